What follows belongs to an exercise in optimizing a design on an open flow for small area; a production flow would make more cautious choices.
The RTL was checked by simulation tests, not by an equivalence proof against the original design.
Runs are listed by start time; runs that overlapped did not see each other's results, and the first one shown may already differ from the original design.
The series may have gaps, and a smaller design here may also do less where the tests do not look.
The clock cells of runs 7 to 13 come from the design's own scripts or RTL, not from TritonCTS.
The clock port is modelled as an ideal driver, which makes a skipped or thinned clock tree look cheaper than it is; a real chip needs a root buffer or a tree.
Power figures rest on the tool's default switching activity, not on a simulated workload.

==> design.v <==
module i2c_slave
    #(
        parameter ADDR_BYTES = 1,
        parameter DATA_BYTES = 2,
        parameter REG_ADDR_WIDTH = 8 * ADDR_BYTES,
        parameter REG_DATA_WIDTH = 8 * DATA_BYTES
    )(
        input  clk,         
        input  reset,       
	    input  enable,
        input  open_drain,  
        input  data_size,
        input  sda_in,     
        output sda_out,    
        output sda_oen,    
        input  scl_in,     
        output scl_out,    
        output scl_oen,    
        input [6:0] chip_addr,   
        input [8 * DATA_BYTES - 1:0] data_in,     
        output reg write_en,     
        output reg [REG_ADDR_WIDTH - 1:0] reg_addr,   
        output reg [8 * DATA_BYTES - 1:0] data_out,   
        output reg done,
        output reg busy
    );
    localparam s_idle   = 0,
              s_shift   = 1,
              s_write   = 2,
              s_send    = 3,
              s_ack     = 4,
              s_ack2    = 5,
              s_chk_ack = 6;
    reg [7:0] sr;    
    reg [REG_DATA_WIDTH - 1:0] sr_send;
    reg [1:0] reg_bytes;
    reg [1:0] addr_bytes;
    reg [1:0] scl_count;
    reg [11:0] clk_count;
    reg sda_reg, oen_reg;
    reg writing, reading, continuing;
    reg rw_bit;
    reg nack;
    reg [6:0] chip_addr_reg;
    wire [7:0] word;
    wire [REG_DATA_WIDTH - 1:0] word_exp;
    wire [REG_ADDR_WIDTH + 8 - 1:0] reg_addr_sh;
    reg  sda_s, scl_s, sda_ss, scl_ss;
    wire scl_rising, scl_falling, sda_rising, sda_falling;
    (* syn_encoding = "safe" *)
    reg [2:0] state;
    assign scl_oen = 1'b1;
    assign scl_out = 1'b0;
    assign sda_oen = oen_reg;
    assign sda_out = sda_reg;
    assign word = {sr[6:0], sda_s};
    assign word_exp = word;
    assign reg_addr_sh = {reg_addr, word};
    assign scl_rising  =  scl_s && ~scl_ss;
    assign scl_falling = ~scl_s &&  scl_ss;
    assign sda_rising  =  sda_s && ~sda_ss;
    assign sda_falling = ~sda_s &&  sda_ss;
    always @(posedge clk) begin
        if (~reset | ~enable) begin
            state       <= s_idle;
            scl_s       <= 1'b1;
            scl_ss      <= 1'b1;
            sda_s       <= 1'b1;
            sda_ss      <= 1'b1;
            sda_reg     <= 1'b1;
            oen_reg     <= 1'b1;
            reg_bytes   <= 1'b0;
            addr_bytes  <= 1'b0;
            sr          <= 8'h01;
            data_out    <= 1'b0;
            reg_addr    <= 1'b0;
            write_en    <= 1'b0;
            rw_bit      <= 1'b0;
            sr_send     <= 1'b0;
            nack        <= 1'b0;
            done        <= 1'b0;
            busy        <= 1'b0;
            chip_addr_reg <= 7'h00;
        end
        else begin
            scl_s         <= scl_in;
            scl_ss        <= scl_s;
            sda_s         <= sda_in;
            sda_ss        <= sda_s;
            chip_addr_reg <= chip_addr;
            if (scl_ss && sda_falling) begin
                state       <= s_shift;
                sda_reg     <= open_drain ? 1'b0 : 1'b1;
                oen_reg     <= 1'b1;
                reg_bytes   <= 1'b0;
                addr_bytes  <= 1'b0;
                sr          <= 8'h01;
                write_en    <= 1'b0;
                busy        <= 1'b1;
                done        <= 1'b0;
            end
            else if (scl_ss && sda_rising) begin
                state    <= s_idle;
                sda_reg  <= open_drain ? 1'b0 : 1'b1;
                oen_reg  <= 1'b1;
                write_en <= 1'b0;
                done     <= busy ? 1'b1 : 1'b0;
            end
            else begin
                case (state)
                    s_idle: begin
                        sda_reg     <= open_drain ? 1'b0 : 1'b1;
                        oen_reg     <= 1'b1;
                        reg_bytes   <= 1'b0;
                        addr_bytes  <= 1'b0;
                        sr          <= 8'h01;
                        write_en    <= 1'b0;
                        busy        <= 1'b0;
                        done        <= 1'b0;
                    end
                    s_shift: begin
                        sda_reg <= open_drain ? 1'b0 : 1'b1;
                        oen_reg <= 1'b1;
                        if (scl_rising) begin
                            sr <= word;
                            if (sr[7]) begin
                                if (addr_bytes <= ADDR_BYTES) begin
                                    addr_bytes <= addr_bytes + 1'b1;
                                    if (addr_bytes == 2'b00) begin
                                        if (word[7:1] != chip_addr_reg) begin
                                            state <= s_idle;
                                            done  <= 1'b1;
                                        end
                                        else begin
                                            state   <= s_ack;
                                            rw_bit  <= word[0];
                                            if (data_size) begin
                                                sr_send <= data_in;
                                            end else begin
                                                sr_send <= {data_in[7:0], 8'b0};
                                            end
                                        end
                                    end
                                    else begin
                                        state    <= s_ack;
                                        reg_addr <= reg_addr_sh[REG_ADDR_WIDTH - 1:0];
                                    end
                                end
                                else begin
                                    data_out <= (data_out << 8) | word_exp;
                                    if (reg_bytes == data_size) begin
                                        state      <= s_write;
                                        write_en   <= 1'b1;
                                        reg_bytes  <= reg_bytes - data_size;
                                    end
                                    else begin
                                        state      <= s_ack;
                                        reg_bytes  <= reg_bytes + 1'b1;
                                    end
                                end
                            end
                        end
                    end
                    s_write: begin
                        state    <= s_ack;
                        sda_reg  <= open_drain ? 1'b0 : 1'b1;
                        oen_reg  <= 1'b1;
                        reg_addr <= reg_addr + 1'b1;
                        write_en <= 1'b0;
                    end
                    s_send: begin
                        if (scl_falling) begin
                            sr <= word;
                            if (sr[7]) begin
                                state     <= s_chk_ack;
                                sda_reg   <= open_drain ? 1'b0 : 1'b1;
                                oen_reg   <= 1'b1;
                                reg_bytes <= reg_bytes + 1'b1;
                                if (reg_bytes == data_size) begin
                                    reg_addr  <= reg_addr + 1'b1;
                                    reg_bytes <= 1'b0;
                                end
                            end
                            else begin
                                sda_reg <= open_drain ? 1'b0 : sr_send[REG_DATA_WIDTH - 1];
                                oen_reg <= open_drain ? sr_send[REG_DATA_WIDTH - 1] : 1'b0;
                                sr_send <= sr_send << 1;
                            end
                        end
                    end
                    s_ack: begin
                        write_en <= 0;
                        if (~scl_ss) begin
                            state   <= s_ack2;
                            sda_reg <= 1'b0;
                            oen_reg <= 1'b0;
                            if (rw_bit && (reg_bytes == 0)) begin
                                if (data_size) begin
                                    sr_send <= data_in;
                                end else begin
                                    sr_send <= {data_in[7:0], 8'b0};
                                end
                            end
                        end
                    end
                    s_ack2: begin
                        sr <= 8'h01;
                        write_en <= 0;
                        if (scl_falling) begin
                            if (rw_bit) begin
                                state   <= s_send;
                                sda_reg <= open_drain ? 1'b0 : sr_send[REG_DATA_WIDTH - 1];
                                oen_reg <= open_drain ? sr_send[REG_DATA_WIDTH - 1] : 1'b0;
                                sr_send <= sr_send << 1;
                            end
                            else begin
                                state   <= s_shift;
                                sda_reg <= open_drain ? 1'b0 : 1'b1;
                                oen_reg <= 1'b1;
                            end
                        end
                    end
                    s_chk_ack: begin
                        sr <= 8'h01;
                        if (scl_rising) begin
                            nack <= sda_s;
                        end
                        if (scl_falling) begin
                            if (nack) begin
                                state   <= s_idle;
                                sda_reg <= open_drain ? 1'b0 : 1'b1;
                                oen_reg <= 1'b1;
                                done    <= 1'b1;
                            end
                            else begin
                                state   <= s_send;
                                sda_reg <= open_drain ? 1'b0 : sr_send[REG_DATA_WIDTH - 1];
                                oen_reg <= open_drain ? sr_send[REG_DATA_WIDTH - 1] : 1'b0;
                                sr_send <= sr_send << 1;
                            end
                        end
                    end
                endcase
            end
        end
    end
endmodule
module i2c_master
    #(
        parameter ADDR_BYTES = 1,
        parameter DATA_BYTES = 2,
        parameter ST_WIDTH = 1 + ADDR_BYTES + DATA_BYTES,
        parameter REG_ADDR_WIDTH = 8 * ADDR_BYTES
    )(
        input  clk,             
        input  reset,           
        input  [11:0] clk_div,  
	    input  enable,
        input open_drain,  
        input  data_size,
        input  sda_in,     
        output sda_out,    
        output sda_oen,    
        input  scl_in,     
        output scl_out,    
        output scl_oen,    
        input [6:0] chip_addr,  
        input [REG_ADDR_WIDTH - 1:0] reg_addr,  
        input write_en,     
        input write_mode,   
        input read_en,      
        output reg [8 * DATA_BYTES - 1:0] data_out,    
        input [8 * DATA_BYTES - 1:0] data_in,          
        output reg [ST_WIDTH - 1:0] status,
        output reg done,
        output reg busy
    );
    localparam SR_WIDTH = 8 * ST_WIDTH;
    localparam s_idle         = 0,
               s_start_write  = 1,
               s_start_read   = 2,
               s_stop         = 3,
               s_shift_out    = 4,
               s_shift_in     = 5,
               s_send_ack     = 6,
               s_send_nack    = 7,
               s_rcv_ack      = 8;
    reg [SR_WIDTH-1:0] sr;    
    reg [5:0] sr_count;       
    wire [2:0] byte_count;
    reg [1:0] scl_count;
    reg [11:0] clk_count;
    reg sda_reg, oen_reg, sda_s, scl_s;
    reg writing, reading, in_prog;
    (* syn_encoding = "safe" *)
    reg [3:0] state;
    assign sda_out = sda_reg;
    assign sda_oen = oen_reg;
    assign scl_out = open_drain ? 1'b0 : scl_count[1];
    assign scl_oen = open_drain ? scl_count[1] : 1'b0;
    assign byte_count = sr_count[5:3];
    always @ (posedge clk) begin
        if (~reset | ~enable) begin
            state     <= s_idle;
            sda_s     <= 1'b1;
            scl_s     <= 1'b1;
            sda_reg   <= 1'b1;
            oen_reg   <= 1'b1;
            sr_count  <= 6'b00_0000;
            sr        <= 24'hFFF;
            writing   <= 1'b1;
            reading   <= 1'b0;
            in_prog   <= 1'b0;
            status    <= 1'b0;
            done      <= 1'b0;
            busy      <= 1'b0;
            data_out  <= 1'b0;
            scl_count <= 2'b10;
            clk_count <= 12'b0000_0000_0000;
        end
        else begin
            sda_s <= sda_in;
            scl_s <= scl_in;
            if (state == s_idle) begin
                done <= 1'b0;
                sr_count <= 6'b00_0000;
                if (~write_mode) begin
                    in_prog <= 1'b0;
                    if (in_prog) begin
                        state <= s_stop;
                        sda_reg <= 1'b0;
                        oen_reg <= 1'b0;
                    end
                    else begin
                        sda_reg <= open_drain ? 1'b0 : 1'b1;
                        oen_reg <= 1'b1;
                        clk_count <= 0;
                    end
                end
                if (in_prog) begin
                    scl_count <= 2'b00;
                    if (data_size) begin
                        sr <= {data_in, {SR_WIDTH - 8 * DATA_BYTES{1'b0}}};
                    end else begin
                        sr <= {data_in[7:0], {SR_WIDTH - 8 {1'b0}}};
                    end
                end
                else begin
                    scl_count <= 2'b10;
                    if (ADDR_BYTES == 0) begin
                        sr <= {chip_addr, 1'b0, data_in};
                    end
                    else begin
                        if (data_size) begin
                            sr <= {chip_addr, 1'b0, reg_addr, data_in};
                        end else begin
                            sr <= {chip_addr, 1'b0, reg_addr, data_in[7:0], {8'b0}};
                        end
                    end
                end
                if (write_en) begin
                    state   <= in_prog ? s_shift_out : s_start_write;
                    writing <= 1'b1;
                    status  <= 1'b0;
                    busy    <= 1'b1;
                end
                else if (read_en) begin
                    state    <= ADDR_BYTES == 0 ? s_start_read : s_start_write;
                    writing  <= 1'b0;
                    reading  <= 1'b0;
                    status   <= 1'b0;
                    busy     <= 1'b1;
                end
                else begin
                    busy     <= 1'b0;
                end
            end
            else begin
                if (clk_count == clk_div) begin
                    clk_count <= 2'b00;
                    scl_count <= scl_count + 1'b1;
                    case (state)
                        s_start_write: begin
                            state   <= s_shift_out;
                            sda_reg <= 1'b0;
                            oen_reg <= 1'b0;
                        end
                        s_start_read: begin
                            if (scl_count == 2'b10) begin
                                state    <= s_shift_out;
                                sda_reg  <= 1'b0;
                                oen_reg  <= 1'b0;
                                sr       <= {chip_addr, 1'b1, reg_addr, {8 * DATA_BYTES{1'b0}}};
                                sr_count <= 6'b00_0000;
                                reading  <= 1'b1;
                            end
                        end
                        s_stop: begin
                            if (scl_count == 2'b10) begin
                                state   <= s_idle;
                                sda_reg <= open_drain ? 1'b0 : 1'b1;
                                oen_reg <= 1'b1;
                                done    <= 1'b1;
                            end
                        end
                        s_shift_out: begin
                            if (scl_count == 2'b00) begin
                                if ((sr_count[2:0]) == 3'b000 && (|sr_count)) begin
                                    state   <= s_rcv_ack;
                                    sda_reg <= open_drain ? 1'b0 : 1'b1;
                                    oen_reg <= 1'b1;
                                end
                                else begin
                                    sda_reg  <= open_drain ? 1'b0 : sr[SR_WIDTH - 1];
                                    oen_reg  <= open_drain ? sr[SR_WIDTH - 1] : 1'b0;
                                    sr       <= {sr[SR_WIDTH - 2:0], 1'b1};
                                    sr_count <= sr_count + 1'b1;
                                end
                            end
                        end
                        s_shift_in: begin
                            if (scl_count == 2'b00) begin
                                if (sr_count == 8 * (data_size + 2)) begin
                                    state   <= s_send_nack;
                                    sda_reg <= open_drain ? 1'b0 : 1'b1;
                                    oen_reg <= 1'b1;
                                end
                                else if (sr_count[2:0] == 3'b000) begin
                                    state   <= s_send_ack;
                                    sda_reg <= 1'b0;
                                    oen_reg <= 1'b0;
                                end
                            end
                            else if (scl_count == 2'b01) begin
                                data_out <= {data_out[8 * DATA_BYTES - 2:0], sda_s};
                                sda_reg  <= open_drain ? 1'b0 : 1'b1;
                                oen_reg  <= 1'b1;
                                sr_count <= sr_count + 1'b1;
                            end
                        end
                        s_send_ack: begin
                            if (scl_count == 2'b00) begin
                                state   <= s_shift_in;
                                sda_reg <= open_drain ? 1'b0 : 1'b1;
                                oen_reg <= 1'b1;
                            end
                            else if (scl_count == 2'b01) begin
                                status <= {status[ST_WIDTH - 2:0], sda_s};
                            end
                        end
                        s_send_nack: begin
                            if (scl_count == 2'b00) begin
                                state   <= s_stop;
                                sda_reg <= 1'b0;
                                oen_reg <= 1'b0;
                            end
                            else begin
                                sda_reg <= open_drain ? 1'b0 : 1'b1;
                                oen_reg <= 1'b1;
                            end
                        end
                        s_rcv_ack: begin
                            if (scl_count == 2'b00) begin
                                if (writing && ((byte_count == data_size + ADDR_BYTES + 2 && ~in_prog) || (byte_count == data_size + 1 && in_prog))) begin
                                    if (write_mode) begin
                                        state   <= s_idle;
                                        in_prog <= 1'b1;
                                        done    <= 1'b1;
                                    end else begin
                                        state   <= s_stop;
                                        sda_reg <= 1'b0;
                                        oen_reg <= 1'b0;
                                    end
                                end
                                else if (~writing && ~reading && (byte_count == ADDR_BYTES + 1)) begin
                                    state <= s_start_read;
                                end
                                else if (~writing && reading) begin
                                    state <= s_shift_in;
                                end
                                else begin
                                    state    <= s_shift_out;
                                    sda_reg  <= open_drain ? 1'b0 : sr[SR_WIDTH - 1];
                                    oen_reg  <= open_drain ? sr[SR_WIDTH - 1] : 1'b0;
                                    sr       <= {sr[SR_WIDTH - 2:0], 1'b1};
                                    sr_count <= sr_count + 1'b1;
                                end
                            end
                            else if (scl_count == 2'b01) begin
                                status <= {status[ST_WIDTH - 2:0], sda_s};
                            end
                        end
                    endcase
                end
                else begin
                    if (scl_count[1] == 1'b0 || scl_s == 1'b1) begin
                        clk_count <= clk_count + 1'b1;
                    end
                end
            end
        end
    end
endmodule
module i2c
    #(
        parameter ADDR_BYTES = 1,
        parameter DATA_BYTES = 2,
        parameter ST_WIDTH = 1 + ADDR_BYTES + DATA_BYTES,
        parameter REG_ADDR_WIDTH = 8 * ADDR_BYTES,
        parameter REG_DATA_WIDTH = 8 * DATA_BYTES
    )(
        input enable,           
        input  clk,             
        input  reset,           
        input  [11:0] clk_div,  
        input  open_drain,      
        input  data_size,       
        input [6:0] chip_addr,                         
        input [REG_ADDR_WIDTH - 1:0] reg_addr,         
        input write_en,                                
        input write_mode,                              
        input read_en,                                 
        output [ST_WIDTH - 1:0] status,
        input [6:0]  chip_id,                           
        output [REG_ADDR_WIDTH - 1:0] slave_reg_addr,   
        output slave_write_en,                          
        input [8 * DATA_BYTES - 1:0] data_in1,          
        input [8 * DATA_BYTES - 1:0] data_in0,          
        output reg [8 * DATA_BYTES - 1:0] data_out1,        
        output reg [8 * DATA_BYTES - 1:0] data_out0,        
        output done,
        output busy,
        input  sda_in,     
        output sda_out,    
        output sda_oen,    
        input  scl_in,     
        output scl_out,    
        output scl_oen     
        );
	    reg i2c_count_write;
	    reg i2c_count_read;
	    reg write_en_pulse;
	    reg read_en_pulse;
        wire master_sda_out;
        wire slave_sda_out;
        wire master_sda_oen;
        wire slave_sda_oen;
        wire master_scl_out;
        wire slave_scl_out;
        wire master_scl_oen;
        wire slave_scl_oen;
        wire [8 * DATA_BYTES - 1:0] master_data_out;
        wire [8 * DATA_BYTES - 1:0] slave_data_out;
        wire master_done;
        wire slave_done;
        wire master_busy;
        wire slave_busy;
        wire [8 * DATA_BYTES - 1:0] data_in;
        wire [8 * DATA_BYTES - 1:0] data_out;
        i2c_master #(
        .ADDR_BYTES     (ADDR_BYTES),
        .DATA_BYTES     (DATA_BYTES),
        .ST_WIDTH       (ST_WIDTH),
        .REG_ADDR_WIDTH (REG_ADDR_WIDTH)
        ) i2c_master (
            .clk        (clk),
            .reset      (reset),
            .clk_div    (clk_div),
            .open_drain (open_drain),
            .data_size  (data_size),
	        .enable	    (enable),
            .chip_addr  (chip_addr),
            .reg_addr   (reg_addr),
            .data_in    (data_in),
            .write_en   (write_en_pulse),
            .write_mode (write_mode),
            .read_en    (read_en_pulse),
            .status     (status),
            .done       (master_done),
            .busy       (master_busy),
            .data_out   (master_data_out),
            .sda_in     (sda_in),
            .scl_in     (scl_in),
            .sda_out    (master_sda_out),
            .sda_oen    (master_sda_oen),
            .scl_out    (master_scl_out),
            .scl_oen    (master_scl_oen)
        );
        i2c_slave #(
        .ADDR_BYTES     (ADDR_BYTES),
        .DATA_BYTES     (DATA_BYTES),
        .REG_ADDR_WIDTH (REG_ADDR_WIDTH),
        .REG_DATA_WIDTH (REG_DATA_WIDTH)
        ) i2c_slave (
            .clk        (clk),
            .reset      (reset),
	        .enable 	(~enable),
            .open_drain (open_drain),
            .data_size  (data_size),
            .chip_addr  (chip_id),
            .reg_addr   (slave_reg_addr),
            .data_in    (data_in),
            .write_en   (slave_write_en),
            .data_out   (slave_data_out),
            .done       (slave_done),
            .busy       (slave_busy),
            .sda_in     (sda_in),
            .scl_in     (scl_in),
            .sda_out    (slave_sda_out),
            .sda_oen    (slave_sda_oen),
            .scl_out    (slave_scl_out),
            .scl_oen    (slave_scl_oen)
        );
        assign sda_out = enable ? master_sda_out : slave_sda_out;
        assign sda_oen = enable ? master_sda_oen : slave_sda_oen;
        assign scl_out = enable ? master_scl_out : slave_scl_out;
        assign scl_oen = enable ? master_scl_oen : slave_scl_oen;
        assign data_out = enable ? master_data_out : slave_data_out;
        assign done = enable ? master_done : slave_done;
        assign busy = enable ? master_busy : slave_busy;
        assign data_in = (enable || (slave_reg_addr == 8'h00)) ? data_in0 : data_in1;
        reg  capture_q;
        wire capture = slave_write_en || master_done;
        always @ (posedge clk) begin
            if (~reset) begin
                capture_q <= 1'b0;
                data_out0 <= 0;
                data_out1 <= 0;
            end else begin
                capture_q <= capture;
                if (capture && ~capture_q) begin
                    if ((slave_reg_addr == 8'h00) || enable) begin
                        data_out0 <= data_out;
                    end else if (slave_reg_addr == 8'h01) begin
                        data_out1 <= data_out;
                    end
                end
            end
        end
        always @ (posedge clk) begin
		    if (~reset) begin
			    i2c_count_write <= 0;
			    write_en_pulse <= 0;
		    end
		    else if (write_en == 1) begin
			    if (i2c_count_write == 0) begin
				    write_en_pulse <= 1; 
				    i2c_count_write <= 1;
			        end
			    else begin
				    write_en_pulse <= 0; 
			    end 
		    end	
		    else begin
			    i2c_count_write <= 0;
			    write_en_pulse <= 0; 
		    end
    	end
	    always @ (posedge clk) begin
		    if (~reset) begin
			    i2c_count_read <= 0;
			    read_en_pulse <= 0;
		    end
		    else if (read_en == 1) begin
			    if (i2c_count_read == 0) begin
				    read_en_pulse <= 1; 
				    i2c_count_read <= 1;
			    end
			else begin
				    read_en_pulse <= 0; 
			    end 
		    end	
		    else begin
			    i2c_count_read <= 0;
			    read_en_pulse <= 0; 
		    end
    	end
endmodule
==> run.sh <==
#!/bin/bash
# synth_recipe.tcl (not shown) runs the flow's synth.tcl, then flattens the netlist and writes it again
# the make line also repeats each setting of config.mk as NAME=value (left out here)
make -C /OpenROAD-flow-scripts/flow DESIGN_CONFIG=/design/flow/config.mk WORK_HOME=/design/flow/orfs CLKGATE_MAP_FILE= SYNTH_SCRIPT=/design/flow/synth_recipe.tcl finish
==> config.mk <==
export PLATFORM = sky130hd
export DESIGN_NAME = i2c
export DESIGN_NICKNAME = i2c
export VERILOG_FILES = /design/flow/design.v
export SDC_FILE = /design/flow/constraint.sdc
export NUM_CORES = 4
export LEC_CHECK = 0
export CAP_MARGIN = 20
export CORE_MARGIN = 2
export CORE_UTILIZATION = 40
export PLACE_DENSITY = 0.6
export SLEW_MARGIN = 20
==> constraint.sdc <==
create_clock -name core_clock -period 10.0 [get_ports {clk}]
set_input_delay 2.0000 -clock core_clock [delete_from_list [all_inputs] [get_ports {clk}]]
set_output_delay 2.0000 -clock core_clock [all_outputs]
set_load 0.01 [all_outputs]
==> metrics.csv, run 1 <==
stage,metric,value,unit
status,status,no timing/DRC/antenna violations,
power_and_ir_drop,power,2.434,mW
cells_and_area,diodes,0,
worst_setup_path,reg2reg_to,i2c_master.sr[28],
clock_network,root_buffer,clkbuf_16,
power_and_ir_drop,irDropWorstVdd,216.8,uV
die,die-area,26980,um^2
place,hpwl,19.49,mm
yosys,ys.flop_type,dfxtp_1,
die,coreArea,25180,um^2
die,die_h,164.3,um
global_route,grt_pass1_vias,8513,
detailed_routing,viasPerCell,5.598,
cells_and_area,fin_cells,1661,
die,die_w,164.3,um
worst_setup_path,crit_type,in2out,
timing,setup_tns,0,ns
global_route,grt_pass1_wl,45.75,mm
yosys,synth_area,10270,um^2
clock_network,cts_made_buffers,17,
hold_path,min_from,i2c_count_write,
detailed_routing,drt-pass1-iter-count,5,
timing,worst_slew_pin_slew,1.112,ns
worst_setup_path,worstSetupEndpointType,output port,
worst_setup_path,path_buf_inv,3,
cells_and_area,final_core_util,48.90,%
timing,finalCritPeriodShare,57.48,%
place,gp_congestion,0.8858,
yosys,yosysWarnings,3,
power_and_ir_drop,seq_power_share,37.4,%
timing,whs,0.3887,ns
yosys,seq_area_frac_synth,37.99,%
clock_network,ctsHoldBuffers,0,
detailed_routing,initialDrtViolationCount,958,
power_and_ir_drop,switchingPower,0.9320,mW
run,cap_violations,0,
cells_and_area,final_common_cell,dfxtp_1,
timing,setup_viol,0,
detailed_routing,drc,0,
die,initial_core_util,40.80,%
die,rows,58,
detailed_routing,avgRoutedWirePerCell,16.99,um
detailed_routing,drtAntennaViolNets,0,
cells_and_area,final_cell_mix,"dfxtp_1 (195), nand2_1 (176), clkdlybuf4s50_1 (125), nor2_1 (100), a21oi_1 (81)",
timing,period_minus_slack,5.748,ns
yosys,syn_avg_cell_area,8.142,um^2
clock_network,clockBufferDepth,2,
yosys,synthesis.nets,1351,
worst_setup_path,path_max_fanout,27,
timing,slew-limit-headroom,25.84,%
detailed_routing,vias,9298,
worst_setup_path,cp_cell_sequence,"clkdlybuf4s50_1, buf_4, mux2_2, clkdlybuf4s50_1",
worst_setup_path,critPathTopFamily,buffers and inverters,
cells_and_area,top_register,i2c_master.sr,
detailed_routing,wl,28.23,mm
cells_and_area,nets,1407,
timing,rsz0062_at_grt,false,
clock_network,h-tree-depth,4,
worst_setup_path,cpMaxStageDelayCell,clkdlybuf4s50_1,
worst_setup_path,r2r_slack,6.74,ns
power_and_ir_drop,leakagePower,4.900,nW
timing,hold_viol,0,
clock_network,ctsResizeCount,0,
power_and_ir_drop,p_comb_share,32.5,%
clock_network,cts_tree,done,
worst_setup_path,regToRegStartpoint,i2c_master.state[0],
clock_network,clkTransAtPathRegs,0.08,ns
power_and_ir_drop,powerDensity,197.6,nW/um^2
timing,slew_violations,0,
place,dpl_cell_area,11630,um^2
global_route,grt_overflow,0,
cells_and_area,design_area,12310,um^2
hold_path,holdPathStages,1,
cells_and_area,largest_reg_flops,32,
global_route,grt_max_degree,43,
clock_network,insertion_delay,0.44,ns
timing,fin_skew,0.01196,ns
die,pin_count,127,
worst_setup_path,crit_arrival,3.75,ns
power_and_ir_drop,p_int,1.502,mW
place,port_buffers,126,
worst_setup_path,crit_path_start_kind,primary input,
yosys,synthCells,1262,
global_route,track_usage,21.15,%
worst_setup_path,critPathMostFrequentCell,clkdlybuf4s50_1,
yosys,ys_types,79,
clock_network,cts_setup_buffers,0,
yosys,synth_edf_count,0,
hold_path,hold_class,reg2reg,
hold_path,whs_endpoint,write_en_pulse,
timing,max_freq,174.0,MHz
worst_setup_path,cp_data_required_time,8.00,ns
place,dp_slack,4.252,ns
timing,fin_ws,4.252,ns
power_and_ir_drop,p_sw_share,38.30,%
power_and_ir_drop,pwr-share-clk,30.1,%
cells_and_area,drive_above_1_share,7.288,%
worst_setup_path,reg2reg_depth,6,
worst_setup_path,max_stage_delay,0.48,ns
global_route,antenna_found_initial,0,
cells_and_area,area_growth,19.85,%
yosys,async_flop_share,0,%
place,placed_cells_incl_taps,1627,
clock_network,cts.sinks,195,
yosys,synth-seq-cells,195,
[cell families after synthesis]
group,count (synthesis),share of synthesized area [%]
AOI/OAI and AO/OA,332,21.79
buffers and inverters,131,5.443
adders and majority gates,13,1.583
muxes,78,7.769
xor gates and xnor gates,26,2.216
and+or+nand+nor,487,23.21
DFF,195,37.99
[power groups by stage]
| stage | Sequential [mW] | Combinational (mW) | Clock (mW) |
|---|---|---|---|
| after floorplan | 0.880 | 0.598 | 0 |
| final | 0.909 | 0.790 | 0.734 |
| after detailed placement | 0.925 | 0.770 | 0 |
| after CTS | 0.907 | 0.777 | 0.749 |
| after global routing | 0.919 | 0.880 | 0.779 |
| after global placement | 0.926 | 0.765 | 0 |
[routing by layer]
metal / up-vias / GRT usage [%] / wire length (um)
met5: - / 0 / 0
met4: 0 / 4.904 / 343
met3: 21 / 2.955 / 1184
met2: 225 / 32.92 / 12730
met1: 4417 / 30.86 / 13960
li1: 4635 / - / -
[worst max-delay path by stage]
stage,start,end,slack (ns),cells past startpoint
2_1_floorplan,enable,busy,4.96,3
3_5_place_dp,enable,sda_oen,4.25,4
6_report,enable,sda_oen,4.25,4
3_3_place_gp,enable,busy,4.26,4
5_1_grt,enable,sda_oen,4.20,4
4_1_cts,enable,sda_oen,4.25,4
[cell usage after synthesis, types with 16 or more instances]
library cell  number  area, um^2
dfxtp_1          195        3904
nand2_1          176       660.6
nor2_1           100       375.4
a21oi_1           82       410.4
clkbuf_1          70       262.8
mux2i_1           64       640.6
o21ai_0           58       290.3
nand3_1           53       265.3
o211a_1           33       330.3
nand2b_1          28       175.2
o21ai_1           28       140.1
inv_1             24       90.09
xor2_1            23       201.4
a31oi_1           20       125.1
nor2b_1           18       112.6
a221oi_1          16       140.1
[final cells by class]
cell class / count / area, um^2
Tap cell: 330 / 412.9
Clock buffer: 17 / 425.4
Fill cell: 2475 / 12870
Clock inverter: 15 / 225.2
Timing Repair Buffer: 143 / 1391
Sequential cell: 195 / 3904
Multi-Input combinational cell: 936 / 5862
Inverter: 25 / 93.84
==> inputs of run 2 (changes only) <==
==> design.v (replaced) <==
module i2c
    #(
        parameter ADDR_BYTES = 1,
        parameter DATA_BYTES = 2,
        parameter ST_WIDTH = 1 + ADDR_BYTES + DATA_BYTES,
        parameter REG_ADDR_WIDTH = 8 * ADDR_BYTES,
        parameter REG_DATA_WIDTH = 8 * DATA_BYTES
    )(
        input enable,
        input  clk,
        input  reset,
        input  [11:0] clk_div,
        input  open_drain,
        input  data_size,
        input [6:0] chip_addr,
        input [REG_ADDR_WIDTH - 1:0] reg_addr,
        input write_en,
        input write_mode,
        input read_en,
        output [ST_WIDTH - 1:0] status,
        input [6:0]  chip_id,
        output [REG_ADDR_WIDTH - 1:0] slave_reg_addr,
        output slave_write_en,
        input [8 * DATA_BYTES - 1:0] data_in1,
        input [8 * DATA_BYTES - 1:0] data_in0,
        output reg [8 * DATA_BYTES - 1:0] data_out1,
        output reg [8 * DATA_BYTES - 1:0] data_out0,
        output done,
        output busy,
        input  sda_in,
        output sda_out,
        output sda_oen,
        input  scl_in,
        output scl_out,
        output scl_oen
        );
    wire en = enable;
    wire od = open_drain;
    wire ds = data_size;
    localparam m_idle         = 4'd0,
               m_start_write  = 4'd1,
               m_start_read   = 4'd2,
               m_stop         = 4'd3,
               m_shift_out    = 4'd4,
               m_shift_in     = 4'd5,
               m_send_ack     = 4'd6,
               m_send_nack    = 4'd7,
               m_rcv_ack      = 4'd8;
    localparam s_idle    = 4'd0,
               s_shift   = 4'd1,
               s_write   = 4'd2,
               s_send    = 4'd3,
               s_ack     = 4'd4,
               s_ack2    = 4'd5,
               s_chk_ack = 4'd6;
    reg [3:0]  state;
    reg [31:0] sr;
    reg sda_s, scl_s, sda_ss, scl_ss;
    reg sda_reg, oen_reg;
    reg done_r, busy_r;
    reg [5:0]  sr_count;
    reg [1:0]  scl_count;
    reg [11:0] clk_count;
    reg writing, reading, in_prog;
    reg [3:0]  status_r;
    reg wc, wp, rc, rp;
    reg a1, a2;         
    reg rb;             
    reg rw_bit, nack;
    reg [7:0] reg_addr_r;
    reg swe;
    assign status = status_r;
    assign slave_reg_addr = reg_addr_r;
    assign slave_write_en = swe;
    assign done = done_r;
    assign busy = busy_r;
    assign sda_out = sda_reg;
    assign sda_oen = oen_reg;
    assign scl_out = en & ~od & scl_count[1];
    assign scl_oen = ~en | (od & scl_count[1]);
    wire [15:0] data_in = (en || (reg_addr_r == 8'h00)) ? data_in0 : data_in1;
    wire [7:0]  dhi = ds ? data_in[15:8] : data_in[7:0];
    wire [15:0] dload = {dhi, ds ? data_in[7:0] : 8'h00};
    wire rel_sda = ~od;           
    wire bit_sda = od ? 1'b0 : sr[31];
    wire bit_oen = od ? sr[31] : 1'b0;
    wire tick = (clk_count == clk_div);
    wire [2:0] byte_count = sr_count[5:3];
    wire scl_rising  =  scl_s && ~scl_ss;
    wire scl_falling = ~scl_s &&  scl_ss;
    wire sda_rising  =  sda_s && ~sda_ss;
    wire sda_falling = ~sda_s &&  sda_ss;
    wire s_start = scl_ss && sda_falling;
    wire s_stop  = scl_ss && sda_rising;
    wire [7:0] word = {sr[6:0], sda_s};
    always @(posedge clk) begin
        if (~reset) begin
            sda_s <= 1'b1; scl_s <= 1'b1; sda_ss <= 1'b1; scl_ss <= 1'b1;
        end else begin
            sda_s <= sda_in; scl_s <= scl_in; sda_ss <= sda_s; scl_ss <= scl_s;
        end
    end
    always @(posedge clk) begin
        if (~reset) begin
            wc <= 1'b0; wp <= 1'b0; rc <= 1'b0; rp <= 1'b0;
        end else begin
            wc <= write_en; wp <= write_en & ~wc;
            rc <= read_en;  rp <= read_en & ~rc;
        end
    end
    always @(posedge clk) begin
        if (~reset) begin
            state    <= 4'd0;
            sda_reg  <= 1'b1;
            oen_reg  <= 1'b1;
            done_r   <= 1'b0;
            busy_r   <= 1'b0;
            sr[15:8] <= 8'h00;
        end else if (en) begin
            if (state == m_idle) begin
                done_r <= 1'b0;
                if (~write_mode) begin
                    if (in_prog) begin
                        state   <= m_stop;
                        sda_reg <= 1'b0;
                        oen_reg <= 1'b0;
                    end else begin
                        sda_reg <= rel_sda;
                        oen_reg <= 1'b1;
                    end
                end
                if (wp | rp) begin
                    sr[31:16] <= in_prog ? dload : {chip_addr, 1'b0, reg_addr};
                    sr[15:0]  <= in_prog ? 16'h0000 : dload;
                end
                if (wp) begin
                    state  <= in_prog ? m_shift_out : m_start_write;
                    busy_r <= 1'b1;
                end else if (rp) begin
                    state  <= m_start_write;
                    busy_r <= 1'b1;
                end else begin
                    busy_r <= 1'b0;
                end
            end else if (tick) begin
                case (state)
                    m_start_write: begin
                        state   <= m_shift_out;
                        sda_reg <= 1'b0;
                        oen_reg <= 1'b0;
                    end
                    m_start_read: begin
                        if (scl_count == 2'b10) begin
                            state     <= m_shift_out;
                            sda_reg   <= 1'b0;
                            oen_reg   <= 1'b0;
                            sr[31:16] <= {chip_addr, 1'b1, reg_addr};
                        end
                    end
                    m_stop: begin
                        if (scl_count == 2'b10) begin
                            state   <= m_idle;
                            sda_reg <= rel_sda;
                            oen_reg <= 1'b1;
                            done_r  <= 1'b1;
                        end
                    end
                    m_shift_out: begin
                        if (scl_count == 2'b00) begin
                            if (sr_count[2:0] == 3'b000 && (|sr_count)) begin
                                state   <= m_rcv_ack;
                                sda_reg <= rel_sda;
                                oen_reg <= 1'b1;
                            end else begin
                                sda_reg <= bit_sda;
                                oen_reg <= bit_oen;
                                sr      <= {sr[30:0], sda_s};
                            end
                        end
                    end
                    m_shift_in: begin
                        if (scl_count == 2'b00) begin
                            if (sr_count == (ds ? 6'd24 : 6'd16)) begin
                                state   <= m_send_nack;
                                sda_reg <= rel_sda;
                                oen_reg <= 1'b1;
                            end else if (sr_count[2:0] == 3'b000) begin
                                state   <= m_send_ack;
                                sda_reg <= 1'b0;
                                oen_reg <= 1'b0;
                            end
                        end else if (scl_count == 2'b01) begin
                            sr      <= {sr[30:0], sda_s};
                            sda_reg <= rel_sda;
                            oen_reg <= 1'b1;
                        end
                    end
                    m_send_ack: begin
                        if (scl_count == 2'b00) begin
                            state   <= m_shift_in;
                            sda_reg <= rel_sda;
                            oen_reg <= 1'b1;
                        end
                    end
                    m_send_nack: begin
                        if (scl_count == 2'b00) begin
                            state   <= m_stop;
                            sda_reg <= 1'b0;
                            oen_reg <= 1'b0;
                        end else begin
                            sda_reg <= rel_sda;
                            oen_reg <= 1'b1;
                        end
                    end
                    m_rcv_ack: begin
                        if (scl_count == 2'b00) begin
                            if (writing && ((byte_count == (ds ? 3'd2 : 3'd1) && in_prog) ||
                                            (byte_count == (ds ? 3'd4 : 3'd3) && ~in_prog))) begin
                                if (write_mode) begin
                                    state  <= m_idle;
                                    done_r <= 1'b1;
                                end else begin
                                    state   <= m_stop;
                                    sda_reg <= 1'b0;
                                    oen_reg <= 1'b0;
                                end
                            end else if (~writing && ~reading && (byte_count == 3'd2)) begin
                                state <= m_start_read;
                            end else if (~writing && reading) begin
                                state <= m_shift_in;
                            end else begin
                                state   <= m_shift_out;
                                sda_reg <= bit_sda;
                                oen_reg <= bit_oen;
                                sr      <= {sr[30:0], sda_s};
                            end
                        end
                    end
                    default: ;
                endcase
            end
        end else begin
            if (s_start) begin
                state   <= s_shift;
                sda_reg <= rel_sda;
                oen_reg <= 1'b1;
                sr[7:0] <= 8'h01;
                busy_r  <= 1'b1;
                done_r  <= 1'b0;
            end else if (s_stop) begin
                state   <= s_idle;
                sda_reg <= rel_sda;
                oen_reg <= 1'b1;
                done_r  <= busy_r;
            end else begin
                case (state)
                    s_idle: begin
                        sda_reg <= rel_sda;
                        oen_reg <= 1'b1;
                        busy_r  <= 1'b0;
                        done_r  <= 1'b0;
                    end
                    s_shift: begin
                        sda_reg <= rel_sda;
                        oen_reg <= 1'b1;
                        if (scl_rising) begin
                            sr[7:0] <= word;
                            if (sr[7]) begin
                                if (~a1) begin
                                    if (word[7:1] != chip_id) begin
                                        state  <= s_idle;
                                        done_r <= 1'b1;
                                    end else begin
                                        state  <= s_ack;
                                    end
                                end else if (~a2) begin
                                    state <= s_ack;
                                end else begin
                                    state <= (~ds | rb) ? s_write : s_ack;
                                end
                            end
                        end
                    end
                    s_write: begin
                        state   <= s_ack;
                        sda_reg <= rel_sda;
                        oen_reg <= 1'b1;
                    end
                    s_send: begin
                        if (scl_falling) begin
                            sr[7:0] <= word;
                            if (sr[7]) begin
                                state   <= s_chk_ack;
                                sda_reg <= rel_sda;
                                oen_reg <= 1'b1;
                            end else begin
                                sda_reg   <= bit_sda;
                                oen_reg   <= bit_oen;
                                sr[31:16] <= {sr[30:16], 1'b0};
                            end
                        end
                    end
                    s_ack: begin
                        if (~scl_ss) begin
                            state   <= s_ack2;
                            sda_reg <= 1'b0;
                            oen_reg <= 1'b0;
                            if (rw_bit) sr[31:16] <= dload;
                        end
                    end
                    s_ack2: begin
                        sr[7:0] <= 8'h01;
                        if (scl_falling) begin
                            if (rw_bit) begin
                                state     <= s_send;
                                sda_reg   <= bit_sda;
                                oen_reg   <= bit_oen;
                                sr[31:16] <= {sr[30:16], 1'b0};
                            end else begin
                                state   <= s_shift;
                                sda_reg <= rel_sda;
                                oen_reg <= 1'b1;
                            end
                        end
                    end
                    s_chk_ack: begin
                        sr[7:0] <= 8'h01;
                        if (scl_falling) begin
                            if (nack) begin
                                state   <= s_idle;
                                sda_reg <= rel_sda;
                                oen_reg <= 1'b1;
                                done_r  <= 1'b1;
                            end else begin
                                state     <= s_send;
                                sda_reg   <= bit_sda;
                                oen_reg   <= bit_oen;
                                sr[31:16] <= {sr[30:16], 1'b0};
                            end
                        end
                    end
                    default: ;
                endcase
            end
            if ((state == s_write) || (state == s_ack && a2 && rb))
                sr[15:8] <= sr[7:0];
        end
    end
    always @(posedge clk) begin
        if (~reset | ~en) begin
            sr_count  <= 6'd0;
            scl_count <= 2'b10;
            clk_count <= 12'd0;
            writing   <= 1'b1;
            reading   <= 1'b0;
            in_prog   <= 1'b0;
            status_r  <= 4'd0;
        end else begin
            if (state == m_idle) begin
                sr_count <= 6'd0;
                if (~write_mode) begin
                    in_prog <= 1'b0;
                    if (~in_prog) clk_count <= 12'd0;
                end
                scl_count <= in_prog ? 2'b00 : 2'b10;
                if (done_r) reading <= 1'b0;
                if (wp) begin
                    writing  <= 1'b1;
                    status_r <= 4'd0;
                end else if (rp) begin
                    writing  <= 1'b0;
                    reading  <= 1'b0;
                    status_r <= 4'd0;
                end
            end else if (tick) begin
                clk_count <= 12'd0;
                scl_count <= scl_count + 1'b1;
                case (state)
                    m_start_read:
                        if (scl_count == 2'b10) begin
                            sr_count <= 6'd0;
                            reading  <= 1'b1;
                        end
                    m_shift_out:
                        if (scl_count == 2'b00 && !(sr_count[2:0] == 3'b000 && (|sr_count)))
                            sr_count <= sr_count + 1'b1;
                    m_shift_in:
                        if (scl_count == 2'b01)
                            sr_count <= sr_count + 1'b1;
                    m_send_ack:
                        if (scl_count == 2'b01)
                            status_r <= {status_r[2:0], sda_s};
                    m_rcv_ack:
                        if (scl_count == 2'b00) begin
                            if (writing && ((byte_count == (ds ? 3'd2 : 3'd1) && in_prog) ||
                                            (byte_count == (ds ? 3'd4 : 3'd3) && ~in_prog))) begin
                                if (write_mode) in_prog <= 1'b1;
                            end else if (~writing && ~reading && (byte_count == 3'd2)) begin
                            end else if (~writing && reading) begin
                            end else begin
                                sr_count <= sr_count + 1'b1;
                            end
                        end else if (scl_count == 2'b01) begin
                            status_r <= {status_r[2:0], sda_s};
                        end
                    default: ;
                endcase
            end else begin
                if (scl_count[1] == 1'b0 || scl_s == 1'b1)
                    clk_count <= clk_count + 1'b1;
            end
        end
    end
    always @(posedge clk) begin
        if (~reset | en) begin
            reg_addr_r <= 8'h00;
            swe        <= 1'b0;
        end else begin
            swe <= 1'b0;
            if (s_start) begin
                a1 <= 1'b0;
                a2 <= 1'b0;
                rb <= 1'b0;
            end else if (!s_stop) begin
                case (state)
                    s_shift:
                        if (scl_rising && sr[7]) begin
                            if (~a1) begin
                                a1 <= 1'b1;
                                rw_bit <= sda_s;
                            end else if (~a2) begin
                                a2 <= 1'b1;
                                reg_addr_r <= word;
                            end else begin
                                if (~ds | rb) swe <= 1'b1;
                                rb <= ds & ~rb;
                            end
                        end
                    s_write:
                        reg_addr_r <= reg_addr_r + 1'b1;
                    s_send:
                        if (scl_falling && sr[7]) begin
                            if (~ds | rb) reg_addr_r <= reg_addr_r + 1'b1;
                            rb <= ds & ~rb;
                        end
                    s_chk_ack:
                        if (scl_rising) nack <= sda_s;
                    default: ;
                endcase
            end
        end
    end
    always @(posedge clk) begin
        if (~reset) begin
            data_out0 <= 16'h0000;
            data_out1 <= 16'h0000;
        end else if (en) begin
            if (done_r && reading)
                data_out0 <= {ds ? sr[15:8] : data_out0[7:0], sr[7:0]};
        end else if (swe) begin
            if (reg_addr_r == 8'h00)
                data_out0 <= sr[15:0];
            else if (reg_addr_r == 8'h01)
                data_out1 <= sr[15:0];
        end
    end
endmodule
==> run 2 against run 1 <==
Net effect: still clean on timing, DRC and antenna; sequential cell count decreased by 74; sequential power down 26%; global-route usage up 4.2 points; clock power shrank 19%; synthesized cell count is 27% lower; register-to-register slack got worse by 0.17 ns; critical path depth stayed put; critical path type unchanged.
==> metrics.csv, run 2 <==
stage,metric,value,unit,change
worst_setup_path,crit_arrival,3.50,ns,-0.25 ns
detailed_routing,avgRoutedWirePerCell,20.41,um,+20%
yosys,synth_top_family_by_area,simple AND/OR/NAND/NOR gates,,
clock_network,insertion_delay,0.43,ns,about the same
clock_network,h-tree-depth,4,,unchanged
power_and_ir_drop,power,2.172,mW,-11%
cells_and_area,drive_above_1_share,7.353,%,+0.065 points
yosys,ys.flop_type,dfxtp_1,,
power_and_ir_drop,p_sw_share,41.36,%,+3.1 points
clock_network,clockBufferDepth,2,,unchanged
yosys,yosysTopAreaCellShare,24.01,%,-14 points
global_route,track_usage,25.32,%,+4.2 points
yosys,yosys.area_share.simple,22.92,%,-0.29 points
worst_setup_path,max_stage_delay,0.58,ns,+0.10 ns
timing,finalCritPeriodShare,54.99,%,-2.5 points
yosys,synth_compound_area_share,22.82,%,+1.0 points
timing,hold_viol,0,,unchanged
yosys,synthesis.nets,1001,,-26%
die,initial_core_util,40.87,%,+0.064 points
cells_and_area,area_growth,25.71,%,
clock_network,ctsHoldBuffers,0,,unchanged
global_route,grt_pass1_wl,40.08,mm,-12%
power_and_ir_drop,p_comb_share,41.7,%,+9.2 points
yosys,yosys-top-cells-count,"nor2_1 (108), dfxtp_1 (92), nand2_1 (76)",,
timing,fin_skew,0.02116,ns,+0.009195 ns
yosys,yosysWarnings,1,,-2
place,dp_slack,4.495,ns,+0.2429 ns
yosys,synthCells,916,,-27%
yosys,synth_edf_count,29,,+29
die,die_w,142.5,um,-13%
timing,fin_ws,4.501,ns,+0.2483 ns
yosys,synth.most_common_cell,nor2_1,,
die,die-area,20300,um^2,-25%
clock_network,cts.sinks,121,,-38%
yosys,synth_xor_xnor_area_share,3.768,%,+1.6 points
power_and_ir_drop,irDropWorstVdd,199.8,uV,-7.8%
worst_setup_path,r2r_slack,6.57,ns,-0.17 ns
detailed_routing,wl,25.61,mm,-9.3%
place,hpwl,17.87,mm,-8.3%
clock_network,ctsResizeCount,0,,unchanged
place,gp_congestion,0.9804,,+11%
detailed_routing,vias,7553,,-19%
yosys,ys_types,81,,+2.5%
clock_network,cts_made_buffers,17,,unchanged
die,coreArea,18770,um^2,-25%
yosys,yosys-top-cells-area,"dfxtp_1 (24%), edfxtp_1 (11%), mux2i_1 (8.6%), nor2_1 (5.3%), a21oi_1 (3.9%)",,
cells_and_area,final_common_cell,clkdlybuf4s50_1,,
die,die_h,142.5,um,-13%
hold_path,min_from,wc,,
cells_and_area,fin_cells,1255,,-24%
cells_and_area,final_core_util,51.37,%,+2.5 points
cells_and_area,nFillCells,1836,,-26%
clock_network,cts_tree,done,,
yosys,seq_area_frac_synth,35.37,%,-2.6 points
detailed_routing,drc,0,,unchanged
global_route,grt_pass1_vias,6995,,-18%
cells_and_area,register_area,2713,um^2,-31%
timing,max_freq,181.8,MHz,+4.5%
global_route,grt_overflow,0,,unchanged
timing,rsz0062_at_grt,false,,
cells_and_area,nets,1092,,-22%
cells_and_area,final_cell_mix,"clkdlybuf4s50_1 (125), nor2_1 (108), dfxtp_1 (92), nand2_1 (76), mux2i_1 (66)",,
timing,slew_violations,0,,unchanged
timing,period_minus_slack,5.499,ns,-0.2483 ns
worst_setup_path,cpMaxStageDelayCell,clkdlybuf4s50_1,,
timing,setup_tns,0,ns,unchanged
power_and_ir_drop,seq_power_share,31.0,%,-6.4 points
worst_setup_path,path_max_fanout,20,,-26%
clock_network,clkTransAtPathRegs,0.06,ns,-0.02 ns
cells_and_area,top_register,sr,,
worst_setup_path,crit_path_start_kind,primary input,,
place,port_buffers,126,,unchanged
power_and_ir_drop,leakagePower,3.419,nW,-30%
status,status,no timing/DRC/antenna violations,,
die,rows,50,,-14%
timing,setup_viol,0,,unchanged
detailed_routing,initialDrtViolationCount,682,,-29%
yosys,synth.area.mux_share,8.907,%,+1.1 points
worst_setup_path,critPathTopFamily,buffers and inverters,,
power_and_ir_drop,switchingPower,0.8982,mW,-3.6%
detailed_routing,viasPerCell,6.018,,+7.5%
worst_setup_path,cp_data_required_time,8.00,ns,about the same
yosys,syn_avg_cell_area,8.373,um^2,+2.8%
detailed_routing,drt-pass1-iter-count,6,,+1
global_route,grt_max_degree,70,,+63%
run,cap_violations,0,,unchanged
clock_network,cts_setup_buffers,0,,unchanged
power_and_ir_drop,p_int,1.273,mW,-15%
yosys,synth_top_area_cell,dfxtp_1,,
worst_setup_path,regToRegStartpoint,state[2],,
clock_network,root_buffer,clkbuf_16,,
place,placed_cells_incl_taps,1222,,-25%
timing,slew-limit-headroom,32.95,%,+7.1 points
power_and_ir_drop,powerDensity,225.2,nW/um^2,+14%
worst_setup_path,startpoint,enable,,
worst_setup_path,crit_type,in2out,,
worst_setup_path,cp_cell_sequence,"buf_2, inv_1, nor3_1, clkdlybuf4s50_1",,
hold_path,hold_class,reg2reg,,
detailed_routing,drtAntennaViolNets,0,,unchanged
timing,worst_slew_pin_slew,0.9927,ns,-0.1196 ns
cells_and_area,largest_reg_flops,32,,unchanged
cells_and_area,largest_registers,"sr: 32 flops, data_out0: 16 flops, data_out1: 16 flops",,
worst_setup_path,path_buf_inv,3,,unchanged
power_and_ir_drop,pwr-share-clk,27.3,%,-2.8 points
cells_and_area,multi_input_area,4629,um^2,-21%
worst_setup_path,worstSetupEndpointType,output port,,
global_route,antenna_found_initial,1,,+1
yosys,synth_adder_area_share,1.468,%,-0.11 points
yosys,synth-seq-cells,121,,-38%
yosys,async_flop_share,0,%,unchanged
yosys,synth_area,7670,um^2,-25%
die,pin_count,127,,unchanged
[run 2: cell count changes after synthesis, sizes merged, moves of 13 or more]
cell	previous run	this run
edfxtp	0	29
nand2	176	76
nand3	53	29
buf	35	15
dfxtp	195	92
o211a	33	2
clkbuf	71	55
a211oi	6	19
o21ai	86	37
a21oi	82	60
[run 2: cells by family after synthesis]
group / after synthesis
AOI/OAI and AO/OA: 247
and+or+nand+nor: 349
DFF: 121
adders and majority gates: 9
buffers and inverters: 89
muxes: 68
xor gates and xnor gates: 33
[run 2: metal layers]
layer	wire, um	track usage (%)
met5	0	0
met2	11560	38.23
met1	11640	36.13
met3	1771	4.509
met4	636	9.171
[run 2: worst paths after layout]
kind / endpoint / cells past startpoint
max: scl_out / 4
min: wp / 1
max reg2reg: sr[13] / 8
min reg2reg: wp / 1
[run 2: cell type report]
| cell class | count | area share, % |
|---|---|---|
| Clock inverter | 10 | 0.6229 |
| Tap cell | 234 | 3.037 |
| Sequential cell | 121 | 28.13 |
| Timing Repair Buffer | 142 | 14.27 |
| Antenna cell | 1 | 0.02595 |
| Clock buffer | 22 | 5.152 |
| Multi-Input combinational cell | 706 | 48.01 |
| Inverter | 19 | 0.7397 |
[run 2: per-stage QoR]
stage               hold slack, ns  cell area [um^2]
CTS                         0.3792              9632
detailed placement          0.3711              9075
floorplan                   0.3674              7670
finish                      0.3801              9642
global route                0.3966              9642
global placement            0.3711              9075
[run 2: power groups by stage]
stage	Sequential, mW	Combinational [mW]	Clock, mW
after floorplan	0.632	0.632	0
after global placement	0.680	0.883	0
after detailed placement	0.679	0.885	0
after CTS	0.669	0.889	0.599
after global routing	0.678	0.979	0.621
final	0.673	0.905	0.594
==> inputs of run 3 (changes only) <==
==> flow/run.sh (new file) <==
#!/bin/bash
# Standard synthesis, then an area re-mapping of the combinational logic
# (flip-flops untouched), then the standard layout steps.
set -euo pipefail
R=orfs/results/sky130hd/i2c/base
LIB=$FLOW_HOME/platforms/sky130hd/lib/sky130_fd_sc_hd__tt_025C_1v80.lib
export BUFFER_PORTS_ARGS="-buffer_cell sky130_fd_sc_hd__buf_1"
bash standard.sh synth > flow_synth.log 2>&1
cp $R/1_2_yosys.v $R/1_2_yosys_std.v
FLOPS=$(grep -o "sky130_fd_sc_hd__[a-z0-9]*df[a-z0-9_]*" $R/1_2_yosys_std.v | sort -u | tr '\n' ' ')
sed -e "s#LIBFILE#$LIB#g" -e "s#IN_NETLIST#$R/1_2_yosys_std.v#" -e "s#OUT_NETLIST#$R/1_2_yosys.v#" -e "s#FLOPCELLS#$FLOPS#g" flow/reopt.ys > reopt_run.ys
yosys -s reopt_run.ys > flow_reopt.log 2>&1
rm -f $R/1_synth.odb $R/1_synth.sdc
bash standard.sh finish > flow_finish.log 2>&1
==> flow/reopt.ys (new file) <==
# Re-map the combinational logic of the standard synthesis for area.
# Every flip-flop instance is kept as it is (same name, same cell type).
read_liberty -ignore_miss_func LIBFILE
read_verilog -defer IN_NETLIST
hierarchy -top i2c
select -none
setattr -mod -set keep_hierarchy 1 FLOPCELLS
flatten
opt_clean
abc -liberty LIBFILE -dont_use sky130_fd_sc_hd__lpflow_bleeder_1 -dont_use sky130_fd_sc_hd__lpflow_clkbufkapwr_1 -dont_use sky130_fd_sc_hd__lpflow_clkbufkapwr_16 -dont_use sky130_fd_sc_hd__lpflow_clkbufkapwr_2 -dont_use sky130_fd_sc_hd__lpflow_clkbufkapwr_4 -dont_use sky130_fd_sc_hd__lpflow_clkbufkapwr_8 -dont_use sky130_fd_sc_hd__lpflow_clkinvkapwr_1 -dont_use sky130_fd_sc_hd__lpflow_clkinvkapwr_16 -dont_use sky130_fd_sc_hd__lpflow_clkinvkapwr_2 -dont_use sky130_fd_sc_hd__lpflow_clkinvkapwr_4 -dont_use sky130_fd_sc_hd__lpflow_clkinvkapwr_8 -dont_use sky130_fd_sc_hd__lpflow_decapkapwr_12 -dont_use sky130_fd_sc_hd__lpflow_decapkapwr_3 -dont_use sky130_fd_sc_hd__lpflow_decapkapwr_4 -dont_use sky130_fd_sc_hd__lpflow_decapkapwr_6 -dont_use sky130_fd_sc_hd__lpflow_decapkapwr_8 -dont_use sky130_fd_sc_hd__lpflow_inputiso0n_1 -dont_use sky130_fd_sc_hd__lpflow_inputiso0p_1 -dont_use sky130_fd_sc_hd__lpflow_inputiso1n_1 -dont_use sky130_fd_sc_hd__lpflow_inputiso1p_1 -dont_use sky130_fd_sc_hd__lpflow_inputisolatch_1 -dont_use sky130_fd_sc_hd__lpflow_isobufsrc_1 -dont_use sky130_fd_sc_hd__lpflow_isobufsrc_16 -dont_use sky130_fd_sc_hd__lpflow_isobufsrc_2 -dont_use sky130_fd_sc_hd__lpflow_isobufsrc_4 -dont_use sky130_fd_sc_hd__lpflow_isobufsrc_8 -dont_use sky130_fd_sc_hd__lpflow_isobufsrckapwr_16 -dont_use sky130_fd_sc_hd__lpflow_lsbuf_lh_hl_isowell_tap_1 -dont_use sky130_fd_sc_hd__lpflow_lsbuf_lh_hl_isowell_tap_2 -dont_use sky130_fd_sc_hd__lpflow_lsbuf_lh_hl_isowell_tap_4 -dont_use sky130_fd_sc_hd__lpflow_lsbuf_lh_isowell_4 -dont_use sky130_fd_sc_hd__lpflow_lsbuf_lh_isowell_tap_1 -dont_use sky130_fd_sc_hd__lpflow_lsbuf_lh_isowell_tap_2 -dont_use sky130_fd_sc_hd__lpflow_lsbuf_lh_isowell_tap_4 -dont_use sky130_fd_sc_hd__probe_p_8 -dont_use sky130_fd_sc_hd__probec_p_8  -D 10000
opt_clean -purge
blackbox FLOPCELLS
hierarchy -top i2c
splitnets
opt_clean -purge
hilomap -singleton -hicell sky130_fd_sc_hd__conb_1 HI -locell sky130_fd_sc_hd__conb_1 LO
insbuf -buf sky130_fd_sc_hd__buf_4 A X
check -assert -mapped
tee -o reopt_stat.txt stat -liberty LIBFILE
write_verilog -noattr -nohex -nodec OUT_NETLIST
==> standard.sh (new file) <==
#!/bin/bash
# synth_recipe.tcl (not shown) runs the flow's synth.tcl, then flattens the netlist and writes it again
# the make line also repeats each setting of config.mk as NAME=value (left out here)
make -C /OpenROAD-flow-scripts/flow DESIGN_CONFIG=/design/flow/config.mk WORK_HOME=/design/flow/orfs CLKGATE_MAP_FILE= SYNTH_SCRIPT=/design/flow/synth_recipe.tcl "${@:-finish}"
removed: run.sh
==> run 3 against run 2 <==
Net effect: the flow now stops in netlist read-in after synthesis.
==> metrics.csv, run 3 <==
stage,metric,value,unit,change
status,firstError,"[ERROR STA-0171] /design/flow/orfs/results/sky130hd/i2c/base/1_2_yosys.v line 6164, syntax error",,
status,haltStage,netlist read-in after synthesis,,
status,status,did not finish,,
yosys,yosysWarnings,1,,unchanged
==> inputs of run 4 (changes only) <==
==> flow/reopt.ys (replaced) <==
# Re-map the combinational logic of the standard synthesis for area.
# Every flip-flop instance is kept as it is (same name, same cell type);
# the flip-flop cells are black boxes here, so only the logic between them
# is re-mapped.
read_liberty -ignore_miss_func LIBFILE
read_verilog IN_NETLIST
hierarchy -top i2c
blackbox FLOPCELLS
flatten
rename -hide w:*
opt_clean -purge
opt -fast
abc -liberty LIBFILE -dont_use sky130_fd_sc_hd__lpflow_bleeder_1 -dont_use sky130_fd_sc_hd__lpflow_clkbufkapwr_1 -dont_use sky130_fd_sc_hd__lpflow_clkbufkapwr_16 -dont_use sky130_fd_sc_hd__lpflow_clkbufkapwr_2 -dont_use sky130_fd_sc_hd__lpflow_clkbufkapwr_4 -dont_use sky130_fd_sc_hd__lpflow_clkbufkapwr_8 -dont_use sky130_fd_sc_hd__lpflow_clkinvkapwr_1 -dont_use sky130_fd_sc_hd__lpflow_clkinvkapwr_16 -dont_use sky130_fd_sc_hd__lpflow_clkinvkapwr_2 -dont_use sky130_fd_sc_hd__lpflow_clkinvkapwr_4 -dont_use sky130_fd_sc_hd__lpflow_clkinvkapwr_8 -dont_use sky130_fd_sc_hd__lpflow_decapkapwr_12 -dont_use sky130_fd_sc_hd__lpflow_decapkapwr_3 -dont_use sky130_fd_sc_hd__lpflow_decapkapwr_4 -dont_use sky130_fd_sc_hd__lpflow_decapkapwr_6 -dont_use sky130_fd_sc_hd__lpflow_decapkapwr_8 -dont_use sky130_fd_sc_hd__lpflow_inputiso0n_1 -dont_use sky130_fd_sc_hd__lpflow_inputiso0p_1 -dont_use sky130_fd_sc_hd__lpflow_inputiso1n_1 -dont_use sky130_fd_sc_hd__lpflow_inputiso1p_1 -dont_use sky130_fd_sc_hd__lpflow_inputisolatch_1 -dont_use sky130_fd_sc_hd__lpflow_isobufsrc_1 -dont_use sky130_fd_sc_hd__lpflow_isobufsrc_16 -dont_use sky130_fd_sc_hd__lpflow_isobufsrc_2 -dont_use sky130_fd_sc_hd__lpflow_isobufsrc_4 -dont_use sky130_fd_sc_hd__lpflow_isobufsrc_8 -dont_use sky130_fd_sc_hd__lpflow_isobufsrckapwr_16 -dont_use sky130_fd_sc_hd__lpflow_lsbuf_lh_hl_isowell_tap_1 -dont_use sky130_fd_sc_hd__lpflow_lsbuf_lh_hl_isowell_tap_2 -dont_use sky130_fd_sc_hd__lpflow_lsbuf_lh_hl_isowell_tap_4 -dont_use sky130_fd_sc_hd__lpflow_lsbuf_lh_isowell_4 -dont_use sky130_fd_sc_hd__lpflow_lsbuf_lh_isowell_tap_1 -dont_use sky130_fd_sc_hd__lpflow_lsbuf_lh_isowell_tap_2 -dont_use sky130_fd_sc_hd__lpflow_lsbuf_lh_isowell_tap_4 -dont_use sky130_fd_sc_hd__probe_p_8 -dont_use sky130_fd_sc_hd__probec_p_8  -D 10000
opt_clean -purge
read_liberty -lib -ignore_redef LIBFILE
hilomap -singleton -hicell sky130_fd_sc_hd__conb_1 HI -locell sky130_fd_sc_hd__conb_1 LO
opt_clean -purge
check -assert -mapped
tee -o reopt_stat.txt stat -liberty LIBFILE
write_verilog -noattr -nohex -nodec OUT_NETLIST
==> run 4 against run 3 <==
Net effect: now clean on timing, DRC and antenna.
==> metrics.csv, run 4 <==
stage,metric,value,unit,change
die,initial_core_util,41.08,%,
clock_network,insertion_delay,0.43,ns,
place,hpwl,15.64,mm,
timing,finalCritPeriodShare,47.85,%,
clock_network,clkTransAtPathRegs,0.06,ns,
cells_and_area,top_register,sr,,
power_and_ir_drop,powerDensity,233.0,nW/um^2,
cells_and_area,final_common_cell,buf_1,,
hold_path,hold_class,reg2reg,,
timing,setup_tns,0,ns,
worst_setup_path,cpMaxStageDelayCell,a21oi_1,,
yosys,synthCells,813,,
worst_setup_path,worstSetupEndpointType,flop,,
timing,rsz0062_at_grt,false,,
hold_path,whs_endpoint,rp,,
timing,fin_ws,5.215,ns,
place,dp_slack,4.902,ns,
detailed_routing,vias,7066,,
cells_and_area,fin_cells,1200,,
worst_setup_path,r2r_slack,6.59,ns,
clock_network,ctsResizeCount,0,,
global_route,track_usage,24.99,%,
hold_path,min_from,rc,,
place,port_buffers,126,,
timing,whs,0.3795,ns,
clock_network,h-tree-depth,4,,
power_and_ir_drop,leakagePower,2.692,nW,
worst_setup_path,max_stage_delay,0.66,ns,
place,gp_congestion,0.9409,,
worst_setup_path,reg2reg_to,sr[14],,
global_route,grt_pass1_wl,34.59,mm,
place,placed_cells_incl_taps,1168,,
clock_network,cts_setup_buffers,0,,
cells_and_area,largest_registers,"sr: 32 flops, data_out0: 16 flops, data_out1: 16 flops",,
status,status,no timing/DRC/antenna violations,,
worst_setup_path,path_max_fanout,17,,
die,pin_count,127,,
yosys,synth_area,6549,um^2,
timing,slew_violations,0,,
worst_setup_path,reg2reg_depth,9,,
die,rows,46,,
hold_path,holdPathStages,1,,
worst_setup_path,path_buf_inv,1,,
worst_setup_path,critPathMostFrequentCell,a21oi_1,,
clock_network,clockBufferDepth,2,,
global_route,grt_max_degree,60,,
global_route,antenna_found_initial,0,,
detailed_routing,wl,21.89,mm,
detailed_routing,avgRoutedWirePerCell,18.24,um,
timing,max_freq,209.0,MHz,
timing,slew-limit-headroom,31.17,%,
detailed_routing,drtAntennaViolNets,0,,
detailed_routing,drc,0,,
die,coreArea,15940,um^2,
yosys,yosysWarnings,1,,unchanged
die,die_h,132.0,um,
power_and_ir_drop,irDropWorstVdd,138.1,uV,
worst_setup_path,cp_data_required_time,10.05,ns,
timing,setup_viol,0,,
cells_and_area,diodes,0,,
clock_network,ctsHoldBuffers,0,,
yosys,synthesis.nets,889,,
power_and_ir_drop,power,1.864,mW,
cells_and_area,nFillCells,1660,,
worst_setup_path,crit_arrival,4.84,ns,
cells_and_area,nets,1047,,
yosys,syn_avg_cell_area,8.055,um^2,
run,cap_violations,0,,
worst_setup_path,cp_cell_sequence,"buf_1, nor4bb_1, a211oi_1, nand4b_1, nand3_1, a2111oi_0, a21oi_1, a21oi_1",,
detailed_routing,drt-pass1-iter-count,8,,
die,die-area,17410,um^2,
timing,worst_slew_pin_slew,1.032,ns,
timing,fin_skew,0.008576,ns,
global_route,grt_overflow,0,,
die,die_w,132.0,um,
detailed_routing,viasPerCell,5.888,,
timing,period_minus_slack,4.785,ns,
worst_setup_path,crit_path_start_kind,primary input,,
clock_network,cts_tree,done,,
clock_network,cts.sinks,121,,
clock_network,cts_made_buffers,17,,
detailed_routing,initialDrtViolationCount,844,,
timing,hold_viol,0,,
clock_network,root_buffer,clkbuf_16,,
worst_setup_path,crit_type,in2reg,,
worst_setup_path,regToRegStartpoint,state[2],,
cells_and_area,final_cell_mix,"buf_1 (124), nor2_1 (104), o21ai_0 (103), nand2_1 (94), dfxtp_1 (92)",,
cells_and_area,drive_above_1_share,5.081,%,
cells_and_area,largest_reg_flops,32,,
cells_and_area,area_growth,22.12,%,
worst_setup_path,critPathTopFamily,compound AO/OA/AOI/OAI gates,,
global_route,grt_pass1_vias,6380,,
run 4: worst max-delay path by stage:
stage | from | to | slack, ns | cells past startpoint
2_1_floorplan | clk_div[6] | sr[16] | 4.62 | 6
3_3_place_gp | data_size | sr[3] | 5.00 | 8
3_5_place_dp | data_size | sr[3] | 4.90 | 8
4_1_cts | data_size | sr[0] | 5.33 | 8
5_1_grt | data_size | sr[0] | 4.98 | 8
6_report | data_size | sr[0] | 5.21 | 8
run 4: stage by stage:
step           util (%)  instance area, um^2
2_1_floorplan         -                 6549
3_3_place_gp      46.48                 7410
3_5_place_dp      46.48                 7410
4_1_cts           50.16                 7998
5_1_grt           50.16                 7998
6_report          50.16                 7998
run 4: routing by layer:
metal  part of all wire [%]  up-vias  wire (um)  global-route usage (%)
li1                       -     3394          -                       -
met2                     44      322       9648                   37.09
met3                    7.5       63       1643                   5.229
met1                     45     3287       9895                   35.08
met4                    3.2        0        705                   10.81
met5                      0        -          0                       0
run 4: cell type report:
cell class | count | area, um^2 | area share, %
multi-input combinational | 666 | 3756 | 46.96
sequential | 121 | 2713 | 33.92
timing repair buffer | 139 | 573.1 | 7.165
clock buffer | 18 | 450.4 | 5.632
tap | 216 | 270.3 | 3.379
clock inverter | 14 | 137.6 | 1.721
inverter | 26 | 97.59 | 1.220
run 4: worst register-to-register path: stages, from the launching register on:
cell and delay, ns:
dfxtp_1 0.31, buf_4 0.29, or3b_1 0.46, nor2_1 0.61, nand2_1 0.13, nand3_1 0.17, a2111oi_0 0.11, a21oi_1 0.86
o21ai_0 0.23, a21oi_1 0.15
run 4: where the power goes:
| group | internal, mW | total (mW) | leakage, nW | switching [mW] |
|---|---|---|---|---|
| sequential | 0.575 | 0.640 | 1.01 | 0.0646 |
| clock | 0.347 | 0.614 | 0.287 | 0.267 |
| combinational | 0.206 | 0.610 | 1.39 | 0.405 |
| total | 1.13 | 1.86 | 2.69 | 0.736 |
==> inputs of run 5 (changes only) <==
--- a/flow/run.sh
+++ b/flow/run.sh
@@ -6,4 +6,5 @@
 LIB=$FLOW_HOME/platforms/sky130hd/lib/sky130_fd_sc_hd__tt_025C_1v80.lib
 export BUFFER_PORTS_ARGS="-buffer_cell sky130_fd_sc_hd__buf_1"
+export CTS_ARGS="-sink_clustering_enable -repair_clock_nets -dont_use_dummy_load -buf_list sky130_fd_sc_hd__clkbuf_8 -sink_clustering_size 30"
 bash standard.sh synth > flow_synth.log 2>&1
 cp $R/1_2_yosys.v $R/1_2_yosys_std.v
--- a/config.mk
+++ b/config.mk
@@ -6,7 +6,8 @@
 export NUM_CORES = 4
 export LEC_CHECK = 0
-export CAP_MARGIN = 20
+export CAP_MARGIN = 5
 export CORE_MARGIN = 2
 export CORE_UTILIZATION = 40
+export GPL_TIMING_DRIVEN = 0
 export PLACE_DENSITY = 0.6
-export SLEW_MARGIN = 20
+export SLEW_MARGIN = 5
==> run 5 against run 4 <==
Net effect: non-clock buffer count is 9 lower; synthesized cell count stayed put; design area is 4.8% lower; sequential cell count stayed put; clock power down 49%; fmax is 13% lower; die area did not move; sequential power is 5.8% higher; cell count shrank 2.0%.
==> metrics.csv, run 5 <==
stage,metric,value,unit,change
global_route,grt_overflow,0,,unchanged
yosys,synthesis.nets,889,,unchanged
worst_setup_path,startpoint,clk_div[6],,
worst_setup_path,crit_path_start_kind,primary input,,
place,dp_slack,4.216,ns,-0.6863 ns
worst_setup_path,path_buf_inv,1,,unchanged
clock_network,root_buffer,clkbuf_8,,
yosys,yosysWarnings,1,,unchanged
timing,setup_tns,0,ns,unchanged
detailed_routing,wl,21.53,mm,-1.7%
hold_path,min_from,rc,,
die,die-area,17410,um^2,unchanged
cells_and_area,area_growth,16.32,%,
power_and_ir_drop,leakagePower,2.492,nW,-7.4%
global_route,grt_max_degree,55,,-8.3%
timing,setup_viol,0,,unchanged
place,gp_congestion,0.9210,,-2.1%
worst_setup_path,max_stage_delay,1.00,ns,+0.34 ns
cells_and_area,multi_input_area,3765,um^2,+0.23%
timing,finalCritPeriodShare,55.10,%,+7.2 points
power_and_ir_drop,powerDensity,204.0,nW/um^2,-12%
global_route,antenna_found_initial,0,,unchanged
cells_and_area,nets,1038,,-0.86%
place,placed_cells_incl_taps,1159,,-0.77%
global_route,grt_pass1_wl,34.56,mm,about the same
clock_network,h-tree-depth,4,,unchanged
die,initial_core_util,41.08,%,unchanged
timing,rsz0062_at_grt,false,,
timing,worst_slew_pin_slew,1.315,ns,+0.2831 ns
cells_and_area,largest_registers,"sr: 32 flops, data_out0: 16 flops, data_out1: 16 flops",,
detailed_routing,drt-pass1-iter-count,4,,-4
global_route,grt_pass1_vias,6274,,-1.7%
place,port_buffers,126,,unchanged
cells_and_area,nFillCells,1680,,+1.2%
clock_network,insertion_delay,0.45,ns,+0.02 ns
yosys,synth_area,6549,um^2,unchanged
cells_and_area,register_area,2713,um^2,unchanged
timing,fin_skew,0.03327,ns,+0.02469 ns
detailed_routing,initialDrtViolationCount,718,,-15%
timing,max_freq,181.5,MHz,-13%
hold_path,hold_class,reg2reg,,
cells_and_area,diodes,0,,unchanged
timing,fin_ws,4.490,ns,-0.7247 ns
clock_network,cts_tree,done,,
global_route,track_usage,24.83,%,-0.16 points
detailed_routing,vias,6895,,-2.4%
die,coreArea,15940,um^2,unchanged
worst_setup_path,path_max_fanout,16,,-1
worst_setup_path,regToRegStartpoint,state[0],,
cells_and_area,largest_reg_flops,32,,unchanged
clock_network,cts.sinks,121,,unchanged
die,rows,46,,unchanged
timing,slew_violations,0,,unchanged
timing,period_minus_slack,5.510,ns,+0.7247 ns
run,cap_violations,0,,unchanged
yosys,syn_avg_cell_area,8.055,um^2,unchanged
detailed_routing,drc,0,,unchanged
clock_network,clockBufferDepth,2,,unchanged
cells_and_area,top_register,sr,,
cells_and_area,drive_above_1_share,2.708,%,-2.4 points
status,status,no timing/DRC/antenna violations,,
clock_network,clkTransAtPathRegs,0.06,ns,about the same
worst_setup_path,critPathMostFrequentCell,a21oi_1,,
worst_setup_path,crit_type,in2reg,,
clock_network,cts_made_buffers,17,,unchanged
clock_network,ctsResizeCount,0,,unchanged
worst_setup_path,cp_cell_sequence,"buf_1, xor2_1, nor4_1, a21oi_1, a2111oi_0, a21oi_1, o31ai_4",,
cells_and_area,final_cell_mix,"buf_1 (124), nor2_1 (104), o21ai_0 (102), nand2_1 (94), dfxtp_1 (92)",,
worst_setup_path,critPathTopFamily,compound AO/OA/AOI/OAI gates,,
worst_setup_path,cpMaxStageDelayCell,nor4_1,,
detailed_routing,drtAntennaViolNets,0,,unchanged
cells_and_area,final_common_cell,buf_1,,
die,die_h,132.0,um,unchanged
worst_setup_path,worstSetupEndpointType,flop,,
die,pin_count,127,,unchanged
cells_and_area,fin_cells,1176,,-2.0%
worst_setup_path,cp_data_required_time,10.04,ns,about the same
timing,hold_viol,0,,unchanged
yosys,synthCells,813,,unchanged
die,die_w,132.0,um,unchanged
timing,slew-limit-headroom,12.18,%,-19 points
detailed_routing,viasPerCell,5.863,,-0.43%
clock_network,cts_setup_buffers,0,,unchanged
place,hpwl,15.65,mm,about the same
worst_setup_path,crit_arrival,5.55,ns,+0.71 ns
detailed_routing,avgRoutedWirePerCell,18.31,um,+0.34%
power_and_ir_drop,irDropWorstVdd,92.64,uV,-33%
clock_network,ctsHoldBuffers,0,,unchanged
-- run 5: layout make-up --
type	count	area share, %
Clock buffer	17	3.072
Inverter	26	1.281
Multi-Input combinational cell	666	49.43
Sequential cell	121	35.61
Tap cell	216	3.548
Timing Repair Buffer	130	7.063
-- run 5: routing by layer --
| metal | up-vias | GRT usage [%] | part of all wire [%] |
|---|---|---|---|
| li1 | 3356 | - | - |
| met2 | 289 | 36.14 | 44 |
| met5 | - | 0 | 0 |
| met3 | 46 | 5.498 | 6.6 |
| met4 | 0 | 11.05 | 3.0 |
| met1 | 3204 | 35.11 | 46 |
-- run 5: final timing paths --
path | to | slack [ns] | cells past startpoint
max reg2reg | sr[30] | 5.68 | 6
min reg2reg | rp | 0.38 | 1
max | sr[30] | 4.49 | 7
min | rp | 0.38 | 1
-- run 5: power by group --
part           leakage [nW]  internal, mW  switching (mW)
logic                  1.36         0.198           0.362
registers              1.01         0.576           0.102
clock network         0.122         0.149           0.167
total                  2.49         0.923           0.631
-- run 5: per-stage QoR --
step	util [%]	hold slack, ns	power [mW]	cell area, um^2
6_report	47.78	0.3809	1.554	7617
5_1_grt	47.78	0.3988	1.655	7617
4_1_cts	47.78	0.3828	1.553	7617
3_5_place_dp	46.31	0.3742	1.235	7383
3_3_place_gp	45.74	0.3705	1.224	7292
2_1_floorplan	-	0.3674	1.021	6549
==> inputs of run 6 (changes only) <==
--- a/design.v
+++ b/design.v
@@ -85,5 +85,5 @@
     wire bit_sda = od ? 1'b0 : sr[31];
     wire bit_oen = od ? sr[31] : 1'b0;
-    wire tick = (clk_count == clk_div);
+    wire tick = (clk_count == 12'd0);    
     wire [2:0] byte_count = sr_count[5:3];
     wire scl_rising  =  scl_s && ~scl_ss;
@@ -155,5 +155,5 @@
                             sda_reg   <= 1'b0;
                             oen_reg   <= 1'b0;
-                            sr[31:16] <= {chip_addr, 1'b1, reg_addr};
+                            sr[31:24] <= {chip_addr, 1'b1};
                         end
                     end
@@ -351,5 +351,5 @@
             sr_count  <= 6'd0;
             scl_count <= 2'b10;
-            clk_count <= 12'd0;
+            clk_count <= clk_div;
             writing   <= 1'b1;
             reading   <= 1'b0;
@@ -361,5 +361,5 @@
                 if (~write_mode) begin
                     in_prog <= 1'b0;
-                    if (~in_prog) clk_count <= 12'd0;
+                    if (~in_prog) clk_count <= clk_div;
                 end
                 scl_count <= in_prog ? 2'b00 : 2'b10;
@@ -374,5 +374,5 @@
                 end
             end else if (tick) begin
-                clk_count <= 12'd0;
+                clk_count <= clk_div;
                 scl_count <= scl_count + 1'b1;
                 case (state)
@@ -408,5 +408,5 @@
             end else begin
                 if (scl_count[1] == 1'b0 || scl_s == 1'b1)
-                    clk_count <= clk_count + 1'b1;
+                    clk_count <= clk_count - 1'b1;
             end
         end
==> flow/run.sh (replaced) <==
#!/bin/bash
# Standard synthesis; then the combinational logic between the flip-flops is
# re-mapped for area with a few ABC scripts, each result proven equal to the
# standard netlist, and the smallest is kept; then the standard layout steps
# with small port buffers and a clock tree of clkbuf_8 without dummy loads.
set -euo pipefail
R=orfs/results/sky130hd/i2c/base
LIB=$FLOW_HOME/platforms/sky130hd/lib/sky130_fd_sc_hd__tt_025C_1v80.lib
export BUFFER_PORTS_ARGS="-buffer_cell sky130_fd_sc_hd__buf_1"
export CTS_ARGS="-sink_clustering_enable -repair_clock_nets -dont_use_dummy_load -buf_list sky130_fd_sc_hd__clkbuf_8 -sink_clustering_size 30"

bash standard.sh synth > flow_synth.log 2>&1
cp $R/1_2_yosys.v $R/1_2_yosys_std.v
FLOPS=$(grep -o "sky130_fd_sc_hd__[a-z0-9]*df[a-z0-9_]*" $R/1_2_yosys_std.v | sort -u | tr '\n' ' ')

best=""
bestarea=""
# a small beam search: each pass re-maps the three smallest netlists so far
echo "std $R/1_2_yosys_std.v" > beam_0.txt
for pass in 1 2 3; do
  : > cand_$pass.txt
  i=0
  while read -r src file; do
    i=$((i+1))
    for s in default flow/abc_*.script; do
      n=p${pass}b${i}_$(basename $s .script)
      if [ $s = default ]; then cmd="abc"; else cmd="abc -script $PWD/$s"; fi
      sed -e "s#LIBFILE#$LIB#g" -e "s#IN_NETLIST#$file#" \
          -e "s#OUT_NETLIST#reopt_$n.v#" -e "s#STATFILE#reopt_stat_$n.txt#" \
          -e "s#FLOPCELLS#$FLOPS#g" -e "s#ABCCMD#$cmd#" flow/reopt.ys > reopt_$n.ys
      yosys -s reopt_$n.ys > flow_reopt_$n.log 2>&1 || continue
      a=$(grep 'Chip area' reopt_stat_$n.txt | awk '{print $NF}')
      sed -e "s#LIBFILE#$LIB#g" -e "s#GOLD_NETLIST#$R/1_2_yosys_std.v#" \
          -e "s#GATE_NETLIST#reopt_$n.v#" flow/equiv.ys > equiv_$n.ys
      yosys -s equiv_$n.ys > flow_equiv_$n.log 2>&1 || { echo "$n $a not proven" >> reopt_summary.txt; continue; }
      echo "$n $a proven (from $src)" >> reopt_summary.txt
      echo "$a $n" >> cand_$pass.txt
      if [ -z "$bestarea" ] || awk "BEGIN{exit !($a < $bestarea - 0.001)}"; then best=$n; bestarea=$a; fi
    done
  done < beam_$((pass-1)).txt
  sort -n -k1,1 -u cand_$pass.txt | head -3 | awk '{print $2, "reopt_"$2".v"}' > beam_$pass.txt
done
echo "chosen: ${best:-standard} $bestarea" >> reopt_summary.txt
if [ -n "$best" ]; then
  cp reopt_$best.v $R/1_2_yosys.v
  rm -f $R/1_synth.odb $R/1_synth.sdc
fi
bash standard.sh finish > flow_finish.log 2>&1
==> flow/abc_a1.script (new file) <==
strash
ifraig
scorr
dc2
strash
&get -n
&dch -f
&nf -R 1000 -a
&put
==> flow/abc_a2.script (new file) <==
strash
ifraig
scorr
dc2
dc2
strash
&get -n
&dch -f
&nf -R 1000 -a
&put
==> flow/abc_a3.script (new file) <==
strash
ifraig
scorr
dc2
dc2
dc2
strash
&get -n
&dch -f
&nf -R 1000 -a
&put
==> flow/abc_a4.script (new file) <==
strash
ifraig
scorr
balance
rewrite
refactor
balance
rewrite
rewrite -z
balance
refactor -z
rewrite -z
balance
dc2
dc2
strash
&get -n
&dch -f
&nf -R 1000 -a
&put
==> flow/abc_a5.script (new file) <==
strash
ifraig
scorr
dc2
dc2
strash
dch -f
map -a
==> flow/abc_a6.script (new file) <==
strash
dc2
dc2
dch -f
map -a
topo
==> flow/equiv.ys (new file) <==
# Prove the re-mapped netlist equal to the standard synthesis: the
# flip-flops are the same instances, so they are matched by name.
read_liberty -ignore_miss_func LIBFILE
read_verilog GOLD_NETLIST
rename i2c gold
read_verilog GATE_NETLIST
rename i2c gate
flatten gold gate
rename -hide gold/w:_* gate/w:_*
rename -hide gold/w:*net* gate/w:*net*
opt_clean
equiv_make gold gate eq
hierarchy -top eq
equiv_simple
equiv_induct
equiv_status -assert
==> flow/reopt.ys (replaced) <==
# Re-map the combinational logic of the standard synthesis for area.
# Every flip-flop instance is kept as it is (same name, same cell type);
# the flip-flop cells are black boxes here, so only the logic between them
# is re-mapped.
read_liberty -ignore_miss_func LIBFILE
read_verilog IN_NETLIST
hierarchy -top i2c
blackbox FLOPCELLS
flatten
rename -hide w:*
opt_clean -purge
opt -fast
ABCCMD -liberty LIBFILE -dont_use sky130_fd_sc_hd__lpflow_bleeder_1 -dont_use sky130_fd_sc_hd__lpflow_clkbufkapwr_1 -dont_use sky130_fd_sc_hd__lpflow_clkbufkapwr_16 -dont_use sky130_fd_sc_hd__lpflow_clkbufkapwr_2 -dont_use sky130_fd_sc_hd__lpflow_clkbufkapwr_4 -dont_use sky130_fd_sc_hd__lpflow_clkbufkapwr_8 -dont_use sky130_fd_sc_hd__lpflow_clkinvkapwr_1 -dont_use sky130_fd_sc_hd__lpflow_clkinvkapwr_16 -dont_use sky130_fd_sc_hd__lpflow_clkinvkapwr_2 -dont_use sky130_fd_sc_hd__lpflow_clkinvkapwr_4 -dont_use sky130_fd_sc_hd__lpflow_clkinvkapwr_8 -dont_use sky130_fd_sc_hd__lpflow_decapkapwr_12 -dont_use sky130_fd_sc_hd__lpflow_decapkapwr_3 -dont_use sky130_fd_sc_hd__lpflow_decapkapwr_4 -dont_use sky130_fd_sc_hd__lpflow_decapkapwr_6 -dont_use sky130_fd_sc_hd__lpflow_decapkapwr_8 -dont_use sky130_fd_sc_hd__lpflow_inputiso0n_1 -dont_use sky130_fd_sc_hd__lpflow_inputiso0p_1 -dont_use sky130_fd_sc_hd__lpflow_inputiso1n_1 -dont_use sky130_fd_sc_hd__lpflow_inputiso1p_1 -dont_use sky130_fd_sc_hd__lpflow_inputisolatch_1 -dont_use sky130_fd_sc_hd__lpflow_isobufsrc_1 -dont_use sky130_fd_sc_hd__lpflow_isobufsrc_16 -dont_use sky130_fd_sc_hd__lpflow_isobufsrc_2 -dont_use sky130_fd_sc_hd__lpflow_isobufsrc_4 -dont_use sky130_fd_sc_hd__lpflow_isobufsrc_8 -dont_use sky130_fd_sc_hd__lpflow_isobufsrckapwr_16 -dont_use sky130_fd_sc_hd__lpflow_lsbuf_lh_hl_isowell_tap_1 -dont_use sky130_fd_sc_hd__lpflow_lsbuf_lh_hl_isowell_tap_2 -dont_use sky130_fd_sc_hd__lpflow_lsbuf_lh_hl_isowell_tap_4 -dont_use sky130_fd_sc_hd__lpflow_lsbuf_lh_isowell_4 -dont_use sky130_fd_sc_hd__lpflow_lsbuf_lh_isowell_tap_1 -dont_use sky130_fd_sc_hd__lpflow_lsbuf_lh_isowell_tap_2 -dont_use sky130_fd_sc_hd__lpflow_lsbuf_lh_isowell_tap_4 -dont_use sky130_fd_sc_hd__probe_p_8 -dont_use sky130_fd_sc_hd__probec_p_8  -D 10000
opt_clean -purge
read_liberty -lib -ignore_redef LIBFILE
hilomap -singleton -hicell sky130_fd_sc_hd__conb_1 HI -locell sky130_fd_sc_hd__conb_1 LO
opt_clean -purge
check -assert -mapped
tee -o STATFILE stat -liberty LIBFILE
write_verilog -noattr -nohex -nodec OUT_NETLIST
--- a/config.mk
+++ b/config.mk
@@ -8,6 +8,6 @@
 export CAP_MARGIN = 5
 export CORE_MARGIN = 2
-export CORE_UTILIZATION = 40
+export CORE_UTILIZATION = 45
 export GPL_TIMING_DRIVEN = 0
-export PLACE_DENSITY = 0.6
+export PLACE_DENSITY = 0.65
 export SLEW_MARGIN = 5
==> run 6 against run 5 <==
Net effect: register-to-register slack worse by 0.85 ns; area after synthesis is 6.2% lower; count of clock-buffer cells in the layout unchanged; worst setup slack worse by 0.12 ns; still clean on timing, DRC and antenna; die area fell by 16%; combinational power is 36% lower; highest routed layer unchanged; largest cell class unchanged.
==> metrics.csv, run 6 <==
stage,metric,value,unit,change
status,status,no timing/DRC/antenna violations,,
cells_and_area,diodes,0,,unchanged
power_and_ir_drop,leakagePower,2.496,nW,+0.17%
clock_network,h-tree-depth,4,,unchanged
timing,period_minus_slack,5.627,ns,+0.1169 ns
clock_network,cts_tree,done,,
cells_and_area,final_cell_mix,"nor2_1 (134), buf_1 (125), o21ai_0 (112), nand2_1 (94), dfxtp_1 (80)",,
timing,finalCritPeriodShare,56.27,%,+1.2 points
cells_and_area,multi_input_area,3259,um^2,-13%
worst_setup_path,cp_cell_sequence,"buf_1, clkinv_1, o2111a_1, o21ai_0, nor2_1, nor4_1, nand2_1, o21ai_0, o211ai_1, o21ai_0, a31o_1",,
detailed_routing,avgRoutedWirePerCell,19.14,um,+4.6%
place,hpwl,14.76,mm,-5.6%
die,die-area,14600,um^2,-16%
cells_and_area,top_register,sr,,
die,pin_count,127,,unchanged
clock_network,cts.sinks,121,,unchanged
worst_setup_path,cpMaxStageDelayCell,buf_1,,
worst_setup_path,critPathMostFrequentCell,o21ai_0,,
clock_network,clockBufferDepth,2,,unchanged
detailed_routing,vias,6533,,-5.3%
cells_and_area,fin_cells,1072,,-8.8%
power_and_ir_drop,powerDensity,185.1,nW/um^2,-9.3%
timing,fin_ws,4.373,ns,-0.1169 ns
die,initial_core_util,46.21,%,+5.1 points
timing,slew-limit-headroom,10.87,%,-1.3 points
place,port_buffers,126,,unchanged
yosys,yosysWarnings,1,,unchanged
cells_and_area,final_common_cell,nor2_1,,
worst_setup_path,path_max_fanout,22,,+6
clock_network,insertion_delay,0.45,ns,about the same
detailed_routing,viasPerCell,6.094,,+3.9%
timing,max_freq,177.7,MHz,-2.1%
cells_and_area,largest_registers,"sr: 32 flops, data_out0: 16 flops, data_out1: 16 flops",,
yosys,synthesis.nets,828,,-6.9%
hold_path,hold_class,reg2reg,,
global_route,grt_pass1_wl,32.51,mm,-5.9%
detailed_routing,wl_met2,9.213,mm,-2.9%
clock_network,clkTransAtPathRegs,0.06,ns,about the same
worst_setup_path,cp_data_required_time,10.08,ns,+0.04 ns
worst_setup_path,crit_path_start_kind,primary input,,
worst_setup_path,r2r_slack,4.83,ns,-0.85 ns
cells_and_area,final_core_util,53.27,%,+5.5 points
global_route,grt_max_degree,57,,+3.6%
cells_and_area,design_area,7082,um^2,-7.0%
global_route,grt_overflow,0,,unchanged
detailed_routing,wl,20.52,mm,-4.7%
power_and_ir_drop,power,1.311,mW,-16%
clock_network,cts_made_buffers,17,,unchanged
die,die_w,120.8,um,-8.4%
place,gp_congestion,0.9441,,+2.5%
yosys,synthCells,752,,-7.5%
cells_and_area,register_area,2833,um^2,+4.4%
detailed_routing,drtAntennaViolNets,0,,unchanged
timing,rsz0062_at_grt,false,,
yosys,syn_avg_cell_area,8.169,um^2,+1.4%
die,coreArea,13300,um^2,-17%
clock_network,root_buffer,clkbuf_8,,
place,dpl_cell_area,6843,um^2,-7.3%
timing,setup_tns,0,ns,unchanged
worst_setup_path,worstSetupEndpoint,sr[31],,
cells_and_area,drive_above_1_share,2.232,%,-0.48 points
die,die_h,120.8,um,-8.4%
cells_and_area,largest_reg_flops,32,,unchanged
cells_and_area,nFillCells,1335,,-21%
detailed_routing,wl_met1,8.948,mm,-10%
detailed_routing,drc,0,,unchanged
detailed_routing,drt-pass1-iter-count,5,,+1
clock_network,ctsResizeCount,0,,unchanged
global_route,grt_pass1_vias,6186,,-1.4%
timing,slew_violations,0,,unchanged
place,dp_slack,4.081,ns,-0.1347 ns
detailed_routing,highest_layer,met4,,
worst_setup_path,crit_type,in2reg,,
clock_network,ctsHoldBuffers,0,,unchanged
timing,worst_slew_pin_slew,1.323,ns,+0.007459 ns
detailed_routing,met3WireLength,1.929,mm,+36%
worst_setup_path,crit_arrival,5.71,ns,+0.16 ns
worst_setup_path,regToRegStartpoint,clk_count[1],,
global_route,track_usage,28.63,%,+3.8 points
timing,whs,0.3843,ns,+0.003398 ns
global_route,antenna_found_initial,0,,unchanged
cells_and_area,nets,974,,-6.2%
yosys,synth_area,6143,um^2,-6.2%
detailed_routing,initialDrtViolationCount,614,,-14%
clock_network,cts_setup_buffers,0,,unchanged
worst_setup_path,max_stage_delay,0.77,ns,-0.23 ns
worst_setup_path,startpoint,data_size,,
run,cap_violations,0,,unchanged
place,placed_cells_incl_taps,1055,,-9.0%
timing,setup_viol,0,,unchanged
cells_and_area,area_growth,15.27,%,
worst_setup_path,reg2reg_depth,14,,+8
timing,hold_viol,0,,unchanged
worst_setup_path,worstSetupEndpointType,flop,,
timing,fin_skew,0.02355,ns,-0.009722 ns
power_and_ir_drop,irDropWorstVdd,90.41,uV,-2.4%
worst_setup_path,reg2reg_to,sr[31],,
die,rows,42,,-8.7%
run 6: where the power goes:
group | switching (mW) | total (mW) | internal, mW | leakage (nW)
clock network | 0.166 | 0.315 | 0.149 | 0.122
logic | 0.243 | 0.360 | 0.117 | 1.34
registers | 0.0662 | 0.636 | 0.570 | 1.04
run 6: routing by layer:
layer	track usage, %	vias up
met4	9.520	0
met3	7.358	37
li1	-	3072
met5	0	-
met1	39.53	3043
met2	43.64	381
run 6: worst min-delay path by stage:
stage                     cells after the start  start  slack (ns)  endpoint
final                                         1     wc        0.38        wp
after global routing                          1     rc        0.40        rp
after CTS                                     1     wc        0.39        wp
after detailed placement                      1     wc        0.38        wp
after global placement                        1     rc        0.37        rp
after floorplan                               1     rc        0.37        rp
run 6: area by class of cell:
type / instances / share of cell area, %
clock buffers: 17 / 3.304
inverters: 15 / 0.7951
multi-input cells: 616 / 46.02
flip-flops and latches: 121 / 40.00
well taps: 176 / 3.110
repair buffers: 127 / 6.767
run 6: worst max-delay path: cells and delay by family:
kind	cells	cell delay, ns
simple gates	3	0.68
buf+inv	2	1.30
compound gates	6	1.75
==> inputs of run 7 (changes only) <==
--- a/flow/run.sh
+++ b/flow/run.sh
@@ -3,10 +3,11 @@
 # re-mapped for area with a few ABC scripts, each result proven equal to the
 # standard netlist, and the smallest is kept; then the standard layout steps
-# with small port buffers and a clock tree of clkbuf_8 without dummy loads.
+# with small port buffers and a small two-level clock tree (cts_hook.tcl).
 set -euo pipefail
 R=orfs/results/sky130hd/i2c/base
 LIB=$FLOW_HOME/platforms/sky130hd/lib/sky130_fd_sc_hd__tt_025C_1v80.lib
 export BUFFER_PORTS_ARGS="-buffer_cell sky130_fd_sc_hd__buf_1"
-export CTS_ARGS="-sink_clustering_enable -repair_clock_nets -dont_use_dummy_load -buf_list sky130_fd_sc_hd__clkbuf_8 -sink_clustering_size 30"
+export MANUAL_TREE_TCL=$PWD/flow/manual_tree.tcl
+export PRE_CTS_TCL=$PWD/flow/cts_hook.tcl
 
 bash standard.sh synth > flow_synth.log 2>&1
==> flow/cts_hook.tcl (new file) <==
# PRE_CTS hook: replace TritonCTS by a small balanced two-level tree
# (see manual_tree.tcl); the rest of the standard CTS step (placement
# legalisation, timing repair) runs as usual.
source $::env(MANUAL_TREE_TCL)
rename clock_tree_synthesis tritoncts_clock_tree_synthesis
proc clock_tree_synthesis { args } {
  manual_clock_tree sky130_fd_sc_hd__clkbuf_8 sky130_fd_sc_hd__clkbuf_16 30
  set_propagated_clock [all_clocks]
}
==> flow/manual_tree.tcl (new file) <==
# A two-level clock tree: one root buffer at the centre of the registers,
# driving one leaf buffer per group of nearby registers (k-means on their
# placed locations). Every register sees the same two buffers on its clock
# path, so the tree stays balanced.
proc manual_clock_tree { root_cell leaf_cell max_fanout } {
  set block [ord::get_db_block]
  set db [ord::get_db]
  set clk_net [$block findNet clk]
  set sinks {}
  foreach it [$clk_net getITerms] {
    if { [$it isInputSignal] } { lappend sinks $it }
  }
  set n [llength $sinks]
  set k [expr { int(ceil(double($n) / $max_fanout)) }]
  if { $k < 1 } { set k 1 }
  # sink locations
  set xs {}; set ys {}
  foreach it $sinks {
    set inst [$it getInst]
    set bb [$inst getBBox]
    lappend xs [expr { ([$bb xMin] + [$bb xMax]) / 2.0 }]
    lappend ys [expr { ([$bb yMin] + [$bb yMax]) / 2.0 }]
  }
  # k-means, seeded by sorting on the angle around the centroid
  set cx 0.0; set cy 0.0
  foreach x $xs y $ys { set cx [expr {$cx + $x}]; set cy [expr {$cy + $y}] }
  set cx [expr {$cx / $n}]; set cy [expr {$cy / $n}]
  set order {}
  for {set i 0} {$i < $n} {incr i} {
    lappend order [list $i [expr { atan2([lindex $ys $i] - $cy, [lindex $xs $i] - $cx) }]]
  }
  set order [lsort -real -index 1 $order]
  set assign [lrepeat $n 0]
  for {set j 0} {$j < $n} {incr j} {
    lset assign [lindex $order $j 0] [expr { $j * $k / $n }]
  }
  for {set iter 0} {$iter < 30} {incr iter} {
    set sx [lrepeat $k 0.0]; set sy [lrepeat $k 0.0]; set sc [lrepeat $k 0]
    for {set i 0} {$i < $n} {incr i} {
      set c [lindex $assign $i]
      lset sx $c [expr {[lindex $sx $c] + [lindex $xs $i]}]
      lset sy $c [expr {[lindex $sy $c] + [lindex $ys $i]}]
      lset sc $c [expr {[lindex $sc $c] + 1}]
    }
    set mx {}; set my {}
    for {set c 0} {$c < $k} {incr c} {
      set m [lindex $sc $c]
      if { $m == 0 } { set m 1 }
      lappend mx [expr {[lindex $sx $c] / $m}]
      lappend my [expr {[lindex $sy $c] / $m}]
    }
    # capacitated reassignment: nearest centre with room left
    set cnt [lrepeat $k 0]
    set pairs {}
    for {set i 0} {$i < $n} {incr i} {
      for {set c 0} {$c < $k} {incr c} {
        set d [expr { abs([lindex $xs $i] - [lindex $mx $c]) + abs([lindex $ys $i] - [lindex $my $c]) }]
        lappend pairs [list $d $i $c]
      }
    }
    set pairs [lsort -real -index 0 $pairs]
    set done [lrepeat $n 0]
    set cap [expr { int(ceil(double($n) / $k)) }]
    foreach p $pairs {
      lassign $p d i c
      if { [lindex $done $i] } continue
      if { [lindex $cnt $c] >= $cap } continue
      lset assign $i $c
      lset done $i 1
      lset cnt $c [expr {[lindex $cnt $c] + 1}]
    }
  }
  # build the tree
  set root_master [$db findMaster $root_cell]
  set leaf_master [$db findMaster $leaf_cell]
  set root [odb::dbInst_create $block $root_master clkroot]
  set root_net [odb::dbNet_create $block clknet_root]
  $root_net setSigType CLOCK
  [$root findITerm A] connect $clk_net
  [$root findITerm X] connect $root_net
  set rx 0.0; set ry 0.0
  for {set c 0} {$c < $k} {incr c} {
    set leaf [odb::dbInst_create $block $leaf_master clkleaf_$c]
    set net [odb::dbNet_create $block clknet_leaf_$c]
    $net setSigType CLOCK
    [$leaf findITerm A] connect $root_net
    [$leaf findITerm X] connect $net
    set bx [expr { int([lindex $mx $c]) }]
    set by [expr { int([lindex $my $c]) }]
    $leaf setLocation $bx $by
    $leaf setPlacementStatus PLACED
    set rx [expr {$rx + $bx}]; set ry [expr {$ry + $by}]
    puts "clock leaf $c: [lindex $cnt $c] registers at ($bx, $by)"
  }
  for {set i 0} {$i < $n} {incr i} {
    set it [lindex $sinks $i]
    $it disconnect
    $it connect [$block findNet clknet_leaf_[lindex $assign $i]]
  }
  $root setLocation [expr { int($rx / $k) }] [expr { int($ry / $k) }]
  $root setPlacementStatus PLACED
  puts "manual clock tree: $n registers, $k leaf buffers"
}
==> run 7 against run 6 <==
Net effect: die area did not move; cell count is 1.0% lower; clock skew shrank 0.014 ns; total power decreased by 4.7%; routed wire length decreased by 0.47%; clock power fell by 19%; fmax decreased by 0.34%; global-route usage down 1.4 points; first-iteration DRC count up 8.1%; sequential cell count stayed put; worst hold slack better by 0.0048 ns; worst setup slack got worse by 0.019 ns; critical path type unchanged.
==> metrics.csv, run 7 <==
stage,metric,value,unit,change
timing,max_freq,177.1,MHz,-0.34%
detailed_routing,avgRoutedWirePerCell,19.25,um,+0.56%
global_route,grt_max_degree,57,,unchanged
cells_and_area,top_register,sr,,
timing,worst_slew_pin_slew,1.338,ns,+0.01488 ns
global_route,grt_overflow,0,,unchanged
timing,hold_viol,0,,unchanged
power_and_ir_drop,p_int,0.7854,mW,-6.0%
worst_setup_path,worstSetupEndpointType,flop,,
detailed_routing,vias,6495,,-0.58%
power_and_ir_drop,p_sw_share,37.16,%,+0.90 points
run,cap_violations,0,,unchanged
die,die-area,14600,um^2,unchanged
die,coreArea,13300,um^2,unchanged
timing,finalCritPeriodShare,56.46,%,+0.19 points
power_and_ir_drop,irDropWorstVdd,92.34,uV,+2.1%
die,die_w,120.8,um,unchanged
place,hpwl,14.76,mm,unchanged
power_and_ir_drop,powerDensity,178.9,nW/um^2,-3.4%
timing,setup_tns,0,ns,unchanged
cells_and_area,largest_reg_flops,32,,unchanged
detailed_routing,drt-pass1-iter-count,6,,+1
power_and_ir_drop,seq_power_share,50.8,%,+2.3 points
yosys,synthesis.nets,828,,unchanged
power_and_ir_drop,power,1.250,mW,-4.7%
place,gp_congestion,0.9441,,unchanged
timing,rsz0062_at_grt,false,,
yosys,syn_avg_cell_area,8.169,um^2,unchanged
timing,fin_ws,4.354,ns,-0.01899 ns
hold_path,hold_class,reg2reg,,
yosys,synth_area,6143,um^2,unchanged
global_route,grt_pass1_vias,6089,,-1.6%
worst_setup_path,path_max_fanout,22,,unchanged
yosys,yosysWarnings,1,,unchanged
power_and_ir_drop,p_comb_share,28.8,%,+1.3 points
power_and_ir_drop,pwr-share-clk,20.4,%,-3.6 points
worst_setup_path,crit_type,in2reg,,
place,dp_slack,4.081,ns,unchanged
die,initial_core_util,46.21,%,unchanged
detailed_routing,drtAntennaViolNets,0,,unchanged
worst_setup_path,crit_arrival,5.70,ns,about the same
clock_network,ctsResizeCount,0,,unchanged
global_route,grt_pass1_wl,32.17,mm,-1.1%
timing,fin_skew,0.009674,ns,-0.01387 ns
timing,slew-limit-headroom,10.81,%,-0.060 points
cells_and_area,drive_above_1_share,1.017,%,-1.2 points
die,die_h,120.8,um,unchanged
clock_network,ctsHoldBuffers,0,,unchanged
cells_and_area,register_area,2833,um^2,unchanged
cells_and_area,final_cell_mix,"nor2_1 (134), buf_1 (125), o21ai_0 (112), nand2_1 (94), dfxtp_1 (80)",,
worst_setup_path,crit_path_start_kind,primary input,,
detailed_routing,initialDrtViolationCount,664,,+8.1%
detailed_routing,viasPerCell,6.122,,+0.45%
die,rows,42,,unchanged
cells_and_area,largest_registers,"sr: 32 flops, data_out0: 16 flops, data_out1: 16 flops",,
timing,period_minus_slack,5.646,ns,+0.01899 ns
global_route,antenna_found_initial,0,,unchanged
place,port_buffers,126,,unchanged
worst_setup_path,r2r_slack,4.82,ns,about the same
clock_network,insertion_delay,0.40,ns,-0.05 ns
cells_and_area,diodes,0,,unchanged
detailed_routing,wl,20.42,mm,-0.47%
status,status,no timing/DRC/antenna violations,,
power_and_ir_drop,leakagePower,2.442,nW,-2.1%
cells_and_area,nets,963,,-1.1%
power_and_ir_drop,switchingPower,0.4645,mW,-2.3%
timing,slew_violations,0,,unchanged
timing,setup_viol,0,,unchanged
global_route,track_usage,27.19,%,-1.4 points
cells_and_area,area_growth,13.73,%,
cells_and_area,nFillCells,1332,,-0.22%
yosys,synthCells,752,,unchanged
clock_network,cts_setup_buffers,0,,unchanged
cells_and_area,final_common_cell,nor2_1,,
die,pin_count,127,,unchanged
cells_and_area,multi_input_area,3259,um^2,unchanged
clock_network,clkTransAtPathRegs,0.09,ns,+0.03 ns
worst_setup_path,cp_data_required_time,10.06,ns,-0.02 ns
detailed_routing,drc,0,,unchanged
run 7: critical path: stages:
cell	delay, ns
buf_1	0.74
clkinv_1	0.50
o2111a_1	0.24
o21ai_0	0.40
nor2_1	0.20
nor4_1	0.37
nand2_1	0.10
o21ai_0	0.19
o211ai_1	0.21
o21ai_0	0.30
a31o_1	0.44
run 7: area by class of cell:
class                   count  share of cell area (%)
multi-input cells         616                   46.65
flip-flops and latches    121                   40.54
repair buffers            127                   6.859
well taps                 176                   3.152
plain buffers               6                   1.988
inverters                  15                  0.8059
run 7: metal layers:
layer / GRT usage, % / vias up / routed length (um)
met5: 0 / - / 0
met4: 6.977 / 0 / 539
met3: 2.877 / 42 / 1934
met2: 43.15 / 367 / 9051
met1: 39.56 / 3026 / 8895
li1: - / 3060 / -
run 7: final timing paths:
kind	depth (start not counted)	start	end
max	11	data_size	sr[31]
min	1	wc	wp
max reg2reg	14	clk_count[1]	sr[31]
min reg2reg	1	wc	wp
run 7: through the flow:
stage / hold slack (ns) / cells / util, % / instance area [um^2]
after floorplan: 0.3674 / 752 / - / 6143
after global placement: 0.3716 / 1054 / 51.42 / 6837
after detailed placement: 0.3785 / 1055 / 51.47 / 6843
after CTS: 0.3929 / 1061 / 52.51 / 6982
after global routing: 0.4077 / 1061 / 52.55 / 6987
final: 0.3891 / 1061 / 52.55 / 6987
run 7: power groups by stage:
stage | Combinational (mW) | Sequential (mW) | Clock (mW)
floorplan | 0.239 | 0.621 | 0
global placement | 0.344 | 0.641 | 0
detailed placement | 0.351 | 0.643 | 0
CTS | 0.353 | 0.632 | 0.260
global route | 0.401 | 0.642 | 0.275
finish | 0.360 | 0.635 | 0.255
==> inputs of run 8 (changes only) <==
==> flow/run.sh (replaced) <==
#!/bin/bash
# Standard synthesis; then the combinational logic between the flip-flops is
# re-mapped for area with a few ABC scripts, each result proven equal to the
# standard netlist, and the smallest is kept; then the standard layout steps
# with small port buffers and a small two-level clock tree (cts_hook.tcl).
set -euo pipefail
R=orfs/results/sky130hd/i2c/base
LIB=$FLOW_HOME/platforms/sky130hd/lib/sky130_fd_sc_hd__tt_025C_1v80.lib
export BUFFER_PORTS_ARGS="-buffer_cell sky130_fd_sc_hd__buf_1"
export MANUAL_TREE_TCL=$PWD/flow/manual_tree.tcl
export PRE_CTS_TCL=$PWD/flow/cts_hook.tcl

bash standard.sh synth > flow_synth.log 2>&1
cp $R/1_2_yosys.v $R/1_2_yosys_std.v
FLOPS=$(grep -o "sky130_fd_sc_hd__[a-z0-9]*df[a-z0-9_]*" $R/1_2_yosys_std.v | sort -u | tr '\n' ' ')

# one candidate: re-map $2 with script $3 into reopt_$1.v and prove it equal
# to the standard netlist; its area goes to cand_$1.txt only if proven
try_script() {
  local n=$1 file=$2 s=$3 cmd
  if [ $s = default ]; then cmd="abc"; else cmd="abc -script $PWD/$s"; fi
  sed -e "s#LIBFILE#$LIB#g" -e "s#IN_NETLIST#$file#" \
      -e "s#OUT_NETLIST#reopt_$n.v#" -e "s#STATFILE#reopt_stat_$n.txt#" \
      -e "s#FLOPCELLS#$FLOPS#g" -e "s#ABCCMD#$cmd#" flow/reopt.ys > reopt_$n.ys
  yosys -s reopt_$n.ys > flow_reopt_$n.log 2>&1 || return 0
  local a=$(grep 'Chip area' reopt_stat_$n.txt | awk '{print $NF}')
  sed -e "s#LIBFILE#$LIB#g" -e "s#GOLD_NETLIST#$R/1_2_yosys_std.v#" \
      -e "s#GATE_NETLIST#reopt_$n.v#" flow/equiv.ys > equiv_$n.ys
  if yosys -s equiv_$n.ys > flow_equiv_$n.log 2>&1; then
    echo "$a $n" > cand_$n.txt
  else
    echo "$n $a not proven" > cand_$n.failed
  fi
}

# a small beam search: each pass re-maps the three smallest netlists so far
echo "std $R/1_2_yosys_std.v" > beam_0.txt
for pass in 1 2 3; do
  i=0
  while read -r src file; do
    i=$((i+1))
    for s in default flow/abc_*.script; do
      n=p${pass}b${i}_$(basename $s .script)
      try_script $n $file $s &
      while [ $(jobs -rp | wc -l) -ge ${NUM_CORES:-4} ]; do sleep 0.2; done
    done
  done < beam_$((pass-1)).txt
  wait
  cat cand_p${pass}b*.txt 2>/dev/null | sort -n -k1,1 > pass_$pass.txt || true
  cat cand_p${pass}b*.failed 2>/dev/null >> reopt_summary.txt || true
  cat pass_$pass.txt >> reopt_summary.txt
  sort -n -k1,1 -u pass_$pass.txt | head -3 | awk '{print $2, "reopt_"$2".v"}' > beam_$pass.txt
done
cat pass_*.txt | sort -n -k1,1 | head -1 > best.txt
best=$(awk '{print $2}' best.txt)
bestarea=$(awk '{print $1}' best.txt)
echo "chosen: ${best:-standard} $bestarea" >> reopt_summary.txt
if [ -n "$best" ]; then
  cp reopt_$best.v $R/1_2_yosys.v
  rm -f $R/1_synth.odb $R/1_synth.sdc
fi
bash standard.sh finish > flow_finish.log 2>&1
==> run 8 against run 7 <==
Net effect: still clean; sequential cell count stayed put; synthesized cell count stayed put; combinational power hardly changed; design area stayed put; clock skew stayed put; cell count stayed put; area after synthesis stayed put; worst hold slack stayed put; fmax stayed put; worst setup slack stayed put; via count stayed put; global-route usage stayed put; critical path type unchanged; critical endpoint unchanged; largest power group unchanged.
==> metrics.csv, run 8 <==
stage,metric,value,unit,change
status,status,no timing/DRC/antenna violations,,
place,port_buffers,126,,unchanged
worst_setup_path,crit_arrival,5.70,ns,about the same
die,die_w,120.8,um,unchanged
detailed_routing,drt-pass1-iter-count,6,,unchanged
clock_network,cts_setup_buffers,0,,unchanged
place,hpwl,14.76,mm,unchanged
worst_setup_path,crit_path_start_kind,primary input,,
timing,setup_viol,0,,unchanged
place,gp_congestion,0.9441,,unchanged
power_and_ir_drop,seq_power_share,50.8,%,about the same
die,initial_core_util,46.21,%,unchanged
global_route,grt_overflow,0,,unchanged
timing,hold_viol,0,,unchanged
cells_and_area,multi_input_area,3259,um^2,unchanged
clock_network,insertion_delay,0.40,ns,about the same
detailed_routing,initialDrtViolationCount,664,,unchanged
worst_setup_path,crit_type,in2reg,,
timing,worst_slew_pin_slew,1.338,ns,unchanged
power_and_ir_drop,pwr-share-clk,20.4,%,about the same
cells_and_area,final_common_cell,nor2_1,,
worst_setup_path,path_max_fanout,22,,unchanged
cells_and_area,final_core_util,52.55,%,unchanged
timing,finalCritPeriodShare,56.46,%,unchanged
power_and_ir_drop,switchingPower,0.4645,mW,unchanged
worst_setup_path,worstSetupEndpointType,flop,,
timing,slew_violations,0,,unchanged
clock_network,ctsHoldBuffers,0,,unchanged
timing,rsz0062_at_grt,false,,
clock_network,clkTransAtPathRegs,0.09,ns,about the same
die,pin_count,127,,unchanged
global_route,antenna_found_initial,0,,unchanged
cells_and_area,largest_reg_flops,32,,unchanged
timing,max_freq,177.1,MHz,unchanged
power_and_ir_drop,leakagePower,2.442,nW,unchanged
cells_and_area,register_area,2833,um^2,unchanged
yosys,syn_avg_cell_area,8.169,um^2,unchanged
global_route,grt_pass1_vias,6089,,unchanged
detailed_routing,avgRoutedWirePerCell,19.25,um,unchanged
power_and_ir_drop,p_comb_share,28.8,%,about the same
worst_setup_path,cpMaxStageDelayCell,buf_1,,
clock_network,ctsResizeCount,0,,unchanged
detailed_routing,viasPerCell,6.122,,unchanged
cells_and_area,area_growth,13.73,%,unchanged
cells_and_area,diodes,0,,unchanged
timing,fin_skew,0.009674,ns,unchanged
cells_and_area,final_cell_mix,"nor2_1 (134), buf_1 (125), o21ai_0 (112), nand2_1 (94), dfxtp_1 (80)",,
worst_setup_path,cp_data_required_time,10.06,ns,about the same
detailed_routing,drc,0,,unchanged
worst_setup_path,critPathMostFrequentCell,o21ai_0,,
cells_and_area,top_register,sr,,
yosys,synthCells,752,,unchanged
timing,period_minus_slack,5.646,ns,unchanged
global_route,track_usage,27.19,%,unchanged
die,coreArea,13300,um^2,unchanged
power_and_ir_drop,irDropWorstVdd,92.34,uV,unchanged
cells_and_area,nets,963,,unchanged
detailed_routing,vias,6495,,unchanged
die,rows,42,,unchanged
yosys,yosysWarnings,1,,unchanged
timing,slew-limit-headroom,10.81,%,unchanged
worst_setup_path,cp_cell_sequence,"buf_1, clkinv_1, o2111a_1, o21ai_0, nor2_1, nor4_1, nand2_1, o21ai_0, o211ai_1, o21ai_0, a31o_1",,
cells_and_area,nFillCells,1332,,unchanged
hold_path,hold_class,reg2reg,,
power_and_ir_drop,p_sw_share,37.16,%,unchanged
timing,setup_tns,0,ns,unchanged
worst_setup_path,max_stage_delay,0.74,ns,about the same
global_route,grt_max_degree,57,,unchanged
power_and_ir_drop,p_int,0.7854,mW,unchanged
yosys,synth_area,6143,um^2,unchanged
yosys,synthesis.nets,828,,unchanged
run,cap_violations,0,,unchanged
global_route,grt_pass1_wl,32.17,mm,unchanged
cells_and_area,largest_registers,"sr: 32 flops, data_out0: 16 flops, data_out1: 16 flops",,
cells_and_area,drive_above_1_share,1.017,%,unchanged
die,die-area,14600,um^2,unchanged
power_and_ir_drop,powerDensity,178.9,nW/um^2,unchanged
detailed_routing,drtAntennaViolNets,0,,unchanged
detailed_routing,wl,20.42,mm,unchanged
die,die_h,120.8,um,unchanged
[run 8: through the flow]
| step | instances | cell area [um^2] | power, mW | hold slack, ns | setup WS [ns] |
|---|---|---|---|---|---|
| finish | 1061 | 6987 | 1.250 | 0.3891 | 4.354 |
| global route | 1061 | 6987 | 1.317 | 0.4077 | 4.064 |
| CTS | 1061 | 6982 | 1.245 | 0.3929 | 4.523 |
| detailed placement | 1055 | 6843 | 0.9947 | 0.3785 | 4.081 |
| global placement | 1054 | 6837 | 0.9854 | 0.3716 | 3.711 |
| floorplan | 752 | 6143 | 0.8599 | 0.3674 | 5.680 |
[run 8: layer usage]
| layer | share of wire (%) | global-route usage, % | wire, um | vias to the layer above |
|---|---|---|---|---|
| li1 | - | - | - | 3060 |
| met1 | 44 | 39.56 | 8895 | 3026 |
| met2 | 44 | 43.15 | 9051 | 367 |
| met3 | 9.5 | 2.877 | 1934 | 42 |
| met4 | 2.6 | 6.977 | 539 | 0 |
| met5 | 0 | 0 | 0 | - |
[run 8: worst max-delay path, delay by kind of cell]
kind | cells | cell delay (ns)
buf+inv | 2 | 1.24
simple gates | 3 | 0.67
compound gates | 6 | 1.78
[run 8: final timing paths]
| kind | endpoint | start | slack [ns] | cells after the start |
|---|---|---|---|---|
| worst min register to register | wp | wc | 0.39 | 1 |
| worst max-delay path | sr[31] | data_size | 4.35 | 11 |
| worst max register to register | sr[31] | clk_count[1] | 4.82 | 14 |
| worst min-delay path | wp | wc | 0.39 | 1 |
[run 8: area by class of cell]
class,count,area share (%)
Timing Repair Buffer,127,6.859
Multi-Input combinational cell,616,46.65
Sequential cell,121,40.54
Buffer,6,1.988
Inverter,15,0.8059
Tap cell,176,3.152
[run 8: power groups by stage]
stage | Clock (mW) | Combinational, mW | Sequential (mW)
global route | 0.275 | 0.401 | 0.642
floorplan | 0 | 0.239 | 0.621
global placement | 0 | 0.344 | 0.641
CTS | 0.260 | 0.353 | 0.632
finish | 0.255 | 0.360 | 0.635
detailed placement | 0 | 0.351 | 0.643
==> inputs of run 9 (changes only) <==
--- a/design.v
+++ b/design.v
@@ -65,7 +65,9 @@
     reg [3:0]  status_r;
     reg wc, wp, rc, rp;
-    reg a1, a2;         
-    reg rb;             
-    reg rw_bit, nack;
+    wire a1 = writing;          
+    wire a2 = reading;          
+    wire rb = in_prog;          
+    wire rw_bit = sr_count[0];
+    wire nack = sr_count[1];
     reg [7:0] reg_addr_r;
     reg swe;
@@ -348,5 +350,5 @@
     end
     always @(posedge clk) begin
-        if (~reset | ~en) begin
+        if (~reset) begin
             sr_count  <= 6'd0;
             scl_count <= 2'b10;
@@ -356,5 +358,5 @@
             in_prog   <= 1'b0;
             status_r  <= 4'd0;
-        end else begin
+        end else if (en) begin
             if (state == m_idle) begin
                 sr_count <= 6'd0;
@@ -410,4 +412,30 @@
                     clk_count <= clk_count - 1'b1;
             end
+        end else begin
+            if (s_start) begin
+                writing <= 1'b0;
+                reading <= 1'b0;
+                in_prog <= 1'b0;
+            end else if (!s_stop) begin
+                case (state)
+                    s_shift:
+                        if (scl_rising && sr[7]) begin
+                            if (~a1) begin
+                                writing <= 1'b1;
+                                sr_count[0] <= sda_s;
+                            end else if (~a2) begin
+                                reading <= 1'b1;
+                            end else begin
+                                in_prog <= ds & ~rb;
+                            end
+                        end
+                    s_send:
+                        if (scl_falling && sr[7])
+                            in_prog <= ds & ~rb;
+                    s_chk_ack:
+                        if (scl_rising) sr_count[1] <= sda_s;
+                    default: ;
+                endcase
+            end
         end
     end
@@ -418,32 +446,18 @@
         end else begin
             swe <= 1'b0;
-            if (s_start) begin
-                a1 <= 1'b0;
-                a2 <= 1'b0;
-                rb <= 1'b0;
-            end else if (!s_stop) begin
+            if (!s_start && !s_stop) begin
                 case (state)
                     s_shift:
-                        if (scl_rising && sr[7]) begin
-                            if (~a1) begin
-                                a1 <= 1'b1;
-                                rw_bit <= sda_s;
-                            end else if (~a2) begin
-                                a2 <= 1'b1;
+                        if (scl_rising && sr[7] && a1) begin
+                            if (~a2)
                                 reg_addr_r <= word;
-                            end else begin
-                                if (~ds | rb) swe <= 1'b1;
-                                rb <= ds & ~rb;
-                            end
+                            else if (~ds | rb)
+                                swe <= 1'b1;
                         end
                     s_write:
                         reg_addr_r <= reg_addr_r + 1'b1;
                     s_send:
-                        if (scl_falling && sr[7]) begin
-                            if (~ds | rb) reg_addr_r <= reg_addr_r + 1'b1;
-                            rb <= ds & ~rb;
-                        end
-                    s_chk_ack:
-                        if (scl_rising) nack <= sda_s;
+                        if (scl_falling && sr[7] && (~ds | rb))
+                            reg_addr_r <= reg_addr_r + 1'b1;
                     default: ;
                 endcase
--- a/flow/run.sh
+++ b/flow/run.sh
@@ -34,7 +34,7 @@
 }
 
-# a small beam search: each pass re-maps the three smallest netlists so far
+# a small beam search: each pass re-maps the five smallest netlists so far
 echo "std $R/1_2_yosys_std.v" > beam_0.txt
-for pass in 1 2 3; do
+for pass in $(seq 1 ${REOPT_PASSES:-4}); do
   i=0
   while read -r src file; do
@@ -50,5 +50,5 @@
   cat cand_p${pass}b*.failed 2>/dev/null >> reopt_summary.txt || true
   cat pass_$pass.txt >> reopt_summary.txt
-  sort -n -k1,1 -u pass_$pass.txt | head -3 | awk '{print $2, "reopt_"$2".v"}' > beam_$pass.txt
+  sort -n -k1,1 -u pass_$pass.txt | head -${REOPT_BEAM:-5} | awk '{print $2, "reopt_"$2".v"}' > beam_$pass.txt
 done
 cat pass_*.txt | sort -n -k1,1 | head -1 > best.txt
--- a/flow/cts_hook.tcl
+++ b/flow/cts_hook.tcl
@@ -5,5 +5,5 @@
 rename clock_tree_synthesis tritoncts_clock_tree_synthesis
 proc clock_tree_synthesis { args } {
-  manual_clock_tree sky130_fd_sc_hd__clkbuf_8 sky130_fd_sc_hd__clkbuf_16 30
+  manual_clock_tree sky130_fd_sc_hd__clkbuf_8 sky130_fd_sc_hd__clkbuf_16 24
   set_propagated_clock [all_clocks]
 }
==> run 9 against run 8 <==
Net effect: design area shrank 0.54%; utilization grew 0.13 points; fmax grew 1.3%; total power grew 45%; sequential power grew 15%; critical endpoint is now clk_count[5].
==> metrics.csv, run 9 <==
stage,metric,value,unit,change
status,status,no timing/DRC/antenna violations,,
cells_and_area,final_cell_mix,"buf_1 (124), nor2_1 (116), o21ai_0 (96), nand2_1 (83), dfxtp_1 (80)",,
cells_and_area,nFillCells,1292,,-3.0%
global_route,grt_overflow,0,,unchanged
power_and_ir_drop,leakagePower,2.390,nW,-2.2%
timing,finalCritPeriodShare,55.73,%,-0.73 points
power_and_ir_drop,power,1.816,mW,+45%
timing,worst_slew_pin_slew,1.270,ns,-0.06735 ns
cells_and_area,final_common_cell,buf_1,,
power_and_ir_drop,seq_power_share,40.3,%,-11 points
worst_setup_path,regToRegStartpoint,clk_count[0],,
worst_setup_path,cp_data_required_time,10.11,ns,+0.05 ns
worst_setup_path,critPathTopFamily,buffers and inverters,,
detailed_routing,drt-pass1-iter-count,5,,-1
die,initial_core_util,45.91,%,-0.30 points
die,die-area,14400,um^2,-1.4%
hold_path,hold_class,reg2reg,,
yosys,syn_avg_cell_area,8.307,um^2,+1.7%
timing,setup_viol,0,,unchanged
worst_setup_path,cp_cell_sequence,"buf_2, clkinv_1, nor2_1, a21oi_1, o21ai_1, buf_4",,
timing,hold_viol,0,,unchanged
worst_setup_path,reg2reg_depth,11,,-3
hold_path,holdPathStages,1,,unchanged
yosys,synth_area,6056,um^2,-1.4%
worst_setup_path,max_stage_delay,1.23,ns,+0.49 ns
yosys,yosysWarnings,1,,unchanged
place,port_buffers,126,,unchanged
power_and_ir_drop,irDropWorstVdd,155.3,uV,+68%
die,die_w,120.0,um,-0.69%
cells_and_area,largest_registers,"sr: 32 flops, data_out0: 16 flops, data_out1: 16 flops",,
cells_and_area,final_core_util,52.68,%,+0.13 points
detailed_routing,drc,0,,unchanged
die,rows,42,,unchanged
power_and_ir_drop,p_int,0.9807,mW,+25%
clock_network,cts_setup_buffers,0,,unchanged
die,coreArea,13190,um^2,-0.79%
detailed_routing,vias,6549,,+0.83%
global_route,grt_pass1_wl,32.31,mm,+0.45%
cells_and_area,area_growth,14.75,%,
timing,slew-limit-headroom,14.41,%,+3.6 points
worst_setup_path,crit_path_start_kind,primary input,,
detailed_routing,avgRoutedWirePerCell,19.80,um,+2.8%
timing,setup_tns,0,ns,unchanged
timing,period_minus_slack,5.573,ns,-0.07326 ns
hold_path,min_from,rc,,
power_and_ir_drop,p_comb_share,45.9,%,+17 points
worst_setup_path,reg2reg_to,sr[4],,
global_route,antenna_found_initial,0,,unchanged
timing,fin_ws,4.427,ns,+0.07326 ns
global_route,grt_max_degree,47,,-18%
clock_network,ctsResizeCount,0,,unchanged
power_and_ir_drop,switchingPower,0.8354,mW,+80%
worst_setup_path,crit_arrival,5.69,ns,about the same
detailed_routing,drtAntennaViolNets,0,,unchanged
worst_setup_path,path_max_fanout,38,,+73%
die,pin_count,127,,unchanged
cells_and_area,multi_input_area,3333,um^2,+2.3%
timing,rsz0062_at_grt,false,,
power_and_ir_drop,powerDensity,261.3,nW/um^2,+46%
cells_and_area,largest_reg_flops,32,,unchanged
worst_setup_path,path_buf_inv,3,,+1
global_route,track_usage,27.66,%,+0.47 points
place,hpwl,15.30,mm,+3.6%
clock_network,insertion_delay,0.41,ns,about the same
worst_setup_path,r2r_slack,4.97,ns,+0.15 ns
cells_and_area,register_area,2683,um^2,-5.3%
cells_and_area,nets,943,,-2.1%
timing,slew_violations,0,,unchanged
yosys,synthCells,729,,-3.1%
die,die_h,120.0,um,-0.69%
detailed_routing,wl,20.61,mm,+0.91%
hold_path,whs_endpoint,rp,,
worst_setup_path,cpMaxStageDelayCell,nor2_1,,
clock_network,ctsHoldBuffers,0,,unchanged
power_and_ir_drop,p_sw_share,46.00,%,+8.8 points
detailed_routing,viasPerCell,6.291,,+2.8%
cells_and_area,diodes,0,,unchanged
worst_setup_path,crit_type,in2reg,,
timing,max_freq,179.4,MHz,+1.3%
power_and_ir_drop,pwr-share-clk,13.8,%,-6.6 points
yosys,synthesis.nets,805,,-2.8%
cells_and_area,top_register,sr,,
timing,fin_skew,0.01669,ns,+0.007015 ns
clock_network,clkTransAtPathRegs,0.09,ns,about the same
run,cap_violations,0,,unchanged
place,gp_congestion,0.9832,,+4.1%
cells_and_area,drive_above_1_share,1.618,%,+0.60 points
global_route,grt_pass1_vias,6081,,-0.13%
worst_setup_path,critical_path_cell_count,6,,-5
place,dp_slack,4.157,ns,+0.07565 ns
worst_setup_path,worstSetupEndpointType,flop,,
detailed_routing,initialDrtViolationCount,636,,-4.2%
-- run 9: cell types whose count changed in the layout (fill, tap and decap cells not counted), moves of 8 or more --
cell,previous run,this run
mux2i_1,8,16
nand2_1,94,83
nor2_1,134,116
o31ai_1,2,11
o21ai_0,112,96
o22ai_1,24,15
-- run 9: worst reg2reg max path: stages, from the launching register on --
cell	delay, ns
edfxtp_1	0.47
or4_1	0.60
nor4_1	0.50
nand2b_1	0.21
nor3_1	0.34
nand2b_1	0.16
nor2_1	0.24
nor2_1	0.12
or4_1	0.63
o21ai_0	0.33
nand2_1	0.13
nor3_1	0.92
-- run 9: area by class of cell --
type	count	share of cell area [%]
repair buffers	130	7.562
inverters	13	0.7022
multi-input cells	600	47.97
flip-flops and latches	116	38.60
plain buffers	6	1.999
well taps	176	3.169
-- run 9: layer usage --
metal / track usage [%] / part of all wire [%]
met4: 7.132 / 2.8
met5: 0 / 0
met1: 38.55 / 43
met3: 3.660 / 8.2
met2: 45.35 / 46
-- run 9: stage by stage --
| stage | hold slack (ns) | instances | instance area (um^2) |
|---|---|---|---|
| global placement | 0.3710 | 1031 | 6749 |
| finish | 0.3904 | 1041 | 6949 |
| global route | 0.4015 | 1041 | 6949 |
| floorplan | 0.3674 | 729 | 6056 |
| CTS | 0.3928 | 1041 | 6949 |
| detailed placement | 0.3792 | 1035 | 6810 |
-- run 9: worst max-delay path by stage --
stage	slack (ns)	to	startpoint
3_3_place_gp	2.50	clk_count[4]	enable
4_1_cts	4.58	sr[24]	enable
6_report	4.43	clk_count[5]	enable
5_1_grt	4.22	sr[24]	enable
2_1_floorplan	5.61	reg_addr_r[7]	data_size
3_5_place_dp	4.16	sr[24]	enable
-- run 9: power by group through the flow --
stage | registers [mW] | logic [mW] | clock network [mW]
3_3_place_gp | 0.734 | 0.790 | 0
4_1_cts | 0.725 | 0.816 | 0.254
5_1_grt | 0.743 | 0.922 | 0.270
2_1_floorplan | 0.691 | 0.569 | 0
3_5_place_dp | 0.736 | 0.812 | 0
6_report | 0.731 | 0.834 | 0.251
==> inputs of run 10 (changes only) <==
==> flow/run.sh (replaced) <==
#!/bin/bash
# Standard synthesis; then the combinational logic between the flip-flops is
# re-mapped for area with ABC (deep AIG synthesis, then a few mapping
# scripts), each result proven equal to the standard netlist, and the
# smallest is kept; then the standard layout steps with small port buffers
# and a small two-level clock tree (cts_hook.tcl).
set -euo pipefail
R=orfs/results/sky130hd/i2c/base
LIB=$FLOW_HOME/platforms/sky130hd/lib/sky130_fd_sc_hd__tt_025C_1v80.lib
NC=${NUM_CORES:-4}
export BUFFER_PORTS_ARGS="-buffer_cell sky130_fd_sc_hd__buf_1"
export MANUAL_TREE_TCL=$PWD/flow/manual_tree.tcl
export PRE_CTS_TCL=$PWD/flow/cts_hook.tcl

bash standard.sh synth > flow_synth.log 2>&1
cp $R/1_2_yosys.v $R/1_2_yosys_std.v
FLOPS=$(grep -o "sky130_fd_sc_hd__[a-z0-9]*df[a-z0-9_]*" $R/1_2_yosys_std.v | sort -u | tr '\n' ' ')
mkdir -p reopt

# one candidate: re-map netlist $2 with ABC script $3 into reopt/$1.v and
# prove it equal to the standard netlist; its area goes to reopt/$1.area
# only if the proof succeeds
try_script() {
  local n=$1 file=$2 s=$3
  sed -e "s#LIBFILE#$LIB#g" -e "s#IN_NETLIST#$file#" \
      -e "s#OUT_NETLIST#reopt/$n.v#" -e "s#STATFILE#reopt/$n.stat#" \
      -e "s#FLOPCELLS#$FLOPS#g" -e "s#ABCCMD#abc -script $s#" flow/reopt.ys > reopt/$n.ys
  yosys -s reopt/$n.ys > reopt/$n.log 2>&1 || return 0
  local a=$(grep 'Chip area' reopt/$n.stat | awk '{print $NF}')
  sed -e "s#LIBFILE#$LIB#g" -e "s#GOLD_NETLIST#$R/1_2_yosys_std.v#" \
      -e "s#GATE_NETLIST#reopt/$n.v#" flow/equiv.ys > reopt/$n.eq.ys
  if yosys -s reopt/$n.eq.ys > reopt/$n.eq.log 2>&1; then
    echo "$a $n" > reopt/$n.area
  else
    echo "$n $a not proven" >> reopt_summary.txt
  fi
}
throttle() { while [ $(jobs -rp | wc -l) -ge $NC ]; do sleep 0.5; done; }
best_of() { cat reopt/*.area 2>/dev/null | sort -n -k1,1 | head -${1:-1}; }

MAP='&get -n\n&dch -f\n&nf -R 1000 -a\n&put\n'
# stage 1: deep AIG synthesis from the standard netlist, several seeds
for sd in 1 2 3 4; do
  printf "strash\nifraig\nscorr\ndc2\ndc2\n&get -n\n&deepsyn -T 150 -S $sd\n&put\n$MAP" > reopt/deep1_$sd.script
  try_script d1s$sd $R/1_2_yosys_std.v $PWD/reopt/deep1_$sd.script &
  throttle
done
wait
src=$(best_of 1 | awk '{print $2}')
for sd in 5 6 7 8; do
  printf "strash\n&get -n\n&deepsyn -T 90 -S $sd\n&put\n$MAP" > reopt/deep2_$sd.script
  if [ -n "$src" ]; then try_script d2s$sd reopt/$src.v $PWD/reopt/deep2_$sd.script & else try_script d2s$sd $R/1_2_yosys_std.v $PWD/reopt/deep2_$sd.script & fi
  throttle
done
wait
# stage 3: the quick mapping scripts, from the three smallest so far
for pass in 1 2; do
  i=0
  best_of 3 > reopt/beam_$pass.txt
  while read -r a src; do
    i=$((i+1))
    for s in flow/abc_*.script; do
      try_script q${pass}b${i}_$(basename $s .script) reopt/$src.v $PWD/$s &
      throttle
    done
  done < reopt/beam_$pass.txt
  wait
done
cat reopt/*.area | sort -n -k1,1 >> reopt_summary.txt
best=$(best_of 1 | awk '{print $2}')
echo "chosen: ${best:-standard} $(best_of 1 | awk '{print $1}')" >> reopt_summary.txt
if [ -n "$best" ]; then
  cp reopt/$best.v $R/1_2_yosys.v
  rm -f $R/1_synth.odb $R/1_synth.sdc
fi
bash standard.sh finish > flow_finish.log 2>&1
==> run 10 against run 9 <==
Net effect: worst hold slack worse by 0.0030 ns; area after synthesis fell by 9.5%; global-route usage shrank 2.2 points; clock power shrank 4%; sequential share of layout area increased by 3.7 points; design area fell by 8.8%; sequential cell count unchanged; synthesized cell count shrank 19%; register-to-register slack gained 0.33 ns; fmax up 4.3%.
==> metrics.csv, run 10 <==
stage,metric,value,unit,change
status,status,no timing/DRC/antenna violations,,
die,pin_count,127,,unchanged
power_and_ir_drop,powerDensity,239.7,nW/um^2,-8.3%
place,dpl_cell_area,6188,um^2,-9.1%
yosys,syn_avg_cell_area,9.291,um^2,+12%
place,hpwl,12.82,mm,-16%
detailed_routing,wl,17.26,mm,-16%
cells_and_area,design_area,6340,um^2,-8.8%
cells_and_area,top_register,sr,,
yosys,yosysWarnings,1,,unchanged
cells_and_area,fin_cells,872,,-16%
worst_setup_path,critPathTopFamily,buffers and inverters,,
place,placed_cells_incl_taps,866,,-16%
timing,setup_viol,0,,unchanged
worst_setup_path,worstSetupEndpointType,flop,,
detailed_routing,vias,5549,,-15%
global_route,grt_overflow,0,,unchanged
yosys,synthesis.nets,666,,-17%
timing,max_freq,187.1,MHz,+4.3%
detailed_routing,avgRoutedWirePerCell,19.79,um,about the same
worst_setup_path,cp_cell_sequence,"buf_1, clkinv_1, nor3_1, nor3_1, a222oi_1, clkinv_1",,
timing,period_minus_slack,5.344,ns,-0.2290 ns
timing,rsz0062_at_grt,false,,
global_route,antenna_found_initial,0,,unchanged
worst_setup_path,crit_type,in2reg,,
cells_and_area,final_cell_mix,"buf_1 (126), nand2_1 (96), dfxtp_1 (80), nor2_1 (50), a22o_1 (37)",,
place,dp_slack,4.357,ns,+0.2003 ns
global_route,grt_pass1_vias,5074,,-17%
worst_setup_path,cpMaxStageDelayCell,nor3_1,,
global_route,grt_pass1_wl,27.00,mm,-16%
global_route,track_usage,25.46,%,-2.2 points
die,die-area,13080,um^2,-9.2%
worst_setup_path,crit_arrival,5.61,ns,-0.08 ns
clock_network,clkTransAtPathRegs,0.09,ns,about the same
global_route,grt_max_degree,25,,-47%
worst_setup_path,max_stage_delay,1.11,ns,-0.12 ns
timing,slew_violations,0,,unchanged
yosys,synthCells,590,,-19%
run,cap_violations,0,,unchanged
detailed_routing,initialDrtViolationCount,873,,+37%
die,initial_core_util,45.83,%,-0.085 points
die,die_h,114.4,um,-4.7%
cells_and_area,largest_registers,"sr: 32 flops, data_out0: 16 flops, data_out1: 16 flops",,
detailed_routing,drt-pass1-iter-count,7,,+2
die,coreArea,11960,um^2,-9.3%
clock_network,cts_setup_buffers,0,,unchanged
detailed_routing,viasPerCell,6.364,,+1.2%
die,rows,40,,-4.8%
cells_and_area,final_core_util,53.00,%,+0.32 points
timing,worst_slew_pin_slew,1.232,ns,-0.03855 ns
worst_setup_path,path_max_fanout,19,,-50%
timing,hold_viol,0,,unchanged
cells_and_area,area_growth,15.66,%,
cells_and_area,nFillCells,1131,,-12%
power_and_ir_drop,irDropWorstVdd,161.4,uV,+3.9%
clock_network,ctsHoldBuffers,0,,unchanged
worst_setup_path,path_buf_inv,3,,unchanged
cells_and_area,nets,803,,-15%
die,die_w,114.4,um,-4.7%
yosys,synth_area,5482,um^2,-9.5%
hold_path,hold_class,reg2reg,,
cells_and_area,largest_reg_flops,32,,unchanged
worst_setup_path,cp_data_required_time,10.27,ns,+0.16 ns
detailed_routing,drc,0,,unchanged
power_and_ir_drop,leakagePower,2.246,nW,-6.0%
cells_and_area,drive_above_1_share,1.931,%,+0.31 points
cells_and_area,final_common_cell,buf_1,,
timing,slew-limit-headroom,17.12,%,+2.7 points
place,port_buffers,126,,unchanged
cells_and_area,diodes,0,,unchanged
timing,setup_tns,0,ns,unchanged
worst_setup_path,crit_path_start_kind,primary input,,
place,gp_congestion,0.9193,,-6.5%
detailed_routing,drtAntennaViolNets,0,,unchanged
clock_network,insertion_delay,0.39,ns,-0.02 ns
timing,finalCritPeriodShare,53.44,%,-2.3 points
timing,fin_skew,0.009634,ns,-0.007056 ns
clock_network,ctsResizeCount,0,,unchanged
timing,fin_ws,4.656,ns,+0.2290 ns
==> run 10: worst paths after layout <==
kind,depth (start not counted),from,endpoint,slack (ns)
worst min-delay path,1,wc,wp,0.39
worst max-delay path,6,reset,data_out0[9],4.66
worst max register to register,11,clk_count[0],sr[11],5.30
worst min register to register,1,wc,wp,0.39
==> run 10: power by group <==
| group | internal (mW) | switching (mW) |
|---|---|---|
| Clock | 0.0991 | 0.142 |
| Sequential | 0.619 | 0.136 |
| Combinational | 0.198 | 0.327 |
==> run 10: cell type report <==
type                            instances  area, um^2  share of cell area, %
Tap cell                              147       183.9                  2.901
Inverter                               20       75.07                  1.184
Timing Repair Buffer                  129       503.0                  7.934
Multi-Input combinational cell        454        2756                  43.48
Sequential cell                       116        2683                  42.31
Buffer                                  6       138.9                  2.191
==> run 10: metal layers <==
metal / up-vias / track usage, % / wire length, um
met4: 0 / 4.472 / 324
met3: 32 / 2.488 / 1417
met2: 299 / 41.98 / 7930
li1: 2579 / - / -
met1: 2639 / 36.90 / 7585
met5: - / 0 / 0
==> run 10: metrics by stage <==
stage | hold WS [ns] | power, mW
floorplan | 0.3674 | 1.076
global placement | 0.3738 | 1.259
detailed placement | 0.3783 | 1.277
CTS | 0.3916 | 1.517
global route | 0.4031 | 1.614
finish | 0.3874 | 1.520
==> inputs of run 11 (changes only) <==
--- a/design.v
+++ b/design.v
@@ -56,5 +56,5 @@
     reg [3:0]  state;
     reg [31:0] sr;
-    reg sda_s, scl_s, sda_ss, scl_ss;
+    reg sda_s, scl_s;
     reg sda_reg, oen_reg;
     reg done_r, busy_r;
@@ -65,4 +65,6 @@
     reg [3:0]  status_r;
     reg wc, wp, rc, rp;
+    wire sda_ss = wc;
+    wire scl_ss = rc;
     wire a1 = writing;          
     wire a2 = reading;          
@@ -98,15 +100,18 @@
     always @(posedge clk) begin
         if (~reset) begin
-            sda_s <= 1'b1; scl_s <= 1'b1; sda_ss <= 1'b1; scl_ss <= 1'b1;
+            sda_s <= 1'b1; scl_s <= 1'b1;
+            wc <= ~en; rc <= ~en;
         end else begin
-            sda_s <= sda_in; scl_s <= scl_in; sda_ss <= sda_s; scl_ss <= scl_s;
+            sda_s <= sda_in; scl_s <= scl_in;
+            wc <= en ? write_en : sda_s;
+            rc <= en ? read_en : scl_s;
         end
     end
     always @(posedge clk) begin
         if (~reset) begin
-            wc <= 1'b0; wp <= 1'b0; rc <= 1'b0; rp <= 1'b0;
+            wp <= 1'b0; rp <= 1'b0;
         end else begin
-            wc <= write_en; wp <= write_en & ~wc;
-            rc <= read_en;  rp <= read_en & ~rc;
+            wp <= write_en & ~wc;
+            rp <= read_en & ~rc;
         end
     end
@@ -118,5 +123,5 @@
             done_r   <= 1'b0;
             busy_r   <= 1'b0;
-            sr[15:8] <= 8'h00;
+            sr <= 32'h0;
         end else if (en) begin
             if (state == m_idle) begin
==> run 11 against run 10 <==
Net effect: first-iteration DRC count down 25%; highest routed layer unchanged; critical path depth increased by 7; sequential cell count down 2; largest cell class unchanged; global-route usage is 0.45 points higher; still clean; combinational power is 8.8% higher.
==> metrics.csv, run 11 <==
stage,metric,value,unit,change
cells_and_area,diodes,0,,unchanged
cells_and_area,largest_registers,"sr: 32 flops, data_out0: 16 flops, data_out1: 16 flops",,
timing,whs,0.4755,ns,+0.08806 ns
power_and_ir_drop,leakagePower,2.222,nW,-1.1%
cells_and_area,area_growth,15.35,%,
cells_and_area,nets,842,,+4.9%
clock_network,insertion_delay,0.39,ns,about the same
global_route,grt_overflow,0,,unchanged
die,die_h,113.9,um,-0.45%
power_and_ir_drop,irDropWorstVdd,124.7,uV,-23%
detailed_routing,avgRoutedWirePerCell,19.11,um,-3.5%
yosys,synth_area,5430,um^2,-0.94%
global_route,grt_pass1_wl,27.36,mm,+1.3%
detailed_routing,wl,17.41,mm,+0.85%
timing,max_freq,171.6,MHz,-8.3%
global_route,track_usage,25.91,%,+0.45 points
cells_and_area,final_common_cell,buf_1,,
timing,rsz0062_at_grt,false,,
power_and_ir_drop,p_int,0.8845,mW,-3.4%
power_and_ir_drop,p_sw_share,42.19,%,+2.5 points
status,status,no timing/DRC/antenna violations,,
detailed_routing,drc,0,,unchanged
run,cap_violations,0,,unchanged
cells_and_area,top_register,sr,,
place,hpwl,12.86,mm,+0.29%
detailed_routing,viasPerCell,6.227,,-2.1%
die,pin_count,127,,unchanged
timing,fin_skew,0.02385,ns,+0.01421 ns
global_route,grt_pass1_vias,5168,,+1.9%
clock_network,ctsResizeCount,0,,unchanged
yosys,syn_avg_cell_area,8.619,um^2,-7.2%
place,port_buffers,126,,unchanged
cells_and_area,largest_reg_flops,32,,unchanged
die,die_w,113.9,um,-0.45%
worst_setup_path,crit_path_start_kind,primary input,,
worst_setup_path,cp_data_required_time,10.33,ns,+0.06 ns
timing,setup_tns,0,ns,unchanged
yosys,synthesis.nets,706,,+6.0%
global_route,grt_max_degree,30,,+20%
worst_setup_path,crit_arrival,6.15,ns,+0.54 ns
detailed_routing,drtAntennaViolNets,0,,unchanged
yosys,synthCells,630,,+6.8%
die,rows,40,,unchanged
power_and_ir_drop,seq_power_share,46.8,%,-2.8 points
detailed_routing,vias,5673,,+2.2%
clock_network,ctsHoldBuffers,0,,unchanged
timing,slew_violations,0,,unchanged
clock_network,cts_setup_buffers,0,,unchanged
timing,hold_viol,0,,unchanged
worst_setup_path,path_max_fanout,29,,+10
power_and_ir_drop,powerDensity,244.3,nW/um^2,+1.9%
timing,period_minus_slack,5.827,ns,+0.4830 ns
detailed_routing,drt-pass1-iter-count,6,,-1
cells_and_area,drive_above_1_share,1.571,%,-0.36 points
timing,finalCritPeriodShare,58.27,%,+4.8 points
detailed_routing,initialDrtViolationCount,656,,-25%
global_route,antenna_found_initial,0,,unchanged
power_and_ir_drop,switchingPower,0.6456,mW,+6.9%
place,gp_congestion,0.9579,,+4.2%
power_and_ir_drop,pwr-share-clk,15.9,%,about the same
hold_path,hold_class,reg2reg,,
worst_setup_path,worstSetupEndpointType,flop,,
cells_and_area,final_cell_mix,"buf_1 (125), dfxtp_1 (102), nand2_1 (101), nor2_1 (61), o21ai_0 (38)",,
worst_setup_path,crit_type,in2reg,,
yosys,yosysWarnings,1,,unchanged
clock_network,clkTransAtPathRegs,0.09,ns,about the same
die,die-area,12960,um^2,-0.91%
power_and_ir_drop,p_comb_share,37.3,%,+2.8 points
die,coreArea,11910,um^2,-0.42%
timing,slew-limit-headroom,20.82,%,+3.7 points
timing,setup_viol,0,,unchanged
timing,worst_slew_pin_slew,1.188,ns,-0.04426 ns
die,initial_core_util,45.59,%,-0.24 points
-- run 11: layout make-up --
type,count,area (um^2)
sequential,114,2402
buffer,6,138.9
inverter,27,101.3
multi-input combinational,489,2944
timing repair buffer,128,493.0
tap,147,183.9
fill,1145,5648
-- run 11: worst max-delay path: stages --
cell and delay, ns:
clkbuf_2 0.49, clkinv_1 0.63, nand2_1 0.38, o32ai_1 0.14, nor2_1 0.17, o21ai_0 0.23
o21a_1 0.26, a21oi_1 0.24, nand2_1 0.11, nor2_1 0.81, and2_0 0.42, a222oi_1 0.19
clkinv_1 0.07
-- run 11: path summary, 6_finish.rpt --
path | startpoint | end | slack (ns) | depth (start not counted)
worst max-delay path | enable | sr[4] | 4.17 | 13
worst min-delay path | data_out0[15] | data_out0[15] | 0.48 | 2
worst max register to register | clk_count[1] | sr[4] | 4.89 | 15
worst min register to register | data_out0[15] | data_out0[15] | 0.48 | 2
-- run 11: power groups by stage --
stage                     Sequential, mW  Combinational [mW]  Clock [mW]
after CTS                          0.713               0.558       0.248
after global placement             0.717               0.546           0
final                              0.716               0.571       0.243
after floorplan                    0.682               0.391           0
after global routing               0.732               0.633       0.262
after detailed placement           0.723               0.554           0
-- run 11: routing by layer --
layer | up-vias | part of all wire [%] | global-route usage, % | wire length, um
li1 | 2692 | - | - | -
met3 | 22 | 7.4 | 2.019 | 1291
met4 | 0 | 1.5 | 4.553 | 267
met1 | 2696 | 47 | 39.07 | 8131
met5 | - | 0 | 0 | 0
met2 | 263 | 44 | 41.28 | 7713
-- run 11: stage by stage --
step / power [mW] / setup slack (ns) / utilization (%) / instance area, um^2 / cells
global route: 1.628 / 3.847 / 52.58 / 6264 / 911
global placement: 1.262 / 3.106 / 51.10 / 6087 / 903
floorplan: 1.073 / 5.711 / - / 5430 / 630
CTS: 1.519 / 3.551 / 52.43 / 6245 / 910
detailed placement: 1.278 / 3.198 / 51.26 / 6106 / 904
finish: 1.530 / 4.173 / 52.58 / 6264 / 911
==> inputs of run 12 (changes only) <==
--- a/flow/run.sh
+++ b/flow/run.sh
@@ -41,5 +41,5 @@
 MAP='&get -n\n&dch -f\n&nf -R 1000 -a\n&put\n'
 # stage 1: deep AIG synthesis from the standard netlist, several seeds
-for sd in 1 2 3 4; do
+for sd in 1 2 3 4 5 6 7 8; do
   printf "strash\nifraig\nscorr\ndc2\ndc2\n&get -n\n&deepsyn -T 150 -S $sd\n&put\n$MAP" > reopt/deep1_$sd.script
   try_script d1s$sd $R/1_2_yosys_std.v $PWD/reopt/deep1_$sd.script &
@@ -47,24 +47,32 @@
 done
 wait
-src=$(best_of 1 | awk '{print $2}')
-for sd in 5 6 7 8; do
-  printf "strash\n&get -n\n&deepsyn -T 90 -S $sd\n&put\n$MAP" > reopt/deep2_$sd.script
-  if [ -n "$src" ]; then try_script d2s$sd reopt/$src.v $PWD/reopt/deep2_$sd.script & else try_script d2s$sd $R/1_2_yosys_std.v $PWD/reopt/deep2_$sd.script & fi
-  throttle
-done
-wait
-# stage 3: the quick mapping scripts, from the three smallest so far
-for pass in 1 2; do
-  i=0
-  best_of 3 > reopt/beam_$pass.txt
+# stages 2 and 3: deep synthesis again from the smallest netlists so far
+deep_stage() {
+  local st=$1 width=$2 t=$3 i=0 a src sd
+  shift 3
+  best_of $width > reopt/seed_$st.txt
   while read -r a src; do
     i=$((i+1))
-    for s in flow/abc_*.script; do
-      try_script q${pass}b${i}_$(basename $s .script) reopt/$src.v $PWD/$s &
+    for sd in "$@"; do
+      printf "strash\n&get -n\n&deepsyn -T $t -S $sd\n&put\n$MAP" > reopt/deep${st}_$sd.script
+      try_script d${st}b${i}s$sd reopt/$src.v $PWD/reopt/deep${st}_$sd.script &
       throttle
     done
-  done < reopt/beam_$pass.txt
+  done < reopt/seed_$st.txt
   wait
-done
+}
+deep_stage 2 3 90 11 12 13 14
+deep_stage 3 2 60 21 22 23 24
+# stage 4: the quick mapping scripts, from the three smallest so far
+best_of 3 > reopt/beam_1.txt
+i=0
+while read -r a src; do
+  i=$((i+1))
+  for s in flow/abc_*.script; do
+    try_script q1b${i}_$(basename $s .script) reopt/$src.v $PWD/$s &
+    throttle
+  done
+done < reopt/beam_1.txt
+wait
 cat reopt/*.area | sort -n -k1,1 >> reopt_summary.txt
 best=$(best_of 1 | awk '{print $2}')
==> run 12 against run 11 <==
Net effect: worst hold slack worse by 0.029 ns; worst setup slack got worse by 0.17 ns; still clean; register-to-register slack worse by 0.89 ns; design area down 0.12%; total power grew 0.81%; sequential share of layout area about the same; area after synthesis is the same; clock skew is 0.013 ns lower; via count increased by 0.74%.
==> metrics.csv, run 12 <==
stage,metric,value,unit,change
status,status,no timing/DRC/antenna violations,,
timing,finalCritPeriodShare,60.01,%,+1.7 points
power_and_ir_drop,powerDensity,246.6,nW/um^2,+0.93%
place,dp_slack,3.725,ns,+0.5269 ns
clock_network,cts_setup_buffers,0,,unchanged
cells_and_area,drive_above_1_share,1.596,%,+0.025 points
die,die_w,113.9,um,unchanged
timing,fin_skew,0.01061,ns,-0.01324 ns
cells_and_area,largest_reg_flops,32,,unchanged
worst_setup_path,path_max_fanout,14,,-52%
place,port_buffers,126,,unchanged
die,coreArea,11910,um^2,unchanged
power_and_ir_drop,p_comb_share,38.3,%,+1.0 points
worst_setup_path,crit_type,reg2reg,,
global_route,grt_pass1_wl,27.73,mm,+1.4%
cells_and_area,diodes,0,,unchanged
timing,setup_viol,0,,unchanged
cells_and_area,area_growth,15.21,%,
place,dpl_cell_area,6110,um^2,about the same
timing,period_minus_slack,6.001,ns,+0.1740 ns
yosys,synth_area,5430,um^2,unchanged
worst_setup_path,critPathMostFrequentCell,nor3_1,,
power_and_ir_drop,p_sw_share,42.92,%,+0.72 points
power_and_ir_drop,p_int,0.8805,mW,-0.45%
worst_setup_path,critPathTopFamily,simple AND/OR/NAND/NOR gates,,
timing,slew_violations,0,,unchanged
worst_setup_path,cp_cell_sequence,"or4_1, nor4_1, nand2b_1, or3_1, nor3_1, a211oi_1, a311oi_1, o31ai_1, o31a_1, a21oi_1, nand2_1, nor3_1, and2_0, a222oi_1, clkinv_1",,
clock_network,ctsHoldBuffers,0,,unchanged
worst_setup_path,path_buf_inv,1,,-2
power_and_ir_drop,pwr-share-clk,15.7,%,-0.2 points
run,cap_violations,0,,unchanged
worst_setup_path,cp_data_required_time,10.33,ns,about the same
timing,worst_slew_pin_slew,1.184,ns,-0.003860 ns
global_route,track_usage,26.28,%,+0.37 points
place,placed_cells_incl_taps,893,,-1.2%
timing,fin_ws,3.999,ns,-0.1740 ns
hold_path,hold_class,reg2reg,,
global_route,grt_max_degree,37,,+23%
cells_and_area,nets,830,,-1.4%
detailed_routing,initialDrtViolationCount,840,,+28%
global_route,grt_pass1_vias,5319,,+2.9%
clock_network,ctsResizeCount,0,,unchanged
die,initial_core_util,45.59,%,unchanged
clock_network,clkTransAtPathRegs,0.09,ns,about the same
timing,max_freq,166.6,MHz,-2.9%
timing,rsz0062_at_grt,false,,
die,die-area,12960,um^2,unchanged
yosys,yosysWarnings,1,,unchanged
die,die_h,113.9,um,unchanged
clock_network,insertion_delay,0.39,ns,about the same
power_and_ir_drop,seq_power_share,46.0,%,-0.8 points
global_route,grt_overflow,0,,unchanged
die,pin_count,127,,unchanged
cells_and_area,final_common_cell,buf_1,,
yosys,synthesis.nets,695,,-1.6%
cells_and_area,top_register,sr,,
worst_setup_path,max_stage_delay,0.93,ns,+0.12 ns
global_route,antenna_found_initial,0,,unchanged
cells_and_area,fin_cells,899,,-1.3%
detailed_routing,drc,0,,unchanged
detailed_routing,drt-pass1-iter-count,6,,unchanged
timing,hold_viol,0,,unchanged
power_and_ir_drop,switchingPower,0.6620,mW,+2.5%
detailed_routing,vias,5715,,+0.74%
timing,setup_tns,0,ns,unchanged
detailed_routing,avgRoutedWirePerCell,20.15,um,+5.5%
detailed_routing,wl,18.11,mm,+4.1%
power_and_ir_drop,irDropWorstVdd,126.0,uV,+1.1%
worst_setup_path,cpMaxStageDelayCell,nor3_1,,
worst_setup_path,crit_path_start_kind,flop,,
cells_and_area,largest_registers,"sr: 32 flops, data_out0: 16 flops, data_out1: 16 flops",,
cells_and_area,final_cell_mix,"buf_1 (124), dfxtp_1 (102), nand2_1 (73), nor2_1 (52), a21oi_1 (40)",,
place,hpwl,13.23,mm,+2.9%
cells_and_area,design_area,6256,um^2,-0.12%
cells_and_area,final_core_util,52.52,%,-0.063 points
place,gp_congestion,0.9720,,+1.5%
detailed_routing,drtAntennaViolNets,0,,unchanged
timing,whs,0.4469,ns,-0.02857 ns
worst_setup_path,worstSetupEndpointType,flop,,
power_and_ir_drop,leakagePower,2.180,nW,-1.9%
yosys,syn_avg_cell_area,8.773,um^2,+1.8%
die,rows,40,,unchanged
worst_setup_path,crit_arrival,6.33,ns,+0.18 ns
power_and_ir_drop,power,1.543,mW,+0.81%
detailed_routing,viasPerCell,6.357,,+2.1%
timing,slew-limit-headroom,20.91,%,+0.087 points
yosys,synthCells,619,,-1.7%
run 12: cell types whose count changed in the layout (fill, tap and decap cells not counted), sizes merged, moves of 4 or more:
cell and change:
o21a -4, a22oi +22, clkinv +7, o21ai -7, nor2b +4, nand2 -28
a222oi -8, mux2 -6, nand2b -5, nor2 -9, nand4 +7
run 12: worst paths after layout:
check	start	endpoint	slack (ns)	cells after the start
worst max-delay path	clk_count[1]	sr[1]	4.00	15
worst min-delay path	wc	wp	0.45	1
worst max register to register	clk_count[1]	sr[1]	4.00	15
worst min register to register	wc	wp	0.45	1
run 12: worst register-to-register path: stages (launching register included):
cell	delay [ns]
edfxtp_1	0.45
or4_1	0.65
nor4_1	0.49
nand2b_1	0.19
or3_1	0.41
nor3_1	0.31
a211oi_1	0.17
a311oi_1	0.42
o31ai_1	0.18
o31a_1	0.35
a21oi_1	0.25
nand2_1	0.14
nor3_1	0.93
and2_0	0.69
a222oi_1	0.25
clkinv_1	0.09
run 12: area by class of cell:
| class | count | area, um^2 |
|---|---|---|
| Multi-Input combinational cell | 471 | 2920 |
| Tap cell | 147 | 183.9 |
| Sequential cell | 114 | 2402 |
| Fill cell | 1159 | 5655 |
| Buffer | 6 | 138.9 |
| Inverter | 34 | 127.6 |
| Timing Repair Buffer | 127 | 483.0 |
run 12: routing by layer:
layer	track usage [%]	share of wire [%]	vias to the layer above
met5	0	0	-
met3	2.657	8.2	28
met4	5.691	1.9	0
met1	38.64	46	2707
li1	-	-	2685
met2	42.04	44	295
run 12: power by group through the flow:
| stage | combinational (mW) | clock [mW] | sequential [mW] |
|---|---|---|---|
| CTS | 0.582 | 0.247 | 0.706 |
| global route | 0.657 | 0.260 | 0.723 |
| detailed placement | 0.578 | 0 | 0.716 |
| floorplan | 0.406 | 0 | 0.673 |
| global placement | 0.562 | 0 | 0.717 |
| finish | 0.591 | 0.242 | 0.710 |
==> inputs of run 13 (changes only) <==
--- a/flow/run.sh
+++ b/flow/run.sh
@@ -46,4 +46,9 @@
   throttle
 done
+for sd in 2 6; do
+  printf "strash\nifraig\nscorr\ndc2\ndc2\n&get -n\n&deepsyn -T 300 -S $sd\n&put\n$MAP" > reopt/deep1l_$sd.script
+  try_script d1ls$sd $R/1_2_yosys_std.v $PWD/reopt/deep1l_$sd.script &
+  throttle
+done
 wait
 # stages 2 and 3: deep synthesis again from the smallest netlists so far
--- a/config.mk
+++ b/config.mk
@@ -6,8 +6,8 @@
 export NUM_CORES = 4
 export LEC_CHECK = 0
-export CAP_MARGIN = 5
+export CAP_MARGIN = 0
 export CORE_MARGIN = 2
 export CORE_UTILIZATION = 45
 export GPL_TIMING_DRIVEN = 0
 export PLACE_DENSITY = 0.65
-export SLEW_MARGIN = 5
+export SLEW_MARGIN = 0
==> run 13 against run 12 <==
Net effect: global-route usage barely moved; critical path depth fell by 3; die area did not move; fmax rose by 3.8%; critical endpoint is now sr[19]; highest routed layer unchanged.
==> metrics.csv, run 13 <==
stage,metric,value,unit,change
place,port_buffers,126,,unchanged
timing,rsz0062_at_grt,false,,
timing,period_minus_slack,5.781,ns,-0.2200 ns
die,initial_core_util,45.59,%,unchanged
power_and_ir_drop,leakagePower,2.218,nW,+1.7%
global_route,grt_overflow,0,,unchanged
clock_network,ctsHoldBuffers,0,,unchanged
cells_and_area,nFillCells,1175,,+1.4%
die,die_w,113.9,um,unchanged
worst_setup_path,path_max_fanout,13,,-1
global_route,track_usage,26.28,%,about the same
timing,fin_skew,0.02370,ns,+0.01309 ns
cells_and_area,largest_registers,"sr: 32 flops, data_out0: 16 flops, data_out1: 16 flops",,
place,gp_congestion,0.9217,,-5.2%
power_and_ir_drop,irDropWorstVdd,108.3,uV,-14%
yosys,yosysWarnings,1,,unchanged
worst_setup_path,crit_path_start_kind,primary input,,
detailed_routing,drc,0,,unchanged
global_route,grt_pass1_vias,5163,,-2.9%
worst_setup_path,worstSetupEndpointType,flop,,
worst_setup_path,cp_data_required_time,10.34,ns,about the same
detailed_routing,initialDrtViolationCount,809,,-3.7%
detailed_routing,drt-pass1-iter-count,8,,+2
cells_and_area,largest_reg_flops,32,,unchanged
timing,finalCritPeriodShare,57.81,%,-2.2 points
detailed_routing,drtAntennaViolNets,0,,unchanged
yosys,syn_avg_cell_area,8.773,um^2,unchanged
clock_network,ctsResizeCount,0,,unchanged
status,status,no timing/DRC/antenna violations,,
detailed_routing,vias,5605,,-1.9%
yosys,synthCells,619,,unchanged
timing,hold_viol,0,,unchanged
timing,slew_violations,0,,unchanged
die,coreArea,11910,um^2,unchanged
hold_path,min_from,data_out0[12],,
worst_setup_path,crit_arrival,6.12,ns,-0.21 ns
timing,setup_tns,0,ns,unchanged
timing,slew-limit-headroom,13.47,%,-7.4 points
cells_and_area,multi_input_area,2920,um^2,unchanged
place,hpwl,13.08,mm,-1.1%
yosys,synthesis.nets,695,,unchanged
timing,worst_slew_pin_slew,1.286,ns,+0.1023 ns
worst_setup_path,r2r_slack,4.65,ns,+0.65 ns
power_and_ir_drop,powerDensity,243.3,nW/um^2,-1.3%
run,cap_violations,0,,unchanged
detailed_routing,avgRoutedWirePerCell,19.78,um,-1.8%
cells_and_area,area_growth,14.98,%,
clock_network,insertion_delay,0.39,ns,about the same
cells_and_area,drive_above_1_share,1.197,%,-0.40 points
worst_setup_path,startpoint,data_size,,
detailed_routing,wl,17.79,mm,-1.8%
global_route,grt_pass1_wl,27.92,mm,+0.70%
die,die-area,12960,um^2,unchanged
cells_and_area,nets,830,,unchanged
clock_network,cts_setup_buffers,0,,unchanged
hold_path,hold_class,reg2reg,,
yosys,synth_area,5430,um^2,unchanged
die,die_h,113.9,um,unchanged
die,rows,40,,unchanged
timing,setup_viol,0,,unchanged
cells_and_area,final_core_util,52.42,%,-0.10 points
worst_setup_path,regToRegStartpoint,clk_count[0],,
cells_and_area,register_area,2402,um^2,unchanged
cells_and_area,top_register,sr,,
place,dp_slack,3.904,ns,+0.1788 ns
global_route,grt_max_degree,38,,+2.7%
power_and_ir_drop,power,1.519,mW,-1.5%
cells_and_area,final_cell_mix,"buf_1 (125), dfxtp_1 (102), nand2_1 (73), nor2_1 (56), o21ai_0 (50)",,
cells_and_area,diodes,0,,unchanged
global_route,antenna_found_initial,0,,unchanged
die,pin_count,127,,unchanged
timing,max_freq,173.0,MHz,+3.8%
clock_network,clkTransAtPathRegs,0.11,ns,+0.02 ns
cells_and_area,final_common_cell,buf_1,,
timing,fin_ws,4.219,ns,+0.2200 ns
detailed_routing,viasPerCell,6.235,,-1.9%
worst_setup_path,crit_type,in2reg,,
run 13: path summary, 6_finish.rpt:
kind	end	depth (start not counted)
max	sr[19]	12
min	data_out0[12]	2
max reg2reg	sr[19]	14
min reg2reg	data_out0[12]	2
run 13: layout make-up:
class,count,share of cell area (%)
Tap cell,147,2.946
Buffer,6,2.224
Inverter,30,1.804
Sequential cell,114,38.48
Timing Repair Buffer,127,7.776
Multi-Input combinational cell,475,46.77
run 13: metrics by stage:
step                      cell area [um^2]  std cells  hold slack (ns)
after floorplan                       5430        619           0.4245
after global placement                6087        892           0.4321
after detailed placement              6105        893           0.4413
after CTS                             6243        899           0.4537
after global routing                  6243        899           0.4660
final                                 6243        899           0.4582
run 13: routing by layer:
metal	up-vias	part of all wire [%]	global-route usage (%)
li1	2666	-	-
met1	2687	47	38.88
met2	229	45	42.12
met3	23	6.7	2.391
met4	0	2.1	5.203
met5	-	0	0
run 13: critical path, cell delays in order:
cell	delay, ns
buf_1	0.71
clkinv_1	0.41
nor2_1	0.58
nor4_1	0.08
o21ai_0	0.26
or2_0	0.19
o211ai_1	0.12
nand2_1	0.17
o21ai_0	0.24
nor4_1	0.95
a222oi_1	0.27
nand2_1	0.12
run 13: report_power, final:
| group | total (mW) | internal (mW) | switching [mW] |
|---|---|---|---|
| Clock | 0.252 | 0.0996 | 0.152 |
| Sequential | 0.687 | 0.562 | 0.124 |
| Combinational | 0.581 | 0.202 | 0.379 |
| Total | 1.52 | 0.864 | 0.655 |

-- re-timing with driven ports --
Ports are ideal in the flow. The routed layouts listed here were re-timed in OpenROAD.
Step 1, drivers: a clkbuf_16 drives clk and a buf_2 each remaining input, both assumed.
Step 2 times the ports against the registers' clock, not the clock port: input delays grow and output delays shrink by t, the midpoint of the rising clock arrivals with the driver on.
a / b / c = ideal ports / drivers / drivers and shift; a / b = the first two.
run	shift t [ns]	setup slack, ns	worst hold slack (ns)
run 1	0.479	4.252 / 4.230 / 4.230	0.389 / 0.389 / 0.389
run 2	0.469	4.501 / 4.479 / 4.479	0.380 / 0.380 / 0.380
run 4	0.466	5.215 / 5.206 / 4.740	0.379 / 0.379 / 0.379
run 5	0.470	4.490 / 4.507 / 4.037	0.381 / 0.381 / 0.381
run 6	0.474	4.373 / 4.380 / 3.906	0.384 / 0.384 / 0.384
run 7	0.429	4.354 / 4.362 / 3.932	0.389 / 0.389 / 0.389
run 8	0.429	4.354 / 4.362 / 3.932	0.389 / 0.389 / 0.389
run 9	0.433	4.427 / 4.441 / 4.008	0.390 / 0.390 / 0.390
run 10	0.418	4.656 / 4.664 / 4.246	0.387 / 0.387 / 0.387
run 11	0.418	4.173 / 4.189 / 3.770	0.475 / 0.475 / 0.475
run 12	0.419	3.999 / 3.999 / 3.626	0.447 / 0.447 / 0.447
run 13	0.418	4.219 / 4.227 / 3.809	0.458 / 0.458 / 0.458
After both steps setup and hold are still met in every run listed. The setup slack of run 4, which loses most, moves by -0.009 ns with the drivers and by -0.475 ns with both steps.
